Context: an optimization exercise on an open-source flow, tuned for small area and a short achievable clock period. The choices shown serve that exercise and are no tape-out recipe. RTL that was checked went through simulation tests only; none was proved equivalent to the original. Runs are listed by start time; runs that overlapped did not see each other's results, and the first one shown may already differ from the original design. Some runs may be left out. An edit can pass the tests and still lose a function that they never use. No functional check of the RTL was part of run 2.

--- config.mk ---
export PLATFORM = sky130hd
export DESIGN_NAME = filter
export DESIGN_NICKNAME = filter
export VERILOG_FILES = /design/flow/design.v
export SDC_FILE = /design/flow/constraint.sdc
export NUM_CORES = 4
export LEC_CHECK = 0
export CAP_MARGIN = 20
export CORE_MARGIN = 2
export CORE_UTILIZATION = 40
export SLEW_MARGIN = 20
--- constraint.sdc ---
create_clock -name core_clock -period 12.0 [get_ports {clk}]
set_input_delay 2.4000 -clock core_clock [delete_from_list [all_inputs] [get_ports {clk}]]
set_output_delay 2.4000 -clock core_clock [all_outputs]
set_load 0.01 [all_outputs]
--- design.v ---
module fa_1bit(s,c_out,a,b,c_in);
	output c_out, s;
	input a,b,c_in;
	assign s=a^b^c_in;
	assign c_out=(a&b)|(a&c_in)|(b&c_in);
endmodule
module fa_8bit (sum,a,b);
input [7:0] a,b;
output [8:0] sum;
wire [7:0] c;
fa_1bit fa0(sum[0],c[0],a[0],b[0],1'b0);
fa_1bit fa1(sum[1],c[1],a[1],b[1],c[0]);
fa_1bit fa2(sum[2],c[2],a[2],b[2],c[1]);
fa_1bit fa3(sum[3],c[3],a[3],b[3],c[2]);
fa_1bit fa4(sum[4],c[4],a[4],b[4],c[3]);
fa_1bit fa5(sum[5],c[5],a[5],b[5],c[4]);
fa_1bit fa6(sum[6],c[6],a[6],b[6],c[5]);
fa_1bit fa7(sum[7],c[7],a[7],b[7],c[6]);
assign sum[8] = c[7];
endmodule
module fa_9bit (sum,a,b);
input [8:0] a,b;
output [9:0] sum;
wire [8:0] c;
fa_1bit fa0(sum[0],c[0],a[0],b[0],1'b0);
fa_1bit fa1(sum[1],c[1],a[1],b[1],c[0]);
fa_1bit fa2(sum[2],c[2],a[2],b[2],c[1]);
fa_1bit fa3(sum[3],c[3],a[3],b[3],c[2]);
fa_1bit fa4(sum[4],c[4],a[4],b[4],c[3]);
fa_1bit fa5(sum[5],c[5],a[5],b[5],c[4]);
fa_1bit fa6(sum[6],c[6],a[6],b[6],c[5]);
fa_1bit fa7(sum[7],c[7],a[7],b[7],c[6]);
fa_1bit fa8(sum[8],c[8],a[8],b[8],c[7]);
assign sum[9] = c[8];
endmodule
module fa_10bit (sum,a,b);
input [9:0] a,b;
output [10:0] sum;
wire [9:0] c;
fa_1bit fa0(sum[0],c[0],a[0],b[0],1'b0);
fa_1bit fa1(sum[1],c[1],a[1],b[1],c[0]);
fa_1bit fa2(sum[2],c[2],a[2],b[2],c[1]);
fa_1bit fa3(sum[3],c[3],a[3],b[3],c[2]);
fa_1bit fa4(sum[4],c[4],a[4],b[4],c[3]);
fa_1bit fa5(sum[5],c[5],a[5],b[5],c[4]);
fa_1bit fa6(sum[6],c[6],a[6],b[6],c[5]);
fa_1bit fa7(sum[7],c[7],a[7],b[7],c[6]);
fa_1bit fa8(sum[8],c[8],a[8],b[8],c[7]);
fa_1bit fa9(sum[9],c[9],a[9],b[9],c[8]);
assign sum[10] = c[9];
endmodule
module fa_11bit (sum,a,b);
input [10:0] a,b;
output [11:0] sum;
wire [10:0] c;
fa_1bit fa0(sum[0],c[0],a[0],b[0],1'b0);
fa_1bit fa1(sum[1],c[1],a[1],b[1],c[0]);
fa_1bit fa2(sum[2],c[2],a[2],b[2],c[1]);
fa_1bit fa3(sum[3],c[3],a[3],b[3],c[2]);
fa_1bit fa4(sum[4],c[4],a[4],b[4],c[3]);
fa_1bit fa5(sum[5],c[5],a[5],b[5],c[4]);
fa_1bit fa6(sum[6],c[6],a[6],b[6],c[5]);
fa_1bit fa7(sum[7],c[7],a[7],b[7],c[6]);
fa_1bit fa8(sum[8],c[8],a[8],b[8],c[7]);
fa_1bit fa9(sum[9],c[9],a[9],b[9],c[8]);
fa_1bit fa10(sum[10],c[10],a[10],b[10],c[9]);
assign sum[11] = c[10];
endmodule
module fa_16bit (sum,a,b);
input [15:0] a,b;
output [16:0] sum;
wire [15:0] c;
fa_1bit fa0(sum[0],c[0],a[0],b[0],1'b0);
fa_1bit fa1(sum[1],c[1],a[1],b[1],c[0]);
fa_1bit fa2(sum[2],c[2],a[2],b[2],c[1]);
fa_1bit fa3(sum[3],c[3],a[3],b[3],c[2]);
fa_1bit fa4(sum[4],c[4],a[4],b[4],c[3]);
fa_1bit fa5(sum[5],c[5],a[5],b[5],c[4]);
fa_1bit fa6(sum[6],c[6],a[6],b[6],c[5]);
fa_1bit fa7(sum[7],c[7],a[7],b[7],c[6]);
fa_1bit fa8(sum[8],c[8],a[8],b[8],c[7]);
fa_1bit fa9(sum[9],c[9],a[9],b[9],c[8]);
fa_1bit fa10(sum[10],c[10],a[10],b[10],c[9]);
fa_1bit fa11(sum[11],c[11],a[11],b[11],c[10]);
fa_1bit fa12(sum[12],c[12],a[12],b[12],c[11]);
fa_1bit fa13(sum[13],c[13],a[13],b[13],c[12]);
fa_1bit fa14(sum[14],c[14],a[14],b[14],c[13]);
fa_1bit fa15(sum[15],c[15],a[15],b[15],c[14]);
assign sum[16] = c[15];
endmodule
module fa_17bit (sum,a,b);
input [16:0] a,b;
output [17:0] sum;
wire [16:0] c;
fa_1bit fa0(sum[0],c[0],a[0],b[0],1'b0);
fa_1bit fa1(sum[1],c[1],a[1],b[1],c[0]);
fa_1bit fa2(sum[2],c[2],a[2],b[2],c[1]);
fa_1bit fa3(sum[3],c[3],a[3],b[3],c[2]);
fa_1bit fa4(sum[4],c[4],a[4],b[4],c[3]);
fa_1bit fa5(sum[5],c[5],a[5],b[5],c[4]);
fa_1bit fa6(sum[6],c[6],a[6],b[6],c[5]);
fa_1bit fa7(sum[7],c[7],a[7],b[7],c[6]);
fa_1bit fa8(sum[8],c[8],a[8],b[8],c[7]);
fa_1bit fa9(sum[9],c[9],a[9],b[9],c[8]);
fa_1bit fa10(sum[10],c[10],a[10],b[10],c[9]);
fa_1bit fa11(sum[11],c[11],a[11],b[11],c[10]);
fa_1bit fa12(sum[12],c[12],a[12],b[12],c[11]);
fa_1bit fa13(sum[13],c[13],a[13],b[13],c[12]);
fa_1bit fa14(sum[14],c[14],a[14],b[14],c[13]);
fa_1bit fa15(sum[15],c[15],a[15],b[15],c[14]);
fa_1bit fa16(sum[16],c[16],a[16],b[16],c[15]);
assign sum[17] = c[16];
endmodule
module fa_18bit (sum,a,b);
input [17:0] a,b;
output [18:0] sum;
wire [17:0] c;
fa_1bit fa0(sum[0],c[0],a[0],b[0],1'b0);
fa_1bit fa1(sum[1],c[1],a[1],b[1],c[0]);
fa_1bit fa2(sum[2],c[2],a[2],b[2],c[1]);
fa_1bit fa3(sum[3],c[3],a[3],b[3],c[2]);
fa_1bit fa4(sum[4],c[4],a[4],b[4],c[3]);
fa_1bit fa5(sum[5],c[5],a[5],b[5],c[4]);
fa_1bit fa6(sum[6],c[6],a[6],b[6],c[5]);
fa_1bit fa7(sum[7],c[7],a[7],b[7],c[6]);
fa_1bit fa8(sum[8],c[8],a[8],b[8],c[7]);
fa_1bit fa9(sum[9],c[9],a[9],b[9],c[8]);
fa_1bit fa10(sum[10],c[10],a[10],b[10],c[9]);
fa_1bit fa11(sum[11],c[11],a[11],b[11],c[10]);
fa_1bit fa12(sum[12],c[12],a[12],b[12],c[11]);
fa_1bit fa13(sum[13],c[13],a[13],b[13],c[12]);
fa_1bit fa14(sum[14],c[14],a[14],b[14],c[13]);
fa_1bit fa15(sum[15],c[15],a[15],b[15],c[14]);
fa_1bit fa16(sum[16],c[16],a[16],b[16],c[15]);
fa_1bit fa17(sum[17],c[17],a[17],b[17],c[16]);
assign sum[18] = c[17];
endmodule
module fa_19bit (sum,a,b);
input [18:0] a,b;
output [19:0] sum;
wire [18:0] c;
fa_1bit fa0(sum[0],c[0],a[0],b[0],1'b0);
fa_1bit fa1(sum[1],c[1],a[1],b[1],c[0]);
fa_1bit fa2(sum[2],c[2],a[2],b[2],c[1]);
fa_1bit fa3(sum[3],c[3],a[3],b[3],c[2]);
fa_1bit fa4(sum[4],c[4],a[4],b[4],c[3]);
fa_1bit fa5(sum[5],c[5],a[5],b[5],c[4]);
fa_1bit fa6(sum[6],c[6],a[6],b[6],c[5]);
fa_1bit fa7(sum[7],c[7],a[7],b[7],c[6]);
fa_1bit fa8(sum[8],c[8],a[8],b[8],c[7]);
fa_1bit fa9(sum[9],c[9],a[9],b[9],c[8]);
fa_1bit fa10(sum[10],c[10],a[10],b[10],c[9]);
fa_1bit fa11(sum[11],c[11],a[11],b[11],c[10]);
fa_1bit fa12(sum[12],c[12],a[12],b[12],c[11]);
fa_1bit fa13(sum[13],c[13],a[13],b[13],c[12]);
fa_1bit fa14(sum[14],c[14],a[14],b[14],c[13]);
fa_1bit fa15(sum[15],c[15],a[15],b[15],c[14]);
fa_1bit fa16(sum[16],c[16],a[16],b[16],c[15]);
fa_1bit fa17(sum[17],c[17],a[17],b[17],c[16]);
fa_1bit fa18(sum[18],c[18],a[18],b[18],c[17]);
assign sum[19] = c[18];
endmodule
module cas(T, rem, b, cin, rout, cout);  
  input  T;      
  input  rem;    
  input  b;    
  input  cin;    
  output rout;   
  output cout;   
  assign rout = (T^b)^rem^cin;
  assign cout = ((T^b)&rem)|((T^b)&cin)|(rem&cin);
endmodule  
module sub_8bit_abs(a, b,sub_abs);   
  input   [7:0] a;  
  input   [7:0] b;   
  output  [7:0] sub_abs;    
 wire [8:0] result_sub1; 
 wire [8:0] cout;
  cas bit03(1'b1,a[0],b[0],1'b1,result_sub1[0], cout[0]);
  cas bit04(1'b1,a[1],b[1],cout[0],result_sub1[1], cout[1]);
  cas bit05(1'b1,a[2],b[2],cout[1],result_sub1[2], cout[2]);
  cas bit06(1'b1,a[3],b[3],cout[2],result_sub1[3], cout[3]);
  cas bit07(1'b1,a[4],b[4],cout[3],result_sub1[4], cout[4]);
  cas bit08(1'b1,a[5],b[5],cout[4],result_sub1[5], cout[5]);
  cas bit09(1'b1,a[6],b[6],cout[5],result_sub1[6], cout[6]);
  cas bit00(1'b1,a[7],b[7],cout[6],result_sub1[7], cout[7]);
  cas bit01(1'b1,1'b0,1'b0,cout[7],result_sub1[8], cout[8]);
  assign sub_abs = (result_sub1[8]) ? (~result_sub1[7:0] + 1'b1) : result_sub1[7:0];
endmodule  
module sub_8bit(a, b,result_sub1);   
  input   [7:0] a;  
  input   [7:0] b;   
  output [8:0] result_sub1; 
  wire [8:0] cout;
  cas bit03(1'b1,a[0],b[0],1'b1,result_sub1[0], cout[0]);
  cas bit04(1'b1,a[1],b[1],cout[0],result_sub1[1], cout[1]);
  cas bit05(1'b1,a[2],b[2],cout[1],result_sub1[2], cout[2]);
  cas bit06(1'b1,a[3],b[3],cout[2],result_sub1[3], cout[3]);
  cas bit07(1'b1,a[4],b[4],cout[3],result_sub1[4], cout[4]);
  cas bit08(1'b1,a[5],b[5],cout[4],result_sub1[5], cout[5]);
  cas bit09(1'b1,a[6],b[6],cout[5],result_sub1[6], cout[6]);
  cas bit00(1'b1,a[7],b[7],cout[6],result_sub1[7], cout[7]);
  cas bit01(1'b1,1'b0,1'b0,cout[7],result_sub1[8], cout[8]);
endmodule  
module fulladd(s,c_out,a,b,c_in);
	output c_out, s;
	input a,b,c_in;
	assign s=a^b^c_in;
	assign c_out=(a&b)|(a&c_in)|(b&c_in);
endmodule
module arr_mul(a,b,x); 
	input [7:0] a,b;
	output [15:0] x;
	wire [63:0]c;
	wire [63:0]s;   
fulladd fa0 (s[0],c[0],a[0]&b[0],1'b0,1'b0);
fulladd fa1 (s[1],c[1],a[1]&b[0],1'b0,c[0]);
fulladd fa2 (s[2],c[2],a[2]&b[0],1'b0,c[1]);
fulladd fa3 (s[3],c[3],a[3]&b[0],1'b0,c[2]);
fulladd fa4 (s[4],c[4],a[4]&b[0],1'b0,c[3]);
fulladd fa5 (s[5],c[5],a[5]&b[0],1'b0,c[4]);
fulladd fa6 (s[6],c[6],a[6]&b[0],1'b0,c[5]);
fulladd fa7 (s[7],c[7],a[7]&b[0],1'b0,c[6]);
fulladd fa8 (s[8],c[8],a[0]&b[1],s[1],1'b0);
fulladd fa9 (s[9],c[9],a[1]&b[1],s[2],c[8]);
fulladd fa10(s[10],c[10],a[2]&b[1],s[3],c[9]);
fulladd fa11(s[11],c[11],a[3]&b[1],s[4],c[10]);
fulladd fa12(s[12],c[12],a[4]&b[1],s[5],c[11]);
fulladd fa13(s[13],c[13],a[5]&b[1],s[6],c[12]);
fulladd fa14(s[14],c[14],a[6]&b[1],s[7],c[13]);
fulladd fa15(s[15],c[15],a[7]&b[1],c[7],c[14]);
fulladd fa16 (s[16],c[16],a[0]&b[2],s[9],1'b0);
fulladd fa17 (s[17],c[17],a[1]&b[2],s[10],c[16]);
fulladd fa18(s[18],c[18],a[2]&b[2],s[11],c[17]);
fulladd fa19(s[19],c[19],a[3]&b[2],s[12],c[18]);
fulladd fa20(s[20],c[20],a[4]&b[2],s[13],c[19]);
fulladd fa21(s[21],c[21],a[5]&b[2],s[14],c[20]);
fulladd fa22(s[22],c[22],a[6]&b[2],s[15],c[21]);
fulladd fa23(s[23],c[23],a[7]&b[2],c[15],c[22]);
fulladd fa24 (s[24],c[24],a[0]&b[3],s[17],1'b0);
fulladd fa25 (s[25],c[25],a[1]&b[3],s[18],c[24]);
fulladd fa26(s[26],c[26],a[2]&b[3],s[19],c[25]);
fulladd fa27(s[27],c[27],a[3]&b[3],s[20],c[26]);
fulladd fa28(s[28],c[28],a[4]&b[3],s[21],c[27]);
fulladd fa29(s[29],c[29],a[5]&b[3],s[22],c[28]);
fulladd fa30(s[30],c[30],a[6]&b[3],s[23],c[29]);
fulladd fa31(s[31],c[31],a[7]&b[3],c[23],c[30]);
fulladd fa32 (s[32],c[32],a[0]&b[4],s[25],1'b0);
fulladd fa33 (s[33],c[33],a[1]&b[4],s[26],c[32]);
fulladd fa34(s[34],c[34],a[2]&b[4],s[27],c[33]);
fulladd fa35(s[35],c[35],a[3]&b[4],s[28],c[34]);
fulladd fa36(s[36],c[36],a[4]&b[4],s[29],c[35]);
fulladd fa37(s[37],c[37],a[5]&b[4],s[30],c[36]);
fulladd fa38(s[38],c[38],a[6]&b[4],s[31],c[37]);
fulladd fa39(s[39],c[39],a[7]&b[4],c[31],c[38]);
fulladd fa40 (s[40],c[40],a[0]&b[5],s[33],1'b0);
fulladd fa41 (s[41],c[41],a[1]&b[5],s[34],c[40]);
fulladd fa42(s[42],c[42],a[2]&b[5],s[35],c[41]);
fulladd fa43(s[43],c[43],a[3]&b[5],s[36],c[42]);
fulladd fa44(s[44],c[44],a[4]&b[5],s[37],c[43]);
fulladd fa45(s[45],c[45],a[5]&b[5],s[38],c[44]);
fulladd fa46(s[46],c[46],a[6]&b[5],s[39],c[45]);
fulladd fa47(s[47],c[47],a[7]&b[5],c[39],c[46]);
fulladd fa48 (s[48],c[48],a[0]&b[6],s[41],1'b0);
fulladd fa49 (s[49],c[49],a[1]&b[6],s[42],c[48]);
fulladd fa50(s[50],c[50],a[2]&b[6],s[43],c[49]);
fulladd fa51(s[51],c[51],a[3]&b[6],s[44],c[50]);
fulladd fa52(s[52],c[52],a[4]&b[6],s[45],c[51]);
fulladd fa53(s[53],c[53],a[5]&b[6],s[46],c[52]);
fulladd fa54(s[54],c[54],a[6]&b[6],s[47],c[53]);
fulladd fa55(s[55],c[55],a[7]&b[6],c[47],c[54]);
fulladd fa56 (s[56],c[56],a[0]&b[7],s[49],1'b0);
fulladd fa57 (s[57],c[57],a[1]&b[7],s[50],c[56]);
fulladd fa58(s[58],c[58],a[2]&b[7],s[51],c[57]);
fulladd fa59(s[59],c[59],a[3]&b[7],s[52],c[58]);
fulladd fa60(s[60],c[60],a[4]&b[7],s[53],c[59]);
fulladd fa61(s[61],c[61],a[5]&b[7],s[54],c[60]);
fulladd fa62(s[62],c[62],a[6]&b[7],s[55],c[61]);
fulladd fa63(s[63],c[63],a[7]&b[7],c[55],c[62]);
	assign x[0]=s[0];
	assign x[1]=s[8];
	assign x[2]=s[16];
	assign x[3]=s[24];
	assign x[4]=s[32];
	assign x[5]=s[40];
	assign x[6]=s[48];
	assign x[7]=s[56];
	assign x[8]=s[57];
	assign x[9]=s[58];
	assign x[10]=s[59];
	assign x[11]=s[60];
	assign x[12]=s[61];
	assign x[13]=s[62];
	assign x[14]=s[63];
	assign x[15]=c[63];
endmodule
module conv_mask (clk,rst_n,act,a,b,result,c_i);
 parameter N = 8;
 input  clk , rst_n , act;
 input wire [7:0] a , b;
 output  [15:0] result;
 output  [7:0] c_i;
wire [8:0] sub_total;
wire [7:0] sub_abs;
reg [15:0] r1,r2,r3,r4;
wire [15:0] result_mul1 , result_mul2 ,result_mul3 , result_mul4 ;
 sub_8bit_abs s_abs (a,b,sub_abs);
 sub_8bit sub (8'd255,sub_abs,sub_total);
always @(posedge clk , negedge rst_n)
 begin 
   if(!rst_n) 
     r1 <= 16'h0;
   else if(act)
     begin 
	   r1[7:0] <= sub_total[7:0]; 
       r1[15:8] <= a;
	 end 
 end 
 arr_mul mul1(r1[7:0],r1[7:0],result_mul1);
always @(posedge clk , negedge rst_n)
  begin 
    if(!rst_n) 
	   r2 <= 16'h0;
	else begin 
       r2[15:8] <= r1[15:8];
	   r2[7:0] <= result_mul1[15:8];
	end 
  end 
arr_mul mul2(r2[7:0],r2[7:0],result_mul2);
always @(posedge clk , negedge rst_n)
  begin 
    if(!rst_n) 
	   r3 <= 16'h0;
	else begin 
       r3[15:8] <= r2[15:8];
	   r3[7:0] <= result_mul2[15:8];
	end 
  end 
arr_mul mul3(r3[7:0],r3[7:0],result_mul3);
always @(posedge clk , negedge rst_n)
  begin 
    if(!rst_n) 
	   r4 <= 16'h0;
	else begin 
       r4[15:8] <= r3[15:8];
	   r4[7:0] <= result_mul3[15:8];
	end 
  end 
assign c_i = r4[7:0];
arr_mul mul4(r4[7:0],r4[15:8],result_mul4);
assign result = result_mul4;
endmodule
module add_pipeline_8bit (c1,c2,c3,c4,c5,c6,c7,c8,c9,clk,rst_n,sum);
	input [7:0] c1,c2,c3,c4,c5,c6,c7,c8,c9;
	input clk,rst_n;
	output [11:0] sum ;
	wire [8:0] sum8_1,sum8_2,sum8_3,sum8_4;
	wire [9:0] sum9_1,sum9_2;
	wire [10:0] sum10_1;
	wire [10:0] c9_1;
	reg [30:0] r5; 
fa_8bit fa1 (sum8_1,c1,c2); 
fa_8bit fa2 (sum8_2,c3,c4); 
fa_9bit fa3 (sum9_1,sum8_1,sum8_2); 
fa_8bit fa4(sum8_3,c5,c6);
fa_8bit fa5(sum8_4,c7,c8);
fa_9bit fa6(sum9_2,sum8_3,sum8_4);	    
assign c9_1={2'b00,c9};
always @(posedge clk or negedge rst_n)
    begin
	  if(!rst_n)
	    r5<=31'd0;
	  else
	  begin
	    r5[9:0]<=sum9_1;
		r5[19:10]<=sum9_2;
		r5[30:20]<=c9_1;
	  end
	end
fa_10bit fa7(sum10_1,r5[9:0],r5[19:10]); 
fa_11bit fa8(sum,sum10_1,r5[30:20]);
endmodule
module add_pipeline_16bit (c1,c2,c3,c4,c5,c6,c7,c8,c9,clk,rst_n,sum);
	input [15:0] c1,c2,c3,c4,c5,c6,c7,c8,c9;
	input clk,rst_n;
	output [19:0] sum ;
	wire [16:0] sum8_1,sum8_2,sum8_3,sum8_4;
	wire [17:0] sum9_1,sum9_2;
	wire [18:0] sum10_1;
	wire [18:0] c9_1;
	reg [54:0] r5;
fa_16bit fa1 (sum8_1,c1,c2); 
fa_16bit fa2 (sum8_2,c3,c4); 
fa_17bit fa3 (sum9_1,sum8_1,sum8_2); 
fa_16bit fa4(sum8_3,c5,c6);
fa_16bit fa5(sum8_4,c7,c8);
fa_17bit fa6(sum9_2,sum8_3,sum8_4);	    
assign c9_1={2'b00,c9};
always @(posedge clk or negedge rst_n)
    begin
	  if(!rst_n)
	    r5<=55'd0;
	  else
	  begin
	    r5[17:0]<=sum9_1; 
		r5[35:18]<=sum9_2;
		r5[54:36]<=c9_1;
	  end
	end
fa_18bit fa7(sum10_1,r5[17:0],r5[35:18]); 
fa_19bit fa8(sum,sum10_1,r5[54:36]);
endmodule
module cas_1bit(a,b,t,c_in,r,q);
input a,b;
input c_in;
input t;
output q;
output r;
wire b1;
assign b1 = b ^ t;
assign r  = a ^ b1 ^ c_in;
assign q = (a & b1) | (b1 & c_in) | (a & c_in);
endmodule
module div_16bit_8bit(a,b,clk,rst_n,q);
input [15:0] a;     
input [7:0] b;     
input clk,rst_n;
output [15:0] q;    
wire [7:0] rem15, rem14,rem13,rem12,rem11, rem10,rem9,rem8,rem7, rem6,rem5,rem4,rem3,rem2,rem1,rem0;
wire [6:0]c_t15,c_t14,c_t13,c_t12,c_t11,c_t10,c_t9,c_t8,c_t7,c_t6,c_t5,c_t4,c_t3,c_t2,c_t1,c_t0;
wire [15:0] a_r1,a_r2,a_r3;
wire [7:0] b_r1,b_r2,b_r3;
wire t_r1,t_r2,t_r3;
wire [6:0] rem_r1,rem_r2,rem_r3;
reg  [34:0] r1;
reg  [38:0]r2;
reg  [42:0]r3;
wire [15:0] q_tmp;
cas_1bit cas_15_0 (a[15],b[0],1'b1,1'b1,rem15[0],c_t15[0]);
cas_1bit cas_15_1 (1'b0,b[1],1'b1,c_t15[0],rem15[1],c_t15[1]);
cas_1bit cas_15_2 (1'b0,b[2],1'b1,c_t15[1],rem15[2],c_t15[2]);
cas_1bit cas_15_3 (1'b0,b[3],1'b1,c_t15[2],rem15[3],c_t15[3]);
cas_1bit cas_15_4 (1'b0,b[4],1'b1,c_t15[3],rem15[4],c_t15[4]);
cas_1bit cas_15_5 (1'b0,b[5],1'b1,c_t15[4],rem15[5],c_t15[5]);
cas_1bit cas_15_6 (1'b0,b[6],1'b1,c_t15[5],rem15[6],c_t15[6]);
cas_1bit cas_15_7 (1'b0,b[7],1'b1,c_t15[6],rem15[7],q_tmp[15]);
cas_1bit cas_14_0 (a[14],b[0],q_tmp[15],q_tmp[15],rem14[0],c_t14[0]);
cas_1bit cas_14_1 (rem15[0],b[1],q_tmp[15],c_t14[0],rem14[1],c_t14[1]);
cas_1bit cas_14_2 (rem15[1],b[2],q_tmp[15],c_t14[1],rem14[2],c_t14[2]);
cas_1bit cas_14_3 (rem15[2],b[3],q_tmp[15],c_t14[2],rem14[3],c_t14[3]);
cas_1bit cas_14_4 (rem15[3],b[4],q_tmp[15],c_t14[3],rem14[4],c_t14[4]);
cas_1bit cas_14_5 (rem15[4],b[5],q_tmp[15],c_t14[4],rem14[5],c_t14[5]);
cas_1bit cas_14_6 (rem15[5],b[6],q_tmp[15],c_t14[5],rem14[6],c_t14[6]);
cas_1bit cas_14_7 (rem15[6],b[7],q_tmp[15],c_t14[6],rem14[7],q_tmp[14]);
cas_1bit cas_13_0 (a[13],b[0],q_tmp[14],q_tmp[14],rem13[0],c_t13[0]);
cas_1bit cas_13_1 (rem14[0],b[1],q_tmp[14],c_t13[0],rem13[1],c_t13[1]);
cas_1bit cas_13_2 (rem14[1],b[2],q_tmp[14],c_t13[1],rem13[2],c_t13[2]);
cas_1bit cas_13_3 (rem14[2],b[3],q_tmp[14],c_t13[2],rem13[3],c_t13[3]);
cas_1bit cas_13_4 (rem14[3],b[4],q_tmp[14],c_t13[3],rem13[4],c_t13[4]);
cas_1bit cas_13_5 (rem14[4],b[5],q_tmp[14],c_t13[4],rem13[5],c_t13[5]);
cas_1bit cas_13_6 (rem14[5],b[6],q_tmp[14],c_t13[5],rem13[6],c_t13[6]);
cas_1bit cas_13_7 (rem14[6],b[7],q_tmp[14],c_t13[6],rem13[7],q_tmp[13]);
cas_1bit cas_12_0 (a[12],b[0],q_tmp[13],q_tmp[13],rem12[0],c_t12[0]);
cas_1bit cas_12_1 (rem13[0],b[1],q_tmp[13],c_t12[0],rem12[1],c_t12[1]);
cas_1bit cas_12_2 (rem13[1],b[2],q_tmp[13],c_t12[1],rem12[2],c_t12[2]);
cas_1bit cas_12_3 (rem13[2],b[3],q_tmp[13],c_t12[2],rem12[3],c_t12[3]);
cas_1bit cas_12_4 (rem13[3],b[4],q_tmp[13],c_t12[3],rem12[4],c_t12[4]);
cas_1bit cas_12_5 (rem13[4],b[5],q_tmp[13],c_t12[4],rem12[5],c_t12[5]);
cas_1bit cas_12_6 (rem13[5],b[6],q_tmp[13],c_t12[5],rem12[6],c_t12[6]);
cas_1bit cas_12_7 (rem13[6],b[7],q_tmp[13],c_t12[6],rem12[7],q_tmp[12]);
always @(posedge clk or negedge rst_n)
 begin
  if(!rst_n)
     r1 <= 0;
  else
     r1 <= {q_tmp[15:12],rem12[6:0],b[7:0],a[15:0]};   
 end                                                   
 assign t_r1 = r1[31];
 assign a_r1   = r1[15:0];
 assign b_r1   = r1[23:16];
 assign rem_r1 = r1[30:24];
cas_1bit cas_11_0 (a_r1[11],b_r1[0],t_r1,t_r1,rem11[0],c_t11[0]);
cas_1bit cas_11_1 (rem_r1[0],b_r1[1],t_r1,c_t11[0],rem11[1],c_t11[1]);
cas_1bit cas_11_2 (rem_r1[1],b_r1[2],t_r1,c_t11[1],rem11[2],c_t11[2]);
cas_1bit cas_11_3 (rem_r1[2],b_r1[3],t_r1,c_t11[2],rem11[3],c_t11[3]);
cas_1bit cas_11_4 (rem_r1[3],b_r1[4],t_r1,c_t11[3],rem11[4],c_t11[4]);
cas_1bit cas_11_5 (rem_r1[4],b_r1[5],t_r1,c_t11[4],rem11[5],c_t11[5]);
cas_1bit cas_11_6 (rem_r1[5],b_r1[6],t_r1,c_t11[5],rem11[6],c_t11[6]);
cas_1bit cas_11_7 (rem_r1[6],b_r1[7],t_r1,c_t11[6],rem11[7],q_tmp[11]);
cas_1bit cas_10_0 (a_r1[10],b_r1[0],q_tmp[11],q_tmp[11],rem10[0],c_t10[0]);
cas_1bit cas_10_1 (rem11[0],b_r1[1],q_tmp[11],c_t10[0],rem10[1],c_t10[1]);
cas_1bit cas_10_2 (rem11[1],b_r1[2],q_tmp[11],c_t10[1],rem10[2],c_t10[2]);
cas_1bit cas_10_3 (rem11[2],b_r1[3],q_tmp[11],c_t10[2],rem10[3],c_t10[3]);
cas_1bit cas_10_4 (rem11[3],b_r1[4],q_tmp[11],c_t10[3],rem10[4],c_t10[4]);
cas_1bit cas_10_5 (rem11[4],b_r1[5],q_tmp[11],c_t10[4],rem10[5],c_t10[5]);
cas_1bit cas_10_6 (rem11[5],b_r1[6],q_tmp[11],c_t10[5],rem10[6],c_t10[6]);
cas_1bit cas_10_7 (rem11[6],b_r1[7],q_tmp[11],c_t10[6],rem10[7],q_tmp[10]);
cas_1bit cas_9_0 (a_r1[9],b_r1[0],q_tmp[10],q_tmp[10],rem9[0],c_t9[0]);
cas_1bit cas_9_1 (rem10[0],b_r1[1],q_tmp[10],c_t9[0],rem9[1],c_t9[1]);
cas_1bit cas_9_2 (rem10[1],b_r1[2],q_tmp[10],c_t9[1],rem9[2],c_t9[2]);
cas_1bit cas_9_3 (rem10[2],b_r1[3],q_tmp[10],c_t9[2],rem9[3],c_t9[3]);
cas_1bit cas_9_4 (rem10[3],b_r1[4],q_tmp[10],c_t9[3],rem9[4],c_t9[4]);
cas_1bit cas_9_5 (rem10[4],b_r1[5],q_tmp[10],c_t9[4],rem9[5],c_t9[5]);
cas_1bit cas_9_6 (rem10[5],b_r1[6],q_tmp[10],c_t9[5],rem9[6],c_t9[6]);
cas_1bit cas_9_7 (rem10[6],b_r1[7],q_tmp[10],c_t9[6],rem9[7],q_tmp[9]);
cas_1bit cas_8_0 (a_r1[8],b_r1[0],q_tmp[9],q_tmp[9],rem8[0],c_t8[0]);
cas_1bit cas_8_1 (rem9[0],b_r1[1],q_tmp[9],c_t8[0],rem8[1],c_t8[1]);
cas_1bit cas_8_2 (rem9[1],b_r1[2],q_tmp[9],c_t8[1],rem8[2],c_t8[2]);
cas_1bit cas_8_3 (rem9[2],b_r1[3],q_tmp[9],c_t8[2],rem8[3],c_t8[3]);
cas_1bit cas_8_4 (rem9[3],b_r1[4],q_tmp[9],c_t8[3],rem8[4],c_t8[4]);
cas_1bit cas_8_5 (rem9[4],b_r1[5],q_tmp[9],c_t8[4],rem8[5],c_t8[5]);
cas_1bit cas_8_6 (rem9[5],b_r1[6],q_tmp[9],c_t8[5],rem8[6],c_t8[6]);
cas_1bit cas_8_7 (rem9[6],b_r1[7],q_tmp[9],c_t8[6],rem8[7],q_tmp[8]);
always @(posedge clk or negedge rst_n)
 begin
  if(!rst_n)
     r2 <= 38'd0;
  else
     r2 <= {r1[34:31],q_tmp[11:8],rem8[6:0],b_r1[7:0],a_r1[15:0]};  
 end
 assign t_r2 = r2[31];
 assign a_r2   = r2[15:0];
 assign b_r2   = r2[23:16];
 assign rem_r2 = r2[30:24];
cas_1bit cas_7_0 (a_r2[7],b_r2[0],t_r2,t_r2,rem7[0],c_t7[0]);
cas_1bit cas_7_1 (rem_r2[0],b_r2[1],t_r2,c_t7[0],rem7[1],c_t7[1]);
cas_1bit cas_7_2 (rem_r2[1],b_r2[2],t_r2,c_t7[1],rem7[2],c_t7[2]);
cas_1bit cas_7_3 (rem_r2[2],b_r2[3],t_r2,c_t7[2],rem7[3],c_t7[3]);
cas_1bit cas_7_4 (rem_r2[3],b_r2[4],t_r2,c_t7[3],rem7[4],c_t7[4]);
cas_1bit cas_7_5 (rem_r2[4],b_r2[5],t_r2,c_t7[4],rem7[5],c_t7[5]);
cas_1bit cas_7_6 (rem_r2[5],b_r2[6],t_r2,c_t7[5],rem7[6],c_t7[6]);
cas_1bit cas_7_7 (rem_r2[6],b_r2[7],t_r2,c_t7[6],rem7[7],q_tmp[7]);
cas_1bit cas_6_0 (a_r2[6],b_r2[0],q_tmp[7],q_tmp[7],rem6[0],c_t6[0]);
cas_1bit cas_6_1 (rem7[0],b_r2[1],q_tmp[7],c_t6[0],rem6[1],c_t6[1]);
cas_1bit cas_6_2 (rem7[1],b_r2[2],q_tmp[7],c_t6[1],rem6[2],c_t6[2]);
cas_1bit cas_6_3 (rem7[2],b_r2[3],q_tmp[7],c_t6[2],rem6[3],c_t6[3]);
cas_1bit cas_6_4 (rem7[3],b_r2[4],q_tmp[7],c_t6[3],rem6[4],c_t6[4]);
cas_1bit cas_6_5 (rem7[4],b_r2[5],q_tmp[7],c_t6[4],rem6[5],c_t6[5]);
cas_1bit cas_6_6 (rem7[5],b_r2[6],q_tmp[7],c_t6[5],rem6[6],c_t6[6]);
cas_1bit cas_6_7 (rem7[6],b_r2[7],q_tmp[7],c_t6[6],rem6[7],q_tmp[6]);
cas_1bit cas_5_0 (a_r2[5],b_r2[0],q_tmp[6],q_tmp[6],rem5[0],c_t5[0]);
cas_1bit cas_5_1 (rem6[0],b_r2[1],q_tmp[6],c_t5[0],rem5[1],c_t5[1]);
cas_1bit cas_5_2 (rem6[1],b_r2[2],q_tmp[6],c_t5[1],rem5[2],c_t5[2]);
cas_1bit cas_5_3 (rem6[2],b_r2[3],q_tmp[6],c_t5[2],rem5[3],c_t5[3]);
cas_1bit cas_5_4 (rem6[3],b_r2[4],q_tmp[6],c_t5[3],rem5[4],c_t5[4]);
cas_1bit cas_5_5 (rem6[4],b_r2[5],q_tmp[6],c_t5[4],rem5[5],c_t5[5]);
cas_1bit cas_5_6 (rem6[5],b_r2[6],q_tmp[6],c_t5[5],rem5[6],c_t5[6]);
cas_1bit cas_5_7 (rem6[6],b_r2[7],q_tmp[6],c_t5[6],rem5[7],q_tmp[5]);
cas_1bit cas_4_0 (a_r2[4],b_r2[0],q_tmp[5],q_tmp[5],rem4[0],c_t4[0]);
cas_1bit cas_4_1 (rem5[0],b_r2[1],q_tmp[5],c_t4[0],rem4[1],c_t4[1]);
cas_1bit cas_4_2 (rem5[1],b_r2[2],q_tmp[5],c_t4[1],rem4[2],c_t4[2]);
cas_1bit cas_4_3 (rem5[2],b_r2[3],q_tmp[5],c_t4[2],rem4[3],c_t4[3]);
cas_1bit cas_4_4 (rem5[3],b_r2[4],q_tmp[5],c_t4[3],rem4[4],c_t4[4]);
cas_1bit cas_4_5 (rem5[4],b_r2[5],q_tmp[5],c_t4[4],rem4[5],c_t4[5]);
cas_1bit cas_4_6 (rem5[5],b_r2[6],q_tmp[5],c_t4[5],rem4[6],c_t4[6]);
cas_1bit cas_4_7 (rem5[6],b_r2[7],q_tmp[5],c_t4[6],rem4[7],q_tmp[4]);
always @(posedge clk or negedge rst_n)
 begin
  if(!rst_n)
     r3 <= 0;
  else
     r3 <= {r2[38:31],q_tmp[7:4],rem4[6:0],b_r2[7:0],a_r2[15:0]};  
 end
 assign t_r3 = r3[31];
 assign a_r3   = r3[15:0];
 assign b_r3   = r3[23:16];
 assign rem_r3 = r3[30:24];
cas_1bit cas_3_0 (a_r3[3],b_r3[0],t_r3,t_r3,rem3[0],c_t3[0]);
cas_1bit cas_3_1 (rem_r3[0],b_r3[1],t_r3,c_t3[0],rem3[1],c_t3[1]);
cas_1bit cas_3_2 (rem_r3[1],b_r3[2],t_r3,c_t3[1],rem3[2],c_t3[2]);
cas_1bit cas_3_3 (rem_r3[2],b_r3[3],t_r3,c_t3[2],rem3[3],c_t3[3]);
cas_1bit cas_3_4 (rem_r3[3],b_r3[4],t_r3,c_t3[3],rem3[4],c_t3[4]);
cas_1bit cas_3_5 (rem_r3[4],b_r3[5],t_r3,c_t3[4],rem3[5],c_t3[5]);
cas_1bit cas_3_6 (rem_r3[5],b_r3[6],t_r3,c_t3[5],rem3[6],c_t3[6]);
cas_1bit cas_3_7 (rem_r3[6],b_r3[7],t_r3,c_t3[6],rem3[7],q_tmp[3]);
cas_1bit cas_2_0 (a_r3[2],b_r3[0],q_tmp[3],q_tmp[3],rem2[0],c_t2[0]);
cas_1bit cas_2_1 (rem3[0],b_r3[1],q_tmp[3],c_t2[0],rem2[1],c_t2[1]);
cas_1bit cas_2_2 (rem3[1],b_r3[2],q_tmp[3],c_t2[1],rem2[2],c_t2[2]);
cas_1bit cas_2_3 (rem3[2],b_r3[3],q_tmp[3],c_t2[2],rem2[3],c_t2[3]);
cas_1bit cas_2_4 (rem3[3],b_r3[4],q_tmp[3],c_t2[3],rem2[4],c_t2[4]);
cas_1bit cas_2_5 (rem3[4],b_r3[5],q_tmp[3],c_t2[4],rem2[5],c_t2[5]);
cas_1bit cas_2_6 (rem3[5],b_r3[6],q_tmp[3],c_t2[5],rem2[6],c_t2[6]);
cas_1bit cas_2_7 (rem3[6],b_r3[7],q_tmp[3],c_t2[6],rem2[7],q_tmp[2]);
cas_1bit cas_1_0 (a_r3[1],b_r3[0],q_tmp[2],q_tmp[2],rem1[0],c_t1[0]);
cas_1bit cas_1_1 (rem2[0],b_r3[1],q_tmp[2],c_t1[0],rem1[1],c_t1[1]);
cas_1bit cas_1_2 (rem2[1],b_r3[2],q_tmp[2],c_t1[1],rem1[2],c_t1[2]);
cas_1bit cas_1_3 (rem2[2],b_r3[3],q_tmp[2],c_t1[2],rem1[3],c_t1[3]);
cas_1bit cas_1_4 (rem2[3],b_r3[4],q_tmp[2],c_t1[3],rem1[4],c_t1[4]);
cas_1bit cas_1_5 (rem2[4],b_r3[5],q_tmp[2],c_t1[4],rem1[5],c_t1[5]);
cas_1bit cas_1_6 (rem2[5],b_r3[6],q_tmp[2],c_t1[5],rem1[6],c_t1[6]);
cas_1bit cas_1_7 (rem2[6],b_r3[7],q_tmp[2],c_t1[6],rem1[7],q_tmp[1]);
cas_1bit cas_0_0 (a_r3[0],b_r3[0],q_tmp[1],q_tmp[1],rem0[0],c_t0[0]);
cas_1bit cas_0_1 (rem1[0],b_r3[1],q_tmp[1],c_t0[0],rem0[1],c_t0[1]);
cas_1bit cas_0_2 (rem1[1],b_r3[2],q_tmp[1],c_t0[1],rem0[2],c_t0[2]);
cas_1bit cas_0_3 (rem1[2],b_r3[3],q_tmp[1],c_t0[2],rem0[3],c_t0[3]);
cas_1bit cas_0_4 (rem1[3],b_r3[4],q_tmp[1],c_t0[3],rem0[4],c_t0[4]);
cas_1bit cas_0_5 (rem1[4],b_r3[5],q_tmp[1],c_t0[4],rem0[5],c_t0[5]);
cas_1bit cas_0_6 (rem1[5],b_r3[6],q_tmp[1],c_t0[5],rem0[6],c_t0[6]);
cas_1bit cas_0_7 (rem1[6],b_r3[7],q_tmp[1],c_t0[6],rem0[7],q_tmp[0]);
assign q = { r3[42:31], q_tmp[3:0] };
endmodule
module filter (clk,rst_n,cl_pixel,act,wr,sw_pixel_1,sw_pixel_2,sw_pixel_3,sw_pixel_4,sw_pixel_5,sw_pixel_6,sw_pixel_7,sw_pixel_8,sw_pixel_9);
input  [7:0] sw_pixel_1,sw_pixel_2,sw_pixel_3,sw_pixel_4,sw_pixel_5,sw_pixel_6,sw_pixel_7,sw_pixel_8,sw_pixel_9;
input clk , rst_n , act;
output  [7:0] cl_pixel ;
output wr;  
reg [15:0]result_mul[8:0] ;
reg [7:0]result_c[8:0] ;
reg [15:0] r_div1; 
reg [7:0] r_div2; 
wire wr;
reg r1,r2,r3,r4,r5,r6,r7,r8,r9,r10,r11;
wire [7:0]sw_pixels[0:8];
wire [7:0] c_tmp[0:8] ;
wire [15:0] result_tmp[0:8] ;
wire [11:0] sum_c;
wire [19:0] sum_mul; 
wire [15:0] result_div;
reg [7:0] result_final;
assign sw_pixels[0]=sw_pixel_1;
assign sw_pixels[1]=sw_pixel_2;
assign sw_pixels[2]=sw_pixel_3;
assign sw_pixels[3]=sw_pixel_4;
assign sw_pixels[4]=sw_pixel_5;
assign sw_pixels[5]=sw_pixel_6;
assign sw_pixels[6]=sw_pixel_7;
assign sw_pixels[7]=sw_pixel_8;
assign sw_pixels[8]=sw_pixel_9;
conv_mask  conv_0(
	    .clk(clk),
        .rst_n(rst_n),
		.act(act),
        .a(sw_pixels[0]),
	    .b(sw_pixels[4]),
	    .result(result_tmp[0]),
        .c_i(c_tmp[0])
		 );
conv_mask  conv_1(
	    .clk(clk),
        .rst_n(rst_n),
		.act(act),
        .a(sw_pixels[1]),
	    .b(sw_pixels[4]),
	    .result(result_tmp[1]),
        .c_i(c_tmp[1])
		 );
conv_mask  conv_2(
	    .clk(clk),
        .rst_n(rst_n),
		.act(act),
        .a(sw_pixels[2]),
	    .b(sw_pixels[4]),
	    .result(result_tmp[2]),
        .c_i(c_tmp[2])
		 );
conv_mask  conv_3(
	    .clk(clk),
        .rst_n(rst_n),
		.act(act),
        .a(sw_pixels[3]),
	    .b(sw_pixels[4]),
	    .result(result_tmp[3]),
        .c_i(c_tmp[3])
		 );
conv_mask  conv_4(
	    .clk(clk),
        .rst_n(rst_n),
		.act(act),
        .a(sw_pixels[4]),
	    .b(sw_pixels[4]),
	    .result(result_tmp[4]),
        .c_i(c_tmp[4])
		 );
conv_mask  conv_5(
	    .clk(clk),
        .rst_n(rst_n),
		.act(act),
        .a(sw_pixels[5]),
	    .b(sw_pixels[4]),
	    .result(result_tmp[5]),
        .c_i(c_tmp[5])
		 );
conv_mask  conv_6(
	    .clk(clk),
        .rst_n(rst_n),
		.act(act),
        .a(sw_pixels[6]),
	    .b(sw_pixels[4]),
	    .result(result_tmp[6]),
        .c_i(c_tmp[6])
		 );
conv_mask  conv_7(
	    .clk(clk),
        .rst_n(rst_n),
		.act(act),
        .a(sw_pixels[7]),
	    .b(sw_pixels[4]),
	    .result(result_tmp[7]),
        .c_i(c_tmp[7])
		 );
conv_mask  conv_8(
	    .clk(clk),
        .rst_n(rst_n),
		.act(act),
        .a(sw_pixels[8]),
	    .b(sw_pixels[4]),
	    .result(result_tmp[8]),
        .c_i(c_tmp[8])
		 );		 
always @(posedge clk or negedge rst_n)
begin
    if(!rst_n)
	begin
	    result_c[0] <= 1'b0;
		result_c[1] <= 1'b0;
		result_c[2] <= 1'b0;
		result_c[3] <= 1'b0;
		result_c[4] <= 1'b0;
	    result_c[5] <= 1'b0;
	    result_c[6] <= 1'b0;
		result_c[7] <= 1'b0;
		result_c[8] <= 1'b0;
	    result_mul[0]<= 1'b0;
	    result_mul[1]<= 1'b0;
	    result_mul[2]<= 1'b0;
	    result_mul[3]<= 1'b0;
	    result_mul[4]<= 1'b0;
	    result_mul[5]<= 1'b0;
	    result_mul[6]<= 1'b0;
	    result_mul[7]<= 1'b0;
	    result_mul[8]<= 1'b0;
	end
	else 
	begin
		result_c[0]<=c_tmp[0];
		result_c[1]<=c_tmp[1];
		result_c[2]<=c_tmp[2];
		result_c[3]<=c_tmp[3];
		result_c[4]<=c_tmp[4];
		result_c[5]<=c_tmp[5];
		result_c[6]<=c_tmp[6];
		result_c[7]<=c_tmp[7];
		result_c[8]<=c_tmp[8];
		result_mul[0]<=result_tmp[0];
		result_mul[1]<=result_tmp[1];
		result_mul[2]<=result_tmp[2];
		result_mul[3]<=result_tmp[3];
		result_mul[4]<=result_tmp[4];
		result_mul[5]<=result_tmp[5];
		result_mul[6]<=result_tmp[6];
		result_mul[7]<=result_tmp[7];
		result_mul[8]<=result_tmp[8];
	end
end
add_pipeline_8bit sum_1(result_c[0],result_c[1],result_c[2],result_c[3],result_c[4],result_c[5],result_c[6],result_c[7],result_c[8],clk,rst_n,sum_c);
add_pipeline_16bit sum_2 (result_mul[0],result_mul[1],result_mul[2],result_mul[3],result_mul[4],result_mul[5],result_mul[6],result_mul[7],result_mul[8],clk,rst_n,sum_mul);
always @(posedge clk or negedge rst_n)
begin
     if(!rst_n)
	 begin
	 r_div1<=16'b0;
	 r_div2<=8'b0;
	 end
	 else
	 begin
	 r_div1<= sum_mul[19:4];
	 r_div2<= sum_c[11:4];
	 end
end
  div_16bit_8bit div ({1'b0,r_div1[15:1]},{1'b0,r_div2[7:1]},clk,rst_n,result_div);
always @(posedge clk,negedge rst_n)
begin
if(!rst_n)
begin
r1 <= 1'b0;
r2 <= 1'b0;
r3 <= 1'b0;
r4 <= 1'b0;
r5 <= 1'b0;
r6 <= 1'b0;
r7 <= 1'b0;
r8 <= 1'b0;
r9 <= 1'b0;
r10<= 1'b0;
r11<= 1'b0;
end
else
begin
r1 <= act;
r2 <= r1;
r3 <= r2;
r4 <= r3;
r5 <= r4;
r6 <= r5;
r7 <= r6;
r8 <= r7;
r9 <= r8;
r10 <= r9;
r11 <= r10;
end
end
assign wr = r11;
always @(posedge clk , negedge rst_n)
   begin 
     if(!rst_n) 
	    result_final <= 8'd0;
	 else result_final <= result_div[7:0];
   end 
assign cl_pixel = result_final;  
endmodule
--- run.sh ---
#!/bin/bash
# synth_recipe.tcl (not shown) runs the flow's synth.tcl, then flattens the netlist and writes it again
# the make line also repeats each setting of config.mk as NAME=value (left out here)
make -C /OpenROAD-flow-scripts/flow DESIGN_CONFIG=/design/flow/config.mk WORK_HOME=/design/flow/orfs CLKGATE_MAP_FILE= SYNTH_SCRIPT=/design/flow/synth_recipe.tcl finish
==> summary.txt, run 1 <==
The run finished with no timing, DRC or antenna violations. The number of buffers created by CTS is 114. The count of unique library cells instantiated by Yosys came out at 38. The post-detailed-placement half-perimeter wirelength came out at approximately 120 mm. The routed via count came out at between 40000 and 50000. The core outline area came out at 211000 µm². TritonCTS built the clock tree. The final layout contains routed wiring with a total length of between 100 and 150 mm. The cell that appears most often on the critical path is sky130_fd_sc_hd__fa_1.

The largest net degree at the start of global routing is 169. Setup repair after global routing could not meet its margin everywhere. For the worst-skew pair, the clock arrives at the later sink with an insertion delay of roughly 750 ps. The register bit count reported by yosys came out at between 900 and 1000.

By area the synthesized netlist is led by sky130_fd_sc_hd__fa_1, sky130_fd_sc_hd__dfrtp_1, sky130_fd_sc_hd__inv_1, sky130_fd_sc_hd__and2_1, sky130_fd_sc_hd__nand2_1. The sequential share of the synthesized area is 0.288. The data arrival time at the worst-slack endpoint came out at around 12000 ps.

The max-slew violation count is 0. The type of the worst setup path is reg2reg. The synthesized net count came out at between 9000 and 10000. The number of max-cap violations came out at 0. The number of global-route vias before repair came out at around 52000. In this run, placement finished with an instance count of about 9800. Setup violations remaining at the end of the flow were counted as 0.

The count of input and output buffers is 83. The worst setup path is captured at a flop. The share of final-layout standard cells stronger than drive strength 1 is 0.0719. The met2 usage in global routing came out at 0.252. The clock-pin transition on the worst setup and hold timing paths came out at around 60 ps.

The clock period minus worst slack is roughly 12000 ps. The slew of the pin with the lowest slew margin is around 980 ps. The synthesized netlist occupies a cell area of 84900 µm². The class of the most critical hold timing path is reg2reg. At the worst endpoint, the required time is about 13000 ps.

The number of buffers on the longest clock path is 3. Summed over all instances, the cell type with the most area after synthesis is sky130_fd_sc_hd__fa_1. For this run, the total global-route usage over all layers was measured as 0.147. The remaining global-route overflow is 0. For met1 alone, demand over resource in global routing was 0.201. Before antenna repair, the detailed router went through 5 iterations. The count of pins on the block boundary is 84. The top cell type's share of synthesized area came out at 0.474.

Timing would allow up to between 80 and 90 MHz. The slowest stage of the critical path is the sky130_fd_sc_hd__dfrtp_2 cell. Among all flip-flop cells after synthesis, the most frequent one is sky130_fd_sc_hd__dfrtp_1. The DRC marker count from the first detailed-route iteration is between 1500 and 2000. The worst setup path is launched from a flop. The met3 track demand over resource came out at 0.0198. The largest fanout on the critical path is 7.

The relative max-transition margin is 0.347. For this configuration, the core starts out at a cell density of 0.401. The count of hold-fix buffers inserted at cts is 0. The first global-routing pass estimated 260 mm of wire. The H-tree was split into 3 levels.

The number of hold-slack violations in the final timing report came out at 0. The layout has just under 20000 filler cells. In this run the most used layer during global routing was met2. The y dimension of the die is roughly 460 µm. The final antenna-violating net count is 0. The signed area change from the synthesized netlist to the final layout is 10.1%. The detailed-route wire length per cell came out at about 15 µm. The number of enable-type register cells in the synthesized netlist is 0. Using the TritonRoute via totals, the vias-per-cell ratio works out to about 4.4. The average size of a mapped cell came out at 12.3 µm². The net count reported at finish came out at around 9300.

The count of yosys warnings during synthesis is 9. The count of cells in the finished layout, fillers not included, comes to roughly 10000. The number of clock sinks came out at between 900 and 1000. Of all flip-flops after synthesis, the portion carrying an async set or reset was 1.00.

The setup clock skew after layout came out at 60.7 ps. The number of antenna violations at the first check in global routing came out at 1. The die area came out at approximately 220000 µm².

In the finished design, the share of the clock period the worst path needs comes to 0.959. The weighted congestion reported at the end of routability-driven placement is between 0.8 and 0.9. The largest stage delay on the critical path is roughly 470 ps.

The count of mapped cells out of synthesis came out at between 6000 and 7000. The clock root buffer is sky130_fd_sc_hd__clkbuf_16. The number of rows in the core area is around 170. The residual DRC count is 0.

The horizontal die dimension is around 460 µm.
[state kept, by name, indices dropped and copies added, names as in the netlist, 22 cells and up]
| register | cells |
|---|---|
| sum_1.r5 | 28 |
| div.r2 | 23 |
| div.r3 | 22 |
| div.r1 | 27 |
| sum_2.r5 | 52 |
| result_mul | 144 |
| result_c | 72 |
[routing by layer]
metal | part of all wire | vias to the layer above
li1 | - | 19900
met5 | 0 | -
met2 | 0.51 | 437
met4 | 0.022 | 0
met1 | 0.44 | 23800
met3 | 0.029 | 184
[cells by family after synthesis]
kind of cell / share of synthesized area
compound gates: 0.00455
xor+xnor: 0.0151
fa+ha+maj: 0.498
buf+inv: 0.0814
flops: 0.288
mux: 0.0199
simple gates: 0.0927
[stage by stage]
stage               setup TNS [ps]  instance area (µm²)  hold WS [ps]  worst slack (ps)  utilization
global route                 -34.9                93500           341             -34.9        0.442
floorplan                        0                84900           331               128            -
global placement                 0                89300           332               412        0.422
finish                           0                93500           326               493        0.442
CTS                              0                93400           333               287        0.442
detailed placement               0                89300           335               304        0.422
[Yosys cell counts (4+ instances only)]
master                        n
sky130_fd_sc_hd__fa_1      2010
sky130_fd_sc_hd__inv_1     1778
sky130_fd_sc_hd__dfrtp_1    978
sky130_fd_sc_hd__and2_1     674
sky130_fd_sc_hd__nand2_1    646
sky130_fd_sc_hd__ha_1       151
sky130_fd_sc_hd__or2_2      136
sky130_fd_sc_hd__mux2_2     134
sky130_fd_sc_hd__xnor2_1     94
sky130_fd_sc_hd__nor2_1      63
sky130_fd_sc_hd__clkbuf_1    52
sky130_fd_sc_hd__xor2_1      52
sky130_fd_sc_hd__a21oi_1     35
sky130_fd_sc_hd__mux2i_1     18
sky130_fd_sc_hd__a31oi_1     14
sky130_fd_sc_hd__maj3_1      13
sky130_fd_sc_hd__nor3_1       9
sky130_fd_sc_hd__nand2b_1     5
sky130_fd_sc_hd__o21ai_0      4
[what timing repair did]
item                       4_1_cts  5_1_grt
setup buffers                    0        3
setup endpoints to repair        0        3
gates resized for setup          0        6
[cell type report]
cell class | instances | area, µm² | area share
diodes | 1 | 2.50 | 0.0000268
clock buffers | 142 | 3120 | 0.0334
clock inverters | 70 | 993 | 0.0106
inverters | 1779 | 6680 | 0.0715
multi-input cells | 4082 | 53500 | 0.573
flip-flops and latches | 978 | 24500 | 0.262
well taps | 2821 | 3530 | 0.0378
repair buffers | 115 | 1130 | 0.0121
[critical path: cells and delay by family (launching register included)]
family                   cells  cell delay, ps
flip-flops                   1             470
adder cells (fa/ha/maj)     27            9810
buffers and inverters        4             250
AND/OR/NAND/NOR              1             110
AO/OA/AOI/OAI                1              70
XOR/XNOR                     4             660
[final timing paths]
check                      slack (ps)  depth (start not counted)               to            from
setup / recovery                  490                         37       div.r3[31]      div.r2[31]
hold / removal                    330                          0     sum_1.r5[27]  result_c[8][7]
setup reg to reg                  490                         37       div.r3[31]      div.r2[31]
hold reg to reg                   330                          0     sum_1.r5[27]  result_c[8][7]
max in group asynchronous        8110                          3     conv_5.r2[0]           rst_n
min in group asynchronous        1660                          1  result_final[5]           rst_n
[cells in the final DEF (no fill, tap or decap), drive strengths merged, types with 18 or more instances in the layout]
cell | synthesis | layout
dfrtp | 978 | 978
nand2 | 646 | 646
a21oi | 35 | 35
ha | 151 | 151
and2 | 674 | 674
clkdlybuf4s50 | 0 | 80
or2 | 136 | 136
nor2 | 63 | 63
clkinv | 0 | 28
clkbuf | 52 | 142
mux2 | 134 | 134
buf | 4 | 35
xnor2 | 94 | 94
fa | 2010 | 2010
xor2 | 52 | 52
inv | 1779 | 1791
mux2i | 18 | 18
Power of run 1 is not shown: default switching activity piles up to over one toggle a cycle in this logic, so the estimate is an artifact.
==> run 2: changes to the inputs <==
==> design.v (replaced) <==
module filter (clk,rst_n,cl_pixel,act,wr,sw_pixel_1,sw_pixel_2,sw_pixel_3,sw_pixel_4,sw_pixel_5,sw_pixel_6,sw_pixel_7,sw_pixel_8,sw_pixel_9);
input  [7:0] sw_pixel_1,sw_pixel_2,sw_pixel_3,sw_pixel_4,sw_pixel_5,sw_pixel_6,sw_pixel_7,sw_pixel_8,sw_pixel_9;
input clk, rst_n, act;
output [7:0] cl_pixel;
output wr;
function [7:0] wlut;
  input [6:0] d;
  begin
    case (d)
      7'd0: wlut = 8'd248;
      7'd1: wlut = 8'd240;
      7'd2: wlut = 8'd232;
      7'd3: wlut = 8'd225;
      7'd4: wlut = 8'd217;
      7'd5: wlut = 8'd210;
      7'd6: wlut = 8'd203;
      7'd7: wlut = 8'd197;
      7'd8: wlut = 8'd190;
      7'd9: wlut = 8'd183;
      7'd10: wlut = 8'd177;
      7'd11: wlut = 8'd172;
      7'd12: wlut = 8'd165;
      7'd13: wlut = 8'd160;
      7'd14: wlut = 8'd154;
      7'd15: wlut = 8'd151;
      7'd16: wlut = 8'd147;
      7'd17: wlut = 8'd141;
      7'd18: wlut = 8'd136;
      7'd19: wlut = 8'd130;
      7'd20: wlut = 8'd126;
      7'd21: wlut = 8'd122;
      7'd22: wlut = 8'd119;
      7'd23: wlut = 8'd115;
      7'd24: wlut = 8'd111;
      7'd25: wlut = 8'd106;
      7'd26: wlut = 8'd102;
      7'd27: wlut = 8'd100;
      7'd28: wlut = 8'd96;
      7'd29: wlut = 8'd92;
      7'd30: wlut = 8'd89;
      7'd31: wlut = 8'd87;
      7'd32: wlut = 8'd84;
      7'd33: wlut = 8'd81;
      7'd34: wlut = 8'd77;
      7'd35: wlut = 8'd75;
      7'd36: wlut = 8'd72;
      7'd37: wlut = 8'd69;
      7'd38: wlut = 8'd66;
      7'd39: wlut = 8'd65;
      7'd40: wlut = 8'd62;
      7'd41: wlut = 8'd59;
      7'd42: wlut = 8'd58;
      7'd43: wlut = 8'd55;
      7'd44: wlut = 8'd52;
      7'd45: wlut = 8'd51;
      7'd46: wlut = 8'd49;
      7'd47: wlut = 8'd48;
      7'd48: wlut = 8'd45;
      7'd49: wlut = 8'd43;
      7'd50: wlut = 8'd43;
      7'd51: wlut = 8'd40;
      7'd52: wlut = 8'd39;
      7'd53: wlut = 8'd37;
      7'd54: wlut = 8'd36;
      7'd55: wlut = 8'd35;
      7'd56: wlut = 8'd33;
      7'd57: wlut = 8'd32;
      7'd58: wlut = 8'd30;
      7'd59: wlut = 8'd29;
      7'd60: wlut = 8'd28;
      7'd61: wlut = 8'd27;
      7'd62: wlut = 8'd26;
      7'd63: wlut = 8'd25;
      7'd64: wlut = 8'd23;
      7'd65: wlut = 8'd23;
      7'd66: wlut = 8'd21;
      7'd67: wlut = 8'd21;
      7'd68: wlut = 8'd20;
      7'd69: wlut = 8'd19;
      7'd70: wlut = 8'd18;
      7'd71: wlut = 8'd18;
      7'd72: wlut = 8'd17;
      7'd73: wlut = 8'd16;
      7'd74: wlut = 8'd15;
      7'd75: wlut = 8'd15;
      7'd76: wlut = 8'd14;
      7'd77: wlut = 8'd13;
      7'd78: wlut = 8'd13;
      7'd79: wlut = 8'd12;
      7'd80: wlut = 8'd11;
      7'd81: wlut = 8'd11;
      7'd82: wlut = 8'd10;
      7'd83: wlut = 8'd10;
      7'd84: wlut = 8'd9;
      7'd85: wlut = 8'd9;
      7'd86: wlut = 8'd9;
      7'd87: wlut = 8'd8;
      7'd88: wlut = 8'd7;
      7'd89: wlut = 8'd7;
      7'd90: wlut = 8'd7;
      7'd91: wlut = 8'd7;
      7'd92: wlut = 8'd6;
      7'd93: wlut = 8'd6;
      7'd94: wlut = 8'd5;
      7'd95: wlut = 8'd5;
      7'd96: wlut = 8'd5;
      7'd97: wlut = 8'd5;
      7'd98: wlut = 8'd5;
      7'd99: wlut = 8'd4;
      7'd100: wlut = 8'd4;
      7'd101: wlut = 8'd4;
      7'd102: wlut = 8'd4;
      7'd103: wlut = 8'd3;
      7'd104: wlut = 8'd3;
      7'd105: wlut = 8'd3;
      7'd106: wlut = 8'd3;
      7'd107: wlut = 8'd3;
      7'd108: wlut = 8'd2;
      7'd109: wlut = 8'd2;
      7'd110: wlut = 8'd2;
      7'd111: wlut = 8'd2;
      7'd112: wlut = 8'd2;
      7'd113: wlut = 8'd2;
      7'd114: wlut = 8'd2;
      7'd115: wlut = 8'd1;
      7'd116: wlut = 8'd1;
      7'd117: wlut = 8'd1;
      7'd118: wlut = 8'd1;
      7'd119: wlut = 8'd1;
      7'd120: wlut = 8'd1;
      7'd121: wlut = 8'd1;
      7'd122: wlut = 8'd1;
      7'd123: wlut = 8'd1;
      7'd124: wlut = 8'd1;
      7'd125: wlut = 8'd1;
      7'd126: wlut = 8'd1;
      7'd127: wlut = 8'd1;
      default: wlut = 8'd0;
    endcase
  end
endfunction
function [7:0] wfun;
  input [7:0] p, c;
  reg [8:0] df;
  reg [7:0] d;
  begin
    df = {1'b0,p} - {1'b0,c};
    d = df[8] ? (8'd0 - df[7:0]) : df[7:0];
    wfun = d[7] ? 8'd0 : wlut(d[6:0]);
  end
endfunction
wire [7:0] pin [0:8];
assign pin[0] = sw_pixel_1;
assign pin[1] = sw_pixel_2;
assign pin[2] = sw_pixel_3;
assign pin[3] = sw_pixel_4;
assign pin[4] = sw_pixel_5;
assign pin[5] = sw_pixel_6;
assign pin[6] = sw_pixel_7;
assign pin[7] = sw_pixel_8;
assign pin[8] = sw_pixel_9;
wire v_in = act;
reg [7:0] p1 [0:8];
always @(posedge clk) begin
  p1[0] <= pin[0];
  p1[1] <= pin[1];
  p1[2] <= pin[2];
  p1[3] <= pin[3];
  p1[4] <= pin[4];
  p1[5] <= pin[5];
  p1[6] <= pin[6];
  p1[7] <= pin[7];
  p1[8] <= pin[8];
end
wire [7:0] wc [0:8];
assign wc[0] = wfun(p1[0], p1[4]);
assign wc[1] = wfun(p1[1], p1[4]);
assign wc[2] = wfun(p1[2], p1[4]);
assign wc[3] = wfun(p1[3], p1[4]);
assign wc[5] = wfun(p1[5], p1[4]);
assign wc[6] = wfun(p1[6], p1[4]);
assign wc[7] = wfun(p1[7], p1[4]);
assign wc[8] = wfun(p1[8], p1[4]);
reg [7:0] w2 [0:8];
reg [7:0] p2 [0:8];
always @(posedge clk) begin
  w2[0] <= wc[0];
  p2[0] <= p1[0];
  w2[1] <= wc[1];
  p2[1] <= p1[1];
  w2[2] <= wc[2];
  p2[2] <= p1[2];
  w2[3] <= wc[3];
  p2[3] <= p1[3];
  p2[4] <= p1[4];
  w2[5] <= wc[5];
  p2[5] <= p1[5];
  w2[6] <= wc[6];
  p2[6] <= p1[6];
  w2[7] <= wc[7];
  p2[7] <= p1[7];
  w2[8] <= wc[8];
  p2[8] <= p1[8];
end
wire [19:0] sp;
wire [11:0] sw;
assign sp = w2[0]*p2[0] + w2[1]*p2[1] + w2[2]*p2[2] + w2[3]*p2[3] + w2[5]*p2[5] + w2[6]*p2[6] + w2[7]*p2[7] + w2[8]*p2[8] + 20'd248*p2[4];
assign sw = w2[0] + w2[1] + w2[2] + w2[3] + w2[5] + w2[6] + w2[7] + w2[8] + 12'd248;
reg [14:0] ra;
reg [6:0]  rb;
always @(posedge clk) begin
  ra <= sp[19:5];
  rb <= sw[11:5];
end
wire [14:0] r9 = ra;
wire [8:0] t8 = {1'b0,r9[14:8]} - {2'b0,rb};
wire q8 = ~t8[8];
wire [14:0] r8;
assign r8[7:0] = r9[7:0];
assign r8[14:8] = q8 ? t8[6:0] : r9[14:8];
reg [14:0] dr1;
reg [6:0] db1;
reg [0:0] dq1;
always @(posedge clk) begin
  dr1 <= r8;
  db1 <= rb;
  dq1 <= q8;
end
wire [8:0] t7 = {1'b0,dr1[14:7]} - {2'b0,db1};
wire q7 = ~t7[8];
wire [14:0] r7;
assign r7[6:0] = dr1[6:0];
assign r7[13:7] = q7 ? t7[6:0] : dr1[13:7];
assign r7[14:14] = 0;
wire [8:0] t6 = {1'b0,r7[13:6]} - {2'b0,db1};
wire q6 = ~t6[8];
wire [14:0] r6;
assign r6[5:0] = r7[5:0];
assign r6[12:6] = q6 ? t6[6:0] : r7[12:6];
assign r6[14:13] = 0;
wire [8:0] t5 = {1'b0,r6[12:5]} - {2'b0,db1};
wire q5 = ~t5[8];
wire [14:0] r5;
assign r5[4:0] = r6[4:0];
assign r5[11:5] = q5 ? t5[6:0] : r6[11:5];
assign r5[14:12] = 0;
reg [14:0] dr2;
reg [6:0] db2;
reg [3:0] dq2;
always @(posedge clk) begin
  dr2 <= r5;
  db2 <= db1;
  dq2 <= {dq1, q7, q6, q5};
end
wire [8:0] t4 = {1'b0,dr2[11:4]} - {2'b0,db2};
wire q4 = ~t4[8];
wire [14:0] r4;
assign r4[3:0] = dr2[3:0];
assign r4[10:4] = q4 ? t4[6:0] : dr2[10:4];
assign r4[14:11] = 0;
wire [8:0] t3 = {1'b0,r4[10:3]} - {2'b0,db2};
wire q3 = ~t3[8];
wire [14:0] r3;
assign r3[2:0] = r4[2:0];
assign r3[9:3] = q3 ? t3[6:0] : r4[9:3];
assign r3[14:10] = 0;
wire [8:0] t2 = {1'b0,r3[9:2]} - {2'b0,db2};
wire q2 = ~t2[8];
wire [14:0] r2;
assign r2[1:0] = r3[1:0];
assign r2[8:2] = q2 ? t2[6:0] : r3[8:2];
assign r2[14:9] = 0;
reg [14:0] dr3;
reg [6:0] db3;
reg [6:0] dq3;
always @(posedge clk) begin
  dr3 <= r2;
  db3 <= db2;
  dq3 <= {dq2, q4, q3, q2};
end
wire [8:0] t1 = {1'b0,dr3[8:1]} - {2'b0,db3};
wire q1 = ~t1[8];
wire [14:0] r1;
assign r1[0:0] = dr3[0:0];
assign r1[7:1] = q1 ? t1[6:0] : dr3[7:1];
assign r1[14:8] = 0;
wire [8:0] t0 = {1'b0,r1[7:0]} - {2'b0,db3};
wire q0 = ~t0[8];
wire [14:0] r0;
assign r0[6:0] = q0 ? t0[6:0] : r1[6:0];
assign r0[14:7] = 0;
reg [7:0] res;
always @(posedge clk) begin
  res <= {dq3, q1, q0};
end
assign cl_pixel = res;
reg [6:0] vp;
always @(posedge clk or negedge rst_n) begin
  if (!rst_n) vp <= 0;
  else vp <= {vp[5:0], act};
end
assign wr = vp[6];
endmodule
==> run 2 against run 1 <==
Net effect:
- still clean on timing, DRC and antenna
- first-iteration DRC count is 51% higher
- worst setup slack improved by 3300 ps
- synthesized area decreased by 50%
- count of clock-buffer cells in the layout down 91
- fmax grew 40%
- die area shrank 49%
- synthesized cell count is 30% lower
- critical endpoint is now ra[14]
==> summary.txt, run 2 <==
The DRC marker count from the first detailed-route iteration is 2706 (was 1790). The largest net degree at the start of global routing is 31 (was 169). The async set or reset register ratio after synthesis came to 0.0225 (was 1.00). The number of stages on the worst hold path is 0 (unchanged). The number of gates resized after CTS was 0 (unchanged). The number of buffers on the longest clock path was 3 (unchanged). The number of global-route vias before repair is 33400 (was 52100). The horizontal die dimension came out at 331 µm (was 465 µm). The sequential share of the synthesized area came out at 0.147 (was 0.288). The largest fanout on the critical path is 9 (was 7). The worst hold margin is 322 ps (was 326 ps). The class of the most critical hold timing path is reg2reg (unchanged). Outcome: timing/DRC/antenna clean (unchanged).

The count of input and output buffers was 83 (unchanged). The remaining global-route overflow was 0 (unchanged). Commonest non-fill, non-tap cells in the layout: sky130_fd_sc_hd__inv_1, sky130_fd_sc_hd__fa_1, sky130_fd_sc_hd__ha_1, sky130_fd_sc_hd__and2_1, sky130_fd_sc_hd__nand2_1 (was sky130_fd_sc_hd__fa_1, sky130_fd_sc_hd__inv_1, sky130_fd_sc_hd__dfrtp_1, sky130_fd_sc_hd__and2_1, sky130_fd_sc_hd__nand2_1). The number of cell instances on the worst register-to-register path is 27 (was 37).

The H-tree depth came out at 2 (was 3). The top achievable clock speed came to 121 MHz (was 86.9 MHz). The number of iterations in the first detailed-routing pass is 6 (was 5). The leading cell type in the layout, fill and taps excluded is sky130_fd_sc_hd__inv_1 (was sky130_fd_sc_hd__fa_1). The max-slew violation count is 0 (unchanged). The global-route wire length before repair is 191 mm (was 260 mm). The slew of the pin with the lowest slew margin came out at 1140 ps (was 980 ps). The die area was 109000 µm² (was 216000 µm²). The average size of a mapped cell came out at 8.89 µm² (was 12.3 µm²). The data arrival time at the worst-slack endpoint is 8750 ps (was 12080 ps). The synthesized net count came out at 5894 (was 9131). The prevailing post-synth register cell is sky130_fd_sc_hd__dfxtp_1 (was sky130_fd_sc_hd__dfrtp_1). The most frequent cell after synthesis is sky130_fd_sc_hd__inv_1 (was sky130_fd_sc_hd__fa_1). The top cell type's share of synthesized area is 0.267 (was 0.474). The count of final setup violators came out at 0 (unchanged).

The number of diodes added for antenna fixing is 0 (was 1). The register area came out at 6260 µm² (was 24500 µm²). The insertion delay of the later-clocked pin in the worst-skew pair is 640 ps (was 750 ps). The number of enable-type register cells in the synthesized netlist came out at 0 (unchanged). The count of mapped cells out of synthesis came to 4800 (was 6895). The count of yosys warnings during synthesis came to 4 (was 9).

The routed wire length came out at 120 mm (was 145 mm). The number of clock sinks is 311 (was 978). The buffer count from post-CTS setup fixing came out at 0 (unchanged). The clock root buffer is sky130_fd_sc_hd__clkbuf_16 (unchanged).

The signed area change from the synthesized netlist to the final layout was 8.68% (was 10.1%). The critical path capture point type is a flop (unchanged). The residual DRC count is 0 (unchanged). The detailed-route wire length per cell is 19.2 µm (was 14.5 µm). The clock-pin transition on the worst setup and hold timing paths came out at 60 ps (about the same). The number of buffers created by CTS was 44 (was 114). The clock tree from TritonCTS is built (unchanged). The net count reported at finish came out at 5908 (was 9306). Largest registers ranked by flip-flop count: p1 x72, p2 x72, w2 x64 (was result_mul x144, result_c x72, sum_2.r5 x52). The relative max-transition margin came out at 0.240 (was 0.347). List of most frequent post-synthesis cells: sky130_fd_sc_hd__inv_1, sky130_fd_sc_hd__fa_1, sky130_fd_sc_hd__ha_1 (was sky130_fd_sc_hd__fa_1, sky130_fd_sc_hd__inv_1, sky130_fd_sc_hd__dfrtp_1).

The count of pins on the block boundary came out at 84 (unchanged). The clock period minus worst slack came out at 8240 ps (was 11510 ps). The number of antenna violations at the first check in global routing came to 4 (was 1). The register bit count reported by yosys is 311 (was 978). The area of the mapped netlist is 42700 µm² (was 84900 µm²). The type of the worst setup path is reg2reg (unchanged). The share of final-layout standard cells stronger than drive strength 1 came out at 0.0483 (was 0.0719). The weighted congestion reported at the end of routability-driven placement is 0.938 (was 0.831). The number of max-cap violations came out at 0 (unchanged). The overall global routing resource usage is 0.222 (was 0.147). The required time of the critical path is 12510 ps (was 12580 ps). The count of hold-fix buffers inserted at cts came out at 0 (unchanged). The count of unique library cells instantiated by Yosys is 109 (was 38). The cell type contributing the most total cell area after synthesis was sky130_fd_sc_hd__fa_1 (unchanged). The total of fill cells in the finished design is 10200 (was 19500).

The initial core utilization was 0.404 (was 0.401). The setup clock skew after layout came out at 35.9 ps (was 60.7 ps). The core outline area was 106000 µm² (was 211000 µm²). The post-detailed-placement half-perimeter wirelength is 96.4 mm (was 121 mm). The y dimension of the die is 331 µm (was 465 µm). The final period utilization is 0.686 (was 0.959). The kind of start point of the critical path was a flop (unchanged). The number of hold-slack violations in the final timing report is 0 (unchanged). The routed via count divided by cell count came out at 5.45 (was 4.44). The routed via count came out at 34000 (was 44300).

The multi-input combinational cell area came out at 32700 µm² (was 53500 µm²). RSZ-0062 raised after global routing: false (was true). Largest cells by area after synthesis: sky130_fd_sc_hd__fa_1, sky130_fd_sc_hd__dfxtp_1, sky130_fd_sc_hd__ha_1, sky130_fd_sc_hd__inv_1, sky130_fd_sc_hd__and2_1 (was sky130_fd_sc_hd__fa_1, sky130_fd_sc_hd__dfrtp_1, sky130_fd_sc_hd__inv_1, sky130_fd_sc_hd__and2_1, sky130_fd_sc_hd__nand2_1). The final antenna-violating net count came to 0 (unchanged). The setup total negative slack came out at 0 ps (unchanged). The number of rows in the core area came out at 119 (was 169).
run 2: through the flow:
step	instance area, µm²	utilization	cells	setup WS, ps
finish	46400	0.439	6238	3760
global route	46400	0.439	6238	3150
CTS	46400	0.439	6238	3740
detailed placement	44900	0.425	6159	3710
global placement	44900	0.425	6159	3820
floorplan	42700	-	4800	4360
run 2: path summary, 6_finish.rpt:
path / from / endpoint / slack [ps]
min in group asynchronous: rst_n / vp[6] / 2030
max: w2[6][4] / ra[14] / 3760
max reg2reg: w2[6][4] / ra[14] / 3760
max in group asynchronous: rst_n / vp[0] / 9750
min reg2reg: dq3[0] / res[2] / 320
min: dq3[0] / res[2] / 320
run 2: area by class of cell:
| cell class | count | share of cell area |
|---|---|---|
| repair buffers | 119 | 0.0237 |
| inverters | 808 | 0.0654 |
| clock buffers | 51 | 0.0261 |
| multi-input cells | 3530 | 0.706 |
| flip-flops and latches | 311 | 0.135 |
| clock inverters | 28 | 0.00647 |
| well taps | 1391 | 0.0375 |
run 2: routing by layer:
layer / vias to the layer above / wire (µm) / GRT usage
met3: 178 / 6880 / 0.0285
met5: - / 13 / 0
met2: 1067 / 55200 / 0.358
met4: 2 / 4560 / 0.0765
li1: 16100 / - / -
met1: 16700 / 53300 / 0.307
run 2: logic make-up after synthesis:
family / Yosys count / share of synthesized area
multiplexers: 55 / 0.0140
AND/OR/NAND/NOR: 1283 / 0.152
AO/OA/AOI/OAI: 1005 / 0.164
adder cells (fa/ha/maj): 1019 / 0.399
flip-flops: 311 / 0.147
XOR/XNOR: 168 / 0.0376
buffers and inverters: 959 / 0.0870
run 2: worst max-delay path, cell delays in order, from the launching register on:
cell                       delay, ps
sky130_fd_sc_hd__dfxtp_1         580
sky130_fd_sc_hd__nand2_1         140
sky130_fd_sc_hd__fa_1            550
sky130_fd_sc_hd__inv_1            50
sky130_fd_sc_hd__fa_1            450
sky130_fd_sc_hd__fa_1            490
sky130_fd_sc_hd__fa_1            510
sky130_fd_sc_hd__inv_1            60
sky130_fd_sc_hd__fa_1            460
sky130_fd_sc_hd__fa_1            530
sky130_fd_sc_hd__inv_1            60
sky130_fd_sc_hd__fa_1            520
sky130_fd_sc_hd__inv_1            60
sky130_fd_sc_hd__fa_1            470
sky130_fd_sc_hd__inv_1            50
sky130_fd_sc_hd__fa_1            470
sky130_fd_sc_hd__inv_1            50
sky130_fd_sc_hd__fa_1            470
sky130_fd_sc_hd__inv_1            40
sky130_fd_sc_hd__ha_1            310
sky130_fd_sc_hd__o21a_1          190
sky130_fd_sc_hd__o31a_1          150
sky130_fd_sc_hd__o2111a_1        300
sky130_fd_sc_hd__o31ai_1         440
sky130_fd_sc_hd__o21ai_0         260
sky130_fd_sc_hd__nor4_1          220
sky130_fd_sc_hd__nor3_1          110
sky130_fd_sc_hd__xnor2_1         130
Power of run 2 is left out for the same reason.
==> run 3: changes to the inputs <==
==> design.v (replaced) <==
module filter (clk,rst_n,cl_pixel,act,wr,sw_pixel_1,sw_pixel_2,sw_pixel_3,sw_pixel_4,sw_pixel_5,sw_pixel_6,sw_pixel_7,sw_pixel_8,sw_pixel_9);
input  [7:0] sw_pixel_1,sw_pixel_2,sw_pixel_3,sw_pixel_4,sw_pixel_5,sw_pixel_6,sw_pixel_7,sw_pixel_8,sw_pixel_9;
input clk, rst_n, act;
output [7:0] cl_pixel;
output wr;
function [7:0] wfun;
  input [7:0] p, c;
  reg [8:0] df;
  reg [7:0] d;
  begin
    df = {1'b0,p} - {1'b0,c};
    d = df[8] ? (8'd0 - df[7:0]) : df[7:0];
    case (d[6:0])
      7'd0: wfun = 8'd248;
      7'd1: wfun = 8'd240;
      7'd2: wfun = 8'd232;
      7'd3: wfun = 8'd225;
      7'd4: wfun = 8'd217;
      7'd5: wfun = 8'd210;
      7'd6: wfun = 8'd203;
      7'd7: wfun = 8'd197;
      7'd8: wfun = 8'd190;
      7'd9: wfun = 8'd183;
      7'd10: wfun = 8'd177;
      7'd11: wfun = 8'd172;
      7'd12: wfun = 8'd165;
      7'd13: wfun = 8'd160;
      7'd14: wfun = 8'd154;
      7'd15: wfun = 8'd151;
      7'd16: wfun = 8'd147;
      7'd17: wfun = 8'd141;
      7'd18: wfun = 8'd136;
      7'd19: wfun = 8'd130;
      7'd20: wfun = 8'd126;
      7'd21: wfun = 8'd122;
      7'd22: wfun = 8'd119;
      7'd23: wfun = 8'd115;
      7'd24: wfun = 8'd111;
      7'd25: wfun = 8'd106;
      7'd26: wfun = 8'd102;
      7'd27: wfun = 8'd100;
      7'd28: wfun = 8'd96;
      7'd29: wfun = 8'd92;
      7'd30: wfun = 8'd89;
      7'd31: wfun = 8'd87;
      7'd32: wfun = 8'd84;
      7'd33: wfun = 8'd81;
      7'd34: wfun = 8'd77;
      7'd35: wfun = 8'd75;
      7'd36: wfun = 8'd72;
      7'd37: wfun = 8'd69;
      7'd38: wfun = 8'd66;
      7'd39: wfun = 8'd65;
      7'd40: wfun = 8'd62;
      7'd41: wfun = 8'd59;
      7'd42: wfun = 8'd58;
      7'd43: wfun = 8'd55;
      7'd44: wfun = 8'd52;
      7'd45: wfun = 8'd51;
      7'd46: wfun = 8'd49;
      7'd47: wfun = 8'd48;
      7'd48: wfun = 8'd45;
      7'd49: wfun = 8'd43;
      7'd50: wfun = 8'd43;
      7'd51: wfun = 8'd40;
      7'd52: wfun = 8'd39;
      7'd53: wfun = 8'd37;
      7'd54: wfun = 8'd36;
      7'd55: wfun = 8'd35;
      7'd56: wfun = 8'd33;
      7'd57: wfun = 8'd32;
      7'd58: wfun = 8'd30;
      7'd59: wfun = 8'd29;
      7'd60: wfun = 8'd28;
      7'd61: wfun = 8'd27;
      7'd62: wfun = 8'd26;
      7'd63: wfun = 8'd25;
      7'd64: wfun = 8'd23;
      7'd65: wfun = 8'd23;
      7'd66: wfun = 8'd21;
      7'd67: wfun = 8'd21;
      7'd68: wfun = 8'd20;
      7'd69: wfun = 8'd19;
      7'd70: wfun = 8'd18;
      7'd71: wfun = 8'd18;
      7'd72: wfun = 8'd17;
      7'd73: wfun = 8'd16;
      7'd74: wfun = 8'd15;
      7'd75: wfun = 8'd15;
      7'd76: wfun = 8'd14;
      7'd77: wfun = 8'd13;
      7'd78: wfun = 8'd13;
      7'd79: wfun = 8'd12;
      7'd80: wfun = 8'd11;
      7'd81: wfun = 8'd11;
      7'd82: wfun = 8'd10;
      7'd83: wfun = 8'd10;
      7'd84: wfun = 8'd9;
      7'd85: wfun = 8'd9;
      7'd86: wfun = 8'd9;
      7'd87: wfun = 8'd8;
      7'd88: wfun = 8'd7;
      7'd89: wfun = 8'd7;
      7'd90: wfun = 8'd7;
      7'd91: wfun = 8'd7;
      7'd92: wfun = 8'd6;
      7'd93: wfun = 8'd6;
      7'd94: wfun = 8'd5;
      7'd95: wfun = 8'd5;
      7'd96: wfun = 8'd5;
      7'd97: wfun = 8'd5;
      7'd98: wfun = 8'd5;
      7'd99: wfun = 8'd4;
      7'd100: wfun = 8'd4;
      7'd101: wfun = 8'd4;
      7'd102: wfun = 8'd4;
      7'd103: wfun = 8'd3;
      7'd104: wfun = 8'd3;
      7'd105: wfun = 8'd3;
      7'd106: wfun = 8'd3;
      7'd107: wfun = 8'd3;
      7'd108: wfun = 8'd2;
      7'd109: wfun = 8'd2;
      7'd110: wfun = 8'd2;
      7'd111: wfun = 8'd2;
      7'd112: wfun = 8'd2;
      7'd113: wfun = 8'd2;
      7'd114: wfun = 8'd2;
      7'd115: wfun = 8'd1;
      7'd116: wfun = 8'd1;
      7'd117: wfun = 8'd1;
      7'd118: wfun = 8'd1;
      7'd119: wfun = 8'd1;
      7'd120: wfun = 8'd1;
      7'd121: wfun = 8'd1;
      7'd122: wfun = 8'd1;
      7'd123: wfun = 8'd1;
      7'd124: wfun = 8'd1;
      7'd125: wfun = 8'd1;
      7'd126: wfun = 8'd1;
      7'd127: wfun = 8'd1;
      default: wfun = 8'd0;
    endcase
    if (d[7]) wfun = 8'd0;
  end
endfunction
function q_of;
  input [7:0] r;
  input [6:0] b;
  begin
    q_of = r >= {1'b0, b};
  end
endfunction
wire [7:0] pin [0:8];
assign pin[0] = sw_pixel_1;
assign pin[1] = sw_pixel_2;
assign pin[2] = sw_pixel_3;
assign pin[3] = sw_pixel_4;
assign pin[4] = sw_pixel_5;
assign pin[5] = sw_pixel_6;
assign pin[6] = sw_pixel_7;
assign pin[7] = sw_pixel_8;
assign pin[8] = sw_pixel_9;
reg [7:0] p1 [0:8];
always @(posedge clk) begin
  p1[0] <= pin[0];
  p1[1] <= pin[1];
  p1[2] <= pin[2];
  p1[3] <= pin[3];
  p1[4] <= pin[4];
  p1[5] <= pin[5];
  p1[6] <= pin[6];
  p1[7] <= pin[7];
  p1[8] <= pin[8];
end
wire [7:0] wc [0:8];
assign wc[0] = wfun(p1[0], p1[4]);
assign wc[1] = wfun(p1[1], p1[4]);
assign wc[2] = wfun(p1[2], p1[4]);
assign wc[3] = wfun(p1[3], p1[4]);
assign wc[5] = wfun(p1[5], p1[4]);
assign wc[6] = wfun(p1[6], p1[4]);
assign wc[7] = wfun(p1[7], p1[4]);
assign wc[8] = wfun(p1[8], p1[4]);
reg [7:0] w2 [0:8];
reg [7:0] p2 [0:8];
always @(posedge clk) begin
  w2[0] <= wc[0];
  p2[0] <= p1[0];
  w2[1] <= wc[1];
  p2[1] <= p1[1];
  w2[2] <= wc[2];
  p2[2] <= p1[2];
  w2[3] <= wc[3];
  p2[3] <= p1[3];
  p2[4] <= p1[4];
  w2[5] <= wc[5];
  p2[5] <= p1[5];
  w2[6] <= wc[6];
  p2[6] <= p1[6];
  w2[7] <= wc[7];
  p2[7] <= p1[7];
  w2[8] <= wc[8];
  p2[8] <= p1[8];
end
wire pp1 = w2[0][0] & p2[0][0];
wire pp2 = w2[0][0] & p2[0][1];
wire pp3 = w2[0][0] & p2[0][2];
wire pp4 = w2[0][0] & p2[0][3];
wire pp5 = w2[0][0] & p2[0][4];
wire pp6 = w2[0][0] & p2[0][5];
wire pp7 = w2[0][0] & p2[0][6];
wire pp8 = w2[0][0] & p2[0][7];
wire pp9 = w2[0][1] & p2[0][0];
wire pp10 = w2[0][1] & p2[0][1];
wire pp11 = w2[0][1] & p2[0][2];
wire pp12 = w2[0][1] & p2[0][3];
wire pp13 = w2[0][1] & p2[0][4];
wire pp14 = w2[0][1] & p2[0][5];
wire pp15 = w2[0][1] & p2[0][6];
wire pp16 = w2[0][1] & p2[0][7];
wire pp17 = w2[0][2] & p2[0][0];
wire pp18 = w2[0][2] & p2[0][1];
wire pp19 = w2[0][2] & p2[0][2];
wire pp20 = w2[0][2] & p2[0][3];
wire pp21 = w2[0][2] & p2[0][4];
wire pp22 = w2[0][2] & p2[0][5];
wire pp23 = w2[0][2] & p2[0][6];
wire pp24 = w2[0][2] & p2[0][7];
wire pp25 = w2[0][3] & p2[0][0];
wire pp26 = w2[0][3] & p2[0][1];
wire pp27 = w2[0][3] & p2[0][2];
wire pp28 = w2[0][3] & p2[0][3];
wire pp29 = w2[0][3] & p2[0][4];
wire pp30 = w2[0][3] & p2[0][5];
wire pp31 = w2[0][3] & p2[0][6];
wire pp32 = w2[0][3] & p2[0][7];
wire pp33 = w2[0][4] & p2[0][0];
wire pp34 = w2[0][4] & p2[0][1];
wire pp35 = w2[0][4] & p2[0][2];
wire pp36 = w2[0][4] & p2[0][3];
wire pp37 = w2[0][4] & p2[0][4];
wire pp38 = w2[0][4] & p2[0][5];
wire pp39 = w2[0][4] & p2[0][6];
wire pp40 = w2[0][4] & p2[0][7];
wire pp41 = w2[0][5] & p2[0][0];
wire pp42 = w2[0][5] & p2[0][1];
wire pp43 = w2[0][5] & p2[0][2];
wire pp44 = w2[0][5] & p2[0][3];
wire pp45 = w2[0][5] & p2[0][4];
wire pp46 = w2[0][5] & p2[0][5];
wire pp47 = w2[0][5] & p2[0][6];
wire pp48 = w2[0][5] & p2[0][7];
wire pp49 = w2[0][6] & p2[0][0];
wire pp50 = w2[0][6] & p2[0][1];
wire pp51 = w2[0][6] & p2[0][2];
wire pp52 = w2[0][6] & p2[0][3];
wire pp53 = w2[0][6] & p2[0][4];
wire pp54 = w2[0][6] & p2[0][5];
wire pp55 = w2[0][6] & p2[0][6];
wire pp56 = w2[0][6] & p2[0][7];
wire pp57 = w2[0][7] & p2[0][0];
wire pp58 = w2[0][7] & p2[0][1];
wire pp59 = w2[0][7] & p2[0][2];
wire pp60 = w2[0][7] & p2[0][3];
wire pp61 = w2[0][7] & p2[0][4];
wire pp62 = w2[0][7] & p2[0][5];
wire pp63 = w2[0][7] & p2[0][6];
wire pp64 = w2[0][7] & p2[0][7];
wire pp65 = w2[1][0] & p2[1][0];
wire pp66 = w2[1][0] & p2[1][1];
wire pp67 = w2[1][0] & p2[1][2];
wire pp68 = w2[1][0] & p2[1][3];
wire pp69 = w2[1][0] & p2[1][4];
wire pp70 = w2[1][0] & p2[1][5];
wire pp71 = w2[1][0] & p2[1][6];
wire pp72 = w2[1][0] & p2[1][7];
wire pp73 = w2[1][1] & p2[1][0];
wire pp74 = w2[1][1] & p2[1][1];
wire pp75 = w2[1][1] & p2[1][2];
wire pp76 = w2[1][1] & p2[1][3];
wire pp77 = w2[1][1] & p2[1][4];
wire pp78 = w2[1][1] & p2[1][5];
wire pp79 = w2[1][1] & p2[1][6];
wire pp80 = w2[1][1] & p2[1][7];
wire pp81 = w2[1][2] & p2[1][0];
wire pp82 = w2[1][2] & p2[1][1];
wire pp83 = w2[1][2] & p2[1][2];
wire pp84 = w2[1][2] & p2[1][3];
wire pp85 = w2[1][2] & p2[1][4];
wire pp86 = w2[1][2] & p2[1][5];
wire pp87 = w2[1][2] & p2[1][6];
wire pp88 = w2[1][2] & p2[1][7];
wire pp89 = w2[1][3] & p2[1][0];
wire pp90 = w2[1][3] & p2[1][1];
wire pp91 = w2[1][3] & p2[1][2];
wire pp92 = w2[1][3] & p2[1][3];
wire pp93 = w2[1][3] & p2[1][4];
wire pp94 = w2[1][3] & p2[1][5];
wire pp95 = w2[1][3] & p2[1][6];
wire pp96 = w2[1][3] & p2[1][7];
wire pp97 = w2[1][4] & p2[1][0];
wire pp98 = w2[1][4] & p2[1][1];
wire pp99 = w2[1][4] & p2[1][2];
wire pp100 = w2[1][4] & p2[1][3];
wire pp101 = w2[1][4] & p2[1][4];
wire pp102 = w2[1][4] & p2[1][5];
wire pp103 = w2[1][4] & p2[1][6];
wire pp104 = w2[1][4] & p2[1][7];
wire pp105 = w2[1][5] & p2[1][0];
wire pp106 = w2[1][5] & p2[1][1];
wire pp107 = w2[1][5] & p2[1][2];
wire pp108 = w2[1][5] & p2[1][3];
wire pp109 = w2[1][5] & p2[1][4];
wire pp110 = w2[1][5] & p2[1][5];
wire pp111 = w2[1][5] & p2[1][6];
wire pp112 = w2[1][5] & p2[1][7];
wire pp113 = w2[1][6] & p2[1][0];
wire pp114 = w2[1][6] & p2[1][1];
wire pp115 = w2[1][6] & p2[1][2];
wire pp116 = w2[1][6] & p2[1][3];
wire pp117 = w2[1][6] & p2[1][4];
wire pp118 = w2[1][6] & p2[1][5];
wire pp119 = w2[1][6] & p2[1][6];
wire pp120 = w2[1][6] & p2[1][7];
wire pp121 = w2[1][7] & p2[1][0];
wire pp122 = w2[1][7] & p2[1][1];
wire pp123 = w2[1][7] & p2[1][2];
wire pp124 = w2[1][7] & p2[1][3];
wire pp125 = w2[1][7] & p2[1][4];
wire pp126 = w2[1][7] & p2[1][5];
wire pp127 = w2[1][7] & p2[1][6];
wire pp128 = w2[1][7] & p2[1][7];
wire pp129 = w2[2][0] & p2[2][0];
wire pp130 = w2[2][0] & p2[2][1];
wire pp131 = w2[2][0] & p2[2][2];
wire pp132 = w2[2][0] & p2[2][3];
wire pp133 = w2[2][0] & p2[2][4];
wire pp134 = w2[2][0] & p2[2][5];
wire pp135 = w2[2][0] & p2[2][6];
wire pp136 = w2[2][0] & p2[2][7];
wire pp137 = w2[2][1] & p2[2][0];
wire pp138 = w2[2][1] & p2[2][1];
wire pp139 = w2[2][1] & p2[2][2];
wire pp140 = w2[2][1] & p2[2][3];
wire pp141 = w2[2][1] & p2[2][4];
wire pp142 = w2[2][1] & p2[2][5];
wire pp143 = w2[2][1] & p2[2][6];
wire pp144 = w2[2][1] & p2[2][7];
wire pp145 = w2[2][2] & p2[2][0];
wire pp146 = w2[2][2] & p2[2][1];
wire pp147 = w2[2][2] & p2[2][2];
wire pp148 = w2[2][2] & p2[2][3];
wire pp149 = w2[2][2] & p2[2][4];
wire pp150 = w2[2][2] & p2[2][5];
wire pp151 = w2[2][2] & p2[2][6];
wire pp152 = w2[2][2] & p2[2][7];
wire pp153 = w2[2][3] & p2[2][0];
wire pp154 = w2[2][3] & p2[2][1];
wire pp155 = w2[2][3] & p2[2][2];
wire pp156 = w2[2][3] & p2[2][3];
wire pp157 = w2[2][3] & p2[2][4];
wire pp158 = w2[2][3] & p2[2][5];
wire pp159 = w2[2][3] & p2[2][6];
wire pp160 = w2[2][3] & p2[2][7];
wire pp161 = w2[2][4] & p2[2][0];
wire pp162 = w2[2][4] & p2[2][1];
wire pp163 = w2[2][4] & p2[2][2];
wire pp164 = w2[2][4] & p2[2][3];
wire pp165 = w2[2][4] & p2[2][4];
wire pp166 = w2[2][4] & p2[2][5];
wire pp167 = w2[2][4] & p2[2][6];
wire pp168 = w2[2][4] & p2[2][7];
wire pp169 = w2[2][5] & p2[2][0];
wire pp170 = w2[2][5] & p2[2][1];
wire pp171 = w2[2][5] & p2[2][2];
wire pp172 = w2[2][5] & p2[2][3];
wire pp173 = w2[2][5] & p2[2][4];
wire pp174 = w2[2][5] & p2[2][5];
wire pp175 = w2[2][5] & p2[2][6];
wire pp176 = w2[2][5] & p2[2][7];
wire pp177 = w2[2][6] & p2[2][0];
wire pp178 = w2[2][6] & p2[2][1];
wire pp179 = w2[2][6] & p2[2][2];
wire pp180 = w2[2][6] & p2[2][3];
wire pp181 = w2[2][6] & p2[2][4];
wire pp182 = w2[2][6] & p2[2][5];
wire pp183 = w2[2][6] & p2[2][6];
wire pp184 = w2[2][6] & p2[2][7];
wire pp185 = w2[2][7] & p2[2][0];
wire pp186 = w2[2][7] & p2[2][1];
wire pp187 = w2[2][7] & p2[2][2];
wire pp188 = w2[2][7] & p2[2][3];
wire pp189 = w2[2][7] & p2[2][4];
wire pp190 = w2[2][7] & p2[2][5];
wire pp191 = w2[2][7] & p2[2][6];
wire pp192 = w2[2][7] & p2[2][7];
wire pp193 = w2[3][0] & p2[3][0];
wire pp194 = w2[3][0] & p2[3][1];
wire pp195 = w2[3][0] & p2[3][2];
wire pp196 = w2[3][0] & p2[3][3];
wire pp197 = w2[3][0] & p2[3][4];
wire pp198 = w2[3][0] & p2[3][5];
wire pp199 = w2[3][0] & p2[3][6];
wire pp200 = w2[3][0] & p2[3][7];
wire pp201 = w2[3][1] & p2[3][0];
wire pp202 = w2[3][1] & p2[3][1];
wire pp203 = w2[3][1] & p2[3][2];
wire pp204 = w2[3][1] & p2[3][3];
wire pp205 = w2[3][1] & p2[3][4];
wire pp206 = w2[3][1] & p2[3][5];
wire pp207 = w2[3][1] & p2[3][6];
wire pp208 = w2[3][1] & p2[3][7];
wire pp209 = w2[3][2] & p2[3][0];
wire pp210 = w2[3][2] & p2[3][1];
wire pp211 = w2[3][2] & p2[3][2];
wire pp212 = w2[3][2] & p2[3][3];
wire pp213 = w2[3][2] & p2[3][4];
wire pp214 = w2[3][2] & p2[3][5];
wire pp215 = w2[3][2] & p2[3][6];
wire pp216 = w2[3][2] & p2[3][7];
wire pp217 = w2[3][3] & p2[3][0];
wire pp218 = w2[3][3] & p2[3][1];
wire pp219 = w2[3][3] & p2[3][2];
wire pp220 = w2[3][3] & p2[3][3];
wire pp221 = w2[3][3] & p2[3][4];
wire pp222 = w2[3][3] & p2[3][5];
wire pp223 = w2[3][3] & p2[3][6];
wire pp224 = w2[3][3] & p2[3][7];
wire pp225 = w2[3][4] & p2[3][0];
wire pp226 = w2[3][4] & p2[3][1];
wire pp227 = w2[3][4] & p2[3][2];
wire pp228 = w2[3][4] & p2[3][3];
wire pp229 = w2[3][4] & p2[3][4];
wire pp230 = w2[3][4] & p2[3][5];
wire pp231 = w2[3][4] & p2[3][6];
wire pp232 = w2[3][4] & p2[3][7];
wire pp233 = w2[3][5] & p2[3][0];
wire pp234 = w2[3][5] & p2[3][1];
wire pp235 = w2[3][5] & p2[3][2];
wire pp236 = w2[3][5] & p2[3][3];
wire pp237 = w2[3][5] & p2[3][4];
wire pp238 = w2[3][5] & p2[3][5];
wire pp239 = w2[3][5] & p2[3][6];
wire pp240 = w2[3][5] & p2[3][7];
wire pp241 = w2[3][6] & p2[3][0];
wire pp242 = w2[3][6] & p2[3][1];
wire pp243 = w2[3][6] & p2[3][2];
wire pp244 = w2[3][6] & p2[3][3];
wire pp245 = w2[3][6] & p2[3][4];
wire pp246 = w2[3][6] & p2[3][5];
wire pp247 = w2[3][6] & p2[3][6];
wire pp248 = w2[3][6] & p2[3][7];
wire pp249 = w2[3][7] & p2[3][0];
wire pp250 = w2[3][7] & p2[3][1];
wire pp251 = w2[3][7] & p2[3][2];
wire pp252 = w2[3][7] & p2[3][3];
wire pp253 = w2[3][7] & p2[3][4];
wire pp254 = w2[3][7] & p2[3][5];
wire pp255 = w2[3][7] & p2[3][6];
wire pp256 = w2[3][7] & p2[3][7];
wire pp257 = w2[5][0] & p2[5][0];
wire pp258 = w2[5][0] & p2[5][1];
wire pp259 = w2[5][0] & p2[5][2];
wire pp260 = w2[5][0] & p2[5][3];
wire pp261 = w2[5][0] & p2[5][4];
wire pp262 = w2[5][0] & p2[5][5];
wire pp263 = w2[5][0] & p2[5][6];
wire pp264 = w2[5][0] & p2[5][7];
wire pp265 = w2[5][1] & p2[5][0];
wire pp266 = w2[5][1] & p2[5][1];
wire pp267 = w2[5][1] & p2[5][2];
wire pp268 = w2[5][1] & p2[5][3];
wire pp269 = w2[5][1] & p2[5][4];
wire pp270 = w2[5][1] & p2[5][5];
wire pp271 = w2[5][1] & p2[5][6];
wire pp272 = w2[5][1] & p2[5][7];
wire pp273 = w2[5][2] & p2[5][0];
wire pp274 = w2[5][2] & p2[5][1];
wire pp275 = w2[5][2] & p2[5][2];
wire pp276 = w2[5][2] & p2[5][3];
wire pp277 = w2[5][2] & p2[5][4];
wire pp278 = w2[5][2] & p2[5][5];
wire pp279 = w2[5][2] & p2[5][6];
wire pp280 = w2[5][2] & p2[5][7];
wire pp281 = w2[5][3] & p2[5][0];
wire pp282 = w2[5][3] & p2[5][1];
wire pp283 = w2[5][3] & p2[5][2];
wire pp284 = w2[5][3] & p2[5][3];
wire pp285 = w2[5][3] & p2[5][4];
wire pp286 = w2[5][3] & p2[5][5];
wire pp287 = w2[5][3] & p2[5][6];
wire pp288 = w2[5][3] & p2[5][7];
wire pp289 = w2[5][4] & p2[5][0];
wire pp290 = w2[5][4] & p2[5][1];
wire pp291 = w2[5][4] & p2[5][2];
wire pp292 = w2[5][4] & p2[5][3];
wire pp293 = w2[5][4] & p2[5][4];
wire pp294 = w2[5][4] & p2[5][5];
wire pp295 = w2[5][4] & p2[5][6];
wire pp296 = w2[5][4] & p2[5][7];
wire pp297 = w2[5][5] & p2[5][0];
wire pp298 = w2[5][5] & p2[5][1];
wire pp299 = w2[5][5] & p2[5][2];
wire pp300 = w2[5][5] & p2[5][3];
wire pp301 = w2[5][5] & p2[5][4];
wire pp302 = w2[5][5] & p2[5][5];
wire pp303 = w2[5][5] & p2[5][6];
wire pp304 = w2[5][5] & p2[5][7];
wire pp305 = w2[5][6] & p2[5][0];
wire pp306 = w2[5][6] & p2[5][1];
wire pp307 = w2[5][6] & p2[5][2];
wire pp308 = w2[5][6] & p2[5][3];
wire pp309 = w2[5][6] & p2[5][4];
wire pp310 = w2[5][6] & p2[5][5];
wire pp311 = w2[5][6] & p2[5][6];
wire pp312 = w2[5][6] & p2[5][7];
wire pp313 = w2[5][7] & p2[5][0];
wire pp314 = w2[5][7] & p2[5][1];
wire pp315 = w2[5][7] & p2[5][2];
wire pp316 = w2[5][7] & p2[5][3];
wire pp317 = w2[5][7] & p2[5][4];
wire pp318 = w2[5][7] & p2[5][5];
wire pp319 = w2[5][7] & p2[5][6];
wire pp320 = w2[5][7] & p2[5][7];
wire pp321 = w2[6][0] & p2[6][0];
wire pp322 = w2[6][0] & p2[6][1];
wire pp323 = w2[6][0] & p2[6][2];
wire pp324 = w2[6][0] & p2[6][3];
wire pp325 = w2[6][0] & p2[6][4];
wire pp326 = w2[6][0] & p2[6][5];
wire pp327 = w2[6][0] & p2[6][6];
wire pp328 = w2[6][0] & p2[6][7];
wire pp329 = w2[6][1] & p2[6][0];
wire pp330 = w2[6][1] & p2[6][1];
wire pp331 = w2[6][1] & p2[6][2];
wire pp332 = w2[6][1] & p2[6][3];
wire pp333 = w2[6][1] & p2[6][4];
wire pp334 = w2[6][1] & p2[6][5];
wire pp335 = w2[6][1] & p2[6][6];
wire pp336 = w2[6][1] & p2[6][7];
wire pp337 = w2[6][2] & p2[6][0];
wire pp338 = w2[6][2] & p2[6][1];
wire pp339 = w2[6][2] & p2[6][2];
wire pp340 = w2[6][2] & p2[6][3];
wire pp341 = w2[6][2] & p2[6][4];
wire pp342 = w2[6][2] & p2[6][5];
wire pp343 = w2[6][2] & p2[6][6];
wire pp344 = w2[6][2] & p2[6][7];
wire pp345 = w2[6][3] & p2[6][0];
wire pp346 = w2[6][3] & p2[6][1];
wire pp347 = w2[6][3] & p2[6][2];
wire pp348 = w2[6][3] & p2[6][3];
wire pp349 = w2[6][3] & p2[6][4];
wire pp350 = w2[6][3] & p2[6][5];
wire pp351 = w2[6][3] & p2[6][6];
wire pp352 = w2[6][3] & p2[6][7];
wire pp353 = w2[6][4] & p2[6][0];
wire pp354 = w2[6][4] & p2[6][1];
wire pp355 = w2[6][4] & p2[6][2];
wire pp356 = w2[6][4] & p2[6][3];
wire pp357 = w2[6][4] & p2[6][4];
wire pp358 = w2[6][4] & p2[6][5];
wire pp359 = w2[6][4] & p2[6][6];
wire pp360 = w2[6][4] & p2[6][7];
wire pp361 = w2[6][5] & p2[6][0];
wire pp362 = w2[6][5] & p2[6][1];
wire pp363 = w2[6][5] & p2[6][2];
wire pp364 = w2[6][5] & p2[6][3];
wire pp365 = w2[6][5] & p2[6][4];
wire pp366 = w2[6][5] & p2[6][5];
wire pp367 = w2[6][5] & p2[6][6];
wire pp368 = w2[6][5] & p2[6][7];
wire pp369 = w2[6][6] & p2[6][0];
wire pp370 = w2[6][6] & p2[6][1];
wire pp371 = w2[6][6] & p2[6][2];
wire pp372 = w2[6][6] & p2[6][3];
wire pp373 = w2[6][6] & p2[6][4];
wire pp374 = w2[6][6] & p2[6][5];
wire pp375 = w2[6][6] & p2[6][6];
wire pp376 = w2[6][6] & p2[6][7];
wire pp377 = w2[6][7] & p2[6][0];
wire pp378 = w2[6][7] & p2[6][1];
wire pp379 = w2[6][7] & p2[6][2];
wire pp380 = w2[6][7] & p2[6][3];
wire pp381 = w2[6][7] & p2[6][4];
wire pp382 = w2[6][7] & p2[6][5];
wire pp383 = w2[6][7] & p2[6][6];
wire pp384 = w2[6][7] & p2[6][7];
wire pp385 = w2[7][0] & p2[7][0];
wire pp386 = w2[7][0] & p2[7][1];
wire pp387 = w2[7][0] & p2[7][2];
wire pp388 = w2[7][0] & p2[7][3];
wire pp389 = w2[7][0] & p2[7][4];
wire pp390 = w2[7][0] & p2[7][5];
wire pp391 = w2[7][0] & p2[7][6];
wire pp392 = w2[7][0] & p2[7][7];
wire pp393 = w2[7][1] & p2[7][0];
wire pp394 = w2[7][1] & p2[7][1];
wire pp395 = w2[7][1] & p2[7][2];
wire pp396 = w2[7][1] & p2[7][3];
wire pp397 = w2[7][1] & p2[7][4];
wire pp398 = w2[7][1] & p2[7][5];
wire pp399 = w2[7][1] & p2[7][6];
wire pp400 = w2[7][1] & p2[7][7];
wire pp401 = w2[7][2] & p2[7][0];
wire pp402 = w2[7][2] & p2[7][1];
wire pp403 = w2[7][2] & p2[7][2];
wire pp404 = w2[7][2] & p2[7][3];
wire pp405 = w2[7][2] & p2[7][4];
wire pp406 = w2[7][2] & p2[7][5];
wire pp407 = w2[7][2] & p2[7][6];
wire pp408 = w2[7][2] & p2[7][7];
wire pp409 = w2[7][3] & p2[7][0];
wire pp410 = w2[7][3] & p2[7][1];
wire pp411 = w2[7][3] & p2[7][2];
wire pp412 = w2[7][3] & p2[7][3];
wire pp413 = w2[7][3] & p2[7][4];
wire pp414 = w2[7][3] & p2[7][5];
wire pp415 = w2[7][3] & p2[7][6];
wire pp416 = w2[7][3] & p2[7][7];
wire pp417 = w2[7][4] & p2[7][0];
wire pp418 = w2[7][4] & p2[7][1];
wire pp419 = w2[7][4] & p2[7][2];
wire pp420 = w2[7][4] & p2[7][3];
wire pp421 = w2[7][4] & p2[7][4];
wire pp422 = w2[7][4] & p2[7][5];
wire pp423 = w2[7][4] & p2[7][6];
wire pp424 = w2[7][4] & p2[7][7];
wire pp425 = w2[7][5] & p2[7][0];
wire pp426 = w2[7][5] & p2[7][1];
wire pp427 = w2[7][5] & p2[7][2];
wire pp428 = w2[7][5] & p2[7][3];
wire pp429 = w2[7][5] & p2[7][4];
wire pp430 = w2[7][5] & p2[7][5];
wire pp431 = w2[7][5] & p2[7][6];
wire pp432 = w2[7][5] & p2[7][7];
wire pp433 = w2[7][6] & p2[7][0];
wire pp434 = w2[7][6] & p2[7][1];
wire pp435 = w2[7][6] & p2[7][2];
wire pp436 = w2[7][6] & p2[7][3];
wire pp437 = w2[7][6] & p2[7][4];
wire pp438 = w2[7][6] & p2[7][5];
wire pp439 = w2[7][6] & p2[7][6];
wire pp440 = w2[7][6] & p2[7][7];
wire pp441 = w2[7][7] & p2[7][0];
wire pp442 = w2[7][7] & p2[7][1];
wire pp443 = w2[7][7] & p2[7][2];
wire pp444 = w2[7][7] & p2[7][3];
wire pp445 = w2[7][7] & p2[7][4];
wire pp446 = w2[7][7] & p2[7][5];
wire pp447 = w2[7][7] & p2[7][6];
wire pp448 = w2[7][7] & p2[7][7];
wire pp449 = w2[8][0] & p2[8][0];
wire pp450 = w2[8][0] & p2[8][1];
wire pp451 = w2[8][0] & p2[8][2];
wire pp452 = w2[8][0] & p2[8][3];
wire pp453 = w2[8][0] & p2[8][4];
wire pp454 = w2[8][0] & p2[8][5];
wire pp455 = w2[8][0] & p2[8][6];
wire pp456 = w2[8][0] & p2[8][7];
wire pp457 = w2[8][1] & p2[8][0];
wire pp458 = w2[8][1] & p2[8][1];
wire pp459 = w2[8][1] & p2[8][2];
wire pp460 = w2[8][1] & p2[8][3];
wire pp461 = w2[8][1] & p2[8][4];
wire pp462 = w2[8][1] & p2[8][5];
wire pp463 = w2[8][1] & p2[8][6];
wire pp464 = w2[8][1] & p2[8][7];
wire pp465 = w2[8][2] & p2[8][0];
wire pp466 = w2[8][2] & p2[8][1];
wire pp467 = w2[8][2] & p2[8][2];
wire pp468 = w2[8][2] & p2[8][3];
wire pp469 = w2[8][2] & p2[8][4];
wire pp470 = w2[8][2] & p2[8][5];
wire pp471 = w2[8][2] & p2[8][6];
wire pp472 = w2[8][2] & p2[8][7];
wire pp473 = w2[8][3] & p2[8][0];
wire pp474 = w2[8][3] & p2[8][1];
wire pp475 = w2[8][3] & p2[8][2];
wire pp476 = w2[8][3] & p2[8][3];
wire pp477 = w2[8][3] & p2[8][4];
wire pp478 = w2[8][3] & p2[8][5];
wire pp479 = w2[8][3] & p2[8][6];
wire pp480 = w2[8][3] & p2[8][7];
wire pp481 = w2[8][4] & p2[8][0];
wire pp482 = w2[8][4] & p2[8][1];
wire pp483 = w2[8][4] & p2[8][2];
wire pp484 = w2[8][4] & p2[8][3];
wire pp485 = w2[8][4] & p2[8][4];
wire pp486 = w2[8][4] & p2[8][5];
wire pp487 = w2[8][4] & p2[8][6];
wire pp488 = w2[8][4] & p2[8][7];
wire pp489 = w2[8][5] & p2[8][0];
wire pp490 = w2[8][5] & p2[8][1];
wire pp491 = w2[8][5] & p2[8][2];
wire pp492 = w2[8][5] & p2[8][3];
wire pp493 = w2[8][5] & p2[8][4];
wire pp494 = w2[8][5] & p2[8][5];
wire pp495 = w2[8][5] & p2[8][6];
wire pp496 = w2[8][5] & p2[8][7];
wire pp497 = w2[8][6] & p2[8][0];
wire pp498 = w2[8][6] & p2[8][1];
wire pp499 = w2[8][6] & p2[8][2];
wire pp500 = w2[8][6] & p2[8][3];
wire pp501 = w2[8][6] & p2[8][4];
wire pp502 = w2[8][6] & p2[8][5];
wire pp503 = w2[8][6] & p2[8][6];
wire pp504 = w2[8][6] & p2[8][7];
wire pp505 = w2[8][7] & p2[8][0];
wire pp506 = w2[8][7] & p2[8][1];
wire pp507 = w2[8][7] & p2[8][2];
wire pp508 = w2[8][7] & p2[8][3];
wire pp509 = w2[8][7] & p2[8][4];
wire pp510 = w2[8][7] & p2[8][5];
wire pp511 = w2[8][7] & p2[8][6];
wire pp512 = w2[8][7] & p2[8][7];
wire s513, c514;
fa_cell us513 (pp8, pp15, pp22, s513, c514);
wire s515, c516;
fa_cell us515 (pp6, pp13, pp20, s515, c516);
wire s517, c518;
fa_cell us517 (pp27, pp34, pp41, s517, c518);
wire s519, c520;
fa_cell us519 (pp70, pp77, pp84, s519, c520);
wire s521, c522;
ha_cell us521 (pp91, pp98, s521, c522);
wire s523, c524;
fa_cell us523 (pp7, pp14, pp21, s523, c524);
wire s525, c526;
fa_cell us525 (pp28, pp35, pp42, s525, c526);
wire s527, c528;
fa_cell us527 (pp49, pp71, pp78, s527, c528);
wire s529, c530;
fa_cell us529 (pp85, pp92, pp99, s529, c530);
wire s531, c532;
fa_cell us531 (pp106, pp113, pp135, s531, c532);
wire s533, c534;
fa_cell us533 (pp142, pp149, pp156, s533, c534);
wire s535, c536;
fa_cell us535 (pp163, pp170, pp177, s535, c536);
wire s537, c538;
fa_cell us537 (pp199, pp206, pp213, s537, c538);
wire s539, c540;
fa_cell us539 (pp220, pp227, pp234, s539, c540);
wire s541, c542;
ha_cell us541 (pp241, pp263, s541, c542);
wire s543, c544;
fa_cell us543 (s513, pp29, pp36, s543, c544);
wire s545, c546;
fa_cell us545 (pp43, pp50, pp57, s545, c546);
wire s547, c548;
fa_cell us547 (pp72, pp79, pp86, s547, c548);
wire s549, c550;
fa_cell us549 (pp93, pp100, pp107, s549, c550);
wire s551, c552;
fa_cell us551 (pp114, pp121, pp136, s551, c552);
wire s553, c554;
fa_cell us553 (pp143, pp150, pp157, s553, c554);
wire s555, c556;
fa_cell us555 (pp164, pp171, pp178, s555, c556);
wire s557, c558;
fa_cell us557 (pp185, pp200, pp207, s557, c558);
wire s559, c560;
fa_cell us559 (pp214, pp221, pp228, s559, c560);
wire s561, c562;
fa_cell us561 (pp235, pp242, pp249, s561, c562);
wire s563, c564;
fa_cell us563 (pp264, pp271, pp278, s563, c564);
wire s565, c566;
fa_cell us565 (pp285, pp292, pp299, s565, c566);
wire s567, c568;
fa_cell us567 (pp306, pp313, pp328, s567, c568);
wire s569, c570;
fa_cell us569 (pp335, pp342, pp349, s569, c570);
wire s571, c572;
fa_cell us571 (pp356, pp363, pp370, s571, c572);
wire s573, c574;
ha_cell us573 (pp377, pp392, s573, c574);
wire s575, c576;
fa_cell us575 (pp16, pp23, pp30, s575, c576);
wire s577, c578;
fa_cell us577 (pp37, pp44, pp51, s577, c578);
wire s579, c580;
fa_cell us579 (pp58, pp80, pp87, s579, c580);
wire s581, c582;
fa_cell us581 (pp94, pp101, pp108, s581, c582);
wire s583, c584;
fa_cell us583 (pp115, pp122, pp144, s583, c584);
wire s585, c586;
fa_cell us585 (pp151, pp158, pp165, s585, c586);
wire s587, c588;
fa_cell us587 (pp172, pp179, pp186, s587, c588);
wire s589, c590;
fa_cell us589 (pp208, pp215, pp222, s589, c590);
wire s591, c592;
fa_cell us591 (pp229, pp236, pp243, s591, c592);
wire s593, c594;
fa_cell us593 (pp250, pp272, pp279, s593, c594);
wire s595, c596;
fa_cell us595 (pp286, pp293, pp300, s595, c596);
wire s597, c598;
fa_cell us597 (pp307, pp314, pp336, s597, c598);
wire s599, c600;
fa_cell us599 (pp343, pp350, pp357, s599, c600);
wire s601, c602;
fa_cell us601 (pp364, pp371, pp378, s601, c602);
wire s603, c604;
fa_cell us603 (pp400, pp407, pp414, s603, c604);
wire s605, c606;
fa_cell us605 (pp421, pp428, pp435, s605, c606);
wire s607, c608;
ha_cell us607 (pp442, pp464, s607, c608);
wire s609, c610;
fa_cell us609 (pp24, pp31, pp38, s609, c610);
wire s611, c612;
fa_cell us611 (pp45, pp52, pp59, s611, c612);
wire s613, c614;
fa_cell us613 (pp88, pp95, pp102, s613, c614);
wire s615, c616;
fa_cell us615 (pp109, pp116, pp123, s615, c616);
wire s617, c618;
fa_cell us617 (pp152, pp159, pp166, s617, c618);
wire s619, c620;
fa_cell us619 (pp173, pp180, pp187, s619, c620);
wire s621, c622;
fa_cell us621 (pp216, pp223, pp230, s621, c622);
wire s623, c624;
fa_cell us623 (pp237, pp244, pp251, s623, c624);
wire s625, c626;
fa_cell us625 (pp280, pp287, pp294, s625, c626);
wire s627, c628;
fa_cell us627 (pp301, pp308, pp315, s627, c628);
wire s629, c630;
fa_cell us629 (pp344, pp351, pp358, s629, c630);
wire s631, c632;
fa_cell us631 (pp365, pp372, pp379, s631, c632);
wire s633, c634;
ha_cell us633 (pp408, pp415, s633, c634);
wire s635, c636;
fa_cell us635 (pp32, pp39, pp46, s635, c636);
wire s637, c638;
fa_cell us637 (pp53, pp60, pp96, s637, c638);
wire s639, c640;
fa_cell us639 (pp103, pp110, pp117, s639, c640);
wire s641, c642;
fa_cell us641 (pp124, pp160, pp167, s641, c642);
wire s643, c644;
fa_cell us643 (pp174, pp181, pp188, s643, c644);
wire s645, c646;
fa_cell us645 (pp224, pp231, pp238, s645, c646);
wire s647, c648;
ha_cell us647 (pp245, pp252, s647, c648);
wire s649, c650;
fa_cell us649 (pp4, pp11, pp18, s649, c650);
wire s651, c652;
fa_cell us651 (pp25, pp68, pp75, s651, c652);
wire s653, c654;
fa_cell us653 (pp82, pp89, pp132, s653, c654);
wire s655, c656;
fa_cell us655 (pp5, pp12, pp19, s655, c656);
wire s657, c658;
fa_cell us657 (pp26, pp33, pp69, s657, c658);
wire s659, c660;
fa_cell us659 (pp76, pp83, pp90, s659, c660);
wire s661, c662;
fa_cell us661 (pp97, pp133, pp140, s661, c662);
wire s663, c664;
fa_cell us663 (pp147, pp154, pp161, s663, c664);
wire s665, c666;
fa_cell us665 (pp197, pp204, pp211, s665, c666);
wire s667, c668;
fa_cell us667 (pp218, pp225, pp261, s667, c668);
wire s669, c670;
fa_cell us669 (pp268, pp275, pp282, s669, c670);
wire s671, c672;
fa_cell us671 (s515, s517, s519, s671, c672);
wire s673, c674;
fa_cell us673 (s521, pp105, pp134, s673, c674);
wire s675, c676;
fa_cell us675 (pp141, pp148, pp155, s675, c676);
wire s677, c678;
fa_cell us677 (pp162, pp169, pp198, s677, c678);
wire s679, c680;
fa_cell us679 (pp205, pp212, pp219, s679, c680);
wire s681, c682;
fa_cell us681 (pp226, pp233, pp262, s681, c682);
wire s683, c684;
fa_cell us683 (pp269, pp276, pp283, s683, c684);
wire s685, c686;
fa_cell us685 (pp290, pp297, pp326, s685, c686);
wire s687, c688;
fa_cell us687 (pp333, pp340, pp347, s687, c688);
wire s689, c690;
fa_cell us689 (pp354, pp361, pp390, s689, c690);
wire s691, c692;
fa_cell us691 (pp397, pp404, pp411, s691, c692);
wire s693, c694;
fa_cell us693 (s523, s525, s527, s693, c694);
wire s695, c696;
fa_cell us695 (s529, s531, s533, s695, c696);
wire s697, c698;
fa_cell us697 (s535, s537, s539, s697, c698);
wire s699, c700;
fa_cell us699 (s541, pp270, pp277, s699, c700);
wire s701, c702;
fa_cell us701 (pp284, pp291, pp298, s701, c702);
wire s703, c704;
fa_cell us703 (pp305, pp327, pp334, s703, c704);
wire s705, c706;
fa_cell us705 (pp341, pp348, pp355, s705, c706);
wire s707, c708;
fa_cell us707 (pp362, pp369, pp391, s707, c708);
wire s709, c710;
fa_cell us709 (pp398, pp405, pp412, s709, c710);
wire s711, c712;
fa_cell us711 (pp419, pp426, pp433, s711, c712);
wire s713, c714;
fa_cell us713 (pp455, pp462, pp469, s713, c714);
wire s715, c716;
fa_cell us715 (pp476, pp483, pp490, s715, c716);
wire s717, c718;
ha_cell us717 (pp497, ~p2[4][3], s717, c718);
wire s719, c720;
fa_cell us719 (s543, s545, s547, s719, c720);
wire s721, c722;
fa_cell us721 (s549, s551, s553, s721, c722);
wire s723, c724;
fa_cell us723 (s555, s557, s559, s723, c724);
wire s725, c726;
fa_cell us725 (s561, s563, s565, s725, c726);
wire s727, c728;
fa_cell us727 (s567, s569, s571, s727, c728);
wire s729, c730;
fa_cell us729 (s573, pp399, pp406, s729, c730);
wire s731, c732;
fa_cell us731 (pp413, pp420, pp427, s731, c732);
wire s733, c734;
fa_cell us733 (pp434, pp441, pp456, s733, c734);
wire s735, c736;
fa_cell us735 (pp463, pp470, pp477, s735, c736);
wire s737, c738;
fa_cell us737 (pp484, pp491, pp498, s737, c738);
wire s739, c740;
fa_cell us739 (pp505, ~p2[4][4], c524, s739, c740);
wire s741, c742;
fa_cell us741 (c526, c528, c530, s741, c742);
wire s743, c744;
fa_cell us743 (c532, c534, c536, s743, c744);
wire s745, c746;
ha_cell us745 (c538, c540, s745, c746);
wire s747, c748;
fa_cell us747 (s575, s577, s579, s747, c748);
wire s749, c750;
fa_cell us749 (s581, s583, s585, s749, c750);
wire s751, c752;
fa_cell us751 (s587, s589, s591, s751, c752);
wire s753, c754;
fa_cell us753 (s593, s595, s597, s753, c754);
wire s755, c756;
fa_cell us755 (s599, s601, s603, s755, c756);
wire s757, c758;
fa_cell us757 (s605, s607, pp471, s757, c758);
wire s759, c760;
fa_cell us759 (pp478, pp485, pp492, s759, c760);
wire s761, c762;
fa_cell us761 (pp499, pp506, p2[4][0], s761, c762);
wire s763, c764;
fa_cell us763 (~p2[4][5], c514, c544, s763, c764);
wire s765, c766;
fa_cell us765 (c546, c548, c550, s765, c766);
wire s767, c768;
fa_cell us767 (c552, c554, c556, s767, c768);
wire s769, c770;
fa_cell us769 (c558, c560, c562, s769, c770);
wire s771, c772;
fa_cell us771 (c564, c566, c568, s771, c772);
wire s773, c774;
fa_cell us773 (c570, c572, c574, s773, c774);
wire s775, c776;
fa_cell us775 (s609, s611, s613, s775, c776);
wire s777, c778;
fa_cell us777 (s615, s617, s619, s777, c778);
wire s779, c780;
fa_cell us779 (s621, s623, s625, s779, c780);
wire s781, c782;
fa_cell us781 (s627, s629, s631, s781, c782);
wire s783, c784;
fa_cell us783 (s633, pp422, pp429, s783, c784);
wire s785, c786;
fa_cell us785 (pp436, pp443, pp472, s785, c786);
wire s787, c788;
fa_cell us787 (pp479, pp486, pp493, s787, c788);
wire s789, c790;
fa_cell us789 (pp500, pp507, p2[4][1], s789, c790);
wire s791, c792;
fa_cell us791 (~p2[4][6], c576, c578, s791, c792);
wire s793, c794;
fa_cell us793 (c580, c582, c584, s793, c794);
wire s795, c796;
fa_cell us795 (c586, c588, c590, s795, c796);
wire s797, c798;
fa_cell us797 (c592, c594, c596, s797, c798);
wire s799, c800;
fa_cell us799 (c598, c600, c602, s799, c800);
wire s801, c802;
fa_cell us801 (c604, c606, c608, s801, c802);
wire s803, c804;
fa_cell us803 (s635, s637, s639, s803, c804);
wire s805, c806;
fa_cell us805 (s641, s643, s645, s805, c806);
wire s807, c808;
fa_cell us807 (s647, pp288, pp295, s807, c808);
wire s809, c810;
fa_cell us809 (pp302, pp309, pp316, s809, c810);
wire s811, c812;
fa_cell us811 (pp352, pp359, pp366, s811, c812);
wire s813, c814;
fa_cell us813 (pp373, pp380, pp416, s813, c814);
wire s815, c816;
fa_cell us815 (pp423, pp430, pp437, s815, c816);
wire s817, c818;
fa_cell us817 (pp444, pp480, pp487, s817, c818);
wire s819, c820;
fa_cell us819 (pp494, pp501, pp508, s819, c820);
wire s821, c822;
fa_cell us821 (p2[4][2], ~p2[4][7], c610, s821, c822);
wire s823, c824;
fa_cell us823 (c612, c614, c616, s823, c824);
wire s825, c826;
fa_cell us825 (c618, c620, c622, s825, c826);
wire s827, c828;
fa_cell us827 (c624, c626, c628, s827, c828);
wire s829, c830;
fa_cell us829 (c630, c632, c634, s829, c830);
wire s831, c832;
fa_cell us831 (pp40, pp47, pp54, s831, c832);
wire s833, c834;
fa_cell us833 (pp61, pp104, pp111, s833, c834);
wire s835, c836;
fa_cell us835 (pp118, pp125, pp168, s835, c836);
wire s837, c838;
fa_cell us837 (pp175, pp182, pp189, s837, c838);
wire s839, c840;
fa_cell us839 (pp232, pp239, pp246, s839, c840);
wire s841, c842;
fa_cell us841 (pp253, pp296, pp303, s841, c842);
wire s843, c844;
fa_cell us843 (pp310, pp317, pp360, s843, c844);
wire s845, c846;
fa_cell us845 (pp367, pp374, pp381, s845, c846);
wire s847, c848;
fa_cell us847 (pp424, pp431, pp438, s847, c848);
wire s849, c850;
fa_cell us849 (pp445, pp488, pp495, s849, c850);
wire s851, c852;
fa_cell us851 (pp502, pp509, p2[4][3], s851, c852);
wire s853, c854;
fa_cell us853 (c636, c638, c640, s853, c854);
wire s855, c856;
fa_cell us855 (c642, c644, c646, s855, c856);
wire s857 = ~c648;
wire c858 = c648;
wire s859, c860;
fa_cell us859 (pp48, pp55, pp62, s859, c860);
wire s861, c862;
fa_cell us861 (pp112, pp119, pp126, s861, c862);
wire s863, c864;
fa_cell us863 (pp176, pp183, pp190, s863, c864);
wire s865, c866;
fa_cell us865 (pp240, pp247, pp254, s865, c866);
wire s867, c868;
fa_cell us867 (pp304, pp311, pp318, s867, c868);
wire s869, c870;
fa_cell us869 (pp368, pp375, pp382, s869, c870);
wire s871, c872;
fa_cell us871 (pp3, pp10, pp17, s871, c872);
wire s873, c874;
fa_cell us873 (pp67, pp74, pp81, s873, c874);
wire s875, c876;
ha_cell us875 (pp131, pp138, s875, c876);
wire s877, c878;
fa_cell us877 (s649, s651, s653, s877, c878);
wire s879, c880;
fa_cell us879 (pp139, pp146, pp153, s879, c880);
wire s881, c882;
fa_cell us881 (pp196, pp203, pp210, s881, c882);
wire s883, c884;
fa_cell us883 (pp217, pp260, pp267, s883, c884);
wire s885, c886;
fa_cell us885 (pp274, pp281, pp324, s885, c886);
wire s887, c888;
fa_cell us887 (pp331, pp338, pp345, s887, c888);
wire s889, c890;
fa_cell us889 (s655, s657, s659, s889, c890);
wire s891, c892;
fa_cell us891 (s661, s663, s665, s891, c892);
wire s893, c894;
fa_cell us893 (s667, s669, pp289, s893, c894);
wire s895, c896;
fa_cell us895 (pp325, pp332, pp339, s895, c896);
wire s897, c898;
fa_cell us897 (pp346, pp353, pp389, s897, c898);
wire s899, c900;
fa_cell us899 (pp396, pp403, pp410, s899, c900);
wire s901, c902;
fa_cell us901 (pp417, pp453, pp460, s901, c902);
wire s903, c904;
ha_cell us903 (pp467, pp474, s903, c904);
wire s905, c906;
fa_cell us905 (s671, s673, s675, s905, c906);
wire s907, c908;
fa_cell us907 (s677, s679, s681, s907, c908);
wire s909, c910;
fa_cell us909 (s683, s685, s687, s909, c910);
wire s911, c912;
fa_cell us911 (s689, s691, pp418, s911, c912);
wire s913, c914;
fa_cell us913 (pp425, pp454, pp461, s913, c914);
wire s915, c916;
fa_cell us915 (pp468, pp475, pp482, s915, c916);
wire s917, c918;
fa_cell us917 (pp489, ~p2[4][2], c656, s917, c918);
wire s919, c920;
fa_cell us919 (c658, c660, c662, s919, c920);
wire s921, c922;
ha_cell us921 (c664, c666, s921, c922);
wire s923, c924;
fa_cell us923 (s693, s695, s697, s923, c924);
wire s925, c926;
fa_cell us925 (s699, s701, s703, s925, c926);
wire s927, c928;
fa_cell us927 (s705, s707, s709, s927, c928);
wire s929, c930;
fa_cell us929 (s711, s713, s715, s929, c930);
wire s931, c932;
fa_cell us931 (s717, c516, c518, s931, c932);
wire s933, c934;
fa_cell us933 (c520, c522, c672, s933, c934);
wire s935, c936;
fa_cell us935 (c674, c676, c678, s935, c936);
wire s937, c938;
fa_cell us937 (c680, c682, c684, s937, c938);
wire s939, c940;
fa_cell us939 (c686, c688, c690, s939, c940);
wire s941, c942;
fa_cell us941 (s719, s721, s723, s941, c942);
wire s943, c944;
fa_cell us943 (s725, s727, s729, s943, c944);
wire s945, c946;
fa_cell us945 (s731, s733, s735, s945, c946);
wire s947, c948;
fa_cell us947 (s737, s739, s741, s947, c948);
wire s949, c950;
fa_cell us949 (s743, s745, c542, s949, c950);
wire s951, c952;
fa_cell us951 (c694, c696, c698, s951, c952);
wire s953, c954;
fa_cell us953 (c700, c702, c704, s953, c954);
wire s955, c956;
fa_cell us955 (c706, c708, c710, s955, c956);
wire s957, c958;
fa_cell us957 (c712, c714, c716, s957, c958);
wire s959, c960;
fa_cell us959 (s747, s749, s751, s959, c960);
wire s961, c962;
fa_cell us961 (s753, s755, s757, s961, c962);
wire s963, c964;
fa_cell us963 (s759, s761, s763, s963, c964);
wire s965, c966;
fa_cell us965 (s765, s767, s769, s965, c966);
wire s967, c968;
fa_cell us967 (s771, s773, c720, s967, c968);
wire s969, c970;
fa_cell us969 (c722, c724, c726, s969, c970);
wire s971, c972;
fa_cell us971 (c728, c730, c732, s971, c972);
wire s973, c974;
fa_cell us973 (c734, c736, c738, s973, c974);
wire s975, c976;
fa_cell us975 (c740, c742, c744, s975, c976);
wire s977, c978;
fa_cell us977 (s775, s777, s779, s977, c978);
wire s979, c980;
fa_cell us979 (s781, s783, s785, s979, c980);
wire s981, c982;
fa_cell us981 (s787, s789, s791, s981, c982);
wire s983, c984;
fa_cell us983 (s793, s795, s797, s983, c984);
wire s985, c986;
fa_cell us985 (s799, s801, c748, s985, c986);
wire s987, c988;
fa_cell us987 (c750, c752, c754, s987, c988);
wire s989, c990;
fa_cell us989 (c756, c758, c760, s989, c990);
wire s991, c992;
fa_cell us991 (c762, c764, c766, s991, c992);
wire s993, c994;
fa_cell us993 (c768, c770, c772, s993, c994);
wire s995, c996;
fa_cell us995 (s803, s805, s807, s995, c996);
wire s997, c998;
fa_cell us997 (s809, s811, s813, s997, c998);
wire s999, c1000;
fa_cell us999 (s815, s817, s819, s999, c1000);
wire s1001, c1002;
fa_cell us1001 (s821, s823, s825, s1001, c1002);
wire s1003, c1004;
fa_cell us1003 (s827, s829, c776, s1003, c1004);
wire s1005, c1006;
fa_cell us1005 (c778, c780, c782, s1005, c1006);
wire s1007, c1008;
fa_cell us1007 (c784, c786, c788, s1007, c1008);
wire s1009, c1010;
fa_cell us1009 (c790, c792, c794, s1009, c1010);
wire s1011, c1012;
fa_cell us1011 (c796, c798, c800, s1011, c1012);
wire s1013, c1014;
fa_cell us1013 (s831, s833, s835, s1013, c1014);
wire s1015, c1016;
fa_cell us1015 (s837, s839, s841, s1015, c1016);
wire s1017, c1018;
fa_cell us1017 (s843, s845, s847, s1017, c1018);
wire s1019, c1020;
fa_cell us1019 (s849, s851, s853, s1019, c1020);
wire s1021, c1022;
fa_cell us1021 (s855, s857, c804, s1021, c1022);
wire s1023, c1024;
fa_cell us1023 (c806, c808, c810, s1023, c1024);
wire s1025, c1026;
fa_cell us1025 (c812, c814, c816, s1025, c1026);
wire s1027, c1028;
fa_cell us1027 (c818, c820, c822, s1027, c1028);
wire s1029, c1030;
fa_cell us1029 (c824, c826, c828, s1029, c1030);
wire s1031, c1032;
fa_cell us1031 (s859, s861, s863, s1031, c1032);
wire s1033, c1034;
fa_cell us1033 (s865, s867, s869, s1033, c1034);
wire s1035, c1036;
fa_cell us1035 (pp432, pp439, pp446, s1035, c1036);
wire s1037, c1038;
fa_cell us1037 (pp496, pp503, pp510, s1037, c1038);
wire s1039, c1040;
fa_cell us1039 (p2[4][4], c832, c834, s1039, c1040);
wire s1041, c1042;
fa_cell us1041 (c836, c838, c840, s1041, c1042);
wire s1043, c1044;
fa_cell us1043 (c842, c844, c846, s1043, c1044);
wire s1045, c1046;
fa_cell us1045 (c848, c850, c852, s1045, c1046);
wire s1047, c1048;
fa_cell us1047 (c854, c856, c858, s1047, c1048);
wire s1049, c1050;
fa_cell us1049 (pp56, pp63, pp120, s1049, c1050);
wire s1051, c1052;
fa_cell us1051 (pp127, pp184, pp191, s1051, c1052);
wire s1053, c1054;
fa_cell us1053 (pp248, pp255, pp312, s1053, c1054);
wire s1055, c1056;
fa_cell us1055 (pp319, pp376, pp383, s1055, c1056);
wire s1057, c1058;
fa_cell us1057 (pp440, pp447, pp504, s1057, c1058);
wire s1059, c1060;
fa_cell us1059 (pp511, p2[4][5], c860, s1059, c1060);
wire s1061, c1062;
fa_cell us1061 (c862, c864, c866, s1061, c1062);
wire s1063, c1064;
fa_cell us1063 (pp2, pp9, pp66, s1063, c1064);
wire s1065, c1066;
ha_cell us1065 (pp73, pp130, s1065, c1066);
wire s1067, c1068;
fa_cell us1067 (s871, s873, s875, s1067, c1068);
wire s1069, c1070;
fa_cell us1069 (pp145, pp195, pp202, s1069, c1070);
wire s1071, c1072;
fa_cell us1071 (pp209, pp259, pp266, s1071, c1072);
wire s1073, c1074;
fa_cell us1073 (pp273, pp323, pp330, s1073, c1074);
wire s1075, c1076;
fa_cell us1075 (s877, s879, s881, s1075, c1076);
wire s1077, c1078;
fa_cell us1077 (s883, s885, s887, s1077, c1078);
wire s1079, c1080;
fa_cell us1079 (pp388, pp395, pp402, s1079, c1080);
wire s1081, c1082;
fa_cell us1081 (pp409, pp452, pp459, s1081, c1082);
wire s1083, c1084;
fa_cell us1083 (pp466, pp473, ~p2[4][0], s1083, c1084);
wire s1085, c1086;
fa_cell us1085 (s889, s891, s893, s1085, c1086);
wire s1087, c1088;
fa_cell us1087 (s895, s897, s899, s1087, c1088);
wire s1089, c1090;
fa_cell us1089 (s901, s903, pp481, s1089, c1090);
wire s1091, c1092;
fa_cell us1091 (~p2[4][1], c650, c652, s1091, c1092);
wire s1093, c1094;
fa_cell us1093 (c654, c878, c880, s1093, c1094);
wire s1095, c1096;
ha_cell us1095 (c882, c884, s1095, c1096);
wire s1097, c1098;
fa_cell us1097 (s905, s907, s909, s1097, c1098);
wire s1099, c1100;
fa_cell us1099 (s911, s913, s915, s1099, c1100);
wire s1101, c1102;
fa_cell us1101 (s917, s919, s921, s1101, c1102);
wire s1103, c1104;
fa_cell us1103 (c668, c670, c890, s1103, c1104);
wire s1105, c1106;
fa_cell us1105 (c892, c894, c896, s1105, c1106);
wire s1107, c1108;
fa_cell us1107 (c898, c900, c902, s1107, c1108);
wire s1109, c1110;
fa_cell us1109 (s923, s925, s927, s1109, c1110);
wire s1111, c1112;
fa_cell us1111 (s929, s931, s933, s1111, c1112);
wire s1113, c1114;
fa_cell us1113 (s935, s937, s939, s1113, c1114);
wire s1115, c1116;
fa_cell us1115 (c692, c906, c908, s1115, c1116);
wire s1117, c1118;
fa_cell us1117 (c910, c912, c914, s1117, c1118);
wire s1119, c1120;
fa_cell us1119 (c916, c918, c920, s1119, c1120);
wire s1121, c1122;
fa_cell us1121 (s941, s943, s945, s1121, c1122);
wire s1123, c1124;
fa_cell us1123 (s947, s949, s951, s1123, c1124);
wire s1125, c1126;
fa_cell us1125 (s953, s955, s957, s1125, c1126);
wire s1127, c1128;
fa_cell us1127 (c718, c924, c926, s1127, c1128);
wire s1129, c1130;
fa_cell us1129 (c928, c930, c932, s1129, c1130);
wire s1131, c1132;
fa_cell us1131 (c934, c936, c938, s1131, c1132);
wire s1133, c1134;
fa_cell us1133 (s959, s961, s963, s1133, c1134);
wire s1135, c1136;
fa_cell us1135 (s965, s967, s969, s1135, c1136);
wire s1137, c1138;
fa_cell us1137 (s971, s973, s975, s1137, c1138);
wire s1139, c1140;
fa_cell us1139 (c746, c942, c944, s1139, c1140);
wire s1141, c1142;
fa_cell us1141 (c946, c948, c950, s1141, c1142);
wire s1143, c1144;
fa_cell us1143 (c952, c954, c956, s1143, c1144);
wire s1145, c1146;
fa_cell us1145 (s977, s979, s981, s1145, c1146);
wire s1147, c1148;
fa_cell us1147 (s983, s985, s987, s1147, c1148);
wire s1149, c1150;
fa_cell us1149 (s989, s991, s993, s1149, c1150);
wire s1151, c1152;
fa_cell us1151 (c774, c960, c962, s1151, c1152);
wire s1153, c1154;
fa_cell us1153 (c964, c966, c968, s1153, c1154);
wire s1155, c1156;
fa_cell us1155 (c970, c972, c974, s1155, c1156);
wire s1157, c1158;
fa_cell us1157 (s995, s997, s999, s1157, c1158);
wire s1159, c1160;
fa_cell us1159 (s1001, s1003, s1005, s1159, c1160);
wire s1161, c1162;
fa_cell us1161 (s1007, s1009, s1011, s1161, c1162);
wire s1163, c1164;
fa_cell us1163 (c802, c978, c980, s1163, c1164);
wire s1165, c1166;
fa_cell us1165 (c982, c984, c986, s1165, c1166);
wire s1167, c1168;
fa_cell us1167 (c988, c990, c992, s1167, c1168);
wire s1169, c1170;
fa_cell us1169 (s1013, s1015, s1017, s1169, c1170);
wire s1171, c1172;
fa_cell us1171 (s1019, s1021, s1023, s1171, c1172);
wire s1173, c1174;
fa_cell us1173 (s1025, s1027, s1029, s1173, c1174);
wire s1175, c1176;
fa_cell us1175 (c830, c996, c998, s1175, c1176);
wire s1177, c1178;
fa_cell us1177 (c1000, c1002, c1004, s1177, c1178);
wire s1179, c1180;
fa_cell us1179 (c1006, c1008, c1010, s1179, c1180);
wire s1181, c1182;
fa_cell us1181 (s1031, s1033, s1035, s1181, c1182);
wire s1183, c1184;
fa_cell us1183 (s1037, s1039, s1041, s1183, c1184);
wire s1185, c1186;
fa_cell us1185 (s1043, s1045, s1047, s1185, c1186);
wire s1187, c1188;
fa_cell us1187 (c1014, c1016, c1018, s1187, c1188);
wire s1189, c1190;
fa_cell us1189 (c1020, c1022, c1024, s1189, c1190);
wire s1191, c1192;
fa_cell us1191 (c1026, c1028, c1030, s1191, c1192);
wire s1193, c1194;
fa_cell us1193 (s1049, s1051, s1053, s1193, c1194);
wire s1195, c1196;
fa_cell us1195 (s1055, s1057, s1059, s1195, c1196);
wire s1197, c1198;
fa_cell us1197 (s1061, c868, c870, s1197, c1198);
wire s1199, c1200;
fa_cell us1199 (c1032, c1034, c1036, s1199, c1200);
wire s1201, c1202;
fa_cell us1201 (c1038, c1040, c1042, s1201, c1202);
wire s1203, c1204;
fa_cell us1203 (c1044, c1046, c1048, s1203, c1204);
wire s1205, c1206;
fa_cell us1205 (pp64, pp128, pp192, s1205, c1206);
wire s1207, c1208;
fa_cell us1207 (pp256, pp320, pp384, s1207, c1208);
wire s1209, c1210;
fa_cell us1209 (pp448, pp512, p2[4][6], s1209, c1210);
wire s1211, c1212;
fa_cell us1211 (c1050, c1052, c1054, s1211, c1212);
wire s1213, c1214;
fa_cell us1213 (c1056, c1058, c1060, s1213, c1214);
wire s1215, c1216;
fa_cell us1215 (s1063, s1065, pp137, s1215, c1216);
wire s1217, c1218;
fa_cell us1217 (pp194, pp201, pp258, s1217, c1218);
wire s1219, c1220;
fa_cell us1219 (s1067, s1069, s1071, s1219, c1220);
wire s1221, c1222;
fa_cell us1221 (s1073, pp337, pp387, s1221, c1222);
wire s1223, c1224;
fa_cell us1223 (pp394, pp401, pp451, s1223, c1224);
wire s1225, c1226;
fa_cell us1225 (s1075, s1077, s1079, s1225, c1226);
wire s1227, c1228;
fa_cell us1227 (s1081, s1083, c872, s1227, c1228);
wire s1229, c1230;
fa_cell us1229 (c874, c876, c1068, s1229, c1230);
wire s1231, c1232;
ha_cell us1231 (c1070, c1072, s1231, c1232);
wire s1233, c1234;
fa_cell us1233 (s1085, s1087, s1089, s1233, c1234);
wire s1235, c1236;
fa_cell us1235 (s1091, s1093, s1095, s1235, c1236);
wire s1237, c1238;
fa_cell us1237 (c886, c888, c1076, s1237, c1238);
wire s1239, c1240;
fa_cell us1239 (c1078, c1080, c1082, s1239, c1240);
wire s1241, c1242;
fa_cell us1241 (s1097, s1099, s1101, s1241, c1242);
wire s1243, c1244;
fa_cell us1243 (s1103, s1105, s1107, s1243, c1244);
wire s1245, c1246;
fa_cell us1245 (c904, c1086, c1088, s1245, c1246);
wire s1247, c1248;
fa_cell us1247 (c1090, c1092, c1094, s1247, c1248);
wire s1249, c1250;
fa_cell us1249 (s1109, s1111, s1113, s1249, c1250);
wire s1251, c1252;
fa_cell us1251 (s1115, s1117, s1119, s1251, c1252);
wire s1253, c1254;
fa_cell us1253 (c922, c1098, c1100, s1253, c1254);
wire s1255, c1256;
fa_cell us1255 (c1102, c1104, c1106, s1255, c1256);
wire s1257, c1258;
fa_cell us1257 (s1121, s1123, s1125, s1257, c1258);
wire s1259, c1260;
fa_cell us1259 (s1127, s1129, s1131, s1259, c1260);
wire s1261, c1262;
fa_cell us1261 (c940, c1110, c1112, s1261, c1262);
wire s1263, c1264;
fa_cell us1263 (c1114, c1116, c1118, s1263, c1264);
wire s1265, c1266;
fa_cell us1265 (s1133, s1135, s1137, s1265, c1266);
wire s1267, c1268;
fa_cell us1267 (s1139, s1141, s1143, s1267, c1268);
wire s1269, c1270;
fa_cell us1269 (c958, c1122, c1124, s1269, c1270);
wire s1271, c1272;
fa_cell us1271 (c1126, c1128, c1130, s1271, c1272);
wire s1273, c1274;
fa_cell us1273 (s1145, s1147, s1149, s1273, c1274);
wire s1275, c1276;
fa_cell us1275 (s1151, s1153, s1155, s1275, c1276);
wire s1277, c1278;
fa_cell us1277 (c976, c1134, c1136, s1277, c1278);
wire s1279, c1280;
fa_cell us1279 (c1138, c1140, c1142, s1279, c1280);
wire s1281, c1282;
fa_cell us1281 (s1157, s1159, s1161, s1281, c1282);
wire s1283, c1284;
fa_cell us1283 (s1163, s1165, s1167, s1283, c1284);
wire s1285, c1286;
fa_cell us1285 (c994, c1146, c1148, s1285, c1286);
wire s1287, c1288;
fa_cell us1287 (c1150, c1152, c1154, s1287, c1288);
wire s1289, c1290;
fa_cell us1289 (s1169, s1171, s1173, s1289, c1290);
wire s1291, c1292;
fa_cell us1291 (s1175, s1177, s1179, s1291, c1292);
wire s1293, c1294;
fa_cell us1293 (c1012, c1158, c1160, s1293, c1294);
wire s1295, c1296;
fa_cell us1295 (c1162, c1164, c1166, s1295, c1296);
wire s1297, c1298;
fa_cell us1297 (s1181, s1183, s1185, s1297, c1298);
wire s1299, c1300;
fa_cell us1299 (s1187, s1189, s1191, s1299, c1300);
wire s1301, c1302;
fa_cell us1301 (c1170, c1172, c1174, s1301, c1302);
wire s1303, c1304;
fa_cell us1303 (c1176, c1178, c1180, s1303, c1304);
wire s1305, c1306;
fa_cell us1305 (s1193, s1195, s1197, s1305, c1306);
wire s1307, c1308;
fa_cell us1307 (s1199, s1201, s1203, s1307, c1308);
wire s1309, c1310;
fa_cell us1309 (c1182, c1184, c1186, s1309, c1310);
wire s1311, c1312;
fa_cell us1311 (c1188, c1190, c1192, s1311, c1312);
wire s1313, c1314;
fa_cell us1313 (s1205, s1207, s1209, s1313, c1314);
wire s1315, c1316;
fa_cell us1315 (s1211, s1213, c1062, s1315, c1316);
wire s1317, c1318;
fa_cell us1317 (c1194, c1196, c1198, s1317, c1318);
wire s1319, c1320;
fa_cell us1319 (c1200, c1202, c1204, s1319, c1320);
wire s1321, c1322;
fa_cell us1321 (p2[4][7], c1206, c1208, s1321, c1322);
wire s1323, c1324;
fa_cell us1323 (pp1, pp65, pp129, s1323, c1324);
wire s1325, c1326;
fa_cell us1325 (s1215, s1217, pp265, s1325, c1326);
wire s1327, c1328;
fa_cell us1327 (pp322, pp329, pp386, s1327, c1328);
wire s1329, c1330;
fa_cell us1329 (s1219, s1221, s1223, s1329, c1330);
wire s1331, c1332;
fa_cell us1331 (pp458, pp465, c1064, s1331, c1332);
wire s1333, c1334;
ha_cell us1333 (c1066, c1216, s1333, c1334);
wire s1335, c1336;
fa_cell us1335 (s1225, s1227, s1229, s1335, c1336);
wire s1337, c1338;
fa_cell us1337 (s1231, c1074, c1220, s1337, c1338);
wire s1339 = ~(c1222 ^ c1224);
wire c1340 = c1222 | c1224;
wire s1341, c1342;
fa_cell us1341 (s1233, s1235, s1237, s1341, c1342);
wire s1343, c1344;
fa_cell us1343 (s1239, c1084, c1226, s1343, c1344);
wire s1345, c1346;
fa_cell us1345 (c1228, c1230, c1232, s1345, c1346);
wire s1347, c1348;
fa_cell us1347 (s1241, s1243, s1245, s1347, c1348);
wire s1349, c1350;
fa_cell us1349 (s1247, c1096, c1234, s1349, c1350);
wire s1351, c1352;
fa_cell us1351 (c1236, c1238, c1240, s1351, c1352);
wire s1353, c1354;
fa_cell us1353 (s1249, s1251, s1253, s1353, c1354);
wire s1355, c1356;
fa_cell us1355 (s1255, c1108, c1242, s1355, c1356);
wire s1357, c1358;
fa_cell us1357 (c1244, c1246, c1248, s1357, c1358);
wire s1359, c1360;
fa_cell us1359 (s1257, s1259, s1261, s1359, c1360);
wire s1361, c1362;
fa_cell us1361 (s1263, c1120, c1250, s1361, c1362);
wire s1363, c1364;
fa_cell us1363 (c1252, c1254, c1256, s1363, c1364);
wire s1365, c1366;
fa_cell us1365 (s1265, s1267, s1269, s1365, c1366);
wire s1367, c1368;
fa_cell us1367 (s1271, c1132, c1258, s1367, c1368);
wire s1369, c1370;
fa_cell us1369 (c1260, c1262, c1264, s1369, c1370);
wire s1371, c1372;
fa_cell us1371 (s1273, s1275, s1277, s1371, c1372);
wire s1373, c1374;
fa_cell us1373 (s1279, c1144, c1266, s1373, c1374);
wire s1375, c1376;
fa_cell us1375 (c1268, c1270, c1272, s1375, c1376);
wire s1377, c1378;
fa_cell us1377 (s1281, s1283, s1285, s1377, c1378);
wire s1379, c1380;
fa_cell us1379 (s1287, c1156, c1274, s1379, c1380);
wire s1381, c1382;
fa_cell us1381 (c1276, c1278, c1280, s1381, c1382);
wire s1383, c1384;
fa_cell us1383 (s1289, s1291, s1293, s1383, c1384);
wire s1385, c1386;
fa_cell us1385 (s1295, c1168, c1282, s1385, c1386);
wire s1387, c1388;
fa_cell us1387 (c1284, c1286, c1288, s1387, c1388);
wire s1389, c1390;
fa_cell us1389 (s1297, s1299, s1301, s1389, c1390);
wire s1391, c1392;
fa_cell us1391 (s1303, c1290, c1292, s1391, c1392);
wire s1393 = ~(c1294 ^ c1296);
wire c1394 = c1294 | c1296;
wire s1395, c1396;
fa_cell us1395 (s1305, s1307, s1309, s1395, c1396);
wire s1397, c1398;
fa_cell us1397 (s1311, c1298, c1300, s1397, c1398);
wire s1399 = ~(c1302 ^ c1304);
wire c1400 = c1302 | c1304;
wire s1401, c1402;
fa_cell us1401 (s1313, s1315, s1317, s1401, c1402);
wire s1403, c1404;
fa_cell us1403 (s1319, c1306, c1308, s1403, c1404);
wire s1405 = ~(c1310 ^ c1312);
wire c1406 = c1310 | c1312;
wire s1407, c1408;
fa_cell us1407 (s1321, c1210, c1212, s1407, c1408);
wire s1409, c1410;
fa_cell us1409 (c1214, c1314, c1316, s1409, c1410);
wire s1411 = ~(c1318 ^ c1320);
wire c1412 = c1318 | c1320;
wire s1413, c1414;
fa_cell us1413 (w2[0][0], w2[1][0], w2[2][0], s1413, c1414);
wire s1415, c1416;
fa_cell us1415 (w2[0][1], w2[1][1], w2[2][1], s1415, c1416);
wire s1417, c1418;
ha_cell us1417 (w2[3][1], w2[5][1], s1417, c1418);
wire s1419, c1420;
fa_cell us1419 (w2[0][2], w2[1][2], w2[2][2], s1419, c1420);
wire s1421, c1422;
fa_cell us1421 (w2[3][2], w2[5][2], w2[6][2], s1421, c1422);
wire s1423, c1424;
fa_cell us1423 (w2[0][3], w2[1][3], w2[2][3], s1423, c1424);
wire s1425, c1426;
fa_cell us1425 (w2[3][3], w2[5][3], w2[6][3], s1425, c1426);
wire s1427, c1428;
ha_cell us1427 (w2[7][3], w2[8][3], s1427, c1428);
wire s1429, c1430;
fa_cell us1429 (w2[0][4], w2[1][4], w2[2][4], s1429, c1430);
wire s1431, c1432;
fa_cell us1431 (w2[3][4], w2[5][4], w2[6][4], s1431, c1432);
wire s1433 = ~(w2[7][4] ^ w2[8][4]);
wire c1434 = w2[7][4] | w2[8][4];
wire s1435, c1436;
fa_cell us1435 (w2[0][5], w2[1][5], w2[2][5], s1435, c1436);
wire s1437, c1438;
fa_cell us1437 (w2[3][5], w2[5][5], w2[6][5], s1437, c1438);
wire s1439 = ~(w2[7][5] ^ w2[8][5]);
wire c1440 = w2[7][5] | w2[8][5];
wire s1441, c1442;
fa_cell us1441 (w2[0][6], w2[1][6], w2[2][6], s1441, c1442);
wire s1443, c1444;
fa_cell us1443 (w2[3][6], w2[5][6], w2[6][6], s1443, c1444);
wire s1445 = ~(w2[7][6] ^ w2[8][6]);
wire c1446 = w2[7][6] | w2[8][6];
wire s1447, c1448;
fa_cell us1447 (w2[0][7], w2[1][7], w2[2][7], s1447, c1448);
wire s1449, c1450;
fa_cell us1449 (w2[3][7], w2[5][7], w2[6][7], s1449, c1450);
wire s1451 = ~(w2[7][7] ^ w2[8][7]);
wire c1452 = w2[7][7] | w2[8][7];
reg [99:0] tsp1;
always @(posedge clk) begin
  tsp1[0] <= s1323;
  tsp1[1] <= pp193;
  tsp1[2] <= pp257;
  tsp1[3] <= pp321;
  tsp1[4] <= pp385;
  tsp1[5] <= pp449;
  tsp1[6] <= s1325;
  tsp1[7] <= s1327;
  tsp1[8] <= pp393;
  tsp1[9] <= pp450;
  tsp1[10] <= pp457;
  tsp1[11] <= c1324;
  tsp1[12] <= s1329;
  tsp1[13] <= s1331;
  tsp1[14] <= s1333;
  tsp1[15] <= c1218;
  tsp1[16] <= c1326;
  tsp1[17] <= c1328;
  tsp1[18] <= s1335;
  tsp1[19] <= s1337;
  tsp1[20] <= s1339;
  tsp1[21] <= c1330;
  tsp1[22] <= c1332;
  tsp1[23] <= c1334;
  tsp1[24] <= s1341;
  tsp1[25] <= s1343;
  tsp1[26] <= s1345;
  tsp1[27] <= c1336;
  tsp1[28] <= c1338;
  tsp1[29] <= c1340;
  tsp1[30] <= s1347;
  tsp1[31] <= s1349;
  tsp1[32] <= s1351;
  tsp1[33] <= c1342;
  tsp1[34] <= c1344;
  tsp1[35] <= c1346;
  tsp1[36] <= s1353;
  tsp1[37] <= s1355;
  tsp1[38] <= s1357;
  tsp1[39] <= c1348;
  tsp1[40] <= c1350;
  tsp1[41] <= c1352;
  tsp1[42] <= s1359;
  tsp1[43] <= s1361;
  tsp1[44] <= s1363;
  tsp1[45] <= c1354;
  tsp1[46] <= c1356;
  tsp1[47] <= c1358;
  tsp1[48] <= s1365;
  tsp1[49] <= s1367;
  tsp1[50] <= s1369;
  tsp1[51] <= c1360;
  tsp1[52] <= c1362;
  tsp1[53] <= c1364;
  tsp1[54] <= s1371;
  tsp1[55] <= s1373;
  tsp1[56] <= s1375;
  tsp1[57] <= c1366;
  tsp1[58] <= c1368;
  tsp1[59] <= c1370;
  tsp1[60] <= s1377;
  tsp1[61] <= s1379;
  tsp1[62] <= s1381;
  tsp1[63] <= c1372;
  tsp1[64] <= c1374;
  tsp1[65] <= c1376;
  tsp1[66] <= s1383;
  tsp1[67] <= s1385;
  tsp1[68] <= s1387;
  tsp1[69] <= c1378;
  tsp1[70] <= c1380;
  tsp1[71] <= c1382;
  tsp1[72] <= s1389;
  tsp1[73] <= s1391;
  tsp1[74] <= s1393;
  tsp1[75] <= c1384;
  tsp1[76] <= c1386;
  tsp1[77] <= c1388;
  tsp1[78] <= s1395;
  tsp1[79] <= s1397;
  tsp1[80] <= s1399;
  tsp1[81] <= c1390;
  tsp1[82] <= c1392;
  tsp1[83] <= c1394;
  tsp1[84] <= s1401;
  tsp1[85] <= s1403;
  tsp1[86] <= s1405;
  tsp1[87] <= c1396;
  tsp1[88] <= c1398;
  tsp1[89] <= c1400;
  tsp1[90] <= s1407;
  tsp1[91] <= s1409;
  tsp1[92] <= s1411;
  tsp1[93] <= c1402;
  tsp1[94] <= c1404;
  tsp1[95] <= c1406;
  tsp1[96] <= c1322;
  tsp1[97] <= c1408;
  tsp1[98] <= c1410;
  tsp1[99] <= c1412;
end
wire s1453, c1454;
fa_cell us1453 (s1413, w2[3][0], w2[5][0], s1453, c1454);
wire s1455, c1456;
fa_cell us1455 (s1415, s1417, w2[6][1], s1455, c1456);
wire s1457, c1458;
ha_cell us1457 (w2[7][1], w2[8][1], s1457, c1458);
wire s1459, c1460;
fa_cell us1459 (s1419, s1421, w2[7][2], s1459, c1460);
wire s1461, c1462;
fa_cell us1461 (w2[8][2], c1416, c1418, s1461, c1462);
wire s1463, c1464;
fa_cell us1463 (s1423, s1425, s1427, s1463, c1464);
wire s1465 = ~(c1420 ^ c1422);
wire c1466 = c1420 | c1422;
wire s1467, c1468;
fa_cell us1467 (s1429, s1431, s1433, s1467, c1468);
wire s1469, c1470;
fa_cell us1469 (c1424, c1426, c1428, s1469, c1470);
wire s1471, c1472;
fa_cell us1471 (s1435, s1437, s1439, s1471, c1472);
wire s1473, c1474;
fa_cell us1473 (c1430, c1432, c1434, s1473, c1474);
wire s1475, c1476;
fa_cell us1475 (s1441, s1443, s1445, s1475, c1476);
wire s1477, c1478;
fa_cell us1477 (c1436, c1438, c1440, s1477, c1478);
wire s1479, c1480;
fa_cell us1479 (s1447, s1449, s1451, s1479, c1480);
wire s1481, c1482;
fa_cell us1481 (c1442, c1444, c1446, s1481, c1482);
wire s1483, c1484;
ha_cell us1483 (c1448, c1450, s1483, c1484);
wire s1485, c1486;
ha_cell us1485 (s1453, w2[6][0], s1485, c1486);
wire s1487, c1488;
fa_cell us1487 (s1455, s1457, c1414, s1487, c1488);
wire s1489, c1490;
fa_cell us1489 (s1459, s1461, c1456, s1489, c1490);
wire s1491, c1492;
fa_cell us1491 (s1463, s1465, c1460, s1491, c1492);
wire s1493, c1494;
fa_cell us1493 (s1467, s1469, c1464, s1493, c1494);
wire s1495, c1496;
fa_cell us1495 (s1471, s1473, c1468, s1495, c1496);
wire s1497, c1498;
fa_cell us1497 (s1475, s1477, c1472, s1497, c1498);
wire s1499, c1500;
fa_cell us1499 (s1479, s1481, c1476, s1499, c1500);
wire s1501, c1502;
fa_cell us1501 (s1483, c1452, c1480, s1501, c1502);
wire s1503, c1504;
ha_cell us1503 (s1485, w2[7][0], s1503, c1504);
wire s1505, c1506;
fa_cell us1505 (s1487, c1454, c1486, s1505, c1506);
wire s1507, c1508;
fa_cell us1507 (s1489, c1458, c1488, s1507, c1508);
wire s1509, c1510;
fa_cell us1509 (s1491, c1462, c1490, s1509, c1510);
wire s1511, c1512;
fa_cell us1511 (s1493, c1466, c1492, s1511, c1512);
wire s1513, c1514;
fa_cell us1513 (s1495, c1470, c1494, s1513, c1514);
wire s1515, c1516;
fa_cell us1515 (s1497, c1474, c1496, s1515, c1516);
wire s1517, c1518;
fa_cell us1517 (s1499, c1478, c1498, s1517, c1518);
wire s1519, c1520;
fa_cell us1519 (s1501, c1482, c1500, s1519, c1520);
wire s1521, c1522;
ha_cell us1521 (c1484, c1502, s1521, c1522);
wire [11:0] swa = {1'b0, c1522, s1521, s1519, s1517, s1515, s1513, s1511, s1509, s1507, s1505, s1503};
wire [11:0] swb = {1'b0, 1'b0, c1520, c1518, c1516, c1514, c1512, c1510, c1508, c1506, c1504, w2[8][0]};
wire [11:0] swsum = swa + swb;
reg [6:0] rb0;
always @(posedge clk) rb0 <= swsum[11:5];
wire s1523, c1524;
fa_cell us1523 (tsp1[0], tsp1[1], tsp1[2], s1523, c1524);
wire s1525, c1526;
fa_cell us1525 (tsp1[6], tsp1[7], tsp1[8], s1525, c1526);
wire s1527, c1528;
ha_cell us1527 (tsp1[9], tsp1[10], s1527, c1528);
wire s1529, c1530;
fa_cell us1529 (tsp1[12], tsp1[13], tsp1[14], s1529, c1530);
wire s1531, c1532;
fa_cell us1531 (tsp1[15], tsp1[16], tsp1[17], s1531, c1532);
wire s1533, c1534;
fa_cell us1533 (tsp1[18], tsp1[19], tsp1[20], s1533, c1534);
wire s1535, c1536;
fa_cell us1535 (tsp1[21], tsp1[22], tsp1[23], s1535, c1536);
wire s1537, c1538;
fa_cell us1537 (tsp1[24], tsp1[25], tsp1[26], s1537, c1538);
wire s1539, c1540;
fa_cell us1539 (tsp1[27], tsp1[28], tsp1[29], s1539, c1540);
wire s1541, c1542;
fa_cell us1541 (tsp1[30], tsp1[31], tsp1[32], s1541, c1542);
wire s1543, c1544;
fa_cell us1543 (tsp1[33], tsp1[34], tsp1[35], s1543, c1544);
wire s1545, c1546;
fa_cell us1545 (tsp1[36], tsp1[37], tsp1[38], s1545, c1546);
wire s1547, c1548;
fa_cell us1547 (tsp1[39], tsp1[40], tsp1[41], s1547, c1548);
wire s1549, c1550;
fa_cell us1549 (tsp1[42], tsp1[43], tsp1[44], s1549, c1550);
wire s1551, c1552;
fa_cell us1551 (tsp1[45], tsp1[46], tsp1[47], s1551, c1552);
wire s1553, c1554;
fa_cell us1553 (tsp1[48], tsp1[49], tsp1[50], s1553, c1554);
wire s1555, c1556;
fa_cell us1555 (tsp1[51], tsp1[52], tsp1[53], s1555, c1556);
wire s1557, c1558;
fa_cell us1557 (tsp1[54], tsp1[55], tsp1[56], s1557, c1558);
wire s1559, c1560;
fa_cell us1559 (tsp1[57], tsp1[58], tsp1[59], s1559, c1560);
wire s1561, c1562;
fa_cell us1561 (tsp1[60], tsp1[61], tsp1[62], s1561, c1562);
wire s1563, c1564;
fa_cell us1563 (tsp1[63], tsp1[64], tsp1[65], s1563, c1564);
wire s1565, c1566;
fa_cell us1565 (tsp1[66], tsp1[67], tsp1[68], s1565, c1566);
wire s1567, c1568;
fa_cell us1567 (tsp1[69], tsp1[70], tsp1[71], s1567, c1568);
wire s1569, c1570;
fa_cell us1569 (tsp1[72], tsp1[73], tsp1[74], s1569, c1570);
wire s1571, c1572;
fa_cell us1571 (tsp1[75], tsp1[76], tsp1[77], s1571, c1572);
wire s1573, c1574;
fa_cell us1573 (tsp1[78], tsp1[79], tsp1[80], s1573, c1574);
wire s1575, c1576;
fa_cell us1575 (tsp1[81], tsp1[82], tsp1[83], s1575, c1576);
wire s1577, c1578;
fa_cell us1577 (tsp1[84], tsp1[85], tsp1[86], s1577, c1578);
wire s1579, c1580;
fa_cell us1579 (tsp1[87], tsp1[88], tsp1[89], s1579, c1580);
wire s1581, c1582;
fa_cell us1581 (tsp1[90], tsp1[91], tsp1[92], s1581, c1582);
wire s1583, c1584;
fa_cell us1583 (tsp1[93], tsp1[94], tsp1[95], s1583, c1584);
wire s1585, c1586;
fa_cell us1585 (tsp1[96], tsp1[97], tsp1[98], s1585, c1586);
wire s1587 = ~tsp1[99];
wire c1588 = tsp1[99];
wire s1589, c1590;
ha_cell us1589 (s1523, tsp1[3], s1589, c1590);
wire s1591, c1592;
fa_cell us1591 (s1525, s1527, tsp1[11], s1591, c1592);
wire s1593, c1594;
fa_cell us1593 (s1529, s1531, c1526, s1593, c1594);
wire s1595, c1596;
fa_cell us1595 (s1533, s1535, c1530, s1595, c1596);
wire s1597, c1598;
fa_cell us1597 (s1537, s1539, c1534, s1597, c1598);
wire s1599, c1600;
fa_cell us1599 (s1541, s1543, c1538, s1599, c1600);
wire s1601, c1602;
fa_cell us1601 (s1545, s1547, c1542, s1601, c1602);
wire s1603, c1604;
fa_cell us1603 (s1549, s1551, c1546, s1603, c1604);
wire s1605, c1606;
fa_cell us1605 (s1553, s1555, c1550, s1605, c1606);
wire s1607, c1608;
fa_cell us1607 (s1557, s1559, c1554, s1607, c1608);
wire s1609, c1610;
fa_cell us1609 (s1561, s1563, c1558, s1609, c1610);
wire s1611, c1612;
fa_cell us1611 (s1565, s1567, c1562, s1611, c1612);
wire s1613, c1614;
fa_cell us1613 (s1569, s1571, c1566, s1613, c1614);
wire s1615, c1616;
fa_cell us1615 (s1573, s1575, c1570, s1615, c1616);
wire s1617, c1618;
fa_cell us1617 (s1577, s1579, c1574, s1617, c1618);
wire s1619, c1620;
fa_cell us1619 (s1581, s1583, c1578, s1619, c1620);
wire s1621, c1622;
fa_cell us1621 (s1585, s1587, c1582, s1621, c1622);
wire s1623, c1624;
ha_cell us1623 (c1586, c1588, s1623, c1624);
wire s1625, c1626;
ha_cell us1625 (s1589, tsp1[4], s1625, c1626);
wire s1627, c1628;
fa_cell us1627 (s1591, c1524, c1590, s1627, c1628);
wire s1629, c1630;
fa_cell us1629 (s1593, c1528, c1592, s1629, c1630);
wire s1631, c1632;
fa_cell us1631 (s1595, c1532, c1594, s1631, c1632);
wire s1633, c1634;
fa_cell us1633 (s1597, c1536, c1596, s1633, c1634);
wire s1635, c1636;
fa_cell us1635 (s1599, c1540, c1598, s1635, c1636);
wire s1637, c1638;
fa_cell us1637 (s1601, c1544, c1600, s1637, c1638);
wire s1639, c1640;
fa_cell us1639 (s1603, c1548, c1602, s1639, c1640);
wire s1641, c1642;
fa_cell us1641 (s1605, c1552, c1604, s1641, c1642);
wire s1643, c1644;
fa_cell us1643 (s1607, c1556, c1606, s1643, c1644);
wire s1645, c1646;
fa_cell us1645 (s1609, c1560, c1608, s1645, c1646);
wire s1647, c1648;
fa_cell us1647 (s1611, c1564, c1610, s1647, c1648);
wire s1649, c1650;
fa_cell us1649 (s1613, c1568, c1612, s1649, c1650);
wire s1651, c1652;
fa_cell us1651 (s1615, c1572, c1614, s1651, c1652);
wire s1653, c1654;
fa_cell us1653 (s1617, c1576, c1616, s1653, c1654);
wire s1655, c1656;
fa_cell us1655 (s1619, c1580, c1618, s1655, c1656);
wire s1657, c1658;
fa_cell us1657 (s1621, c1584, c1620, s1657, c1658);
wire s1659 = ~(s1623 ^ c1622);
wire c1660 = s1623 | c1622;
wire s1661 = ~c1624;
wire c1662 = c1624;
wire [19:0] spa = {1'b1, s1661, s1659, s1657, s1655, s1653, s1651, s1649, s1647, s1645, s1643, s1641, s1639, s1637, s1635, s1633, s1631, s1629, s1627, s1625};
wire [19:0] spb = {c1662, c1660, c1658, c1656, c1654, c1652, c1650, c1648, c1646, c1644, c1642, c1640, c1638, c1636, c1634, c1632, c1630, c1628, c1626, tsp1[5]};
wire [19:0] spsum = spa + spb;
reg [14:0] ra;
reg [6:0]  rb;
always @(posedge clk) begin
  ra <= spsum[19:5];
  rb <= rb0;
end
wire q8;
wire [6:0] m8;
divstep #(.W(7)) st8 (.r(ra[14:8]), .b(rb), .q(q8), .m(m8));
wire [14:0] r8;
assign r8[7:0] = ra[7:0];
assign r8[14:8] = m8;
wire q7;
wire [6:0] m7;
divstep #(.W(8)) st7 (.r(r8[14:7]), .b(rb), .q(q7), .m(m7));
wire [14:0] r7;
assign r7[6:0] = r8[6:0];
assign r7[13:7] = m7;
assign r7[14:14] = 0;
wire q6;
wire [6:0] m6;
divstep #(.W(8)) st6 (.r(r7[13:6]), .b(rb), .q(q6), .m(m6));
wire [14:0] r6;
assign r6[5:0] = r7[5:0];
assign r6[12:6] = m6;
assign r6[14:13] = 0;
reg [12:0] dr1;
reg [6:0] db1;
reg [2:0] dq1;
always @(posedge clk) begin
  dr1 <= r6[12:0];
  db1 <= rb;
  dq1 <= {q8, q7, q6};
end
wire [14:0] dx1 = dr1;
wire q5;
wire [6:0] m5;
divstep #(.W(8)) st5 (.r(dx1[12:5]), .b(db1), .q(q5), .m(m5));
wire [14:0] r5;
assign r5[4:0] = dx1[4:0];
assign r5[11:5] = m5;
assign r5[14:12] = 0;
wire q4;
wire [6:0] m4;
divstep #(.W(8)) st4 (.r(r5[11:4]), .b(db1), .q(q4), .m(m4));
wire [14:0] r4;
assign r4[3:0] = r5[3:0];
assign r4[10:4] = m4;
assign r4[14:11] = 0;
wire q3;
wire [6:0] m3;
divstep #(.W(8)) st3 (.r(r4[10:3]), .b(db1), .q(q3), .m(m3));
wire [14:0] r3;
assign r3[2:0] = r4[2:0];
assign r3[9:3] = m3;
assign r3[14:10] = 0;
reg [9:0] dr2;
reg [6:0] db2;
reg [5:0] dq2;
always @(posedge clk) begin
  dr2 <= r3[9:0];
  db2 <= db1;
  dq2 <= {dq1, q5, q4, q3};
end
wire [14:0] dx2 = dr2;
wire q2;
wire [6:0] m2;
divstep #(.W(8)) st2 (.r(dx2[9:2]), .b(db2), .q(q2), .m(m2));
wire [14:0] r2;
assign r2[1:0] = dx2[1:0];
assign r2[8:2] = m2;
assign r2[14:9] = 0;
wire q1;
wire [6:0] m1;
divstep #(.W(8)) st1 (.r(r2[8:1]), .b(db2), .q(q1), .m(m1));
wire [14:0] r1;
assign r1[0:0] = r2[0:0];
assign r1[7:1] = m1;
assign r1[14:8] = 0;
wire q0;
wire [6:0] m0;
divstep #(.W(8)) st0 (.r(r1[7:0]), .b(db2), .q(q0), .m(m0));
wire [14:0] r0;
assign r0[6:0] = m0;
assign r0[14:7] = 0;
wire [15:0] qall = {dq2, q2, q1, q0};
reg [7:0] res;
always @(posedge clk) begin
  res <= qall[7:0];
end
assign cl_pixel = res;
reg [6:0] vp;
always @(posedge clk or negedge rst_n) begin
  if (!rst_n) vp <= 0;
  else vp <= {vp[5:0], act};
end
assign wr = vp[6];
endmodule
module wgt (input [7:0] p, input [7:0] c, output reg [7:0] w);
reg [8:0] df;
reg [7:0] d;
always @* begin
  df = {1'b0,p} - {1'b0,c};
  d = df[8] ? (8'd0 - df[7:0]) : df[7:0];
  case (d[6:0])
    7'd0: w = 8'd248;
    7'd1: w = 8'd240;
    7'd2: w = 8'd232;
    7'd3: w = 8'd225;
    7'd4: w = 8'd217;
    7'd5: w = 8'd210;
    7'd6: w = 8'd203;
    7'd7: w = 8'd197;
    7'd8: w = 8'd190;
    7'd9: w = 8'd183;
    7'd10: w = 8'd177;
    7'd11: w = 8'd172;
    7'd12: w = 8'd165;
    7'd13: w = 8'd160;
    7'd14: w = 8'd154;
    7'd15: w = 8'd151;
    7'd16: w = 8'd147;
    7'd17: w = 8'd141;
    7'd18: w = 8'd136;
    7'd19: w = 8'd130;
    7'd20: w = 8'd126;
    7'd21: w = 8'd122;
    7'd22: w = 8'd119;
    7'd23: w = 8'd115;
    7'd24: w = 8'd111;
    7'd25: w = 8'd106;
    7'd26: w = 8'd102;
    7'd27: w = 8'd100;
    7'd28: w = 8'd96;
    7'd29: w = 8'd92;
    7'd30: w = 8'd89;
    7'd31: w = 8'd87;
    7'd32: w = 8'd84;
    7'd33: w = 8'd81;
    7'd34: w = 8'd77;
    7'd35: w = 8'd75;
    7'd36: w = 8'd72;
    7'd37: w = 8'd69;
    7'd38: w = 8'd66;
    7'd39: w = 8'd65;
    7'd40: w = 8'd62;
    7'd41: w = 8'd59;
    7'd42: w = 8'd58;
    7'd43: w = 8'd55;
    7'd44: w = 8'd52;
    7'd45: w = 8'd51;
    7'd46: w = 8'd49;
    7'd47: w = 8'd48;
    7'd48: w = 8'd45;
    7'd49: w = 8'd43;
    7'd50: w = 8'd43;
    7'd51: w = 8'd40;
    7'd52: w = 8'd39;
    7'd53: w = 8'd37;
    7'd54: w = 8'd36;
    7'd55: w = 8'd35;
    7'd56: w = 8'd33;
    7'd57: w = 8'd32;
    7'd58: w = 8'd30;
    7'd59: w = 8'd29;
    7'd60: w = 8'd28;
    7'd61: w = 8'd27;
    7'd62: w = 8'd26;
    7'd63: w = 8'd25;
    7'd64: w = 8'd23;
    7'd65: w = 8'd23;
    7'd66: w = 8'd21;
    7'd67: w = 8'd21;
    7'd68: w = 8'd20;
    7'd69: w = 8'd19;
    7'd70: w = 8'd18;
    7'd71: w = 8'd18;
    7'd72: w = 8'd17;
    7'd73: w = 8'd16;
    7'd74: w = 8'd15;
    7'd75: w = 8'd15;
    7'd76: w = 8'd14;
    7'd77: w = 8'd13;
    7'd78: w = 8'd13;
    7'd79: w = 8'd12;
    7'd80: w = 8'd11;
    7'd81: w = 8'd11;
    7'd82: w = 8'd10;
    7'd83: w = 8'd10;
    7'd84: w = 8'd9;
    7'd85: w = 8'd9;
    7'd86: w = 8'd9;
    7'd87: w = 8'd8;
    7'd88: w = 8'd7;
    7'd89: w = 8'd7;
    7'd90: w = 8'd7;
    7'd91: w = 8'd7;
    7'd92: w = 8'd6;
    7'd93: w = 8'd6;
    7'd94: w = 8'd5;
    7'd95: w = 8'd5;
    7'd96: w = 8'd5;
    7'd97: w = 8'd5;
    7'd98: w = 8'd5;
    7'd99: w = 8'd4;
    7'd100: w = 8'd4;
    7'd101: w = 8'd4;
    7'd102: w = 8'd4;
    7'd103: w = 8'd3;
    7'd104: w = 8'd3;
    7'd105: w = 8'd3;
    7'd106: w = 8'd3;
    7'd107: w = 8'd3;
    7'd108: w = 8'd2;
    7'd109: w = 8'd2;
    7'd110: w = 8'd2;
    7'd111: w = 8'd2;
    7'd112: w = 8'd2;
    7'd113: w = 8'd2;
    7'd114: w = 8'd2;
    7'd115: w = 8'd1;
    7'd116: w = 8'd1;
    7'd117: w = 8'd1;
    7'd118: w = 8'd1;
    7'd119: w = 8'd1;
    7'd120: w = 8'd1;
    7'd121: w = 8'd1;
    7'd122: w = 8'd1;
    7'd123: w = 8'd1;
    7'd124: w = 8'd1;
    7'd125: w = 8'd1;
    7'd126: w = 8'd1;
    7'd127: w = 8'd1;
    default: w = 8'd0;
  endcase
  if (d[7]) w = 8'd0;
end
endmodule
module absdist (input [7:0] p, input [7:0] c, output [7:0] d);
wire [8:0] df = {1'b0,p} - {1'b0,c};
assign d = df[8] ? (8'd0 - df[7:0]) : df[7:0];
endmodule
module wlut (input [7:0] d, output reg [7:0] w);
always @* begin
  case (d[6:0])
    7'd0: w = 8'd248;
    7'd1: w = 8'd240;
    7'd2: w = 8'd232;
    7'd3: w = 8'd225;
    7'd4: w = 8'd217;
    7'd5: w = 8'd210;
    7'd6: w = 8'd203;
    7'd7: w = 8'd197;
    7'd8: w = 8'd190;
    7'd9: w = 8'd183;
    7'd10: w = 8'd177;
    7'd11: w = 8'd172;
    7'd12: w = 8'd165;
    7'd13: w = 8'd160;
    7'd14: w = 8'd154;
    7'd15: w = 8'd151;
    7'd16: w = 8'd147;
    7'd17: w = 8'd141;
    7'd18: w = 8'd136;
    7'd19: w = 8'd130;
    7'd20: w = 8'd126;
    7'd21: w = 8'd122;
    7'd22: w = 8'd119;
    7'd23: w = 8'd115;
    7'd24: w = 8'd111;
    7'd25: w = 8'd106;
    7'd26: w = 8'd102;
    7'd27: w = 8'd100;
    7'd28: w = 8'd96;
    7'd29: w = 8'd92;
    7'd30: w = 8'd89;
    7'd31: w = 8'd87;
    7'd32: w = 8'd84;
    7'd33: w = 8'd81;
    7'd34: w = 8'd77;
    7'd35: w = 8'd75;
    7'd36: w = 8'd72;
    7'd37: w = 8'd69;
    7'd38: w = 8'd66;
    7'd39: w = 8'd65;
    7'd40: w = 8'd62;
    7'd41: w = 8'd59;
    7'd42: w = 8'd58;
    7'd43: w = 8'd55;
    7'd44: w = 8'd52;
    7'd45: w = 8'd51;
    7'd46: w = 8'd49;
    7'd47: w = 8'd48;
    7'd48: w = 8'd45;
    7'd49: w = 8'd43;
    7'd50: w = 8'd43;
    7'd51: w = 8'd40;
    7'd52: w = 8'd39;
    7'd53: w = 8'd37;
    7'd54: w = 8'd36;
    7'd55: w = 8'd35;
    7'd56: w = 8'd33;
    7'd57: w = 8'd32;
    7'd58: w = 8'd30;
    7'd59: w = 8'd29;
    7'd60: w = 8'd28;
    7'd61: w = 8'd27;
    7'd62: w = 8'd26;
    7'd63: w = 8'd25;
    7'd64: w = 8'd23;
    7'd65: w = 8'd23;
    7'd66: w = 8'd21;
    7'd67: w = 8'd21;
    7'd68: w = 8'd20;
    7'd69: w = 8'd19;
    7'd70: w = 8'd18;
    7'd71: w = 8'd18;
    7'd72: w = 8'd17;
    7'd73: w = 8'd16;
    7'd74: w = 8'd15;
    7'd75: w = 8'd15;
    7'd76: w = 8'd14;
    7'd77: w = 8'd13;
    7'd78: w = 8'd13;
    7'd79: w = 8'd12;
    7'd80: w = 8'd11;
    7'd81: w = 8'd11;
    7'd82: w = 8'd10;
    7'd83: w = 8'd10;
    7'd84: w = 8'd9;
    7'd85: w = 8'd9;
    7'd86: w = 8'd9;
    7'd87: w = 8'd8;
    7'd88: w = 8'd7;
    7'd89: w = 8'd7;
    7'd90: w = 8'd7;
    7'd91: w = 8'd7;
    7'd92: w = 8'd6;
    7'd93: w = 8'd6;
    7'd94: w = 8'd5;
    7'd95: w = 8'd5;
    7'd96: w = 8'd5;
    7'd97: w = 8'd5;
    7'd98: w = 8'd5;
    7'd99: w = 8'd4;
    7'd100: w = 8'd4;
    7'd101: w = 8'd4;
    7'd102: w = 8'd4;
    7'd103: w = 8'd3;
    7'd104: w = 8'd3;
    7'd105: w = 8'd3;
    7'd106: w = 8'd3;
    7'd107: w = 8'd3;
    7'd108: w = 8'd2;
    7'd109: w = 8'd2;
    7'd110: w = 8'd2;
    7'd111: w = 8'd2;
    7'd112: w = 8'd2;
    7'd113: w = 8'd2;
    7'd114: w = 8'd2;
    7'd115: w = 8'd1;
    7'd116: w = 8'd1;
    7'd117: w = 8'd1;
    7'd118: w = 8'd1;
    7'd119: w = 8'd1;
    7'd120: w = 8'd1;
    7'd121: w = 8'd1;
    7'd122: w = 8'd1;
    7'd123: w = 8'd1;
    7'd124: w = 8'd1;
    7'd125: w = 8'd1;
    7'd126: w = 8'd1;
    7'd127: w = 8'd1;
    default: w = 8'd0;
  endcase
  if (d[7]) w = 8'd0;
end
endmodule
module divstep #(parameter W = 8) (input [W-1:0] r, input [6:0] b, output q, output [6:0] m);
wire [8:0] t = {{(9-W){1'b0}}, r} - {2'b0, b};
assign q = ~t[8];
wire [7:0] rr = r;
assign m = q ? t[6:0] : rr[6:0];
endmodule
module fa_cell (input a, input b, input ci, output s, output co);
assign s = a ^ b ^ ci;
assign co = (a & b) | (a & ci) | (b & ci);
endmodule
module ha_cell (input a, input b, output s, output co);
assign s = a ^ b;
assign co = a & b;
endmodule
--- a/config.mk
+++ b/config.mk
@@ -9,3 +9,5 @@
 export CORE_MARGIN = 2
 export CORE_UTILIZATION = 40
 export SLEW_MARGIN = 20
+export SYNTH_HIERARCHICAL = 1
+export SYNTH_MINIMUM_KEEP_SIZE = 0
==> run 3 against run 2 <==
Net effect:
- still clean
- sequential share of layout area is 5.0 points higher
- synthesized area is 8.3% lower
- final cell count shrank 15%
- non-clock buffer count increased by 15
- critical path type unchanged
==> summary.txt, run 3 <==
The horizontal die dimension is 317 µm (was 331 µm). The weighted congestion reported at the end of routability-driven placement is 0.980 (was 0.938). The post-detailed-placement half-perimeter wirelength is 91.5 mm (was 96.4 mm). The number of rows in the core area is 114 (was 119). The routed via count came to 29900 (was 34000). The detailed-route wire length per cell came out at 22.1 µm (was 19.2 µm). The remaining global-route overflow is 0 (unchanged). The setup total negative slack is 0 ps (unchanged). The endpoint of the worst hold-timing path is dr1[2] (was res[2]).

The max-slew violation count came out at 0 (unchanged). The clock-pin transition on the worst setup and hold timing paths is 70 ps (was 60 ps). The required time of the critical path came to 12550 ps (was 12510 ps).

The data arrival time at the worst-slack endpoint is 5710 ps (was 8750 ps). The register with the most flip-flops is tsp1. The number of antenna violations at the first check in global routing is 6 (was 4). The count of yosys warnings during synthesis came out at 13 (was 4). Largest registers ranked by flip-flop count: tsp1 x100, p1 x72, p2 x72 (was p1 x72, p2 x72, w2 x64). The most prevalent standard cell on the critical path is sky130_fd_sc_hd__inv_1 (was sky130_fd_sc_hd__fa_1). The number of global-route vias before repair is 30300 (was 33400). The number of stages on the worst hold path is 0 (unchanged). The launch point of the worst reg-to-reg path is p1[4][0] (was w2[6][4]). The number of max-cap violations is 0 (unchanged). The clock tree from TritonCTS was built (unchanged). The kind of start point of the critical path is a flop (unchanged). The relative max-transition margin is 0.277 (was 0.240). The largest stage delay on the critical path was 1010 ps (was 580 ps).

The largest fanout on the critical path came out at 12 (was 9). The overall global routing resource usage is 0.235 (was 0.222). The count of mapped cells out of synthesis came to 3920 (was 4800).

The share of final-layout standard cells stronger than drive strength 1 is 0.0718 (was 0.0483). The count of final setup violators came out at 0 (unchanged). The total of fill cells in the finished design came out at 9137 (was 10200).

The count of pins on the block boundary is 84 (unchanged). The number of buffers on the longest clock path came out at 3 (unchanged). The met3 track demand over resource came out at 0.0426 (was 0.0285). The clock root buffer is sky130_fd_sc_hd__clkbuf_16 (unchanged). The y dimension of the die came out at 317 µm (was 331 µm). The gate family responsible for the most delay along the worst path is compound AO/OA/AOI/OAI gates (was adder cells).

The DRC marker count from the first detailed-route iteration came out at 2981 (was 2706). The number of cell instances on the worst register-to-register path is 16 (was 27). The class of the most critical hold timing path is reg2reg (unchanged). The buffer count from post-CTS setup fixing is 0 (unchanged). The count of hold-fix buffers inserted at cts is 0 (unchanged).

The final antenna-violating net count came to 0 (unchanged). The insertion delay of the later-clocked pin in the worst-skew pair came out at 650 ps (was 640 ps). The average size of a mapped cell is 9.98 µm² (was 8.89 µm²).

Commonest non-fill, non-tap cells in the layout: sky130_fd_sc_hd__fa_1, sky130_fd_sc_hd__and2_1, sky130_fd_sc_hd__dfxtp_1, sky130_fd_sc_hd__ha_1, sky130_fd_sc_hd__nand2_1 (was sky130_fd_sc_hd__inv_1, sky130_fd_sc_hd__fa_1, sky130_fd_sc_hd__ha_1, sky130_fd_sc_hd__and2_1, sky130_fd_sc_hd__nand2_1). Outcome: timing/DRC/antenna clean (unchanged). The number of gates resized after CTS is 0 (unchanged). The global-route wire length before repair came out at 181 mm (was 191 mm). The signed area change from the synthesized netlist to the final layout is 10.0% (was 8.68%). The most used routing layer is met2 (unchanged). The setup clock skew after layout came out at 29.0 ps (was 35.9 ps). The smallest setup slack after layout is 6850 ps (was 3760 ps).

The worst hold path startpoint is ra[2] (was dq3[0]). The critical path capture point type is a flop (unchanged). The synthesized net count is 4838 (was 5894). The slew of the pin with the lowest slew margin came out at 1080 ps (was 1140 ps). The net count reported at finish is 4902 (was 5908). The reg-to-reg setup timing slack came out at 6850 ps (was 3760 ps).

The critical register-to-register path endpoint is w2[3][2] (was ra[14]). The largest net degree at the start of global routing came out at 37 (was 31). The routed via count divided by cell count came out at 5.64 (was 5.45). The type of the worst setup path is reg2reg (unchanged). The number of buffers created by CTS was 49 (was 44).

The number of clock sinks is 396 (was 311). The final period utilization is 0.430 (was 0.686). Traced cell by cell, the critical path runs through ha_1, inv_1, fa_1, a211oi_2, o21ai_1, a211oi_2, nor2_1, mux2i_2, inv_1, ha_1, inv_1, a221oi_1, o31a_1, a41oi_1, o21ai_0, o21ai_1.

The core outline area is 96900 µm² (was 106000 µm²). The area of the mapped netlist is 39100 µm² (was 42700 µm²). RSZ-0062 raised after global routing: false (unchanged). The slowest stage cell on the critical path is sky130_fd_sc_hd__dfxtp_1 (unchanged). The met2 usage in global routing is 0.379 (was 0.358).

The met1 capacity usage during global routing was 0.314 (was 0.307). The residual DRC count is 0 (unchanged). The clock period minus worst slack is 5150 ps (was 8240 ps). The routed wire length came to 117 mm (was 120 mm). The count of input and output buffers came to 83 (unchanged).

The leading cell type in the layout, fill and taps excluded is sky130_fd_sc_hd__fa_1 (was sky130_fd_sc_hd__inv_1). The flip-flop count of the largest register, all copies and words added is 100. The number of iterations in the first detailed-routing pass came out at 8 (was 6). The top achievable clock speed came out at 194 MHz (was 121 MHz). The worst setup slack after placement came to 6910 ps (was 3710 ps). The initial core utilization is 0.404 (about the same). The H-tree depth came out at 2 (unchanged). The number of hold-slack violations in the final timing report is 0 (unchanged). The count of buffering cells on the critical path with inverters included is 3 (was 7). The die area is 100000 µm² (was 109000 µm²). The total number of cells along the worst setup path is 16 (was 27).
==> run 3: cell count changes in the layout (fill, tap and decap cells not counted), moves of 17 or more <==
cell and delta:
sky130_fd_sc_hd__a21oi_1 -43, sky130_fd_sc_hd__nand2_1 -119, sky130_fd_sc_hd__or3_1 -17, sky130_fd_sc_hd__a21o_1 -20
sky130_fd_sc_hd__and2_1 +151, sky130_fd_sc_hd__nand3_1 -39, sky130_fd_sc_hd__ha_1 -159, sky130_fd_sc_hd__inv_1 -581
sky130_fd_sc_hd__dfxtp_1 +85, sky130_fd_sc_hd__and3_1 -20, sky130_fd_sc_hd__fa_1 -17, sky130_fd_sc_hd__nand2b_1 -19
==> run 3: area by class of cell <==
cell class | count | area [µm²] | share of cell area
sequential | 396 | 7960 | 0.185
clock buffer | 61 | 1320 | 0.0307
tap | 1276 | 1600 | 0.0371
timing repair buffer | 134 | 1210 | 0.0282
clock inverter | 29 | 332 | 0.00770
antenna | 3 | 7.51 | 0.000174
inverter | 227 | 852 | 0.0198
multi-input combinational | 3176 | 29800 | 0.691
==> run 3: routing by layer <==
metal	wire, µm	vias to the layer above
met5	26	-
met3	8490	257
li1	-	13600
met1	49600	14800
met4	5070	4
met2	53900	1196
==> run 3: through the flow <==
stage	util	cell area (µm²)	std cells	hold WS (ps)
after global routing	0.444	43000	5299	313
final	0.445	43100	5302	314
after global placement	0.427	41400	5209	310
after floorplan	-	39100	3920	310
after detailed placement	0.427	41400	5209	312
after CTS	0.444	43000	5299	311
==> run 3: worst max-delay path by stage <==
stage,end,start
after floorplan,dr1[10],rb[1]
after global placement,ra[14],tsp1[6]
after detailed placement,w2[3][2],p1[4][0]
after CTS,w2[3][2],p1[4][0]
after global routing,w2[3][2],p1[4][0]
final,w2[3][2],p1[4][0]
Power of run 3 is left out for the same reason.
==> run 4: changes to the inputs <==
==> flow/run.sh (new file) <==
#!/bin/bash
# Standard ORFS layout (standard.sh), with the resizer's setup margin raised so that
# repair_timing keeps working on paths well inside the 12 ns clock. The SDC is unchanged.
set -euo pipefail
bash standard.sh SETUP_SLACK_MARGIN=7.8 finish > standard_make.log 2>&1
==> standard.sh (new file) <==
#!/bin/bash
# synth_recipe.tcl (not shown) runs the flow's synth.tcl, then flattens the netlist and writes it again
# the make line also repeats each setting of config.mk as NAME=value (left out here)
make -C /OpenROAD-flow-scripts/flow DESIGN_CONFIG=/design/flow/config.mk WORK_HOME=/design/flow/orfs CLKGATE_MAP_FILE= SYNTH_SCRIPT=/design/flow/synth_recipe.tcl "${@:-finish}"
removed: run.sh
==> run 4 against run 3 <==
Net effect:
- cell area grew 4.8%
- die area is the same
- worst setup slack gained 850 ps
- first-iteration DRC count shrank 8.2%
- global-route usage grew 0.26 points
- clock skew shrank 5.0 ps
- critical path depth shrank 7
- fmax grew 20%
- via count grew 2.0%
- register-to-register slack gained 850 ps
- sequential share of layout area shrank 0.61 points
==> summary.txt, run 4 <==
The number of buffers on the longest clock path came out at 3 (unchanged). The worst hold margin came out at 318 ps (was 314 ps). The largest fanout on the critical path came out at 6 (was 12). The global-route wire length before repair was 183 mm (was 181 mm). The count of mapped cells out of synthesis came out at 3920 (unchanged). The number of rows in the core area was 114 (unchanged). The remaining global-route overflow is 0 (unchanged).

The setup total negative slack is 0 ps (unchanged). The register with the most flip-flops is tsp1 (unchanged). The final period utilization is 0.359 (was 0.430). The data arrival time at the worst-slack endpoint is 4810 ps (was 5710 ps). The net count reported at finish came to 5007 (was 4902). The count of final setup violators came out at 0 (unchanged).

The routed via count was 30500 (was 29900). The clock root buffer was sky130_fd_sc_hd__clkbuf_16 (unchanged). The kind of start point of the critical path is a flop (unchanged).

The share of final-layout standard cells stronger than drive strength 1 came out at 0.145 (was 0.0718). The flip-flop count of the largest register, all copies and words added is 100 (unchanged). The count of pins on the block boundary came to 84 (unchanged). The insertion delay of the later-clocked pin in the worst-skew pair came out at 640 ps (was 650 ps). The clock tree from TritonCTS is built (unchanged). The count of hold-fix buffers inserted at cts came out at 0 (unchanged).

The class of the most critical hold timing path is reg2reg (unchanged). The number of global-route vias before repair is 30500 (was 30300). The number of iterations in the first detailed-routing pass is 22 (was 8).

The slew of the pin with the lowest slew margin is 1040 ps (was 1080 ps). The average size of a mapped cell is 9.98 µm² (unchanged). The area of the mapped netlist came out at 39100 µm² (unchanged).

The weighted congestion reported at the end of routability-driven placement was 0.981 (was 0.980). Critical path, cell by cell: buf_6, and2_4, fa_1, fa_2, fa_2, fa_2, fa_2, fa_1, fa_1 (was ha_1, inv_1, fa_1, a211oi_2, o21ai_1, a211oi_2, nor2_1, mux2i_2, inv_1, ha_1, inv_1, a221oi_1, o31a_1, a41oi_1, o21ai_0, o21ai_1). The number of antenna violations at the first check in global routing came out at 4 (was 6). The type of the worst setup path is reg2reg (unchanged). RSZ-0062 raised after global routing: true (was false). The post-detailed-placement half-perimeter wirelength came out at 91.4 mm (was 91.5 mm). The y dimension of the die came to 317 µm (unchanged).

The signed area change from the synthesized netlist to the final layout is 15.3% (was 10.0%). The count of non-filler cells in the finished layout is 5407 (was 5302). The leading cell type in the layout, fill and taps excluded is sky130_fd_sc_hd__fa_1 (unchanged). Commonest non-fill, non-tap cells in the layout: sky130_fd_sc_hd__fa_1, sky130_fd_sc_hd__and2_1, sky130_fd_sc_hd__dfxtp_1, sky130_fd_sc_hd__ha_1, sky130_fd_sc_hd__nand2_1 (unchanged). Outcome: timing/DRC/antenna clean (unchanged). The count of input and output buffers is 83 (unchanged). The routed via count divided by cell count is 5.64 (about the same).

The total of fill cells in the finished design came out at 9006 (was 9137). The gate family responsible for the most delay along the worst path was adder cells (was compound AO/OA/AOI/OAI gates). The routed wire length is 120 mm (was 117 mm).

The count of buffering cells on the critical path with inverters included came out at 1 (was 3). Largest registers ranked by flip-flop count: tsp1 x100, p1 x72, p2 x72 (unchanged). The die area came to 100000 µm² (unchanged). The cell total after placement came out at 5207 (was 5209). The clock-pin transition on the worst setup and hold timing paths came out at 60 ps (was 70 ps).

The count of yosys warnings during synthesis is 13 (unchanged). The H-tree depth came out at 2 (unchanged). The slowest stage cell on the critical path was sky130_fd_sc_hd__fa_2 (was sky130_fd_sc_hd__dfxtp_1). The max-slew violation count is 0 (unchanged). The core outline area came to 96900 µm² (unchanged). The required time of the critical path came out at 12500 ps (was 12550 ps). The clock period minus worst slack came out at 4310 ps (was 5150 ps).

The largest stage delay on the critical path came to 580 ps (was 1010 ps). The multi-input combinational cell area came out at 30700 µm² (was 29800 µm²). The most prevalent standard cell on the critical path was sky130_fd_sc_hd__fa_2 (was sky130_fd_sc_hd__inv_1). The final antenna-violating net count is 0 (unchanged). The top achievable clock speed is 232 MHz (was 194 MHz). The setup clock skew after layout came to 24.0 ps (was 29.0 ps). The relative max-transition margin is 0.303 (was 0.277). The DRC marker count from the first detailed-route iteration came to 2736 (was 2981).

The residual DRC count is 0 (unchanged). The initial core utilization came out at 0.404 (unchanged). The overall global routing resource usage is 0.238 (was 0.235). The number of hold-slack violations in the final timing report is 0 (unchanged). The synthesized net count was 4838 (unchanged). The horizontal die dimension came to 317 µm (unchanged). The largest net degree at the start of global routing is 37 (unchanged). The number of max-cap violations came to 0 (unchanged).

The critical path capture point type is a flop (unchanged). The detailed-route wire length per cell is 22.2 µm (was 22.1 µm). The number of clock sinks came out at 396 (unchanged). The number of buffers created by CTS was 50 (was 49).

The register area was 8070 µm² (was 7960 µm²).
run 4: timing repair:
item | CTS | global route
pin swaps | 36 | 68
buffers inserted | 51 | 54
gates resized for setup | 104 | 162
cloned | 0 | 1
endpoints found under the setup margin | 103 | 81
run 4: cell type report:
class                      instances  share of cell area
timing repair buffer             237              0.0469
tap                             1276              0.0354
sequential                       396               0.179
clock inverter                    31             0.00882
antenna                            2            0.000111
multi-input combinational       3177               0.680
clock buffer                      61              0.0302
inverter                         227              0.0198
run 4: path summary, 6_finish.rpt:
path	start	to	slack (ps)	depth (start not counted)
setup / recovery	w2[0][1]	tsp1[42]	7690	9
hold / removal	rb0[2]	rb[2]	320	0
setup reg to reg	w2[0][1]	tsp1[42]	7690	9
hold reg to reg	rb0[2]	rb[2]	320	0
max in group asynchronous	rst_n	vp[5]	9740	1
min in group asynchronous	rst_n	vp[6]	2020	1
run 4: per-layer routing:
layer / share of wire / GRT usage / up-vias / routed length, µm
met2: 0.46 / 0.382 / 1267 / 55200
met4: 0.046 / 0.0964 / 0 / 5470
met3: 0.075 / 0.0398 / 281 / 9050
met5: 0 / 0 / - / 0
met1: 0.42 / 0.320 / 15100 / 50300
li1: - / - / 13900 / -
run 4: per-stage QoR:
step                      setup slack, ps  instance area [µm²]  utilization
after floorplan                      7800                39200            -
after global placement               7020                41400        0.428
after detailed placement             6970                41400        0.428
after CTS                            7540                44000        0.454
after global routing                 7520                45100        0.466
final                                7690                45100        0.466
run 4: worst reg2reg max path: cells and delay by family (launching register included):
family,cells,cell delay [ps]
adders and majority gates,7,3530
buffers and inverters,1,140
DFF,1,370
and+or+nand+nor,1,150
Power of run 4 is left out for the same reason.

## afterwards: timing with drivers on the ports
The flow's constraints put no driver on any port. The routed layouts listed below were extracted and timed again, unchanged, in two steps.
Step 1 (the two cells are an assumption about what drives the block):
set clk [get_ports {clk}]
set_driving_cell -lib_cell sky130_fd_sc_hd__clkbuf_16 $clk
set_driving_cell -lib_cell sky130_fd_sc_hd__buf_2 [delete_from_list [all_inputs] $clk]
Step 2 adds t to the input delays and takes it off the output delays; t is the mean of the earliest and latest rising clock arrival at the registers after step 1. Input paths then give back, and output paths get back, about the clock's delay inside the block.
Three values: ideal ports, drivers, drivers and shift; two values: the first two.
run | t (ns) | setup slack, ns | slew at the worst register clock pin (ns) | worst data-port slew with drivers (ns)
run 1 | 0.812 | 0.493 / 0.493 / 0.493 | 0.08 / 0.08 | 0.07
run 2 | 0.695 | 3.763 / 3.763 / 3.763 | 0.08 / 0.08 | 0.04
run 3 | 0.695 | 6.845 / 6.845 / 6.845 | 0.07 / 0.07 | 0.07
run 4 | 0.688 | 7.690 / 7.690 / 7.690 | 0.06 / 0.06 | 0.05
After both steps every run listed still meets setup and hold.
